This design comes from an exercise in tuning for a short achievable clock period and few clock cycles on the open sky130 flow, not from production work.
RTL that was checked went through simulation tests only; none was proved equivalent to the original.
The runs stand in the order in which they began. Some may have run side by side, so a run need not build on the results above it, and the first need not be the original design.
Some runs may be left out. An edit can pass the tests and still lose a function that they never use.
No functional check of the RTL was part of runs 2 and 3.
Power is estimated from default activity; no workload was simulated.

File: config.mk
export PLATFORM = sky130hd
export DESIGN_NAME = rv32_core
export DESIGN_NICKNAME = rv32_core
export VERILOG_FILES = /design/flow/design.v
export SDC_FILE = /design/flow/constraint.sdc
export NUM_CORES = 4
export LEC_CHECK = 0
export CAP_MARGIN = 20
export CORE_MARGIN = 2
export CORE_UTILIZATION = 40
export PLACE_DENSITY = 0.6
export SLEW_MARGIN = 20
File: constraint.sdc
create_clock -name core_clock -period 8.0 [get_ports {clk}]
set_input_delay 1.6000 -clock core_clock [delete_from_list [all_inputs] [get_ports {clk}]]
set_output_delay 1.6000 -clock core_clock [all_outputs]
set_load 0.01 [all_outputs]
File: design.v
package rv32_pkg;
  typedef logic [31:0] u32;
  typedef enum logic [3:0] {
    ALU_ADD, ALU_SUB, ALU_AND, ALU_OR, ALU_XOR,
    ALU_SLT, ALU_SLTU, ALU_SLL, ALU_SRL, ALU_SRA
  } alu_op_e;
  typedef enum logic [2:0] {WB_NONE, WB_ALU, WB_MEM, WB_PC4, WB_IMM} wb_sel_e;
  typedef struct packed {
    logic valid;
    u32 pc;
    u32 instr;
    logic [4:0] rs1, rs2, rd;
    u32 rs1_val, rs2_val;
    u32 imm;
    logic regwrite;
    wb_sel_e wb_sel;
    logic memread;
    logic memwrite;
    logic [1:0] mem_size;  
    logic mem_sign;  
    logic is_branch;
    logic is_jal;
    logic is_jalr;
    logic [2:0] br_funct3;
    alu_op_e alu_op;
    logic alu_src_imm;  
  } idex_t;
  typedef struct packed {
    logic valid;
    u32 pc;
    u32 pc4;
    u32 alu_y;
    u32 rs2_fwd;  
    logic [4:0] rd;
    logic regwrite;
    wb_sel_e wb_sel;
    logic memread;
    logic memwrite;
    logic [1:0] mem_size;
    logic mem_sign;
    logic took_branch;
    u32 br_target;
  } exmem_t;
  typedef struct packed {
    logic valid;
    u32 pc4;
    u32 alu_y;
    u32 mem_rdata;
    logic [4:0] rd;
    logic regwrite;
    wb_sel_e wb_sel;
  } memwb_t;
endpackage
module rv32_alu (
  input rv32_pkg::alu_op_e op,
  input logic [31:0] a,
  input logic [31:0] b,
  output logic [31:0] y
);
  logic signed [31:0] as, bs;
  always_comb begin
    as = $signed(a);
    bs = $signed(b);
    y = 32'd0;
    unique case (op)
      rv32_pkg::ALU_ADD : y = a + b;
      rv32_pkg::ALU_SUB : y = a - b;
      rv32_pkg::ALU_AND : y = a & b;
      rv32_pkg::ALU_OR  : y = a | b;
      rv32_pkg::ALU_XOR : y = a ^ b;
      rv32_pkg::ALU_SLT : y = (as < bs) ? 32'd1 : 32'd0;
      rv32_pkg::ALU_SLTU: y = (a  < b ) ? 32'd1 : 32'd0;
      rv32_pkg::ALU_SLL : y = a << b[4:0];
      rv32_pkg::ALU_SRL : y = a >> b[4:0];
      rv32_pkg::ALU_SRA : y = as >>> b[4:0];
      default : y = 32'd0;
    endcase
  end
endmodule
module rv32_branch_unit (
  input logic is_branch,
  input logic [2:0] br_funct3,
  input logic is_jal,
  input logic is_jalr,
  input logic [31:0] pc,
  input logic [31:0] rs1,
  input logic [31:0] rs2,
  input logic [31:0] imm,
  output logic took,
  output logic [31:0] target
);
  logic signed [31:0] rs1s, rs2s;
  always_comb begin
    rs1s = $signed(rs1);
    rs2s = $signed(rs2);
    took = 1'b0;
    target = pc + 32'd4;
    if (is_jal) begin
      took = 1'b1;
      target = pc + imm;
    end else if (is_jalr) begin
      took = 1'b1;
      target = (rs1 + imm) & 32'hFFFF_FFFE;  
    end else if (is_branch) begin
      unique case (br_funct3)
        3'b000: took = (rs1 == rs2);  
        3'b001: took = (rs1 != rs2);  
        3'b100: took = (rs1s < rs2s);  
        3'b101: took = (rs1s >= rs2s);  
        3'b110: took = (rs1 < rs2);  
        3'b111: took = (rs1 >= rs2);  
        default: took = 1'b0;
      endcase
      target = pc + imm;
    end
  end
endmodule
module rv32_decode (
  input logic [31:0] instr,
  output logic regwrite,
  output rv32_pkg::wb_sel_e wb_sel,
  output logic memread,
  output logic memwrite,
  output logic [1:0] mem_size,  
  output logic mem_sign,  
  output rv32_pkg::alu_op_e alu_op,
  output logic alu_src_imm,
  output logic is_branch,
  output logic [2:0] br_funct3,
  output logic is_jal,
  output logic is_jalr,
  output logic [31:0] imm
);
  logic [6:0] opcode;
  logic [2:0] funct3;
  logic [6:0] funct7;
  function automatic logic [31:0] imm_i(input logic [31:0] i);
    imm_i = {{20{i[31]}}, i[31:20]};
  endfunction
  function automatic logic [31:0] imm_s(input logic [31:0] i);
    imm_s = {{20{i[31]}}, i[31:25], i[11:7]};
  endfunction
  function automatic logic [31:0] imm_b(input logic [31:0] i);
    imm_b = {{19{i[31]}}, i[31], i[7], i[30:25], i[11:8], 1'b0};
  endfunction
  function automatic logic [31:0] imm_u(input logic [31:0] i);
    imm_u = {i[31:12], 12'b0};
  endfunction
  function automatic logic [31:0] imm_j(input logic [31:0] i);
    imm_j = {{11{i[31]}}, i[31], i[19:12], i[20], i[30:21], 1'b0};
  endfunction
  always_comb begin
    opcode = instr[6:0];
    funct3 = instr[14:12];
    funct7 = instr[31:25];
    regwrite = 1'b0;
    wb_sel = rv32_pkg::WB_NONE;
    memread = 1'b0;
    memwrite = 1'b0;
    mem_size = 2'd2;  
    mem_sign = 1'b1;
    alu_op = rv32_pkg::ALU_ADD;
    alu_src_imm = 1'b0;
    is_branch = 1'b0;
    br_funct3 = funct3;
    is_jal = 1'b0;
    is_jalr = 1'b0;
    imm = 32'd0;
    unique case (opcode)
      7'b0110111: begin
        regwrite = 1'b1;
        wb_sel = rv32_pkg::WB_ALU;  
        alu_op = rv32_pkg::ALU_ADD;
        alu_src_imm = 1'b1;
        imm = imm_u(instr);
      end
      7'b0010111: begin
        regwrite = 1'b1;
        wb_sel = rv32_pkg::WB_ALU;  
        alu_op = rv32_pkg::ALU_ADD;
        alu_src_imm = 1'b1;
        imm = imm_u(instr);
      end
      7'b1101111: begin
        regwrite = 1'b1;
        wb_sel = rv32_pkg::WB_PC4;
        is_jal = 1'b1;
        imm = imm_j(instr);
      end
      7'b1100111: begin
        regwrite = 1'b1;
        wb_sel = rv32_pkg::WB_PC4;
        is_jalr = 1'b1;
        alu_op = rv32_pkg::ALU_ADD;
        alu_src_imm = 1'b1;
        imm = imm_i(instr);
      end
      7'b1100011: begin
        is_branch = 1'b1;
        br_funct3 = funct3;
        imm = imm_b(instr);
      end
      7'b0000011: begin
        regwrite = 1'b1;
        wb_sel = rv32_pkg::WB_MEM;
        memread = 1'b1;
        alu_op = rv32_pkg::ALU_ADD;
        alu_src_imm = 1'b1;
        imm = imm_i(instr);
        unique case (funct3)
          3'b000: begin mem_size = 2'd0; mem_sign = 1'b1; end  
          3'b001: begin mem_size = 2'd1; mem_sign = 1'b1; end  
          3'b010: begin mem_size = 2'd2; mem_sign = 1'b1; end  
          3'b100: begin mem_size = 2'd0; mem_sign = 1'b0; end  
          3'b101: begin mem_size = 2'd1; mem_sign = 1'b0; end  
          default: begin
            regwrite = 1'b0; memread = 1'b0; wb_sel = rv32_pkg::WB_NONE;
          end
        endcase
      end
      7'b0100011: begin
        memwrite = 1'b1;
        alu_op = rv32_pkg::ALU_ADD;
        alu_src_imm = 1'b1;
        imm = imm_s(instr);
        unique case (funct3)
          3'b000: mem_size = 2'd0;  
          3'b001: mem_size = 2'd1;  
          3'b010: mem_size = 2'd2;  
          default: begin
            memwrite = 1'b0;
          end
        endcase
      end
      7'b0010011: begin
        regwrite = 1'b1;
        wb_sel = rv32_pkg::WB_ALU;
        alu_src_imm = 1'b1;
        imm = imm_i(instr);
        unique case (funct3)
          3'b000: alu_op = rv32_pkg::ALU_ADD;  
          3'b010: alu_op = rv32_pkg::ALU_SLT;  
          3'b011: alu_op = rv32_pkg::ALU_SLTU;  
          3'b100: alu_op = rv32_pkg::ALU_XOR;  
          3'b110: alu_op = rv32_pkg::ALU_OR;  
          3'b111: alu_op = rv32_pkg::ALU_AND;  
          3'b001: alu_op = rv32_pkg::ALU_SLL;  
          3'b101: begin
            alu_op = (instr[30] == 1'b1) ? rv32_pkg::ALU_SRA : rv32_pkg::ALU_SRL;
          end
          default: begin
            regwrite = 1'b0; wb_sel = rv32_pkg::WB_NONE;
          end
        endcase
      end
      7'b0110011: begin
        regwrite = 1'b1;
        wb_sel = rv32_pkg::WB_ALU;
        alu_src_imm = 1'b0;
        unique case (funct3)
          3'b000: alu_op = (funct7 == 7'b0100000) ? rv32_pkg::ALU_SUB : rv32_pkg::ALU_ADD;
          3'b001: alu_op = rv32_pkg::ALU_SLL;
          3'b010: alu_op = rv32_pkg::ALU_SLT;
          3'b011: alu_op = rv32_pkg::ALU_SLTU;
          3'b100: alu_op = rv32_pkg::ALU_XOR;
          3'b101: alu_op = (funct7 == 7'b0100000) ? rv32_pkg::ALU_SRA : rv32_pkg::ALU_SRL;
          3'b110: alu_op = rv32_pkg::ALU_OR;
          3'b111: alu_op = rv32_pkg::ALU_AND;
          default: begin
            regwrite = 1'b0; wb_sel = rv32_pkg::WB_NONE;
          end
        endcase
      end
      default: begin
      end
    endcase
  end
endmodule
module rv32_forward (
  input logic [4:0] idex_rs1,
  input logic [4:0] idex_rs2,
  input logic exmem_regwrite,
  input logic [4:0] exmem_rd,
  input logic memwb_regwrite,
  input logic [4:0] memwb_rd,
  output logic [1:0] fwd_a_sel,
  output logic [1:0] fwd_b_sel
);
  always_comb begin
    fwd_a_sel = 2'b00;
    fwd_b_sel = 2'b00;
    if (exmem_regwrite && (exmem_rd != 5'd0) && (exmem_rd == idex_rs1)) fwd_a_sel = 2'b01;
    else if (memwb_regwrite && (memwb_rd != 5'd0) && (memwb_rd == idex_rs1)) fwd_a_sel = 2'b10;
    if (exmem_regwrite && (exmem_rd != 5'd0) && (exmem_rd == idex_rs2)) fwd_b_sel = 2'b01;
    else if (memwb_regwrite && (memwb_rd != 5'd0) && (memwb_rd == idex_rs2)) fwd_b_sel = 2'b10;
  end
endmodule
module rv32_hazard (
  input logic ifid_valid,
  input logic idex_valid,
  input logic idex_memread,
  input logic [4:0] ifid_rs1,
  input logic [4:0] ifid_rs2,
  input logic [4:0] idex_rd,
  output logic stall_if,
  output logic stall_id
);
  logic hazard;
  always_comb begin
    hazard = 1'b0;
    if (ifid_valid && idex_valid && idex_memread && (idex_rd != 5'd0)) begin
      if ((idex_rd == ifid_rs1) || (idex_rd == ifid_rs2)) hazard = 1'b1;
    end
    stall_if = hazard;
    stall_id = hazard;
  end
endmodule
module rv32_memmap (
  input logic [31:0] addr,
  output logic is_mmio,
  output logic mmio_we,
  output logic [31:0] mmio_addr
);
  always_comb begin
    is_mmio = 1'b0;
    mmio_we = 1'b0;
    mmio_addr = addr;
    if (addr[31:28] == 4'hF) begin
      is_mmio = 1'b1;
      mmio_we = 1'b0;
    end
  end
endmodule
module rv32_regfile (
  input logic clk,
  input logic rst_n,
  input logic [4:0] raddr1,
  input logic [4:0] raddr2,
  output logic [31:0] rdata1,
  output logic [31:0] rdata2,
  input logic we,
  input logic [4:0] waddr,
  input logic [31:0] wdata
);
  logic [31:0] regs [31:0];
  always_ff @(posedge clk) begin
    if (!rst_n) begin
    end else begin
      if (we && (waddr != 5'd0)) regs[waddr] <= wdata;
      regs[5'd0] <= 32'd0;
    end
  end
  always_comb begin
    rdata1 = (raddr1 == 5'd0) ? 32'd0 : regs[raddr1];
    rdata2 = (raddr2 == 5'd0) ? 32'd0 : regs[raddr2];
  end
endmodule
module rv32_core (
  input logic clk,
  input logic rst_n,
  output logic [31:0] imem_addr,
  input logic [31:0] imem_rdata,
  output logic dmem_valid,
  output logic dmem_we,
  output logic [31:0] dmem_addr,
  output logic [31:0] dmem_wdata,
  output logic [3:0] dmem_wstrb,
  input logic dmem_ready,
  input logic [31:0] dmem_rdata,
  output logic mmio_we,
  output logic [31:0] mmio_addr,
  output logic [31:0] mmio_wdata,
  input logic [31:0] mmio_rdata
);
  logic [31:0] pc_q, pc_d;
  logic [31:0] if_pc4;
  logic [31:0] if_instr;
  logic ifid_valid_q, ifid_valid_d;
  logic [31:0] ifid_pc_q, ifid_pc_d;
  logic [31:0] ifid_instr_q, ifid_instr_d;
  rv32_pkg::idex_t idex_q;
  rv32_pkg::idex_t idex_d;
  rv32_pkg::exmem_t exmem_q;
  rv32_pkg::exmem_t exmem_d;
  rv32_pkg::memwb_t memwb_q;
  rv32_pkg::memwb_t memwb_d;
  logic [4:0] rs1, rs2, rd;
  logic [31:0] rs1_val, rs2_val;
  logic dec_regwrite, dec_memread, dec_memwrite;
  logic [1:0] dec_mem_size;
  logic dec_mem_sign;
  rv32_pkg::wb_sel_e dec_wb_sel;
  rv32_pkg::alu_op_e dec_alu_op;
  logic dec_alu_src_imm;
  logic dec_is_branch, dec_is_jal, dec_is_jalr;
  logic [2:0] dec_br_funct3;
  logic [31:0] dec_imm;
  logic stall_if, stall_id;
  logic flush_ifid, flush_idex;
  logic [1:0] fwd_a_sel, fwd_b_sel;  
  logic [31:0] ex_op_a, ex_op_b, ex_op_b_raw;
  logic [31:0] alu_y;
  logic took_branch;
  logic [31:0] br_target;
  logic [31:0] pc_next_seq;
  logic [31:0] wb_data;
  assign imem_addr = pc_q;
  assign if_instr = imem_rdata;
  assign if_pc4 = pc_q + 32'd4;
  assign pc_next_seq = if_pc4;
  assign rs1 = ifid_instr_q[19:15];
  assign rs2 = ifid_instr_q[24:20];
  assign rd = ifid_instr_q[11:7];
  logic [31:0] rf_rdata1, rf_rdata2;
  rv32_regfile u_rf (
    .clk(clk), .rst_n(rst_n),
    .raddr1(rs1), .raddr2(rs2),
    .rdata1(rf_rdata1), .rdata2(rf_rdata2),
    .we(memwb_q.regwrite && memwb_q.valid && !stall_mem),
    .waddr(memwb_q.rd),
    .wdata(wb_data)
  );
  assign rs1_val = (memwb_q.regwrite && memwb_q.valid && (memwb_q.rd != 5'd0) && (memwb_q.rd == rs1)) ? wb_data : rf_rdata1;
  assign rs2_val = (memwb_q.regwrite && memwb_q.valid && (memwb_q.rd != 5'd0) && (memwb_q.rd == rs2)) ? wb_data : rf_rdata2;
  rv32_decode u_dec (
    .instr(ifid_instr_q),
    .regwrite(dec_regwrite),
    .wb_sel(dec_wb_sel),
    .memread(dec_memread),
    .memwrite(dec_memwrite),
    .mem_size(dec_mem_size),
    .mem_sign(dec_mem_sign),
    .alu_op(dec_alu_op),
    .alu_src_imm(dec_alu_src_imm),
    .is_branch(dec_is_branch),
    .br_funct3(dec_br_funct3),
    .is_jal(dec_is_jal),
    .is_jalr(dec_is_jalr),
    .imm(dec_imm)
  );
  rv32_hazard u_haz (
    .ifid_valid(ifid_valid_q),
    .idex_valid(idex_q.valid),
    .idex_memread(idex_q.memread),
    .ifid_rs1(rs1),
    .ifid_rs2(rs2),
    .idex_rd(idex_q.rd),
    .stall_if(stall_if),
    .stall_id(stall_id)
  );
  rv32_forward u_fwd (
    .idex_rs1(idex_q.rs1),
    .idex_rs2(idex_q.rs2),
    .exmem_regwrite(exmem_q.regwrite && exmem_q.valid),
    .exmem_rd(exmem_q.rd),
    .memwb_regwrite(memwb_q.regwrite && memwb_q.valid),
    .memwb_rd(memwb_q.rd),
    .fwd_a_sel(fwd_a_sel),
    .fwd_b_sel(fwd_b_sel)
  );
  always_comb begin
    flush_ifid = took_branch;
    flush_idex = took_branch;
  end
  always_comb begin
    idex_d = '0;
    idex_d.valid = ifid_valid_q && !flush_idex && !stall_id;
    idex_d.pc = ifid_pc_q;
    idex_d.instr = ifid_instr_q;
    idex_d.rs1 = rs1;
    idex_d.rs2 = rs2;
    idex_d.rd = rd;
    idex_d.rs1_val = rs1_val;
    idex_d.rs2_val = rs2_val;
    idex_d.imm = dec_imm;
    idex_d.regwrite = dec_regwrite;
    idex_d.wb_sel = dec_wb_sel;
    idex_d.memread = dec_memread;
    idex_d.memwrite = dec_memwrite;
    idex_d.mem_size = dec_mem_size;
    idex_d.mem_sign = dec_mem_sign;
    idex_d.is_branch = dec_is_branch;
    idex_d.br_funct3 = dec_br_funct3;
    idex_d.is_jal = dec_is_jal;
    idex_d.is_jalr = dec_is_jalr;
    idex_d.alu_op = dec_alu_op;
    idex_d.alu_src_imm = dec_alu_src_imm;
    if (stall_id) begin
      idex_d = '0;
    end
  end
  logic [6:0] ex_opcode;
  assign ex_opcode = idex_q.instr[6:0];
  always_comb begin
    ex_op_a = idex_q.rs1_val;
    ex_op_b_raw = idex_q.rs2_val;
    case (fwd_a_sel)
      2'b01: ex_op_a = exmem_q.alu_y;
      2'b10: ex_op_a = wb_data;
      default:   ;
    endcase
    case (fwd_b_sel)
      2'b01: ex_op_b_raw = exmem_q.alu_y;
      2'b10: ex_op_b_raw = wb_data;
      default:   ;
    endcase
    if (ex_opcode == 7'b0110111) begin
      ex_op_a = 32'd0;
    end else if (ex_opcode == 7'b0010111) begin
      ex_op_a = idex_q.pc;
    end
  end
  assign ex_op_b = (idex_q.alu_src_imm) ? idex_q.imm : ex_op_b_raw;
  rv32_alu u_alu (
    .op(idex_q.alu_op),
    .a(ex_op_a),
    .b(ex_op_b),
    .y(alu_y)
  );
  rv32_branch_unit u_bru (
    .is_branch(idex_q.is_branch && idex_q.valid),
    .br_funct3(idex_q.br_funct3),
    .is_jal(idex_q.is_jal && idex_q.valid),
    .is_jalr(idex_q.is_jalr && idex_q.valid),
    .pc(idex_q.pc),
    .rs1(ex_op_a),
    .rs2(ex_op_b_raw),
    .imm(idex_q.imm),
    .took(took_branch),
    .target(br_target)
  );
  always_comb begin
    pc_d = pc_q;
    if (!stall_if) begin
      pc_d = took_branch ? br_target : pc_next_seq;
    end
  end
  always_comb begin
    exmem_d = '0;
    exmem_d.valid = idex_q.valid;
    exmem_d.pc4 = idex_q.pc + 32'd4;
    exmem_d.alu_y = alu_y;
    exmem_d.rs2_fwd = ex_op_b_raw;
    exmem_d.rd = idex_q.rd;
    exmem_d.regwrite = idex_q.regwrite;
    exmem_d.wb_sel = idex_q.wb_sel;
    exmem_d.memread = idex_q.memread;
    exmem_d.memwrite = idex_q.memwrite;
    exmem_d.mem_size = idex_q.mem_size;
    exmem_d.mem_sign = idex_q.mem_sign;
    exmem_d.took_branch = took_branch;
    exmem_d.br_target = br_target;
  end
  logic mem_is_mmio, mem_mmio_we_unused;
  logic mem_rd, mem_wr;
  logic stall_mem;
  logic [3:0] mem_strb;
  logic [31:0] mem_wdata, mem_raw, mem_shifted, mem_load;
  rv32_memmap u_mm (
    .addr(exmem_q.alu_y),
    .is_mmio(mem_is_mmio),
    .mmio_we(mem_mmio_we_unused),
    .mmio_addr(mmio_addr)
  );
  assign mem_rd = exmem_q.valid && exmem_q.memread;
  assign mem_wr = exmem_q.valid && exmem_q.memwrite;
  always_comb begin
    unique case (exmem_q.mem_size)
      2'd0: begin
        mem_wdata = {4{exmem_q.rs2_fwd[7:0]}};
        mem_strb = 4'b0001 << exmem_q.alu_y[1:0];
      end
      2'd1: begin
        mem_wdata = {2{exmem_q.rs2_fwd[15:0]}};
        mem_strb = exmem_q.alu_y[1] ? 4'b1100 : 4'b0011;
      end
      default: begin
        mem_wdata = exmem_q.rs2_fwd;
        mem_strb = 4'b1111;
      end
    endcase
  end
  assign dmem_valid = (mem_rd || mem_wr) && !mem_is_mmio;
  assign dmem_we = mem_wr && !mem_is_mmio;
  assign dmem_addr = exmem_q.alu_y;
  assign dmem_wdata = mem_wdata;
  assign dmem_wstrb = mem_strb;
  assign mmio_we = mem_wr && mem_is_mmio;
  assign mmio_wdata = mem_wdata;
  assign stall_mem = dmem_valid && !dmem_ready;
  always_comb begin
    mem_raw = mem_is_mmio ? mmio_rdata : dmem_rdata;
    mem_shifted = mem_raw >> {exmem_q.alu_y[1:0], 3'b000};
    unique case (exmem_q.mem_size)
      2'd0: mem_load = {{24{exmem_q.mem_sign & mem_shifted[7]}}, mem_shifted[7:0]};
      2'd1: mem_load = {{16{exmem_q.mem_sign & mem_shifted[15]}}, mem_shifted[15:0]};
      default: mem_load = mem_shifted;
    endcase
  end
  always_comb begin
    memwb_d = '0;
    memwb_d.valid = exmem_q.valid;
    memwb_d.pc4 = exmem_q.pc4;
    memwb_d.alu_y = exmem_q.alu_y;
    memwb_d.mem_rdata = mem_load;
    memwb_d.rd = exmem_q.rd;
    memwb_d.regwrite = exmem_q.regwrite;
    memwb_d.wb_sel = exmem_q.wb_sel;
  end
  always_comb begin
    wb_data = 32'd0;
    unique case (memwb_q.wb_sel)
      rv32_pkg::WB_ALU: wb_data = memwb_q.alu_y;
      rv32_pkg::WB_MEM: wb_data = memwb_q.mem_rdata;
      rv32_pkg::WB_PC4: wb_data = memwb_q.pc4;
      rv32_pkg::WB_IMM: wb_data = memwb_q.alu_y;
      default: wb_data = 32'd0;
    endcase
  end
  always_ff @(posedge clk) begin
    if (!rst_n) begin
      pc_q <= 32'd0;
      ifid_valid_q <= 1'b0;
      ifid_pc_q <= 32'd0;
      ifid_instr_q <= 32'd0;
      idex_q <= '0;
      exmem_q <= '0;
      memwb_q <= '0;
    end else if (!stall_mem) begin
      pc_q <= pc_d;
      if (!stall_if) begin
        ifid_valid_q <= 1'b1;
        ifid_pc_q <= pc_q;
        ifid_instr_q <= if_instr;
      end
      if (flush_ifid) begin
        ifid_valid_q <= 1'b0;
      end
      idex_q <= idex_d;
      exmem_q <= exmem_d;
      memwb_q <= memwb_d;
    end
  end
endmodule
File: run.sh
#!/bin/bash
# synth_recipe.tcl (not shown) runs the flow's synth.tcl, then flattens the netlist and writes it again
# the make line also repeats each setting of config.mk as NAME=value (left out here)
make -C /OpenROAD-flow-scripts/flow DESIGN_CONFIG=/design/flow/config.mk WORK_HOME=/design/flow/orfs CLKGATE_MAP_FILE= SYNTH_SCRIPT=/design/flow/synth_recipe.tcl finish
==> results.sh, run 1 <==
export IMPL_status="finished clean"
export IMPL_grt_max_degree=169
export IMPL_clkPwrFrac=0.412
export IMPL_multi_input_area_um2=40300
export IMPL_fin_hold_ws_ns=0.447
export IMPL_clkSinkCount=1516
export IMPL_synth_ff_type="edfxtp_1"
export IMPL_regArea_um2=40300
export IMPL_end_kind="flop"
export IMPL_clkTransAtPathRegs_ns=0.06
export IMPL_yosys_warnings=8
export IMPL_place_port_buffers=265
export IMPL_final_cell_area_um2=95000
export IMPL_final_hold_violation_count=0
export IMPL_synthArstFlopShare=0
export IMPL_hold_depth=2
export IMPL_min_from="memwb_q[41]"
export IMPL_crit_chain="xnor2_1 > and2_1 > nand3_2 > buf_4 > nor2_1 > a21oi_1 > o21ai_0 > inv_1 > ha_1 > nand4_1 > nor4_1 > nand3_1 > xnor2_1 > a21oi_1 > or4_1 > or2_2 > a21oi_1 > nor2_1 > a22oi_1 > a41oi_1"
export IMPL_p_total_w=0.0189
export IMPL_r2r_start="memwb_q[5]"
export IMPL_cp_top_family="simple AND/OR/NAND/NOR gates"
export IMPL_die_h_um=462
export IMPL_fmax_mhz=135
export IMPL_drt_wirelength_per_cell_um=33.7
export IMPL_path_common_cell="a21oi_1"
export IMPL_cts_setup_buffers=0
export IMPL_grt_total_usage=0.311
export IMPL_swShare=0.278
export IMPL_antenna_found_initial=12
export IMPL_cts_buffers=165
export IMPL_powerDensity_nw_per_um2=199
export IMPL_ant_nets=0
export IMPL_yosysTopAreaCell="edfxtp_1"
export IMPL_syn_to_final_growth_pct=13.3
export IMPL_synth_fp_nets=7317
export IMPL_reg2reg_depth=20
export IMPL_cts_tree="yes"
export IMPL_cts_root_buf="clkbuf_16"
export IMPL_netlist_area_leader_share=0.355
export IMPL_final_period_utilization=0.926
export IMPL_setup_worst_path_class="flop to flop"
export IMPL_clock_latency_ns=0.85
export IMPL_maxCapViolCount=0
export IMPL_grt_pass1_vias=62750
export IMPL_syn_area_um2=83900
export IMPL_die_x_um=462
export IMPL_rows=168
export IMPL_crit_buf_inv=2
export IMPL_hold_buffers=0
export IMPL_grt_pass1_wl_um=475000
export IMPL_cpPeakStageDelay_ns=0.88
export IMPL_die_area_um2=213000
export IMPL_placed_area_um2=89500
export IMPL_rsz0062_at_grt="false"
export IMPL_hpwl_um=235000
export IMPL_postSynthCellCount=7022
export IMPL_fin_worst_skew_ns=0.0772
export IMPL_synth_seq_cells=1516
export IMPL_ys_types=108
export IMPL_worstSetupStartpoint="memwb_q[5]"
export IMPL_max_slew_margin=0.223
export IMPL_worst_pin_slew_ns=1.16
export IMPL_synth_edf_count=992
export IMPL_ir_drop_mv=0.231
export IMPL_intPower_w=0.0137
export IMPL_slew_viol_final=0
export IMPL_cp_data_required_time_ns=8.72
export IMPL_routed_wl_um=336000
export IMPL_tns_ns=0
export IMPL_final_nets=7350
export IMPL_hp_class="flop to flop"
export IMPL_cts_repair_resized=0
export IMPL_start_kind="flop"
export IMPL_syn_avg_cell_area_um2=11.9
export IMPL_combPwrFrac=0.129
export IMPL_grt_ovfl_total=0
export IMPL_setup_violations=0
export IMPL_drc=0
export IMPL_cp_max_fo=18
export IMPL_io_pins=266
export IMPL_cp_data_arrival_time_ns=8.12
export IMPL_period_minus_slack_ns=7.40
export IMPL_yosysSeqAreaShare=0.480
export IMPL_core_um2=209000
export IMPL_p_seq_frac=0.459
export IMPL_p_sw_w=0.00525
export IMPL_cp_slowest_cell="nor2_1"
export IMPL_first_pass_iters=6
export IMPL_fillers=18904
export IMPL_cp_depth=20
export IMPL_initial_core_util=0.401
export IMPL_drive_gt1_frac=0.193
export IMPL_first_iter_violations=8398
export IMPL_max_clock_path_buffers=3
export IMPL_place_congestion=1.02
export IMPL_synth_area_leaders="edfxtp_1 (36%), mux4_2 (17%), dfxtp_1 (13%)"
export IMPL_cts_max_level=4
export IMPL_via_per_inst=6.47
export IMPL_num_vias=64719
export IMPL_p_leak_nw=34.4
## worst reg2reg max path: stages, from the launching register on
cell and delay, ns:
dfxtp_1 0.78, xnor2_1 0.21, and2_1 0.42, nand3_2 0.54, buf_4 0.38, nor2_1 0.10
a21oi_1 0.10, o21ai_0 0.72, inv_1 0.24, ha_1 0.39, nand4_1 0.13, nor4_1 0.57
nand3_1 0.38, xnor2_1 0.23, a21oi_1 0.24, or4_1 0.25, or2_2 0.16, a21oi_1 0.10
nor2_1 0.88, a22oi_1 0.23, a41oi_1 0.27
## cell usage after synthesis, types with 28 or more instances
cell type  count
mux2i_1      150
o21a_1        28
and2_1        30
edfxtp_1     992
buf_4        111
a21oi_1      493
a22oi_1      201
dfxtp_1      524
nand2_1      644
a21o_1        69
buf_1         83
clkbuf_1     403
buf_2         39
ha_1         192
nor4_1        49
inv_1        184
mux4_2       643
nor2b_1       55
a211oi_1     117
nand3_1       89
o211ai_1      30
o22ai_1      105
nor2_1       549
xnor2_1       91
a31oi_1       83
o21ai_0      241
nor3_1       115
nand4_1       57
mux2_2        93
xor2_1        61
## path summary, 6_finish.rpt
path / endpoint / slack, ns
max: pc_q[29] / 0.60
min: memwb_q[41] / 0.45
max reg2reg: pc_q[29] / 0.60
min reg2reg: memwb_q[41] / 0.45
## power by group through the flow
stage	combinational, W	sequential, W	clock [W]
finish	0.00243	0.00869	0.00780
global route	0.00256	0.00868	0.00819
CTS	0.00238	0.00867	0.00789
detailed placement	0.00237	0.00884	0
global placement	0.00238	0.00884	0
floorplan	0.00155	0.00861	0
## stage by stage
stage,utilization,cells,setup slack [ns]
3_3_place_gp,0.428,9693,0.862
3_5_place_dp,0.429,9693,0.889
5_1_grt,0.455,9998,0.322
2_1_floorplan,-,7022,1.90
4_1_cts,0.455,9998,0.829
6_report,0.455,9999,0.596
## per-layer routing
| layer | wire (µm) | global-route usage |
|---|---|---|
| met1 | 129000 | 0.399 |
| met2 | 156000 | 0.494 |
| met3 | 26800 | 0.0475 |
| met4 | 24400 | 0.193 |
| met5 | 46 | 0 |
## sequential cells by signal (all words and copies together), names as in the netlist, named ones only
signal        flops
ifid_pc_q        32
ifid_valid_q      1
memwb_q         105
exmem_q         110
idex_q          170
ifid_instr_q     32
pc_q             32
u_rf.regs      1024
## cells in the final DEF, fill, tap and decap left out, types with 25 or more instances in the layout
cell | netlist | final
o211ai_1 | 30 | 30
nand3_1 | 89 | 88
a211oi_1 | 117 | 116
buf_4 | 111 | 234
a221oi_1 | 27 | 27
clkdlybuf4s50_1 | 0 | 264
inv_1 | 184 | 183
clkbuf_1 | 403 | 36
ha_1 | 192 | 192
nor3_1 | 115 | 110
dfxtp_1 | 524 | 512
a22oi_1 | 201 | 201
clkbuf_16 | 0 | 165
mux2i_1 | 150 | 150
xor2_1 | 61 | 61
mux2_2 | 93 | 93
o21ai_0 | 241 | 240
xnor2_1 | 91 | 91
clkinv_1 | 2 | 25
a21o_1 | 69 | 69
and2_1 | 30 | 30
nor2_1 | 549 | 521
nand4_1 | 57 | 57
mux4_2 | 643 | 643
nor2b_1 | 55 | 55
o22ai_1 | 105 | 105
nand2b_1 | 27 | 27
o21a_1 | 28 | 27
a31oi_1 | 83 | 83
a21oi_1 | 493 | 493
edfxtp_1 | 992 | 992
nor4_1 | 49 | 49
nand2_1 | 644 | 644
nor2_4 | 1 | 29
o221ai_1 | 25 | 25
## cell type report
cell class                 instances  area share
multi-input combinational       4669       0.425
sequential                      1516       0.424
timing repair buffer             510      0.0488
clock buffer                     216      0.0471
tap                             2805      0.0369
clock inverter                    89      0.0106
inverter                         193     0.00770
antenna                            1   0.0000263
## cells by family (layout without fill, tap and decap cells)
kind of cell,count (synthesis),count (layout),share of synthesized area
xor+xnor,152,152,0.0159
flops,1516,1516,0.480
simple gates,1736,1736,0.0924
buf+inv,837,1008,0.0436
mux,890,890,0.204
compound gates,1695,1695,0.134
other cells,0,1,0
fa+ha+maj,196,196,0.0296
Testbench counts, summed over its fixed seeds: cycles 197,697.
==> inputs of run 2 (changes only) <==
==> design.v (replaced) <==
package rv32_pkg;
  localparam logic [6:0] OP_LUI    = 7'b0110111;
  localparam logic [6:0] OP_AUIPC  = 7'b0010111;
  localparam logic [6:0] OP_JAL    = 7'b1101111;
  localparam logic [6:0] OP_JALR   = 7'b1100111;
  localparam logic [6:0] OP_BRANCH = 7'b1100011;
  localparam logic [6:0] OP_LOAD   = 7'b0000011;
  localparam logic [6:0] OP_STORE  = 7'b0100011;
  localparam logic [6:0] OP_IMM    = 7'b0010011;
  localparam logic [6:0] OP_REG    = 7'b0110011;
endpackage
module rv32_alu (
  input logic [31:0] a,
  input logic [31:0] b,
  input logic [31:0] link,
  input logic sub,
  input logic arith,
  input logic [8:0] sel,
  output logic [31:0] y,
  output logic [31:0] sum,
  output logic eq,
  output logic lt,
  output logic ltu
);
  logic [33:0] s34;
  logic [31:0] bx;
  logic [31:0] sll_y, sr_y;
  logic [32:0] sr_in;
  assign bx = b ^ {32{sub}};
  assign s34 = {1'b0, a, 1'b1} + {1'b0, bx, sub};
  assign sum = s34[32:1];
  assign ltu = ~s34[33];
  assign lt = (a[31] ^ b[31]) ? a[31] : s34[32];
  assign eq = (a == b);
  assign sll_y = a << b[4:0];
  assign sr_in = {arith & a[31], a};
  assign sr_y = 32'($signed(sr_in) >>> b[4:0]);
  assign y = ({32{sel[0]}} & sum)
           | ({32{sel[1]}} & (a & b))
           | ({32{sel[2]}} & (a | b))
           | ({32{sel[3]}} & (a ^ b))
           | {31'd0, (sel[4] & lt) | (sel[5] & ltu)}
           | ({32{sel[6]}} & sll_y)
           | ({32{sel[7]}} & sr_y)
           | ({32{sel[8]}} & link);
endmodule
module rv32_regfile (
  input logic clk,
  input logic [4:0] raddr1,
  input logic [4:0] raddr2,
  output logic [31:0] rdata1,
  output logic [31:0] rdata2,
  input logic we,
  input logic [4:0] waddr,
  input logic [31:0] wdata
);
  logic [31:0] regs [1:31];
  always_ff @(posedge clk) begin
    if (we && (waddr != 5'd0)) regs[waddr] <= wdata;
  end
  always_comb begin
    rdata1 = (raddr1 == 5'd0) ? 32'd0 : regs[raddr1];
    rdata2 = (raddr2 == 5'd0) ? 32'd0 : regs[raddr2];
  end
endmodule
module rv32_core (
  input logic clk,
  input logic rst_n,
  output logic [31:0] imem_addr,
  input logic [31:0] imem_rdata,
  output logic dmem_valid,
  output logic dmem_we,
  output logic [31:0] dmem_addr,
  output logic [31:0] dmem_wdata,
  output logic [3:0] dmem_wstrb,
  input logic dmem_ready,
  input logic [31:0] dmem_rdata,
  output logic mmio_we,
  output logic [31:0] mmio_addr,
  output logic [31:0] mmio_wdata,
  input logic [31:0] mmio_rdata
);
  localparam int BHT_N = 64;
  logic stall_mem;    
  logic stall_id;     
  logic redirect;     
  logic [31:0] redirect_pc;
  logic [31:0] pc_q, pc_d, if_pc4;
  logic [31:0] fi;
  logic f_is_jal, f_is_br, f_pred, f_bpred;
  logic [31:0] f_imm, f_target;
  logic [1:0] bht [0:BHT_N-1];
  logic [1:0] f_ctr;
  assign imem_addr = pc_q;
  assign fi = imem_rdata;
  assign if_pc4 = pc_q + 32'd4;
  assign f_is_jal = (fi[6:0] == rv32_pkg::OP_JAL);
  assign f_is_br = (fi[6:0] == rv32_pkg::OP_BRANCH);
  assign f_ctr = bht[pc_q[7:2]];
  assign f_bpred = (f_ctr == 2'b11) | ((f_ctr != 2'b00) & fi[31]);
  assign f_pred = f_is_jal | (f_is_br & f_bpred);
  assign f_imm = fi[3] ? {{12{fi[31]}}, fi[19:12], fi[20], fi[30:21], 1'b0}
                       : {{20{fi[31]}}, fi[7], fi[30:25], fi[11:8], 1'b0};
  assign f_target = pc_q + f_imm;
  always_comb begin
    if (redirect) pc_d = redirect_pc;
    else if (stall_id) pc_d = pc_q;
    else if (f_pred) pc_d = f_target;
    else pc_d = if_pc4;
  end
  logic ifid_valid;
  logic [31:0] ifid_pc, ifid_pc4, ifid_instr;
  logic ifid_pred;
  logic [31:0] di;
  logic [6:0] d_op;
  logic [2:0] d_f3;
  logic [4:0] d_rs1, d_rs2, d_rd;
  logic d_lui, d_auipc, d_jal, d_jalr, d_br, d_ld, d_st, d_opi, d_opr;
  logic d_use1, d_use2, d_regw, d_srcimm, d_sub, d_arith;
  logic [8:0] d_sel;
  logic [31:0] d_imm_i, d_imm_s, d_imm_b, d_imm_u, d_imm;
  logic [31:0] d_pcimm, d_alt;
  logic [31:0] rf_r1, rf_r2, d_v1, d_v2;
  assign di = ifid_instr;
  assign d_op = di[6:0];
  assign d_f3 = di[14:12];
  assign d_rs1 = di[19:15];
  assign d_rs2 = di[24:20];
  assign d_rd = di[11:7];
  assign d_lui = (d_op == rv32_pkg::OP_LUI);
  assign d_auipc = (d_op == rv32_pkg::OP_AUIPC);
  assign d_jal = (d_op == rv32_pkg::OP_JAL);
  assign d_jalr = (d_op == rv32_pkg::OP_JALR);
  assign d_br = (d_op == rv32_pkg::OP_BRANCH);
  assign d_ld = (d_op == rv32_pkg::OP_LOAD);
  assign d_st = (d_op == rv32_pkg::OP_STORE);
  assign d_opi = (d_op == rv32_pkg::OP_IMM);
  assign d_opr = (d_op == rv32_pkg::OP_REG);
  assign d_use1 = d_jalr | d_br | d_ld | d_st | d_opi | d_opr;
  assign d_use2 = d_br | d_st | d_opr;
  assign d_regw = (d_lui | d_auipc | d_jal | d_jalr | d_ld | d_opi | d_opr) && (d_rd != 5'd0);
  assign d_srcimm = !(d_opr | d_br);
  assign d_sub = (d_opr & (d_f3 == 3'b000) & di[30]) | ((d_opr | d_opi) & (d_f3[2:1] == 2'b01)) | d_br;
  assign d_arith = di[30];
  always_comb begin
    d_sel = 9'd0;
    if (d_opr | d_opi) begin
      unique case (d_f3)
        3'b000: d_sel[0] = 1'b1;
        3'b001: d_sel[6] = 1'b1;
        3'b010: d_sel[4] = 1'b1;
        3'b011: d_sel[5] = 1'b1;
        3'b100: d_sel[3] = 1'b1;
        3'b101: d_sel[7] = 1'b1;
        3'b110: d_sel[2] = 1'b1;
        default: d_sel[1] = 1'b1;
      endcase
    end else if (d_jal | d_jalr) begin
      d_sel[8] = 1'b1;
    end else begin
      d_sel[0] = 1'b1;    
    end
  end
  assign d_imm_i = {{20{di[31]}}, di[31:20]};
  assign d_imm_s = {{20{di[31]}}, di[31:25], di[11:7]};
  assign d_imm_b = {{20{di[31]}}, di[7], di[30:25], di[11:8], 1'b0};
  assign d_imm_u = {di[31:12], 12'd0};
  assign d_pcimm = ifid_pc + (d_auipc ? d_imm_u : d_imm_b);
  assign d_alt = ifid_pred ? ifid_pc4 : d_pcimm;
  always_comb begin
    if (d_st) d_imm = d_imm_s;
    else if (d_lui) d_imm = d_imm_u;
    else if (d_auipc) d_imm = d_pcimm;
    else d_imm = d_imm_i;
  end
  logic exmem_wr, exmem_ld, exmem_st, exmem_sign;
  logic [1:0] exmem_size;
  logic [4:0] exmem_rd;
  logic [31:0] exmem_res, exmem_sdata;
  logic memwb_wr;
  logic [4:0] memwb_rd;
  logic [31:0] memwb_res;
  rv32_regfile u_rf (
    .clk(clk),
    .raddr1(d_rs1), .raddr2(d_rs2),
    .rdata1(rf_r1), .rdata2(rf_r2),
    .we(memwb_wr), .waddr(memwb_rd), .wdata(memwb_res)
  );
  assign d_v1 = !d_use1 ? 32'd0 : (memwb_wr && memwb_rd == d_rs1) ? memwb_res : rf_r1;
  assign d_v2 = (memwb_wr && memwb_rd == d_rs2) ? memwb_res : rf_r2;
  logic idex_valid, idex_wr, idex_ld, idex_st, idex_br, idex_jalr;
  logic idex_pred, idex_sub, idex_arith, idex_srcimm, idex_sign;
  logic [1:0] idex_size;
  logic [2:0] idex_f3;
  logic [8:0] idex_sel;
  logic [4:0] idex_rd;
  logic [5:0] idex_bidx;
  logic [31:0] idex_v1, idex_v2, idex_imm, idex_link, idex_alt;
  logic idex_fa_m, idex_fa_w, idex_fb_m, idex_fb_w;
  assign stall_id = ifid_valid && idex_ld && idex_wr &&
                    ((d_use1 && idex_rd == d_rs1) || (d_use2 && idex_rd == d_rs2));
  logic d_go;
  assign d_go = ifid_valid && !redirect && !stall_id;
  logic d_fa_m, d_fa_w, d_fb_m, d_fb_w;
  assign d_fa_m = d_use1 && idex_wr && idex_rd == d_rs1;
  assign d_fa_w = d_use1 && !d_fa_m && exmem_wr && exmem_rd == d_rs1;
  assign d_fb_m = idex_wr && idex_rd == d_rs2;
  assign d_fb_w = !d_fb_m && exmem_wr && exmem_rd == d_rs2;
  logic [31:0] ex_a, ex_rs2, ex_b, ex_y, ex_sum, ex_sdata;
  logic ex_eq, ex_lt, ex_ltu, ex_cond, ex_taken;
  assign ex_a = ({32{idex_fa_m}} & exmem_res)
              | ({32{idex_fa_w}} & memwb_res)
              | ({32{!idex_fa_m && !idex_fa_w}} & idex_v1);
  assign ex_rs2 = ({32{idex_fb_m}} & exmem_res)
                | ({32{idex_fb_w}} & memwb_res)
                | ({32{!idex_fb_m && !idex_fb_w}} & idex_v2);
  assign ex_b = idex_srcimm ? idex_imm : ex_rs2;
  rv32_alu u_alu (
    .a(ex_a), .b(ex_b), .link(idex_link),
    .sub(idex_sub), .arith(idex_arith), .sel(idex_sel),
    .y(ex_y), .sum(ex_sum), .eq(ex_eq), .lt(ex_lt), .ltu(ex_ltu)
  );
  assign ex_cond = idex_f3[2] ? (idex_f3[1] ? ex_ltu : ex_lt) : ex_eq;
  assign ex_taken = ex_cond ^ idex_f3[0];
  assign redirect = idex_valid && (idex_jalr || (idex_br && (ex_taken != idex_pred)));
  assign redirect_pc = idex_jalr ? {ex_sum[31:1], 1'b0} : idex_alt;
  always_comb begin
    unique case (idex_size)
      2'd0: ex_sdata = {4{ex_rs2[7:0]}};
      2'd1: ex_sdata = {2{ex_rs2[15:0]}};
      default: ex_sdata = ex_rs2;
    endcase
  end
  logic mem_mmio;
  logic [31:0] mem_raw, mem_sh, mem_load, mem_res;
  assign mem_mmio = (exmem_res[31:28] == 4'hF);
  assign dmem_valid = (exmem_ld || exmem_st) && !mem_mmio;
  assign dmem_we = exmem_st && !mem_mmio;
  assign dmem_addr = exmem_res;
  assign dmem_wdata = exmem_sdata;
  always_comb begin
    unique case (exmem_size)
      2'd0: dmem_wstrb = 4'b0001 << exmem_res[1:0];
      2'd1: dmem_wstrb = exmem_res[1] ? 4'b1100 : 4'b0011;
      default: dmem_wstrb = 4'b1111;
    endcase
  end
  assign mmio_we = exmem_st && mem_mmio;
  assign mmio_addr = exmem_res;
  assign mmio_wdata = exmem_sdata;
  assign stall_mem = dmem_valid && !dmem_ready;
  always_comb begin
    mem_raw = mem_mmio ? mmio_rdata : dmem_rdata;
    mem_sh = mem_raw >> {exmem_res[1:0], 3'b000};
    unique case (exmem_size)
      2'd0: mem_load = {{24{exmem_sign & mem_sh[7]}}, mem_sh[7:0]};
      2'd1: mem_load = {{16{exmem_sign & mem_sh[15]}}, mem_sh[15:0]};
      default: mem_load = mem_sh;
    endcase
    mem_res = exmem_ld ? mem_load : exmem_res;
  end
  always_ff @(posedge clk) begin
    if (!rst_n) begin
      pc_q <= 32'd0;
      ifid_valid <= 1'b0;
      idex_valid <= 1'b0;
      idex_wr <= 1'b0;
      idex_ld <= 1'b0;
      idex_st <= 1'b0;
      idex_br <= 1'b0;
      idex_jalr <= 1'b0;
      exmem_wr <= 1'b0;
      exmem_ld <= 1'b0;
      exmem_st <= 1'b0;
      memwb_wr <= 1'b0;
    end else if (!stall_mem) begin
      pc_q <= pc_d;
      if (redirect) ifid_valid <= 1'b0;
      else if (!stall_id) ifid_valid <= 1'b1;
      idex_valid <= d_go;
      idex_wr <= d_go && d_regw;
      idex_ld <= d_go && d_ld;
      idex_st <= d_go && d_st;
      idex_br <= d_go && d_br;
      idex_jalr <= d_go && d_jalr;
      exmem_wr <= idex_wr;
      exmem_ld <= idex_ld;
      exmem_st <= idex_st;
      memwb_wr <= exmem_wr;
    end
  end
  always_ff @(posedge clk) begin
    if (!stall_mem) begin
      if (!stall_id) begin
        ifid_pc <= pc_q;
        ifid_pc4 <= if_pc4;
        ifid_instr <= fi;
        ifid_pred <= f_pred;
      end
      idex_pred <= ifid_pred;
      idex_sub <= d_sub;
      idex_arith <= d_arith;
      idex_srcimm <= d_srcimm;
      idex_sign <= !d_f3[2];
      idex_size <= d_f3[1:0];
      idex_f3 <= d_f3;
      idex_sel <= d_sel;
      idex_rd <= d_rd;
      idex_bidx <= ifid_pc[7:2];
      idex_v1 <= d_v1;
      idex_v2 <= d_v2;
      idex_imm <= d_imm;
      idex_link <= ifid_pc4;
      idex_alt <= d_alt;
      idex_fa_m <= d_fa_m;
      idex_fa_w <= d_fa_w;
      idex_fb_m <= d_fb_m;
      idex_fb_w <= d_fb_w;
      exmem_rd <= idex_rd;
      exmem_res <= ex_y;
      exmem_sdata <= ex_sdata;
      exmem_size <= idex_size;
      exmem_sign <= idex_sign;
      memwb_rd <= exmem_rd;
      memwb_res <= mem_res;
    end
  end
  always_ff @(posedge clk) begin
    if (!rst_n) begin
      for (int i = 0; i < BHT_N; i++) bht[i] <= 2'b01;
    end else if (!stall_mem && idex_valid && idex_br) begin
      if (ex_taken && bht[idex_bidx] != 2'b11) bht[idex_bidx] <= bht[idex_bidx] + 2'd1;
      if (!ex_taken && bht[idex_bidx] != 2'b00) bht[idex_bidx] <= bht[idex_bidx] - 2'd1;
    end
  end
endmodule
--- a/config.mk
+++ b/config.mk
@@ -7,2 +7,3 @@
 export LEC_CHECK = 0
+export ABC_CLOCK_PERIOD_IN_PS = 4500
 export CAP_MARGIN = 20
@@ -11,2 +12,4 @@
 export PLACE_DENSITY = 0.6
+export SETUP_SLACK_MARGIN = 3.5
 export SLEW_MARGIN = 20
+export TNS_END_PERCENT = 100
==> run 2 against run 1 <==
Critical endpoint is now bht[54][0]; clock skew rose by 0.0093 ns; still clean on timing, DRC and antenna; clock power rose by 5.4%; critical path type unchanged; largest power group unchanged; core utilization rose by 2.9 points.
==> results.sh, run 2 <==
export IMPL_status="finished clean"
export IMPL_synthTopCellsByCount="edfxtp_1 (1,516), mux4_2 (641), nand2_1 (576)"
export IMPL_hpwl_um=203000
export IMPL_die_x_um=463
export IMPL_synth_most_common_cell="edfxtp_1"
export IMPL_ir_drop_mv=0.222
export IMPL_synth_xor_area_frac=0.0177
export IMPL_place_port_buffers=265
export IMPL_drt_wirelength_per_cell_um=33.7
export IMPL_final_nets=6711
export IMPL_syn_area_um2=84200
export IMPL_first_pass_iters=7
export IMPL_largest_register="u_rf.regs"
export IMPL_synth_fp_nets=6374
export IMPL_ys_types=83
export IMPL_cp_data_required_time_ns=8.51
export IMPL_synth_seq_cells=1581
export IMPL_grt_ovfl_total=0
export IMPL_yosysSeqAreaShare=0.556
export IMPL_p_sw_w=0.00564
export IMPL_synth_edf_count=1516
export IMPL_crit_buf_inv=4
export IMPL_cp_top_family="compound AO/OA/AOI/OAI gates"
export IMPL_rows=168
export IMPL_netlist_area_leader_share=0.541
export IMPL_synth_compound_area_share=0.0930
export IMPL_fin_worst_skew_ns=0.0864
export IMPL_io_pins=266
export IMPL_synth_simple_area_share=0.0722
export IMPL_initial_core_util=0.402
export IMPL_cts_buffers=173
export IMPL_grt_pass1_wl_um=443000
export IMPL_first_iter_violations=8926
export IMPL_cp_slowest_cell="edfxtp_1"
export IMPL_start_kind="flop"
export IMPL_die_area_um2=214000
export IMPL_core_um2=209000
export IMPL_fmax_mhz=192
export IMPL_drc=0
export IMPL_setup_ws_ns=2.80
export IMPL_powerDensity_nw_per_um2=207
export IMPL_post_place_ws_ns=1.31
export IMPL_p_seq_frac=0.465
export IMPL_routed_wl_um=318000
export IMPL_setup_worst_path_class="flop to flop"
export IMPL_antenna_found_initial=37
export IMPL_synth_top_family_by_area="multiplexers"
export IMPL_die_h_um=463
export IMPL_combPwrFrac=0.142
export IMPL_synth_ff_type="edfxtp_1"
export IMPL_num_vias=60065
export IMPL_drive_gt1_frac=0.276
export IMPL_cpPeakStageDelay_ns=0.41
export IMPL_crit_chain="buf_6 > buf_6 > buf_16 > a22oi_2 > nand2_2 > mux2i_4 > xnor2_2 > ha_1 > buf_6 > a21oi_4 > nor2_2 > a311oi_2 > nor3b_4 > a21oi_4 > mux2i_4 > a2111oi_4 > or3_4 > mux2i_4 > and3_4 > nand3_4 > o21ai_4"
export IMPL_synthArstFlopShare=0
export IMPL_end_kind="flop"
export IMPL_syn_to_final_growth_pct=20.3
export IMPL_swShare=0.269
export IMPL_clkPwrFrac=0.393
export IMPL_final_cell_mix="edfxtp_1 (1,516), mux4_2 (641), nand2_1 (511)"
export IMPL_max_slew_margin=0.0809
export IMPL_period_minus_slack_ns=5.20
export IMPL_grt_pass1_vias=58186
export IMPL_postSynthCellCount=6115
export IMPL_grt_total_usage=0.289
export IMPL_clkSinkCount=1581
export IMPL_worst_pin_slew_ns=1.38
export IMPL_clock_latency_ns=0.86
export IMPL_via_per_inst=6.38
export IMPL_intPower_w=0.0153
export IMPL_synth_area_leaders="edfxtp_1 (54%), mux4_2 (17%), mux2i_1 (2.8%)"
export IMPL_cp_data_arrival_time_ns=5.72
export IMPL_place_congestion=1.01
export IMPL_yosys_warnings=2
export IMPL_max_clock_path_buffers=3
export IMPL_hp_class="flop to flop"
export IMPL_synthMuxAreaShare=0.206
export IMPL_cp_max_fo=8
export IMPL_reg_top3="u_rf.regs (992), bht (128)"
export IMPL_grt_max_degree=157
export IMPL_p_leak_nw=34.7
export IMPL_clkTransAtPathRegs_ns=0.06
export IMPL_final_hold_violation_count=0
export IMPL_rsz0062_at_grt="true"
export IMPL_cts_root_buf="clkbuf_16"
export IMPL_cts_tree="yes"
export IMPL_final_period_utilization=0.651
export IMPL_tns_ns=0
export IMPL_largest_reg_flops=992
export IMPL_synthAdderAreaFrac=0.0241
export IMPL_ant_nets=0
export IMPL_maxCapViolCount=0
export IMPL_syn_avg_cell_area_um2=13.8
export IMPL_slew_viol_final=0
export IMPL_yosysTopAreaCell="edfxtp_1"
export IMPL_setup_violations=0
export IMPL_final_common_cell="edfxtp_1"
export IMPL_cts_max_level=4
## run 2: kinds of logic (layout without fill, tap and decap cells)
family	count (synthesis)	after routing
xor gates and xnor gates	170	170
muxes	922	924
other	0	15
buffers and inverters	630	1103
AOI/OAI and AO/OA	1229	1230
adders and majority gates	161	161
and+or+nand+nor	1422	1428
DFF	1581	1581
## run 2: repair_timing
action | 4_1_cts | 5_1_grt
pin swaps | 92 | 84
hold buffers | 0 | 0
gates cloned | 23 | 2
buffers inserted | 180 | 41
endpoints found under the setup margin | 408 | 345
gates resized for setup | 409 | 208
## run 2: path summary, 6_finish.rpt
path,to,startpoint,slack [ns],cells past startpoint
worst min register to register,exmem_sign,idex_sign,0.42,0
worst min-delay path,exmem_sign,idex_sign,0.42,0
worst max register to register,bht[54][0],idex_fb_m,2.80,21
worst max-delay path,bht[54][0],idex_fb_m,2.80,21
## run 2: stage by stage
stage	instances	instance area (µm²)	hold slack, ns	total power, W	utilization
after CTS	9356	99900	0.422	0.0209	0.477
after detailed placement	8833	90200	0.407	0.0125	0.431
after global placement	8833	90200	0.405	0.0125	0.431
final	9417	101000	0.420	0.0209	0.484
after floorplan	6115	84800	0.400	0.0113	-
after global routing	9410	101000	0.437	0.0214	0.484
## run 2: per-layer routing
metal	part of all wire	vias up	track usage
met3	0.11	685	0.0662
met1	0.40	30923	0.403
met5	0.00077	-	0
met4	0.053	40	0.130
met2	0.44	3744	0.432
li1	-	24673	-
## run 2: power groups by stage
stage | Clock [W] | Sequential, W | Combinational (W)
3_3_place_gp | 0 | 0.00998 | 0.00249
3_5_place_dp | 0 | 0.00999 | 0.00250
6_report | 0.00822 | 0.00973 | 0.00297
2_1_floorplan | 0 | 0.00983 | 0.00143
5_1_grt | 0.00863 | 0.00973 | 0.00308
4_1_cts | 0.00832 | 0.00972 | 0.00286
## run 2: area by class of cell
class	count	area [µm²]
clock inverters	101	1160
flip-flops and latches	1581	46900
diodes	15	37.5
repair buffers	668	6710
multi-input cells	3913	37900
clock buffers	219	4680
well taps	2805	3510
fillers	17954	108000
inverters	115	452
==> inputs of run 3 (changes only) <==
--- a/design.v
+++ b/design.v
@@ -15,21 +15,15 @@
   input logic [31:0] link,
-  input logic sub,
   input logic arith,
-  input logic [8:0] sel,
-  output logic [31:0] y,
-  output logic [31:0] sum,
-  output logic eq,
-  output logic lt,
-  output logic ltu
+  input logic [9:0] sel,
+  output logic [31:0] y
 );
-  logic [33:0] s34;
-  logic [31:0] bx;
+  logic [31:0] sum, diff;
+  logic lt, ltu;
   logic [31:0] sll_y, sr_y;
   logic [32:0] sr_in;
-  assign bx = b ^ {32{sub}};
-  assign s34 = {1'b0, a, 1'b1} + {1'b0, bx, sub};
-  assign sum = s34[32:1];
-  assign ltu = ~s34[33];
-  assign lt = (a[31] ^ b[31]) ? a[31] : s34[32];
-  assign eq = (a == b);
+  logic co_s, co_d;
+  rv32_add u_sum (.a(a), .b(b), .ci(1'b0), .y(sum), .co(co_s));
+  rv32_add u_diff (.a(a), .b(~b), .ci(1'b1), .y(diff), .co(co_d));
+  rv32_ltu u_ltu (.a(a), .b(b), .ltu(ltu));
+  assign lt = ltu ^ a[31] ^ b[31];
   assign sll_y = a << b[4:0];
@@ -38,2 +32,3 @@
   assign y = ({32{sel[0]}} & sum)
+           | ({32{sel[9]}} & diff)
            | ({32{sel[1]}} & (a & b))
@@ -46,2 +41,72 @@
 endmodule
+module rv32_branch_unit (
+  input logic [5:0] csel,
+  input logic [31:0] a,
+  input logic [31:0] b,
+  output logic hit
+);
+  logic eq, lt, ltu;
+  assign eq = (a == b);
+  rv32_ltu u_ltu (.a(a), .b(b), .ltu(ltu));
+  assign lt = ltu ^ a[31] ^ b[31];
+  assign hit = (csel[0] & eq) | (csel[1] & !eq) | (csel[2] & lt) | (csel[3] & !lt)
+             | (csel[4] & ltu) | (csel[5] & !ltu);
+endmodule
+module rv32_add #(parameter int W = 32) (
+  input logic [W-1:0] a,
+  input logic [W-1:0] b,
+  input logic ci,
+  output logic [W-1:0] y,
+  output logic co
+);
+  localparam int L = $clog2(W);
+  logic [W-1:0] g [0:L];
+  logic [W-1:0] p [0:L];
+  logic [W-1:0] x;
+  always_comb begin
+    x = a ^ b;
+    g[0] = a & b;
+    p[0] = x;
+    g[0][0] = (a[0] & b[0]) | (x[0] & ci);
+    for (int k = 0; k < L; k++) begin
+      for (int i = 0; i < W; i++) begin
+        if (i >= (1 << k)) begin
+          g[k+1][i] = g[k][i] | (p[k][i] & g[k][i - (1 << k)]);
+          p[k+1][i] = p[k][i] & p[k][i - (1 << k)];
+        end else begin
+          g[k+1][i] = g[k][i];
+          p[k+1][i] = p[k][i];
+        end
+      end
+    end
+    y[0] = x[0] ^ ci;
+    for (int i = 1; i < W; i++) y[i] = x[i] ^ g[L][i-1];
+    co = g[L][W-1];
+  end
+endmodule
+module rv32_ltu #(parameter int W = 32) (
+  input logic [W-1:0] a,
+  input logic [W-1:0] b,
+  output logic ltu
+);
+  localparam int L = $clog2(W);
+  logic [W-1:0] g [0:L];
+  logic [W-1:0] p [0:L];
+  always_comb begin
+    g[0] = a & ~b;
+    p[0] = a | ~b;
+    for (int k = 0; k < L; k++) begin
+      for (int i = 0; i < W; i++) begin
+        if (i >= (1 << k)) begin
+          g[k+1][i] = g[k][i] | (p[k][i] & g[k][i - (1 << k)]);
+          p[k+1][i] = p[k][i] & p[k][i - (1 << k)];
+        end else begin
+          g[k+1][i] = g[k][i];
+          p[k+1][i] = p[k][i];
+        end
+      end
+    end
+    ltu = !(g[L][W-1] | p[L][W-1]);
+  end
+endmodule
 module rv32_regfile (
@@ -87,8 +152,10 @@
   logic [31:0] redirect_pc;
-  logic [31:0] pc_q, pc_d, if_pc4;
+  logic [31:0] pc_q, pc_a, pc_b, pc_b_d, if_pc4;
+  logic pc_sel;
   logic [31:0] fi;
   logic f_is_jal, f_is_br, f_pred, f_bpred;
-  logic [31:0] f_imm, f_target;
+  logic [31:0] f_target;
   logic [1:0] bht [0:BHT_N-1];
   logic [1:0] f_ctr;
+  assign pc_q = pc_sel ? pc_a : pc_b;
   assign imem_addr = pc_q;
@@ -101,10 +168,10 @@
   assign f_pred = f_is_jal | (f_is_br & f_bpred);
-  assign f_imm = fi[3] ? {{12{fi[31]}}, fi[19:12], fi[20], fi[30:21], 1'b0}
-                       : {{20{fi[31]}}, fi[7], fi[30:25], fi[11:8], 1'b0};
-  assign f_target = pc_q + f_imm;
+  logic [31:0] f_tj, f_tb;
+  assign f_tj = pc_q + {{12{fi[31]}}, fi[19:12], fi[20], fi[30:21], 1'b0};
+  assign f_tb = pc_q + {{20{fi[31]}}, fi[7], fi[30:25], fi[11:8], 1'b0};
+  assign f_target = ({32{fi[3]}} & f_tj) | ({32{!fi[3]}} & f_tb);
   always_comb begin
-    if (redirect) pc_d = redirect_pc;
-    else if (stall_id) pc_d = pc_q;
-    else if (f_pred) pc_d = f_target;
-    else pc_d = if_pc4;
+    if (stall_id) pc_b_d = pc_q;
+    else if (f_pred) pc_b_d = f_target;
+    else pc_b_d = if_pc4;
   end
@@ -118,4 +185,4 @@
   logic d_lui, d_auipc, d_jal, d_jalr, d_br, d_ld, d_st, d_opi, d_opr;
-  logic d_use1, d_use2, d_regw, d_srcimm, d_sub, d_arith;
-  logic [8:0] d_sel;
+  logic d_use1, d_use2, d_regw, d_srcimm, d_arith;
+  logic [9:0] d_sel;
   logic [31:0] d_imm_i, d_imm_s, d_imm_b, d_imm_u, d_imm;
@@ -142,9 +209,8 @@
   assign d_srcimm = !(d_opr | d_br);
-  assign d_sub = (d_opr & (d_f3 == 3'b000) & di[30]) | ((d_opr | d_opi) & (d_f3[2:1] == 2'b01)) | d_br;
   assign d_arith = di[30];
   always_comb begin
-    d_sel = 9'd0;
+    d_sel = 10'd0;
     if (d_opr | d_opi) begin
       unique case (d_f3)
-        3'b000: d_sel[0] = 1'b1;
+        3'b000: if (d_opr & di[30]) d_sel[9] = 1'b1; else d_sel[0] = 1'b1;
         3'b001: d_sel[6] = 1'b1;
@@ -167,3 +233,5 @@
   assign d_imm_u = {di[31:12], 12'd0};
-  assign d_pcimm = ifid_pc + (d_auipc ? d_imm_u : d_imm_b);
+  logic [31:0] d_pcu;
+  assign d_pcimm = ifid_pc + d_imm_b;
+  assign d_pcu = ifid_pc + d_imm_u;
   assign d_alt = ifid_pred ? ifid_pc4 : d_pcimm;
@@ -172,3 +240,3 @@
     else if (d_lui) d_imm = d_imm_u;
-    else if (d_auipc) d_imm = d_pcimm;
+    else if (d_auipc) d_imm = d_pcu;
     else d_imm = d_imm_i;
@@ -191,6 +259,5 @@
   logic idex_valid, idex_wr, idex_ld, idex_st, idex_br, idex_jalr;
-  logic idex_pred, idex_sub, idex_arith, idex_srcimm, idex_sign;
+  logic idex_pred, idex_arith, idex_sign;
   logic [1:0] idex_size;
-  logic [2:0] idex_f3;
-  logic [8:0] idex_sel;
+  logic [9:0] idex_sel;
   logic [4:0] idex_rd;
@@ -199,2 +266,8 @@
   logic idex_fa_m, idex_fa_w, idex_fb_m, idex_fb_w;
+  logic [2:0] idex_sa;
+  logic [8:0] idex_pair;
+  logic [5:0] idex_csel;    
+  logic [8:0] idex_pbr;    
+  logic idex_sbv, idex_sbm, idex_sbw;
+  logic [31:0] idex_bv;
   assign stall_id = ifid_valid && idex_ld && idex_wr &&
@@ -208,7 +281,18 @@
   assign d_fb_w = !d_fb_m && exmem_wr && exmem_rd == d_rs2;
-  logic [31:0] ex_a, ex_rs2, ex_b, ex_y, ex_sum, ex_sdata;
-  logic ex_eq, ex_lt, ex_ltu, ex_cond, ex_taken;
-  assign ex_a = ({32{idex_fa_m}} & exmem_res)
-              | ({32{idex_fa_w}} & memwb_res)
-              | ({32{!idex_fa_m && !idex_fa_w}} & idex_v1);
+  logic [2:0] d_sa, d_sb;    
+  assign d_sa = {d_fa_w, d_fa_m, !d_fa_m && !d_fa_w};
+  assign d_sb = {d_fb_w, d_fb_m, !d_fb_m && !d_fb_w};
+  logic [31:0] ex_a, ex_rs2, ex_b, ex_y, ex_sdata;
+  logic ex_cond, ex_taken;
+  logic [31:0] src [0:2];
+  assign src[0] = idex_v1;
+  assign src[1] = exmem_res;
+  assign src[2] = memwb_res;
+  logic [31:0] srcb [0:2];
+  assign srcb[0] = idex_v2;
+  assign srcb[1] = exmem_res;
+  assign srcb[2] = memwb_res;
+  assign ex_a = ({32{idex_sa[0]}} & idex_v1)
+              | ({32{idex_sa[1]}} & exmem_res)
+              | ({32{idex_sa[2]}} & memwb_res);
   assign ex_rs2 = ({32{idex_fb_m}} & exmem_res)
@@ -216,12 +300,25 @@
                 | ({32{!idex_fb_m && !idex_fb_w}} & idex_v2);
-  assign ex_b = idex_srcimm ? idex_imm : ex_rs2;
+  assign ex_b = ({32{idex_sbv}} & idex_bv)
+              | ({32{idex_sbm}} & exmem_res)
+              | ({32{idex_sbw}} & memwb_res);
   rv32_alu u_alu (
     .a(ex_a), .b(ex_b), .link(idex_link),
-    .sub(idex_sub), .arith(idex_arith), .sel(idex_sel),
-    .y(ex_y), .sum(ex_sum), .eq(ex_eq), .lt(ex_lt), .ltu(ex_ltu)
+    .arith(idex_arith), .sel(idex_sel), .y(ex_y)
   );
-  assign ex_cond = idex_f3[2] ? (idex_f3[1] ? ex_ltu : ex_lt) : ex_eq;
-  assign ex_taken = ex_cond ^ idex_f3[0];
-  assign redirect = idex_valid && (idex_jalr || (idex_br && (ex_taken != idex_pred)));
-  assign redirect_pc = idex_jalr ? {ex_sum[31:1], 1'b0} : idex_alt;
+  logic [8:0] ex_pcond;
+  logic [31:0] ex_jt [0:2];
+  logic [31:0] ex_jtarget;
+  for (genvar i = 0; i < 3; i++) begin : g_a
+    for (genvar j = 0; j < 3; j++) begin : g_b
+      rv32_branch_unit u_bru (.csel(idex_csel), .a(src[i]), .b(srcb[j]), .hit(ex_pcond[3*i+j]));
+    end
+    assign ex_jt[i] = src[i] + idex_imm;
+  end
+  assign ex_cond = |(ex_pcond & idex_pair);
+  assign ex_taken = ex_cond ^ idex_pred;
+  assign ex_jtarget = ({32{idex_sa[0]}} & ex_jt[0])
+                    | ({32{idex_sa[1]}} & ex_jt[1])
+                    | ({32{idex_sa[2]}} & ex_jt[2]);
+  assign redirect = idex_jalr || |(ex_pcond & idex_pbr);
+  assign redirect_pc = idex_jalr ? {ex_jtarget[31:1], 1'b0} : idex_alt;
   always_comb begin
@@ -263,3 +360,4 @@
     if (!rst_n) begin
-      pc_q <= 32'd0;
+      pc_b <= 32'd0;
+      pc_sel <= 1'b0;
       ifid_valid <= 1'b0;
@@ -276,3 +374,4 @@
     end else if (!stall_mem) begin
-      pc_q <= pc_d;
+      pc_b <= pc_b_d;
+      pc_sel <= redirect;
       if (redirect) ifid_valid <= 1'b0;
@@ -299,9 +398,7 @@
       end
+      pc_a <= redirect_pc;
       idex_pred <= ifid_pred;
-      idex_sub <= d_sub;
       idex_arith <= d_arith;
-      idex_srcimm <= d_srcimm;
       idex_sign <= !d_f3[2];
       idex_size <= d_f3[1:0];
-      idex_f3 <= d_f3;
       idex_sel <= d_sel;
@@ -311,3 +408,3 @@
       idex_v2 <= d_v2;
-      idex_imm <= d_imm;
+      idex_imm <= d_imm_i;
       idex_link <= ifid_pc4;
@@ -318,2 +415,23 @@
       idex_fb_w <= d_fb_w;
+      idex_sa <= d_sa;
+      for (int i = 0; i < 3; i++)
+        for (int j = 0; j < 3; j++)
+          idex_pair[3*i+j] <= d_sa[i] & d_sb[j];
+      for (int i = 0; i < 3; i++)
+        for (int j = 0; j < 3; j++)
+          idex_pbr[3*i+j] <= d_go && d_br && d_sa[i] && d_sb[j];
+      idex_csel <= '0;
+      unique case ({d_f3[2:1], d_f3[0] ^ ifid_pred})
+        3'b000: idex_csel[0] <= 1'b1;
+        3'b001: idex_csel[1] <= 1'b1;
+        3'b100: idex_csel[2] <= 1'b1;
+        3'b101: idex_csel[3] <= 1'b1;
+        3'b110: idex_csel[4] <= 1'b1;
+        3'b111: idex_csel[5] <= 1'b1;
+        default: ;
+      endcase
+      idex_bv <= d_srcimm ? d_imm : d_v2;
+      idex_sbv <= d_srcimm || d_sb[0];
+      idex_sbm <= !d_srcimm && d_sb[1];
+      idex_sbw <= !d_srcimm && d_sb[2];
       exmem_rd <= idex_rd;
@@ -327,2 +445,10 @@
   end
+  logic bu_en, bu_taken;
+  logic [5:0] bu_idx;
+  always_ff @(posedge clk) begin
+    if (!rst_n) bu_en <= 1'b0;
+    else bu_en <= !stall_mem && idex_valid && idex_br;
+    bu_taken <= ex_taken;
+    bu_idx <= idex_bidx;
+  end
   always_ff @(posedge clk) begin
@@ -330,5 +456,5 @@
       for (int i = 0; i < BHT_N; i++) bht[i] <= 2'b01;
-    end else if (!stall_mem && idex_valid && idex_br) begin
-      if (ex_taken && bht[idex_bidx] != 2'b11) bht[idex_bidx] <= bht[idex_bidx] + 2'd1;
-      if (!ex_taken && bht[idex_bidx] != 2'b00) bht[idex_bidx] <= bht[idex_bidx] - 2'd1;
+    end else if (bu_en) begin
+      if (bu_taken && bht[bu_idx] != 2'b11) bht[bu_idx] <= bht[bu_idx] + 2'd1;
+      if (!bu_taken && bht[bu_idx] != 2'b00) bht[bu_idx] <= bht[bu_idx] - 2'd1;
     end
--- a/config.mk
+++ b/config.mk
@@ -7,3 +7,3 @@
 export LEC_CHECK = 0
-export ABC_CLOCK_PERIOD_IN_PS = 4500
+export ABC_CLOCK_PERIOD_IN_PS = 4000
 export CAP_MARGIN = 20
@@ -12,3 +12,3 @@
 export PLACE_DENSITY = 0.6
-export SETUP_SLACK_MARGIN = 3.5
+export SETUP_SLACK_MARGIN = 4.0
 export SLEW_MARGIN = 20
==> run 3 against run 2 <==
Critical path depth is 2 lower; cell count is 36% higher; non-clock buffer count is 384 higher; final area is 24% higher; combinational power is 74% higher; wire length is 43% higher; synthesized area is 22% higher; sequential cell count is 66 higher; setup slack better by 0.86 ns; first-iteration DRC count is 38% higher; largest power group unchanged.
==> results.sh, run 3 <==
export IMPL_fin_worst_skew_ns=0.0895
export IMPL_intPower_w=0.0167
export IMPL_drc=0
export IMPL_largest_register="u_rf.regs"
export IMPL_routed_wl_um=455000
export IMPL_final_hold_violation_count=0
export IMPL_maxCapViolCount=0
export IMPL_r2r_start="idex_sa[2]"
export IMPL_place_port_buffers=265
export IMPL_multi_input_area_um2=53400
export IMPL_netlist_area_leader_share=0.462
export IMPL_io_pins=266
export IMPL_synth_ff_type="edfxtp_1"
export IMPL_drt_wirelength_per_cell_um=35.4
export IMPL_grt_total_usage=0.334
export IMPL_synth_most_common_cell="edfxtp_1"
export IMPL_max_slew_margin=0.181
export IMPL_ir_drop_mv=0.237
export IMPL_synth_area_leaders="edfxtp_1 (46%), mux4_2 (12%), ha_1 (8.5%)"
export IMPL_regArea_um2=48900
export IMPL_synthTopCellsByCount="edfxtp_1 (1,585), nor2_1 (710), ha_1 (696)"
export IMPL_cts_max_level=4
export IMPL_ys_types=95
export IMPL_setup_ws_ns=3.66
export IMPL_first_pass_iters=13
export IMPL_hp_class="flop to flop"
export IMPL_post_place_ws_ns=2.43
export IMPL_syn_avg_cell_area_um2=11.9
export IMPL_ant_nets=0
export IMPL_grt_ovfl_total=0
export IMPL_yosysTopAreaCell="edfxtp_1"
export IMPL_first_iter_violations=12276
export IMPL_final_cell_mix="edfxtp_1 (1,585), nor2_1 (662), nand2_1 (661)"
export IMPL_period_minus_slack_ns=4.34
export IMPL_rows=186
export IMPL_grt_max_degree=128
export IMPL_reg_top3="u_rf.regs (992), bht (128)"
export IMPL_r2r_setup_slack_ns=3.66
export IMPL_cp_max_fo=7
export IMPL_clkSinkCount=1647
export IMPL_worst_pin_slew_ns=1.22
export IMPL_fin_hold_ws_ns=0.336
export IMPL_p_seq_frac=0.422
export IMPL_rsz0062_at_grt="true"
export IMPL_core_um2=256000
export IMPL_reg2reg_depth=19
export IMPL_hpwl_um=298000
export IMPL_yosysSeqAreaShare=0.474
export IMPL_clock_latency_ns=0.91
export IMPL_end_kind="flop"
export IMPL_largest_reg_flops=992
export IMPL_clkPwrFrac=0.363
export IMPL_clkTransAtPathRegs_ns=0.06
export IMPL_num_vias=83866
export IMPL_start_kind="flop"
export IMPL_place_congestion=1.03
export IMPL_r2r_end="exmem_res[28]"
export IMPL_cts_root_buf="clkbuf_16"
export IMPL_final_cell_area_um2=125000
export IMPL_postSynthCellCount=8623
export IMPL_fmax_mhz=230
export IMPL_max_clock_path_buffers=3
export IMPL_via_per_inst=6.53
export IMPL_drive_gt1_frac=0.241
export IMPL_cts_tree="yes"
export IMPL_hold_buffers=0
export IMPL_die_area_um2=262000
export IMPL_synth_edf_count=1585
export IMPL_synthArstFlopShare=0
export IMPL_worstSetupStartpoint="idex_sa[2]"
export IMPL_synth_seq_cells=1647
export IMPL_cts_buffers=182
export IMPL_initial_core_util=0.402
export IMPL_p_sw_w=0.00728
export IMPL_placed_area_um2=110000
export IMPL_cp_data_arrival_time_ns=4.93
export IMPL_grt_pass1_vias=80612
export IMPL_yosys_warnings=14
export IMPL_syn_to_final_growth_pct=21.6
export IMPL_status="finished clean"
export IMPL_powerDensity_nw_per_um2=192
export IMPL_die_x_um=511
export IMPL_cp_data_required_time_ns=8.58
export IMPL_final_nets=10097
export IMPL_synth_fp_nets=9427
export IMPL_p_leak_nw=46.7
export IMPL_endpoint="exmem_res[28]"
export IMPL_combPwrFrac=0.215
export IMPL_setup_violations=0
export IMPL_slew_viol_final=0
export IMPL_syn_area_um2=103000
export IMPL_tns_ns=0
export IMPL_antenna_found_initial=35
export IMPL_final_common_cell="edfxtp_1"
export IMPL_setup_worst_path_class="flop to flop"
export IMPL_die_h_um=511
export IMPL_grt_pass1_wl_um=622000
export IMPL_final_period_utilization=0.543
export IMPL_fillers=22489
export IMPL_swShare=0.303
## run 3: layer usage
metal | track usage | share of wire | vias up
met3 | 0.0847 | 0.11 | 1204
met1 | 0.445 | 0.39 | 42351
met4 | 0.185 | 0.069 | 34
met5 | 0 | 0.00058 | -
li1 | - | - | 34656
met2 | 0.497 | 0.43 | 5621
## run 3: kinds of logic after synthesis
logic type,synth area share
muxes,0.159
adders and majority gates,0.0863
DFF,0.474
and+or+nand+nor,0.0905
xor gates and xnor gates,0.0190
AOI/OAI and AO/OA,0.132
buffers and inverters,0.0397
## run 3: worst min-delay path by stage
stage,startpoint,to,slack [ns],depth (start not counted)
CTS,idex_bidx[1],bu_idx[1],0.34,0
finish,idex_bidx[1],bu_idx[1],0.34,0
global placement,idex_bidx[2],bu_idx[2],0.34,0
floorplan,idex_bidx[0],bu_idx[0],0.32,0
detailed placement,idex_bidx[2],bu_idx[2],0.33,0
global route,idex_bidx[2],bu_idx[2],0.35,0
## run 3: repair_timing
action                     CTS  global route
setup buffers              360           125
setup endpoints to repair  835           393
resized for setup          639           347
pin swaps                  129           167
cloned                      32            14
## run 3: power groups by stage
stage	logic (W)	clock network [W]	registers (W)
floorplan	0.00236	0	0.0102
global placement	0.00407	0	0.0104
detailed placement	0.00408	0	0.0104
CTS	0.00478	0.00880	0.0101
global route	0.00535	0.00912	0.0101
finish	0.00517	0.00871	0.0101
## run 3: layout make-up
class / instances / area share
clock inverter: 119 / 0.0115
clock buffer: 218 / 0.0378
multi-input combinational: 5993 / 0.427
inverter: 410 / 0.0142
tap: 3384 / 0.0338
timing repair inverter: 7 / 0.000530
antenna: 12 / 0.000240
timing repair buffer: 1052 / 0.0851
sequential: 1647 / 0.390
## run 3: metrics by stage
step                      utilization  std cells  power (W)
after floorplan                     -       8623     0.0126
after CTS                       0.478      12691     0.0237
final                           0.488      12842     0.0240
after global routing            0.488      12835     0.0246
after detailed placement        0.430      11962     0.0145
after global placement          0.430      11960     0.0144
## run 3: worst max-delay path, cell delays in order (launching register included)
cell and delay (ns):
edfxtp_1 0.52, buf_6 0.20, a222oi_1 0.33, buf_4 0.22
inv_4 0.06, ha_4 0.16, fa_2 0.36, nor2b_4 0.15
o21a_1 0.21, o21bai_2 0.16, a21oi_2 0.10, o21a_2 0.26
o211ai_1 0.19, buf_4 0.18, buf_6 0.12, a2111oi_4 0.08
o41ai_2 0.28, inv_1 0.10, a221oi_2 0.27, o221ai_1 0.13
==> inputs of run 4 (changes only) <==
--- a/design.v
+++ b/design.v
@@ -12,30 +12,29 @@
 module rv32_alu (
-  input logic [31:0] a,
-  input logic [31:0] b,
-  input logic [31:0] link,
-  input logic arith,
-  input logic [9:0] sel,
-  output logic [31:0] y
+  input logic [31:0] sum_a, sum_b,      
+  input logic [31:0] dif_a, dif_b,      
+  input logic [31:0] oth_a, oth_b,      
+  input logic [2:0] lg_sel,             
+  input logic [1:0] cmp_sel,            
+  input logic [1:0] sh_sel,             
+  input logic sr_arith,
+  input logic [4:0] shamt,
+  output logic [31:0] y,
+  output logic [31:0] sum_y
 );
-  logic [31:0] sum, diff;
-  logic lt, ltu;
-  logic [31:0] sll_y, sr_y;
+  logic [31:0] sum, diff, lg, sll_y, sr_y;
+  logic lt, ltu, co_s, co_d;
   logic [32:0] sr_in;
-  logic co_s, co_d;
-  rv32_add u_sum (.a(a), .b(b), .ci(1'b0), .y(sum), .co(co_s));
-  rv32_add u_diff (.a(a), .b(~b), .ci(1'b1), .y(diff), .co(co_d));
-  rv32_ltu u_ltu (.a(a), .b(b), .ltu(ltu));
-  assign lt = ltu ^ a[31] ^ b[31];
-  assign sll_y = a << b[4:0];
-  assign sr_in = {arith & a[31], a};
-  assign sr_y = 32'($signed(sr_in) >>> b[4:0]);
-  assign y = ({32{sel[0]}} & sum)
-           | ({32{sel[9]}} & diff)
-           | ({32{sel[1]}} & (a & b))
-           | ({32{sel[2]}} & (a | b))
-           | ({32{sel[3]}} & (a ^ b))
-           | {31'd0, (sel[4] & lt) | (sel[5] & ltu)}
-           | ({32{sel[6]}} & sll_y)
-           | ({32{sel[7]}} & sr_y)
-           | ({32{sel[8]}} & link);
+  rv32_add u_sum (.a(sum_a), .b(sum_b), .ci(1'b0), .y(sum), .co(co_s));
+  rv32_add u_diff (.a(dif_a), .b(~dif_b), .ci(1'b1), .y(diff), .co(co_d));
+  rv32_ltu u_ltu (.a(oth_a), .b(oth_b), .ltu(ltu));
+  assign lt = ltu ^ oth_a[31] ^ oth_b[31];
+  assign lg = ({32{lg_sel[0]}} & (oth_a & oth_b))
+            | ({32{lg_sel[1]}} & (oth_a | oth_b))
+            | ({32{lg_sel[2]}} & (oth_a ^ oth_b));
+  assign sll_y = oth_a << shamt;
+  assign sr_in = {sr_arith & oth_a[31], oth_a};
+  assign sr_y = 32'($signed(sr_in) >>> shamt);
+  assign sum_y = sum;
+  assign y = sum | diff | lg | ({32{sh_sel[0]}} & sll_y) | ({32{sh_sel[1]}} & sr_y)
+           | {31'd0, (cmp_sel[0] & lt) | (cmp_sel[1] & ltu)};
 endmodule
@@ -61,3 +60,3 @@
 );
-  localparam int L = $clog2(W);
+  localparam int L = 5;    
   logic [W-1:0] g [0:L];
@@ -91,3 +90,3 @@
 );
-  localparam int L = $clog2(W);
+  localparam int L = 5;    
   logic [W-1:0] g [0:L];
@@ -113,4 +112,4 @@
   input logic clk,
-  input logic [4:0] raddr1,
-  input logic [4:0] raddr2,
+  input logic [31:1] rsel1,
+  input logic [31:1] rsel2,
   output logic [31:0] rdata1,
@@ -126,4 +125,8 @@
   always_comb begin
-    rdata1 = (raddr1 == 5'd0) ? 32'd0 : regs[raddr1];
-    rdata2 = (raddr2 == 5'd0) ? 32'd0 : regs[raddr2];
+    rdata1 = 32'd0;
+    rdata2 = 32'd0;
+    for (int i = 1; i < 32; i++) begin
+      rdata1 = rdata1 | ({32{rsel1[i]}} & regs[i]);
+      rdata2 = rdata2 | ({32{rsel2[i]}} & regs[i]);
+    end
   end
@@ -156,23 +159,38 @@
   logic f_is_jal, f_is_br, f_pred, f_bpred;
-  logic [31:0] f_target;
   logic [1:0] bht [0:BHT_N-1];
   logic [1:0] f_ctr;
-  assign pc_q = pc_sel ? pc_a : pc_b;
+  assign pc_q = ({32{pc_sel}} & pc_a) | ({32{!pc_sel}} & pc_b);
   assign imem_addr = pc_q;
   assign fi = imem_rdata;
-  assign if_pc4 = pc_q + 32'd4;
+  logic [31:0] imm_fj, imm_fb;
+  logic [31:0] pa4, pb4, pa_tj, pb_tj, pa_tb, pb_tb;
+  logic [1:0] ctr_a, ctr_b;
+  assign imm_fj = {{12{fi[31]}}, fi[19:12], fi[20], fi[30:21], 1'b0};
+  assign imm_fb = {{20{fi[31]}}, fi[7], fi[30:25], fi[11:8], 1'b0};
+  assign pa4 = pc_a + 32'd4;
+  assign pb4 = pc_b + 32'd4;
+  assign pa_tj = pc_a + imm_fj;
+  assign pb_tj = pc_b + imm_fj;
+  assign pa_tb = pc_a + imm_fb;
+  assign pb_tb = pc_b + imm_fb;
+  assign ctr_a = bht[pc_a[7:2]];
+  assign ctr_b = bht[pc_b[7:2]];
+  assign if_pc4 = ({32{pc_sel}} & pa4) | ({32{!pc_sel}} & pb4);
+  assign f_ctr = ({2{pc_sel}} & ctr_a) | ({2{!pc_sel}} & ctr_b);
   assign f_is_jal = (fi[6:0] == rv32_pkg::OP_JAL);
   assign f_is_br = (fi[6:0] == rv32_pkg::OP_BRANCH);
-  assign f_ctr = bht[pc_q[7:2]];
   assign f_bpred = (f_ctr == 2'b11) | ((f_ctr != 2'b00) & fi[31]);
   assign f_pred = f_is_jal | (f_is_br & f_bpred);
-  logic [31:0] f_tj, f_tb;
-  assign f_tj = pc_q + {{12{fi[31]}}, fi[19:12], fi[20], fi[30:21], 1'b0};
-  assign f_tb = pc_q + {{20{fi[31]}}, fi[7], fi[30:25], fi[11:8], 1'b0};
-  assign f_target = ({32{fi[3]}} & f_tj) | ({32{!fi[3]}} & f_tb);
-  always_comb begin
-    if (stall_id) pc_b_d = pc_q;
-    else if (f_pred) pc_b_d = f_target;
-    else pc_b_d = if_pc4;
-  end
+  logic s_hold, s_aj, s_bj, s_ab, s_bb, s_a4, s_b4;
+  assign s_hold = stall_id;
+  assign s_aj = !stall_id && f_pred && pc_sel && fi[3];
+  assign s_bj = !stall_id && f_pred && !pc_sel && fi[3];
+  assign s_ab = !stall_id && f_pred && pc_sel && !fi[3];
+  assign s_bb = !stall_id && f_pred && !pc_sel && !fi[3];
+  assign s_a4 = !stall_id && !f_pred && pc_sel;
+  assign s_b4 = !stall_id && !f_pred && !pc_sel;
+  assign pc_b_d = ({32{s_hold && pc_sel}} & pc_a) | ({32{s_hold && !pc_sel}} & pc_b)
+                | ({32{s_aj}} & pa_tj) | ({32{s_bj}} & pb_tj)
+                | ({32{s_ab}} & pa_tb) | ({32{s_bb}} & pb_tb)
+                | ({32{s_a4}} & pa4) | ({32{s_b4}} & pb4);
   logic ifid_valid;
@@ -180,2 +198,3 @@
   logic ifid_pred;
+  logic [31:1] ifid_rs1oh, ifid_rs2oh;    
   logic [31:0] di;
@@ -186,3 +205,2 @@
   logic d_use1, d_use2, d_regw, d_srcimm, d_arith;
-  logic [9:0] d_sel;
   logic [31:0] d_imm_i, d_imm_s, d_imm_b, d_imm_u, d_imm;
@@ -210,21 +228,14 @@
   assign d_arith = di[30];
-  always_comb begin
-    d_sel = 10'd0;
-    if (d_opr | d_opi) begin
-      unique case (d_f3)
-        3'b000: if (d_opr & di[30]) d_sel[9] = 1'b1; else d_sel[0] = 1'b1;
-        3'b001: d_sel[6] = 1'b1;
-        3'b010: d_sel[4] = 1'b1;
-        3'b011: d_sel[5] = 1'b1;
-        3'b100: d_sel[3] = 1'b1;
-        3'b101: d_sel[7] = 1'b1;
-        3'b110: d_sel[2] = 1'b1;
-        default: d_sel[1] = 1'b1;
-      endcase
-    end else if (d_jal | d_jalr) begin
-      d_sel[8] = 1'b1;
-    end else begin
-      d_sel[0] = 1'b1;    
-    end
-  end
+  logic d_alu, u_add, u_sub, u_lg, u_cmp, u_sll, u_sr;
+  logic [2:0] d_lgsel;
+  logic [1:0] d_cmpsel;
+  assign d_alu = d_opr | d_opi;
+  assign u_sub = d_opr & (d_f3 == 3'b000) & di[30];
+  assign u_add = (d_alu & (d_f3 == 3'b000) & !u_sub) | d_lui | d_auipc | d_ld | d_st | d_jal | d_jalr;
+  assign u_lg = d_alu & (d_f3[2:1] == 2'b11 || d_f3 == 3'b100);
+  assign u_cmp = d_alu & (d_f3[2:1] == 2'b01);
+  assign u_sll = d_alu & (d_f3 == 3'b001);
+  assign u_sr = d_alu & (d_f3 == 3'b101);
+  assign d_lgsel = {d_f3 == 3'b100, d_f3 == 3'b110, d_f3 == 3'b111};
+  assign d_cmpsel = {d_f3[0], !d_f3[0]};
   assign d_imm_i = {{20{di[31]}}, di[31:20]};
@@ -233,5 +244,3 @@
   assign d_imm_u = {di[31:12], 12'd0};
-  logic [31:0] d_pcu;
   assign d_pcimm = ifid_pc + d_imm_b;
-  assign d_pcu = ifid_pc + d_imm_u;
   assign d_alt = ifid_pred ? ifid_pc4 : d_pcimm;
@@ -239,4 +248,3 @@
     if (d_st) d_imm = d_imm_s;
-    else if (d_lui) d_imm = d_imm_u;
-    else if (d_auipc) d_imm = d_pcu;
+    else if (d_lui || d_auipc) d_imm = d_imm_u;
     else d_imm = d_imm_i;
@@ -250,23 +258,26 @@
   logic [31:0] memwb_res;
+  logic [31:0] memwb_rfd;    
+  logic [31:0] exmem_addr;   
   rv32_regfile u_rf (
     .clk(clk),
-    .raddr1(d_rs1), .raddr2(d_rs2),
+    .rsel1(ifid_rs1oh), .rsel2(ifid_rs2oh),
     .rdata1(rf_r1), .rdata2(rf_r2),
-    .we(memwb_wr), .waddr(memwb_rd), .wdata(memwb_res)
+    .we(memwb_wr), .waddr(memwb_rd), .wdata(memwb_rfd)
   );
-  assign d_v1 = !d_use1 ? 32'd0 : (memwb_wr && memwb_rd == d_rs1) ? memwb_res : rf_r1;
-  assign d_v2 = (memwb_wr && memwb_rd == d_rs2) ? memwb_res : rf_r2;
-  logic idex_valid, idex_wr, idex_ld, idex_st, idex_br, idex_jalr;
+  assign d_v1 = d_auipc ? ifid_pc : !d_use1 ? 32'd0 : (memwb_wr && memwb_rd == d_rs1) ? memwb_rfd : rf_r1;
+  assign d_v2 = (memwb_wr && memwb_rd == d_rs2) ? memwb_rfd : rf_r2;
+  logic idex_kill;    
+  logic idex_wr, idex_ld, idex_st, idex_br, idex_jalr;
   logic idex_pred, idex_arith, idex_sign;
   logic [1:0] idex_size;
-  logic [9:0] idex_sel;
   logic [4:0] idex_rd;
   logic [5:0] idex_bidx;
-  logic [31:0] idex_v1, idex_v2, idex_imm, idex_link, idex_alt;
-  logic idex_fa_m, idex_fa_w, idex_fb_m, idex_fb_w;
-  logic [2:0] idex_sa;
-  logic [8:0] idex_pair;
+  logic [31:0] idex_v1, idex_v2, idex_imm, idex_alt;
+  logic [2:0] idex_sa_sum, idex_sb_sum, idex_sa_dif, idex_sb_dif, idex_sa_oth, idex_sb_oth;
+  logic [2:0] idex_ss;
+  logic [1:0] idex_shsel;
+  logic [2:0] idex_lgsel;
+  logic [1:0] idex_cmpsel;
+  logic [2:0] idex_sa_br, idex_sb_br;
   logic [5:0] idex_csel;    
-  logic [8:0] idex_pbr;    
-  logic idex_sbv, idex_sbm, idex_sbw;
   logic [31:0] idex_bv;
@@ -275,3 +286,3 @@
   logic d_go;
-  assign d_go = ifid_valid && !redirect && !stall_id;
+  assign d_go = ifid_valid && !stall_id;
   logic d_fa_m, d_fa_w, d_fb_m, d_fb_w;
@@ -284,40 +295,36 @@
   assign d_sb = {d_fb_w, d_fb_m, !d_fb_m && !d_fb_w};
-  logic [31:0] ex_a, ex_rs2, ex_b, ex_y, ex_sdata;
-  logic ex_cond, ex_taken;
-  logic [31:0] src [0:2];
-  assign src[0] = idex_v1;
-  assign src[1] = exmem_res;
-  assign src[2] = memwb_res;
-  logic [31:0] srcb [0:2];
-  assign srcb[0] = idex_v2;
-  assign srcb[1] = exmem_res;
-  assign srcb[2] = memwb_res;
-  assign ex_a = ({32{idex_sa[0]}} & idex_v1)
-              | ({32{idex_sa[1]}} & exmem_res)
-              | ({32{idex_sa[2]}} & memwb_res);
-  assign ex_rs2 = ({32{idex_fb_m}} & exmem_res)
-                | ({32{idex_fb_w}} & memwb_res)
-                | ({32{!idex_fb_m && !idex_fb_w}} & idex_v2);
-  assign ex_b = ({32{idex_sbv}} & idex_bv)
-              | ({32{idex_sbm}} & exmem_res)
-              | ({32{idex_sbw}} & memwb_res);
+  logic [2:0] d_sbi;         
+  assign d_sbi = {!d_srcimm && d_fb_w, !d_srcimm && d_fb_m, d_srcimm || d_sb[0]};
+  logic [31:0] ex_rs2, ex_y, ex_sum, ex_sdata;
+  logic ex_taken;
+  function automatic logic [31:0] pick(input logic [2:0] sel, input logic [31:0] v,
+                                       input logic [31:0] m, input logic [31:0] w);
+    pick = ({32{sel[0]}} & v) | ({32{sel[1]}} & m) | ({32{sel[2]}} & w);
+  endfunction
+  logic [4:0] ex_shamt;
+  assign ex_shamt = ({5{idex_ss[0]}} & idex_bv[4:0])
+                  | ({5{idex_ss[1]}} & exmem_res[4:0])
+                  | ({5{idex_ss[2]}} & memwb_res[4:0]);
+  logic [31:0] ex_sum_a, ex_sum_b;
+  assign ex_sum_a = pick(idex_sa_sum, idex_v1, exmem_res, memwb_res);
+  assign ex_sum_b = pick(idex_sb_sum, idex_bv, exmem_res, memwb_res);
   rv32_alu u_alu (
-    .a(ex_a), .b(ex_b), .link(idex_link),
-    .arith(idex_arith), .sel(idex_sel), .y(ex_y)
+    .sum_a(ex_sum_a), .sum_b(ex_sum_b),
+    .dif_a(pick(idex_sa_dif, idex_v1, exmem_res, memwb_res)),
+    .dif_b(pick(idex_sb_dif, idex_bv, exmem_res, memwb_res)),
+    .oth_a(pick(idex_sa_oth, idex_v1, exmem_res, memwb_res)),
+    .oth_b(pick(idex_sb_oth, idex_bv, exmem_res, memwb_res)),
+    .lg_sel(idex_lgsel),
+    .cmp_sel(idex_cmpsel),
+    .sh_sel(idex_shsel),
+    .sr_arith(idex_arith), .shamt(ex_shamt), .y(ex_y), .sum_y(ex_sum)
   );
-  logic [8:0] ex_pcond;
-  logic [31:0] ex_jt [0:2];
-  logic [31:0] ex_jtarget;
-  for (genvar i = 0; i < 3; i++) begin : g_a
-    for (genvar j = 0; j < 3; j++) begin : g_b
-      rv32_branch_unit u_bru (.csel(idex_csel), .a(src[i]), .b(srcb[j]), .hit(ex_pcond[3*i+j]));
-    end
-    assign ex_jt[i] = src[i] + idex_imm;
-  end
-  assign ex_cond = |(ex_pcond & idex_pair);
-  assign ex_taken = ex_cond ^ idex_pred;
-  assign ex_jtarget = ({32{idex_sa[0]}} & ex_jt[0])
-                    | ({32{idex_sa[1]}} & ex_jt[1])
-                    | ({32{idex_sa[2]}} & ex_jt[2]);
-  assign redirect = idex_jalr || |(ex_pcond & idex_pbr);
+  logic [31:0] ex_ra, ex_jtarget;
+  logic ex_hit;
+  assign ex_ra = pick(idex_sa_br, idex_v1, exmem_res, memwb_res);
+  assign ex_rs2 = pick(idex_sb_br, idex_v2, exmem_res, memwb_res);
+  rv32_branch_unit u_bru (.csel(idex_csel), .a(ex_ra), .b(ex_rs2), .hit(ex_hit));
+  assign ex_jtarget = ex_ra + idex_imm;
+  assign ex_taken = ex_hit ^ idex_pred;
+  assign redirect = !idex_kill && (idex_jalr || (idex_br && ex_hit));
   assign redirect_pc = idex_jalr ? {ex_jtarget[31:1], 1'b0} : idex_alt;
@@ -332,6 +339,6 @@
   logic [31:0] mem_raw, mem_sh, mem_load, mem_res;
-  assign mem_mmio = (exmem_res[31:28] == 4'hF);
+  assign mem_mmio = (exmem_addr[31:28] == 4'hF);
   assign dmem_valid = (exmem_ld || exmem_st) && !mem_mmio;
   assign dmem_we = exmem_st && !mem_mmio;
-  assign dmem_addr = exmem_res;
+  assign dmem_addr = exmem_addr;
   assign dmem_wdata = exmem_sdata;
@@ -339,4 +346,4 @@
     unique case (exmem_size)
-      2'd0: dmem_wstrb = 4'b0001 << exmem_res[1:0];
-      2'd1: dmem_wstrb = exmem_res[1] ? 4'b1100 : 4'b0011;
+      2'd0: dmem_wstrb = 4'b0001 << exmem_addr[1:0];
+      2'd1: dmem_wstrb = exmem_addr[1] ? 4'b1100 : 4'b0011;
       default: dmem_wstrb = 4'b1111;
@@ -345,3 +352,3 @@
   assign mmio_we = exmem_st && mem_mmio;
-  assign mmio_addr = exmem_res;
+  assign mmio_addr = exmem_addr;
   assign mmio_wdata = exmem_sdata;
@@ -350,3 +357,3 @@
     mem_raw = mem_mmio ? mmio_rdata : dmem_rdata;
-    mem_sh = mem_raw >> {exmem_res[1:0], 3'b000};
+    mem_sh = mem_raw >> {exmem_addr[1:0], 3'b000};
     unique case (exmem_size)
@@ -363,3 +370,3 @@
       ifid_valid <= 1'b0;
-      idex_valid <= 1'b0;
+      idex_kill <= 1'b0;
       idex_wr <= 1'b0;
@@ -378,3 +385,3 @@
       else if (!stall_id) ifid_valid <= 1'b1;
-      idex_valid <= d_go;
+      idex_kill <= redirect;
       idex_wr <= d_go && d_regw;
@@ -384,5 +391,5 @@
       idex_jalr <= d_go && d_jalr;
-      exmem_wr <= idex_wr;
-      exmem_ld <= idex_ld;
-      exmem_st <= idex_st;
+      exmem_wr <= idex_wr && !idex_kill;
+      exmem_ld <= idex_ld && !idex_kill;
+      exmem_st <= idex_st && !idex_kill;
       memwb_wr <= exmem_wr;
@@ -396,2 +403,6 @@
         ifid_instr <= fi;
+        for (int i = 1; i < 32; i++) begin
+          ifid_rs1oh[i] <= (fi[19:15] == 5'(i));
+          ifid_rs2oh[i] <= (fi[24:20] == 5'(i));
+        end
         ifid_pred <= f_pred;
@@ -403,3 +414,2 @@
       idex_size <= d_f3[1:0];
-      idex_sel <= d_sel;
       idex_rd <= d_rd;
@@ -409,15 +419,5 @@
       idex_imm <= d_imm_i;
-      idex_link <= ifid_pc4;
       idex_alt <= d_alt;
-      idex_fa_m <= d_fa_m;
-      idex_fa_w <= d_fa_w;
-      idex_fb_m <= d_fb_m;
-      idex_fb_w <= d_fb_w;
-      idex_sa <= d_sa;
-      for (int i = 0; i < 3; i++)
-        for (int j = 0; j < 3; j++)
-          idex_pair[3*i+j] <= d_sa[i] & d_sb[j];
-      for (int i = 0; i < 3; i++)
-        for (int j = 0; j < 3; j++)
-          idex_pbr[3*i+j] <= d_go && d_br && d_sa[i] && d_sb[j];
+      idex_sa_br <= d_sa & {3{d_br || d_jalr}};
+      idex_sb_br <= d_sb & {3{d_br || d_st}};
       idex_csel <= '0;
@@ -432,8 +432,15 @@
       endcase
-      idex_bv <= d_srcimm ? d_imm : d_v2;
-      idex_sbv <= d_srcimm || d_sb[0];
-      idex_sbm <= !d_srcimm && d_sb[1];
-      idex_sbw <= !d_srcimm && d_sb[2];
+      idex_bv <= (d_jal || d_jalr) ? ifid_pc4 : d_srcimm ? d_imm : d_v2;
+      idex_sa_sum <= d_sa & {3{u_add && !d_jalr}};
+      idex_sb_sum <= d_sbi & {3{u_add}};
+      idex_sa_dif <= d_sa & {3{u_sub}};
+      idex_sb_dif <= d_sbi & {3{u_sub}};
+      idex_sa_oth <= d_sa & {3{u_lg || u_cmp || u_sll || u_sr}};
+      idex_sb_oth <= d_sbi & {3{u_lg || u_cmp}};
+      idex_shsel <= {u_sr, u_sll};
+      idex_ss <= d_sbi & {3{u_sll || u_sr}};
+      idex_lgsel <= d_lgsel & {3{u_lg}};
+      idex_cmpsel <= d_cmpsel & {2{u_cmp}};
       exmem_rd <= idex_rd;
-      exmem_res <= ex_y;
+      exmem_addr <= ex_sum;
       exmem_sdata <= ex_sdata;
@@ -443,18 +450,23 @@
       memwb_res <= mem_res;
+      memwb_rfd <= exmem_wr ? mem_res : 32'd0;
     end
   end
-  logic bu_en, bu_taken;
-  logic [5:0] bu_idx;
+  always_ff @(posedge clk) exmem_res <= ex_y;
+  logic [BHT_N-1:0] bu_we;
+  logic [1:0] bu_inc, bu_dec, ex_ctr;
+  logic bu_taken;
+  assign ex_ctr = bht[idex_bidx];
   always_ff @(posedge clk) begin
-    if (!rst_n) bu_en <= 1'b0;
-    else bu_en <= !stall_mem && idex_valid && idex_br;
+    for (int i = 0; i < BHT_N; i++) begin
+      if (!rst_n) bu_we[i] <= 1'b0;
+      else bu_we[i] <= !stall_mem && idex_br && !idex_kill && (idex_bidx == 6'(i));
+    end
     bu_taken <= ex_taken;
-    bu_idx <= idex_bidx;
+    bu_inc <= (ex_ctr == 2'b11) ? 2'b11 : ex_ctr + 2'd1;
+    bu_dec <= (ex_ctr == 2'b00) ? 2'b00 : ex_ctr - 2'd1;
   end
   always_ff @(posedge clk) begin
-    if (!rst_n) begin
-      for (int i = 0; i < BHT_N; i++) bht[i] <= 2'b01;
-    end else if (bu_en) begin
-      if (bu_taken && bht[bu_idx] != 2'b11) bht[bu_idx] <= bht[bu_idx] + 2'd1;
-      if (!bu_taken && bht[bu_idx] != 2'b00) bht[bu_idx] <= bht[bu_idx] - 2'd1;
+    for (int i = 0; i < BHT_N; i++) begin
+      if (!rst_n) bht[i] <= 2'b01;
+      else if (bu_we[i]) bht[i] <= bu_taken ? bu_inc : bu_dec;
     end
==> run 4 against run 3 <==
Still clean; first-iteration DRC count up 74%; maximum frequency down 1.3%; clock skew down 0.0098 ns; sequential power about the same; clock-buffer cell count up 31; synthesized area down 3.7%; non-clock buffer count down 110; synthesized cell count up 7.6%; global-route usage up 5.4 points; combinational power down 47%; core utilization down 1.0 points; largest cell class is now sequential cells.
==> results.sh, run 4 <==
export IMPL_status="finished clean"
export IMPL_place_inst=12438
export IMPL_die_h_um=502
export IMPL_hpwl_um=329000
export IMPL_via_per_inst=7.14
export IMPL_grt_pass1_vias=85766
export IMPL_max_slew_margin=0.105
export IMPL_final_cell_area_um2=118000
export IMPL_drc=0
export IMPL_setup_ws_ns=3.60
export IMPL_drive_gt1_frac=0.146
export IMPL_place_port_buffers=265
export IMPL_final_nets=10182
export IMPL_syn_area_um2=99200
export IMPL_synth_seq_cells=1789
export IMPL_cp_data_required_time_ns=8.64
export IMPL_grt_ovfl_total=0
export IMPL_cts_max_level=4
export IMPL_p_leak_nw=44.7
export IMPL_clkSinkCount=1789
export IMPL_setup_violations=0
export IMPL_final_hold_violation_count=0
export IMPL_regArea_um2=51000
export IMPL_hp_class="flop to flop"
export IMPL_num_vias=93943
export IMPL_postSynthCellCount=9282
export IMPL_initial_core_util=0.403
export IMPL_cts_tree="yes"
export IMPL_maxCapViolCount=0
export IMPL_synthTopCellsByCount="edfxtp_1 (1,517), nand2_1 (760), nor2_1 (642)"
export IMPL_swShare=0.271
export IMPL_cpPeakStageDelay_ns=0.92
export IMPL_synth_edf_count=1517
export IMPL_clock_latency_ns=0.91
export IMPL_cp_max_fo=17
export IMPL_ys_types=100
export IMPL_path_common_cell="buf_4"
export IMPL_synth_area_leaders="edfxtp_1 (46%), dfxtp_1 (5.5%), ha_1 (5.2%)"
export IMPL_ant_nets=0
export IMPL_post_route_util=0.478
export IMPL_synthArstFlopShare=0
export IMPL_fmax_mhz=227
export IMPL_slew_viol_final=0
export IMPL_tns_ns=0
export IMPL_die_area_um2=252000
export IMPL_max_clock_path_buffers=3
export IMPL_synth_most_common_cell="edfxtp_1"
export IMPL_drt_wirelength_per_cell_um=38.9
export IMPL_start_kind="flop"
export IMPL_fillers=22346
export IMPL_clkTransAtPathRegs_ns=0.06
export IMPL_stdcell_count=13162
export IMPL_cts_buffers=190
export IMPL_first_pass_iters=23
export IMPL_p_sw_w=0.00609
export IMPL_post_place_ws_ns=2.31
export IMPL_first_iter_violations=21321
export IMPL_worst_pin_slew_ns=1.33
export IMPL_place_congestion=1.06
export IMPL_reg_top3="u_rf.regs (992), bht (128), bu_we (64)"
export IMPL_grt_max_degree=177
export IMPL_crit_buf_inv=2
export IMPL_cp_top_family="compound AO/OA/AOI/OAI gates"
export IMPL_final_period_utilization=0.550
export IMPL_rows=182
export IMPL_synth_fp_nets=9799
export IMPL_crit_chain="buf_4 > buf_4 > a221oi_1 > nand4_1 > nor3_1 > a21oi_1 > mux2i_1 > o21ai_0"
export IMPL_grt_total_usage=0.388
export IMPL_syn_avg_cell_area_um2=10.7
export IMPL_core_um2=246000
export IMPL_intPower_w=0.0164
export IMPL_grt_pass1_wl_um=687000
export IMPL_multi_input_area_um2=45800
export IMPL_p_seq_frac=0.464
export IMPL_syn_to_final_growth_pct=18.7
export IMPL_final_common_cell="edfxtp_1"
export IMPL_netlist_area_leader_share=0.459
export IMPL_die_x_um=502
export IMPL_yosys_warnings=9
export IMPL_powerDensity_nw_per_um2=191
export IMPL_cts_root_buf="clkbuf_16"
export IMPL_yosysSeqAreaShare=0.514
export IMPL_placed_area_um2=106000
export IMPL_setup_worst_path_class="flop to flop"
export IMPL_synth_ff_type="edfxtp_1"
export IMPL_end_kind="flop"
export IMPL_largest_register="u_rf.regs"
export IMPL_rsz0062_at_grt="true"
export IMPL_cp_slowest_cell="nor3_1"
export IMPL_ir_drop_mv=0.212
export IMPL_routed_wl_um=512000
export IMPL_combPwrFrac=0.121
export IMPL_clkPwrFrac=0.414
export IMPL_antenna_found_initial=22
export IMPL_yosysTopAreaCell="edfxtp_1"
export IMPL_period_minus_slack_ns=4.40
export IMPL_io_pins=266
export IMPL_hold_buffers=0
export IMPL_cp_data_arrival_time_ns=5.03
export IMPL_largest_reg_flops=992
export IMPL_fin_worst_skew_ns=0.0796
export IMPL_final_cell_mix="edfxtp_1 (1,517), nand2_1 (752), nor2_1 (605)"
==> run 4: path summary, 6_finish.rpt <==
kind	from	endpoint	slack, ns	cells past startpoint
setup / recovery	ifid_rs2oh[30]	idex_bv[31]	3.60	8
hold / removal	idex_sign	exmem_sign	0.45	0
setup reg to reg	ifid_rs2oh[30]	idex_bv[31]	3.60	8
hold reg to reg	idex_sign	exmem_sign	0.45	0
==> run 4: power by group through the flow <==
| stage | registers, W | logic [W] | clock network [W] |
|---|---|---|---|
| 2_1_floorplan | 0.0105 | 0.00141 | 0 |
| 3_3_place_gp | 0.0106 | 0.00227 | 0 |
| 3_5_place_dp | 0.0106 | 0.00227 | 0 |
| 4_1_cts | 0.0104 | 0.00245 | 0.00929 |
| 5_1_grt | 0.0104 | 0.00280 | 0.00964 |
| 6_report | 0.0104 | 0.00273 | 0.00931 |
==> run 4: kinds of logic after synthesis <==
| group | count (synthesis) | share of synthesized area |
|---|---|---|
| AO/OA/AOI/OAI | 3045 | 0.227 |
| XOR/XNOR | 280 | 0.0247 |
| adder cells (fa/ha/maj) | 418 | 0.0533 |
| buffers and inverters | 1125 | 0.0466 |
| flip-flops | 1789 | 0.514 |
| multiplexers | 156 | 0.0169 |
| AND/OR/NAND/NOR | 2469 | 0.117 |
==> run 4: cell type report <==
class                   count  share of cell area
repair buffers            942              0.0742
repair inverters            1           0.0000638
diodes                     24            0.000510
clock buffers             249              0.0439
multi-input cells        6369               0.389
well taps                3312              0.0352
flip-flops and latches   1789               0.433
inverters                 372              0.0122
clock inverters           104              0.0111
==> run 4: through the flow <==
step | hold WS [ns] | total power [W]
global route | 0.466 | 0.0229
detailed placement | 0.418 | 0.0129
floorplan | 0.400 | 0.0119
global placement | 0.417 | 0.0129
CTS | 0.453 | 0.0222
finish | 0.445 | 0.0225
==> run 4: what timing repair did <==
item | CTS | global route
setup buffers | 196 | 117
endpoints found under the setup margin | 371 | 281
resized for setup | 341 | 277
cloned | 10 | 9
pin swaps | 120 | 186
==> run 4: metal layers <==
| metal | vias up | GRT usage | share of wire |
|---|---|---|---|
| li1 | 37089 | - | - |
| met1 | 45197 | 0.491 | 0.35 |
| met2 | 9171 | 0.535 | 0.39 |
| met3 | 2458 | 0.152 | 0.16 |
| met4 | 28 | 0.279 | 0.094 |
| met5 | - | 0.0135 | 0.00098 |
Testbench counts for the RTL of run 4, summed over its fixed seeds: cycles 174,594.
==> inputs of run 5 (changes only) <==
--- a/design.v
+++ b/design.v
@@ -155,2 +155,4 @@
   logic [31:0] redirect_pc;
+  logic id_flip;      
+  logic [31:0] id_target;
   logic [31:0] pc_q, pc_a, pc_b, pc_b_d, if_pc4;
@@ -181,3 +183,3 @@
   assign f_is_br = (fi[6:0] == rv32_pkg::OP_BRANCH);
-  assign f_bpred = (f_ctr == 2'b11) | ((f_ctr != 2'b00) & fi[31]);
+  assign f_bpred = fi[31];
   assign f_pred = f_is_jal | (f_is_br & f_bpred);
@@ -185,9 +187,12 @@
   assign s_hold = stall_id;
-  assign s_aj = !stall_id && f_pred && pc_sel && fi[3];
-  assign s_bj = !stall_id && f_pred && !pc_sel && fi[3];
-  assign s_ab = !stall_id && f_pred && pc_sel && !fi[3];
-  assign s_bb = !stall_id && f_pred && !pc_sel && !fi[3];
-  assign s_a4 = !stall_id && !f_pred && pc_sel;
-  assign s_b4 = !stall_id && !f_pred && !pc_sel;
+  logic s_go;
+  assign s_go = !stall_id && !id_flip;
+  assign s_aj = s_go && f_pred && pc_sel && fi[3];
+  assign s_bj = s_go && f_pred && !pc_sel && fi[3];
+  assign s_ab = s_go && f_pred && pc_sel && !fi[3];
+  assign s_bb = s_go && f_pred && !pc_sel && !fi[3];
+  assign s_a4 = s_go && !f_pred && pc_sel;
+  assign s_b4 = s_go && !f_pred && !pc_sel;
   assign pc_b_d = ({32{s_hold && pc_sel}} & pc_a) | ({32{s_hold && !pc_sel}} & pc_b)
+                | ({32{id_flip}} & id_target)
                 | ({32{s_aj}} & pa_tj) | ({32{s_bj}} & pb_tj)
@@ -198,2 +203,3 @@
   logic ifid_pred;
+  logic [1:0] ifid_ctr;      
   logic [31:1] ifid_rs1oh, ifid_rs2oh;    
@@ -245,3 +251,7 @@
   assign d_pcimm = ifid_pc + d_imm_b;
-  assign d_alt = ifid_pred ? ifid_pc4 : d_pcimm;
+  logic d_pred;
+  assign d_pred = !d_br ? ifid_pred : (ifid_ctr == 2'b11) ? 1'b1 : (ifid_ctr == 2'b00) ? 1'b0 : ifid_pred;
+  assign id_flip = ifid_valid && d_br && (d_pred != ifid_pred) && !stall_id;
+  assign id_target = d_pred ? d_pcimm : ifid_pc4;
+  assign d_alt = d_pred ? ifid_pc4 : d_pcimm;
   always_comb begin
@@ -255,2 +265,3 @@
   logic [31:0] exmem_res, exmem_sdata;
+  logic [31:0] exmem_fwd;
   logic memwb_wr;
@@ -305,4 +316,4 @@
   assign ex_shamt = ({5{idex_ss[0]}} & idex_bv[4:0])
-                  | ({5{idex_ss[1]}} & exmem_res[4:0])
-                  | ({5{idex_ss[2]}} & memwb_res[4:0]);
+                  | ({5{idex_ss[1]}} & exmem_fwd[4:0])
+                  | ({5{idex_ss[2]}} & memwb_rfd[4:0]);
   logic [31:0] ex_sum_a, ex_sum_b;
@@ -314,4 +325,4 @@
     .dif_b(pick(idex_sb_dif, idex_bv, exmem_res, memwb_res)),
-    .oth_a(pick(idex_sa_oth, idex_v1, exmem_res, memwb_res)),
-    .oth_b(pick(idex_sb_oth, idex_bv, exmem_res, memwb_res)),
+    .oth_a(pick(idex_sa_oth, idex_v1, exmem_fwd, memwb_rfd)),
+    .oth_b(pick(idex_sb_oth, idex_bv, exmem_fwd, memwb_rfd)),
     .lg_sel(idex_lgsel),
@@ -323,4 +334,4 @@
   logic ex_hit;
-  assign ex_ra = pick(idex_sa_br, idex_v1, exmem_res, memwb_res);
-  assign ex_rs2 = pick(idex_sb_br, idex_v2, exmem_res, memwb_res);
+  assign ex_ra = pick(idex_sa_br, idex_v1, exmem_fwd, memwb_rfd);
+  assign ex_rs2 = pick(idex_sb_br, idex_v2, exmem_fwd, memwb_rfd);
   rv32_branch_unit u_bru (.csel(idex_csel), .a(ex_ra), .b(ex_rs2), .hit(ex_hit));
@@ -363,3 +374,3 @@
     endcase
-    mem_res = exmem_ld ? mem_load : exmem_res;
+    mem_res = exmem_ld ? mem_load : exmem_fwd;
   end
@@ -383,3 +394,3 @@
       pc_sel <= redirect;
-      if (redirect) ifid_valid <= 1'b0;
+      if (redirect || id_flip) ifid_valid <= 1'b0;
       else if (!stall_id) ifid_valid <= 1'b1;
@@ -408,5 +419,6 @@
         ifid_pred <= f_pred;
+        ifid_ctr <= f_ctr;
       end
       pc_a <= redirect_pc;
-      idex_pred <= ifid_pred;
+      idex_pred <= d_pred;
       idex_arith <= d_arith;
@@ -423,3 +435,3 @@
       idex_csel <= '0;
-      unique case ({d_f3[2:1], d_f3[0] ^ ifid_pred})
+      unique case ({d_f3[2:1], d_f3[0] ^ d_pred})
         3'b000: idex_csel[0] <= 1'b1;
@@ -453,3 +465,6 @@
   end
-  always_ff @(posedge clk) exmem_res <= ex_y;
+  always_ff @(posedge clk) begin
+    exmem_res <= ex_y;
+    exmem_fwd <= (idex_wr && !idex_kill) ? ex_y : 32'd0;
+  end
   logic [BHT_N-1:0] bu_we;
--- a/config.mk
+++ b/config.mk
@@ -7,7 +7,6 @@
 export LEC_CHECK = 0
-export ABC_CLOCK_PERIOD_IN_PS = 4000
 export CAP_MARGIN = 20
 export CORE_MARGIN = 2
-export CORE_UTILIZATION = 40
-export PLACE_DENSITY = 0.6
+export CORE_UTILIZATION = 35
+export PLACE_DENSITY = 0.5
 export SETUP_SLACK_MARGIN = 4.0
==> run 5 against run 4 <==
Maximum frequency grew 4.5%; global-route usage down 4.3 points; cell count increased by 2.1%; critical path type unchanged; critical path depth up 7; synthesized cell count is 1.7% lower; setup slack better by 0.19 ns; synthesized area is 0.26% higher; critical endpoint is now pc_a[30]; sequential power barely moved; clock-buffer cell count is 8 higher; power rose by 3.2%; clock skew increased by 0.025 ns; first-iteration DRC count decreased by 10%.
==> results.sh, run 5 <==
export IMPL_grt_pass1_vias=84876
export IMPL_final_nets=10024
export IMPL_synth_area_leaders="edfxtp_1 (46%), dfxtp_1 (6.1%), ha_1 (5.2%)"
export IMPL_cts_tree="yes"
export IMPL_syn_avg_cell_area_um2=10.9
export IMPL_cts_root_buf="clkbuf_16"
export IMPL_fmax_mhz=238
export IMPL_reg_top3="u_rf.regs (992), bht (128), bu_we (64)"
export IMPL_via_per_inst=6.87
export IMPL_cp_max_fo=3
export IMPL_cp_data_required_time_ns=8.63
export IMPL_synth_most_common_cell="edfxtp_1"
export IMPL_final_hold_violation_count=0
export IMPL_drc=0
export IMPL_setup_worst_path_class="flop to flop"
export IMPL_reg2reg_depth=15
export IMPL_clkSinkCount=1823
export IMPL_largest_reg_flops=992
export IMPL_end_kind="flop"
export IMPL_synth_edf_count=1519
export IMPL_synth_ff_type="edfxtp_1"
export IMPL_syn_area_um2=99500
export IMPL_cp_data_arrival_time_ns=4.84
export IMPL_synthArstFlopShare=0
export IMPL_tns_ns=0
export IMPL_cts_max_level=4
export IMPL_powerDensity_nw_per_um2=196
export IMPL_netlist_area_leader_share=0.459
export IMPL_place_port_buffers=265
export IMPL_synth_seq_cells=1823
export IMPL_drive_gt1_frac=0.138
export IMPL_grt_total_usage=0.345
export IMPL_die_area_um2=288000
export IMPL_maxCapViolCount=0
export IMPL_r2r_end="pc_a[30]"
export IMPL_cts_buffers=210
export IMPL_post_route_util=0.418
export IMPL_synthTopCellsByCount="edfxtp_1 (1,519), nor2_1 (711), nand2_1 (599)"
export IMPL_io_pins=266
export IMPL_num_vias=92380
export IMPL_synth_fp_nets=9642
export IMPL_ys_types=97
export IMPL_place_congestion=0.999
export IMPL_grt_pass1_wl_um=699000
export IMPL_r2r_start="idex_v1[0]"
export IMPL_period_minus_slack_ns=4.21
export IMPL_postSynthCellCount=9125
export IMPL_die_h_um=537
export IMPL_max_slew_margin=0.151
export IMPL_max_clock_path_buffers=4
export IMPL_slew_viol_final=0
export IMPL_first_pass_iters=13
export IMPL_core_um2=283000
export IMPL_ant_nets=0
export IMPL_r2r_setup_slack_ns=3.79
export IMPL_setup_violations=0
export IMPL_whs_endpoint="exmem_sign"
export IMPL_first_iter_violations=19147
export IMPL_hpwl_um=334000
export IMPL_hold_buffers=0
export IMPL_rows=195
export IMPL_grt_max_degree=170
export IMPL_worst_pin_slew_ns=1.26
export IMPL_clock_latency_ns=0.94
export IMPL_initial_core_util=0.352
export IMPL_largest_register="u_rf.regs"
export IMPL_yosysTopAreaCell="edfxtp_1"
export IMPL_yosysSeqAreaShare=0.520
export IMPL_p_leak_nw=44.1
export IMPL_hold_depth=0
export IMPL_min_from="idex_sign"
export IMPL_status="finished clean"
export IMPL_start_kind="flop"
export IMPL_fillers=26794
export IMPL_final_cell_mix="edfxtp_1 (1,519), nor2_1 (671), nand2_1 (596)"
export IMPL_ir_drop_mv=0.188
export IMPL_die_x_um=537
export IMPL_final_period_utilization=0.526
export IMPL_fin_worst_skew_ns=0.104
export IMPL_rsz0062_at_grt="true"
export IMPL_hp_class="flop to flop"
export IMPL_antenna_found_initial=30
export IMPL_drt_wirelength_per_cell_um=38.8
export IMPL_syn_to_final_growth_pct=18.8
export IMPL_yosys_warnings=9
export IMPL_clkTransAtPathRegs_ns=0.06
export IMPL_routed_wl_um=522000
export IMPL_final_common_cell="edfxtp_1"
export IMPL_grt_ovfl_total=0
[run 5: cell count changes in the layout (fill, tap and decap cells not counted), moves of 43 or more]
cell,previous run,this run
nand2_1,752,596
mux2i_1,81,169
nor2_1,605,671
mux2_2,57,100
o211a_1,66,2
buf_4,564,510
a211oi_1,20,124
[run 5: stage by stage]
stage                     hold WS, ns  std cells  area, µm²  total power [W]  worst slack, ns
after global placement          0.420      12821     107000           0.0130             2.06
after floorplan                 0.400       9125      99700           0.0119             3.10
final                           0.433      13438     118000           0.0232             3.79
after detailed placement        0.406      12823     107000           0.0130             2.04
after CTS                       0.441      13345     117000           0.0231             3.90
after global routing            0.466      13425     118000           0.0237             3.79
[run 5: kinds of logic after synthesis]
kind of cell,share of synthesized area
AND/OR/NAND/NOR,0.105
AO/OA/AOI/OAI,0.227
buffers and inverters,0.0414
multiplexers,0.0301
adder cells (fa/ha/maj),0.0532
flip-flops,0.520
XOR/XNOR,0.0236
[run 5: what timing repair did]
action | CTS | global route
gates cloned | 18 | 3
setup endpoints to repair | 168 | 97
pin swaps | 88 | 94
setup buffers | 118 | 75
gates resized for setup | 253 | 178
[run 5: cell type report]
type | count | area, µm² | share of cell area
antenna | 14 | 35.0 | 0.000296
sequential | 1823 | 51700 | 0.438
timing repair buffer | 845 | 7850 | 0.0665
clock inverter | 129 | 1470 | 0.0124
clock buffer | 257 | 5640 | 0.0478
inverter | 338 | 1280 | 0.0109
multi-input combinational | 6289 | 45500 | 0.385
tap | 3743 | 4680 | 0.0396
[run 5: worst max-delay path by stage]
stage                              start       endpoint  slack, ns  cells after the start
final                         idex_v1[0]       pc_a[30]       3.79                     15
after global routing      idex_sb_dif[1]  exmem_fwd[26]       3.79                     16
after CTS                 idex_sb_sum[1]  exmem_fwd[26]       3.90                     17
after detailed placement   imem_rdata[2]       pc_b[26]       2.04                     12
after global placement     imem_rdata[2]       pc_b[27]       2.06                     12
after floorplan               dmem_ready     ifid_valid       3.10                      6
[run 5: per-layer routing]
metal | GRT usage | part of all wire | vias up
li1 | - | - | 36899
met1 | 0.474 | 0.39 | 45732
met5 | 0.00132 | 0.00030 | -
met4 | 0.175 | 0.064 | 20
met2 | 0.494 | 0.41 | 8056
met3 | 0.0986 | 0.14 | 1673
[run 5: where the power goes]
group	switching [W]	internal, W
clock	0.00423	0.00595
sequential	0.000230	0.0103
combinational	0.00167	0.000779
[run 5: worst max-delay path: stages (launching register included)]
cell and delay, ns:
edfxtp_1 0.49, buf_4 0.22, a222oi_1 0.55, buf_4 0.28, nor2b_4 0.05, fa_2 0.36, a21o_1 0.19, a21oi_2 0.15
o21ai_2 0.08, a41o_1 0.23, o221a_4 0.30, o21a_1 0.21, nand3b_1 0.17, a31oi_1 0.20, xnor2_1 0.12, mux2_4 0.28
Testbench counts for the RTL of run 5, summed over its fixed seeds: cycles 178,277.
==> inputs of run 6 (changes only) <==
--- a/design.v
+++ b/design.v
@@ -185,6 +185,5 @@
   assign f_pred = f_is_jal | (f_is_br & f_bpred);
-  logic s_hold, s_aj, s_bj, s_ab, s_bb, s_a4, s_b4;
-  assign s_hold = stall_id;
+  logic s_aj, s_bj, s_ab, s_bb, s_a4, s_b4;
   logic s_go;
-  assign s_go = !stall_id && !id_flip;
+  assign s_go = !id_flip;
   assign s_aj = s_go && f_pred && pc_sel && fi[3];
@@ -195,4 +194,3 @@
   assign s_b4 = s_go && !f_pred && !pc_sel;
-  assign pc_b_d = ({32{s_hold && pc_sel}} & pc_a) | ({32{s_hold && !pc_sel}} & pc_b)
-                | ({32{id_flip}} & id_target)
+  assign pc_b_d = ({32{id_flip}} & id_target)
                 | ({32{s_aj}} & pa_tj) | ({32{s_bj}} & pb_tj)
@@ -392,7 +390,9 @@
     end else if (!stall_mem) begin
-      pc_b <= pc_b_d;
-      pc_sel <= redirect;
+      if (!stall_id) begin
+        pc_b <= pc_b_d;
+        pc_sel <= redirect;
+      end
       if (redirect || id_flip) ifid_valid <= 1'b0;
       else if (!stall_id) ifid_valid <= 1'b1;
-      idex_kill <= redirect;
+      idex_kill <= redirect && ifid_valid;
       idex_wr <= d_go && d_regw;
@@ -421,3 +421,3 @@
       end
-      pc_a <= redirect_pc;
+      if (!stall_id) pc_a <= redirect_pc;
       idex_pred <= d_pred;
==> run 6 against run 5 <==
Via count fell by 1.3%; setup slack improved by 0.080 ns; sequential power barely moved; final area fell by 0.56%; wire length rose by 0.17%; register-to-register slack improved by 0.08 ns; cell count fell by 0.25%; still clean on timing, DRC and antenna; synthesized cell count barely moved; non-clock buffer count fell by 40; power fell by 0.74%.
==> results.sh, run 6 <==
export IMPL_ys_types=101
export IMPL_regArea_um2=51700
export IMPL_synth_ff_type="edfxtp_1"
export IMPL_drc=0
export IMPL_grt_ovfl_total=0
export IMPL_r2r_start="idex_sb_dif[1]"
export IMPL_synth_edf_count=1519
export IMPL_fillers=26686
export IMPL_die_area_um2=288000
export IMPL_grt_pass1_wl_um=702000
export IMPL_slew_viol_final=0
export IMPL_grt_max_degree=163
export IMPL_clkSinkCount=1824
export IMPL_cts_tree="yes"
export IMPL_grt_total_usage=0.348
export IMPL_core_um2=282000
export IMPL_status="finished clean"
export IMPL_yosys_warnings=9
export IMPL_final_hold_violation_count=0
export IMPL_cts_buffers=206
export IMPL_clkTransAtPathRegs_ns=0.06
export IMPL_synth_area_leaders="edfxtp_1 (46%), dfxtp_1 (6.1%), ha_1 (5.2%)"
export IMPL_multi_input_area_um2=45300
export IMPL_first_pass_iters=17
export IMPL_final_period_utilization=0.516
export IMPL_largest_register="u_rf.regs"
export IMPL_place_inst=12821
export IMPL_final_cell_mix="edfxtp_1 (1,519), nor2_1 (675), nand2_1 (605)"
export IMPL_synthArstFlopShare=0
export IMPL_setup_worst_path_class="flop to flop"
export IMPL_hp_class="flop to flop"
export IMPL_placed_area_um2=107000
export IMPL_final_cell_area_um2=118000
export IMPL_syn_to_final_growth_pct=18.2
export IMPL_die_x_um=537
export IMPL_tns_ns=0
export IMPL_reg2reg_depth=12
export IMPL_max_slew_margin=0.0616
export IMPL_fmax_mhz=242
export IMPL_synthTopCellsByCount="edfxtp_1 (1,519), nor2_1 (720), nand2_1 (609)"
export IMPL_ant_nets=0
export IMPL_r2r_setup_slack_ns=3.87
export IMPL_clock_latency_ns=0.92
export IMPL_place_congestion=0.992
export IMPL_postSynthCellCount=9127
export IMPL_initial_core_util=0.352
export IMPL_max_clock_path_buffers=4
export IMPL_synth_fp_nets=9644
export IMPL_cts_max_level=4
export IMPL_synth_seq_cells=1824
export IMPL_routed_wl_um=522000
export IMPL_die_h_um=537
export IMPL_powerDensity_nw_per_um2=196
export IMPL_largest_reg_flops=992
export IMPL_io_pins=266
export IMPL_cp_max_fo=32
export IMPL_rsz0062_at_grt="true"
export IMPL_reg_top3="u_rf.regs (992), bht (128), bu_we (64)"
export IMPL_setup_violations=0
export IMPL_drt_wirelength_per_cell_um=39.0
export IMPL_final_common_cell="edfxtp_1"
export IMPL_netlist_area_leader_share=0.459
export IMPL_via_per_inst=6.80
export IMPL_end_kind="flop"
export IMPL_synth_most_common_cell="edfxtp_1"
export IMPL_hold_depth=0
export IMPL_p_leak_nw=44.0
export IMPL_cp_data_required_time_ns=8.82
export IMPL_start_kind="flop"
export IMPL_syn_area_um2=99400
export IMPL_maxCapViolCount=0
export IMPL_place_port_buffers=265
export IMPL_final_nets=9997
export IMPL_drive_gt1_frac=0.133
export IMPL_whs_endpoint="exmem_sign"
export IMPL_stdcell_count=13404
export IMPL_min_from="idex_sign"
export IMPL_syn_avg_cell_area_um2=10.9
export IMPL_rows=195
export IMPL_grt_pass1_vias=84772
export IMPL_hpwl_um=337000
export IMPL_cp_data_arrival_time_ns=4.94
export IMPL_antenna_found_initial=24
export IMPL_num_vias=91142
export IMPL_yosysTopAreaCell="edfxtp_1"
export IMPL_worst_pin_slew_ns=1.41
export IMPL_ir_drop_mv=0.206
export IMPL_period_minus_slack_ns=4.13
export IMPL_first_iter_violations=18684
export IMPL_r2r_end="exmem_fwd[31]"
export IMPL_hold_buffers=0
export IMPL_yosysSeqAreaShare=0.520
export IMPL_cts_root_buf="clkbuf_16"
export IMPL_fin_worst_skew_ns=0.0973
==> run 6: logic make-up after synthesis <==
group | count (synthesis) | synth area share
mux | 243 | 0.0256
xor+xnor | 263 | 0.0232
flops | 1824 | 0.520
compound gates | 3061 | 0.228
buf+inv | 1002 | 0.0413
fa+ha+maj | 418 | 0.0532
simple gates | 2316 | 0.109
==> run 6: worst max-delay path by stage <==
stage / endpoint / depth (start not counted) / slack [ns] / start
global placement: pc_b[22] / 11 / 2.44 / imem_rdata[20]
floorplan: pc_b[21] / 8 / 0.14 / dmem_ready
finish: exmem_fwd[31] / 12 / 3.87 / idex_sb_dif[1]
global route: pc_a[31] / 16 / 3.76 / idex_sa_br[1]
detailed placement: pc_b[27] / 13 / 2.36 / imem_rdata[21]
CTS: exmem_fwd[31] / 15 / 3.88 / idex_sa_sum[0]
==> run 6: per-stage QoR <==
stage / setup WS (ns) / util / power, W / hold WS (ns)
3_3_place_gp: 2.44 / 0.379 / 0.0129 / 0.407
5_1_grt: 3.76 / 0.416 / 0.0235 / 0.429
2_1_floorplan: 0.138 / - / 0.0118 / 0.400
4_1_cts: 3.88 / 0.411 / 0.0229 / 0.421
3_5_place_dp: 2.36 / 0.379 / 0.0129 / 0.406
6_report: 3.87 / 0.416 / 0.0230 / 0.420
==> run 6: critical path: stages, from the launching register on <==
cell and delay (ns):
edfxtp_1 0.35, buf_4 0.28, a222oi_1 0.66, ha_4 0.32
a2111o_1 0.43, o211a_1 0.28, o2111ai_2 0.25, a31o_4 0.24
nor3_4 0.05, o31ai_4 0.32, mux2i_1 0.13, or4b_4 0.56
and2_1 0.15
==> run 6: report_power, final <==
part           leakage (nW)  internal [W]  switching (W)  total, W
Sequential             17.8        0.0103       0.000216    0.0106
Clock                  3.41       0.00584        0.00422    0.0101
Combinational          22.8      0.000770        0.00164   0.00241
==> run 6: final cells by class <==
cell class,count,share of cell area
timing repair inverter,1,0.0000426
clock buffer,249,0.0467
clock inverter,127,0.0130
antenna,13,0.000277
sequential,1824,0.440
multi-input combinational,6301,0.386
timing repair buffer,805,0.0627
inverter,341,0.0112
tap,3743,0.0399
==> run 6: timing repair <==
| item | CTS | global route |
|---|---|---|
| gates resized for setup | 216 | 223 |
| setup buffers | 108 | 72 |
| pin swaps | 76 | 117 |
| hold endpoints to repair | 0 | 0 |
| gates cloned | 10 | 2 |
| setup endpoints to repair | 194 | 110 |
==> run 6: metal layers <==
metal	up-vias	global-route usage	routed length, µm
met3	1578	0.105	71600
li1	36826	-	-
met4	28	0.174	32400
met1	45211	0.472	204000
met5	-	0	302
met2	7499	0.499	215000
Testbench counts for the RTL of run 6, summed over its fixed seeds: cycles 178,277.
==> inputs of run 7 (changes only) <==
--- a/design.v
+++ b/design.v
@@ -155,4 +155,2 @@
   logic [31:0] redirect_pc;
-  logic id_flip;      
-  logic [31:0] id_target;
   logic [31:0] pc_q, pc_a, pc_b, pc_b_d, if_pc4;
@@ -183,14 +181,13 @@
   assign f_is_br = (fi[6:0] == rv32_pkg::OP_BRANCH);
-  assign f_bpred = fi[31];
+  assign f_bpred = (f_ctr == 2'b11) | ((f_ctr != 2'b00) & fi[31]);
   assign f_pred = f_is_jal | (f_is_br & f_bpred);
-  logic s_aj, s_bj, s_ab, s_bb, s_a4, s_b4;
-  logic s_go;
-  assign s_go = !id_flip;
-  assign s_aj = s_go && f_pred && pc_sel && fi[3];
-  assign s_bj = s_go && f_pred && !pc_sel && fi[3];
-  assign s_ab = s_go && f_pred && pc_sel && !fi[3];
-  assign s_bb = s_go && f_pred && !pc_sel && !fi[3];
-  assign s_a4 = s_go && !f_pred && pc_sel;
-  assign s_b4 = s_go && !f_pred && !pc_sel;
-  assign pc_b_d = ({32{id_flip}} & id_target)
+  logic s_hold, s_aj, s_bj, s_ab, s_bb, s_a4, s_b4;
+  assign s_hold = stall_id;
+  assign s_aj = !stall_id && f_pred && pc_sel && fi[3];
+  assign s_bj = !stall_id && f_pred && !pc_sel && fi[3];
+  assign s_ab = !stall_id && f_pred && pc_sel && !fi[3];
+  assign s_bb = !stall_id && f_pred && !pc_sel && !fi[3];
+  assign s_a4 = !stall_id && !f_pred && pc_sel;
+  assign s_b4 = !stall_id && !f_pred && !pc_sel;
+  assign pc_b_d = ({32{s_hold && pc_sel}} & pc_a) | ({32{s_hold && !pc_sel}} & pc_b)
                 | ({32{s_aj}} & pa_tj) | ({32{s_bj}} & pb_tj)
@@ -201,3 +198,2 @@
   logic ifid_pred;
-  logic [1:0] ifid_ctr;      
   logic [31:1] ifid_rs1oh, ifid_rs2oh;    
@@ -249,7 +245,3 @@
   assign d_pcimm = ifid_pc + d_imm_b;
-  logic d_pred;
-  assign d_pred = !d_br ? ifid_pred : (ifid_ctr == 2'b11) ? 1'b1 : (ifid_ctr == 2'b00) ? 1'b0 : ifid_pred;
-  assign id_flip = ifid_valid && d_br && (d_pred != ifid_pred) && !stall_id;
-  assign id_target = d_pred ? d_pcimm : ifid_pc4;
-  assign d_alt = d_pred ? ifid_pc4 : d_pcimm;
+  assign d_alt = ifid_pred ? ifid_pc4 : d_pcimm;
   always_comb begin
@@ -390,9 +382,7 @@
     end else if (!stall_mem) begin
-      if (!stall_id) begin
-        pc_b <= pc_b_d;
-        pc_sel <= redirect;
-      end
-      if (redirect || id_flip) ifid_valid <= 1'b0;
+      pc_b <= pc_b_d;
+      pc_sel <= redirect;
+      if (redirect) ifid_valid <= 1'b0;
       else if (!stall_id) ifid_valid <= 1'b1;
-      idex_kill <= redirect && ifid_valid;
+      idex_kill <= redirect;
       idex_wr <= d_go && d_regw;
@@ -419,6 +409,5 @@
         ifid_pred <= f_pred;
-        ifid_ctr <= f_ctr;
       end
-      if (!stall_id) pc_a <= redirect_pc;
-      idex_pred <= d_pred;
+      pc_a <= redirect_pc;
+      idex_pred <= ifid_pred;
       idex_arith <= d_arith;
@@ -435,3 +424,3 @@
       idex_csel <= '0;
-      unique case ({d_f3[2:1], d_f3[0] ^ d_pred})
+      unique case ({d_f3[2:1], d_f3[0] ^ ifid_pred})
         3'b000: idex_csel[0] <= 1'b1;
==> run 7 against run 6 <==
Final area rose by 2.1%; maximum frequency decreased by 1.6%; global-route usage grew 0.92 points; worst hold slack worse by 0.00066 ns; first-iteration DRC count up 0.19%; critical endpoint is now idex_bv[24].
==> results.sh, run 7 <==
export IMPL_cp_max_fo=20
export IMPL_cts_buffers=211
export IMPL_min_from="bu_we[7]"
export IMPL_cp_slowest_cell="nor3_2"
export IMPL_place_congestion=1.01
export IMPL_syn_avg_cell_area_um2=10.8
export IMPL_synth_seq_cells=1821
export IMPL_grt_max_degree=163
export IMPL_r2r_setup_slack_ns=3.81
export IMPL_netlist_area_leader_share=0.457
export IMPL_setup_worst_path_class="flop to flop"
export IMPL_postSynthCellCount=9209
export IMPL_cts_tree="yes"
export IMPL_multi_input_area_um2=46500
export IMPL_cts_root_buf="clkbuf_16"
export IMPL_swShare=0.283
export IMPL_max_slew_margin=0.0934
export IMPL_yosys_warnings=9
export IMPL_yosysTopAreaCell="edfxtp_1"
export IMPL_ys_types=113
export IMPL_hpwl_um=344000
export IMPL_synth_area_leaders="edfxtp_1 (46%), dfxtp_1 (6.1%), ha_1 (5.1%)"
export IMPL_cp_data_required_time_ns=8.56
export IMPL_drive_gt1_frac=0.153
export IMPL_synth_most_common_cell="edfxtp_1"
export IMPL_end_kind="flop"
export IMPL_combPwrFrac=0.156
export IMPL_final_nets=10192
export IMPL_rsz0062_at_grt="true"
export IMPL_p_leak_nw=44.6
export IMPL_first_pass_iters=14
export IMPL_intPower_w=0.0177
export IMPL_period_minus_slack_ns=4.19
export IMPL_max_clock_path_buffers=4
export IMPL_grt_pass1_wl_um=718000
export IMPL_synth_edf_count=1517
export IMPL_final_common_cell="edfxtp_1"
export IMPL_rows=195
export IMPL_grt_pass1_vias=85588
export IMPL_p_sw_w=0.00699
export IMPL_final_hold_violation_count=0
export IMPL_synth_fp_nets=9726
export IMPL_grt_total_usage=0.357
export IMPL_synth_ff_type="edfxtp_1"
export IMPL_cp_top_family="compound AO/OA/AOI/OAI gates"
export IMPL_io_pins=266
export IMPL_die_x_um=538
export IMPL_worst_pin_slew_ns=1.35
export IMPL_die_h_um=538
export IMPL_final_cell_mix="edfxtp_1 (1,517), nor2_1 (671), nand2_1 (658)"
export IMPL_tns_ns=0
export IMPL_hold_depth=1
export IMPL_first_iter_violations=18719
export IMPL_cpPeakStageDelay_ns=1.10
export IMPL_status="finished clean"
export IMPL_p_seq_frac=0.435
export IMPL_clkSinkCount=1821
export IMPL_largest_reg_flops=992
export IMPL_fin_worst_skew_ns=0.106
export IMPL_regArea_um2=51700
export IMPL_syn_area_um2=99700
export IMPL_core_um2=283000
export IMPL_reg2reg_depth=9
export IMPL_post_place_ws_ns=2.37
export IMPL_cp_data_arrival_time_ns=4.76
export IMPL_worstSetupStartpoint="ifid_rs2oh[12]"
export IMPL_ant_nets=0
export IMPL_ir_drop_mv=0.175
export IMPL_yosysSeqAreaShare=0.518
export IMPL_fillers=26545
export IMPL_whs_endpoint="bht[7][1]"
export IMPL_setup_ws_ns=3.81
export IMPL_reg_top3="u_rf.regs (992), bht (128), bu_we (64)"
export IMPL_clkPwrFrac=0.409
export IMPL_antenna_found_initial=38
export IMPL_largest_register="u_rf.regs"
export IMPL_hp_class="flop to flop"
export IMPL_r2r_start="ifid_rs2oh[12]"
export IMPL_routed_wl_um=541000
export IMPL_synthTopCellsByCount="edfxtp_1 (1,517), nor2_1 (705), nand2_1 (666)"
export IMPL_grt_ovfl_total=0
export IMPL_start_kind="flop"
export IMPL_fmax_mhz=238
export IMPL_maxCapViolCount=0
export IMPL_drt_wirelength_per_cell_um=39.8
export IMPL_drc=0
export IMPL_hold_buffers=0
export IMPL_via_per_inst=6.83
export IMPL_setup_violations=0
export IMPL_final_period_utilization=0.524
export IMPL_synthArstFlopShare=0
export IMPL_num_vias=92918
export IMPL_initial_core_util=0.353
export IMPL_powerDensity_nw_per_um2=206
export IMPL_crit_buf_inv=2
export IMPL_slew_viol_final=0
export IMPL_syn_to_final_growth_pct=20.3
export IMPL_clock_latency_ns=0.93
export IMPL_cts_max_level=4
export IMPL_clkTransAtPathRegs_ns=0.06
export IMPL_place_port_buffers=265
export IMPL_r2r_end="idex_bv[24]"
export IMPL_crit_chain="buf_4 > buf_4 > a22o_1 > a221oi_1 > nand4_1 > nor3_2 > a21oi_1 > a21oi_1 > o21ai_0"
export IMPL_die_area_um2=289000
==> run 7: routing by layer <==
| layer | global-route usage | part of all wire | vias up |
|---|---|---|---|
| li1 | - | - | 37175 |
| met1 | 0.470 | 0.38 | 45977 |
| met2 | 0.512 | 0.41 | 7877 |
| met3 | 0.115 | 0.14 | 1861 |
| met4 | 0.206 | 0.075 | 28 |
| met5 | 0.00724 | 0.00085 | - |
==> run 7: area by class of cell <==
cell class              instances  area share
well taps                    3743      0.0390
inverters                     336      0.0108
diodes                         22    0.000459
clock inverters               116      0.0119
flip-flops and latches       1821       0.431
repair inverters                1   0.0000417
repair buffers                928      0.0735
clock buffers                 257      0.0462
multi-input cells            6376       0.387
==> run 7: kinds of logic after synthesis <==
family | share of synthesized area
and+or+nand+nor | 0.121
buffers and inverters | 0.0439
AOI/OAI and AO/OA | 0.221
DFF | 0.518
muxes | 0.0182
adders and majority gates | 0.0532
xor gates and xnor gates | 0.0251
==> run 7: worst max path at each step <==
stage | end | cells past startpoint
5_1_grt | pc_a[28] | 17
2_1_floorplan | ifid_instr[0] | 4
3_3_place_gp | pc_b[31] | 14
4_1_cts | pc_a[28] | 17
6_report | idex_bv[24] | 9
3_5_place_dp | pc_b[31] | 15
==> run 7: power by group through the flow <==
stage	logic, W	clock network (W)	registers, W
4_1_cts	0.00346	0.0101	0.0108
6_report	0.00387	0.0101	0.0108
3_3_place_gp	0.00324	0	0.0110
2_1_floorplan	0.00211	0	0.0107
3_5_place_dp	0.00322	0	0.0110
5_1_grt	0.00402	0.0105	0.0108
==> run 7: timing repair <==
item                                    CTS  global route
resized for setup                       356           335
endpoints found under the setup margin  381           134
cloned                                   18             7
pin swaps                               157           150
endpoints found under the hold margin     0             0
buffers inserted                        201            93
==> run 7: through the flow <==
stage | cells | hold slack [ns] | util | instance area (µm²) | total power, W
2_1_floorplan | 9209 | 0.400 | - | 100000 | 0.0129
3_3_place_gp | 12878 | 0.419 | 0.379 | 107000 | 0.0142
3_5_place_dp | 12884 | 0.422 | 0.379 | 107000 | 0.0142
4_1_cts | 13476 | 0.420 | 0.415 | 117000 | 0.0244
5_1_grt | 13581 | 0.438 | 0.424 | 120000 | 0.0253
6_report | 13600 | 0.420 | 0.424 | 120000 | 0.0247
Testbench counts for the RTL of run 7, summed over its fixed seeds: cycles 174,594.
==> inputs of run 8 (changes only) <==
--- a/design.v
+++ b/design.v
@@ -155,2 +155,4 @@
   logic [31:0] redirect_pc;
+  logic id_flip;      
+  logic [31:0] id_target;
   logic [31:0] pc_q, pc_a, pc_b, pc_b_d, if_pc4;
@@ -181,13 +183,14 @@
   assign f_is_br = (fi[6:0] == rv32_pkg::OP_BRANCH);
-  assign f_bpred = (f_ctr == 2'b11) | ((f_ctr != 2'b00) & fi[31]);
+  assign f_bpred = fi[31];
   assign f_pred = f_is_jal | (f_is_br & f_bpred);
-  logic s_hold, s_aj, s_bj, s_ab, s_bb, s_a4, s_b4;
-  assign s_hold = stall_id;
-  assign s_aj = !stall_id && f_pred && pc_sel && fi[3];
-  assign s_bj = !stall_id && f_pred && !pc_sel && fi[3];
-  assign s_ab = !stall_id && f_pred && pc_sel && !fi[3];
-  assign s_bb = !stall_id && f_pred && !pc_sel && !fi[3];
-  assign s_a4 = !stall_id && !f_pred && pc_sel;
-  assign s_b4 = !stall_id && !f_pred && !pc_sel;
-  assign pc_b_d = ({32{s_hold && pc_sel}} & pc_a) | ({32{s_hold && !pc_sel}} & pc_b)
+  logic s_aj, s_bj, s_ab, s_bb, s_a4, s_b4;
+  logic s_go;
+  assign s_go = !id_flip;
+  assign s_aj = s_go && f_pred && pc_sel && fi[3];
+  assign s_bj = s_go && f_pred && !pc_sel && fi[3];
+  assign s_ab = s_go && f_pred && pc_sel && !fi[3];
+  assign s_bb = s_go && f_pred && !pc_sel && !fi[3];
+  assign s_a4 = s_go && !f_pred && pc_sel;
+  assign s_b4 = s_go && !f_pred && !pc_sel;
+  assign pc_b_d = ({32{id_flip}} & id_target)
                 | ({32{s_aj}} & pa_tj) | ({32{s_bj}} & pb_tj)
@@ -198,2 +201,3 @@
   logic ifid_pred;
+  logic [1:0] ifid_ctr;      
   logic [31:1] ifid_rs1oh, ifid_rs2oh;    
@@ -245,3 +249,7 @@
   assign d_pcimm = ifid_pc + d_imm_b;
-  assign d_alt = ifid_pred ? ifid_pc4 : d_pcimm;
+  logic d_pred;
+  assign d_pred = !d_br ? ifid_pred : (ifid_ctr == 2'b11) ? 1'b1 : (ifid_ctr == 2'b00) ? 1'b0 : ifid_pred;
+  assign id_flip = ifid_valid && d_br && (d_pred != ifid_pred) && !stall_id;
+  assign id_target = d_pred ? d_pcimm : ifid_pc4;
+  assign d_alt = d_pred ? ifid_pc4 : d_pcimm;
   always_comb begin
@@ -275,2 +283,3 @@
   logic [5:0] idex_bidx;
+  logic [1:0] idex_ctr;
   logic [31:0] idex_v1, idex_v2, idex_imm, idex_alt;
@@ -382,7 +391,9 @@
     end else if (!stall_mem) begin
-      pc_b <= pc_b_d;
-      pc_sel <= redirect;
-      if (redirect) ifid_valid <= 1'b0;
+      if (!stall_id) begin
+        pc_b <= pc_b_d;
+        pc_sel <= redirect;
+      end
+      if (redirect || id_flip) ifid_valid <= 1'b0;
       else if (!stall_id) ifid_valid <= 1'b1;
-      idex_kill <= redirect;
+      idex_kill <= redirect && ifid_valid;
       idex_wr <= d_go && d_regw;
@@ -409,5 +420,6 @@
         ifid_pred <= f_pred;
+        ifid_ctr <= f_ctr;
       end
-      pc_a <= redirect_pc;
-      idex_pred <= ifid_pred;
+      if (!stall_id) pc_a <= redirect_pc;
+      idex_pred <= d_pred;
       idex_arith <= d_arith;
@@ -417,2 +429,3 @@
       idex_bidx <= ifid_pc[7:2];
+      idex_ctr <= ifid_ctr;
       idex_v1 <= d_v1;
@@ -424,3 +437,3 @@
       idex_csel <= '0;
-      unique case ({d_f3[2:1], d_f3[0] ^ ifid_pred})
+      unique case ({d_f3[2:1], d_f3[0] ^ d_pred})
         3'b000: idex_csel[0] <= 1'b1;
@@ -461,3 +474,3 @@
   logic bu_taken;
-  assign ex_ctr = bht[idex_bidx];
+  assign ex_ctr = idex_ctr;    
   always_ff @(posedge clk) begin
==> run 8 against run 7 <==
Combinational power is 42% lower; highest routed layer unchanged; wire length shrank 7.4%; still clean on timing, DRC and antenna; clock power about the same; first-iteration DRC count down 4.4%; final area decreased by 2.2%; clock-buffer cell count down 9; cell count shrank 2.6%.
==> results.sh, run 8 <==
export IMPL_fillers=26275
export IMPL_die_x_um=535
export IMPL_synth_fp_nets=9495
export IMPL_hold_buffers=0
export IMPL_synthArstFlopShare=0
export IMPL_yosysTopAreaCell="edfxtp_1"
export IMPL_clock_latency_ns=0.93
export IMPL_clkSinkCount=1826
export IMPL_first_iter_violations=17891
export IMPL_hpwl_um=320000
export IMPL_io_pins=266
export IMPL_die_area_um2=286000
export IMPL_postSynthCellCount=8978
export IMPL_cts_max_level=4
export IMPL_synthTopCellsByCount="edfxtp_1 (1,521), nand2_1 (700), nor2_1 (600)"
export IMPL_grt_max_degree=142
export IMPL_yosys_warnings=9
export IMPL_final_hold_violation_count=0
export IMPL_end_kind="flop"
export IMPL_p_total_w=0.0231
export IMPL_clkTransAtPathRegs_ns=0.06
export IMPL_setup_ws_ns=3.74
export IMPL_first_pass_iters=15
export IMPL_start_kind="flop"
export IMPL_ys_types=89
export IMPL_max_clock_path_buffers=4
export IMPL_routed_wl_um=501000
export IMPL_drc=0
export IMPL_period_minus_slack_ns=4.26
export IMPL_syn_area_um2=98600
export IMPL_p_leak_nw=44.6
export IMPL_netlist_area_leader_share=0.463
export IMPL_synthMuxAreaShare=0.0264
export IMPL_grt_pass1_vias=82070
export IMPL_fmax_mhz=235
export IMPL_status="finished clean"
export IMPL_post_place_ws_ns=2.38
export IMPL_synth_top_family_by_area="compound AO/OA/AOI/OAI gates"
export IMPL_setup_violations=0
export IMPL_grt_total_usage=0.333
export IMPL_synth_edf_count=1521
export IMPL_via_per_inst=6.73
export IMPL_grt_pass1_wl_um=671000
export IMPL_ant_nets=0
export IMPL_final_common_cell="edfxtp_1"
export IMPL_regArea_um2=51800
export IMPL_cts_buffers=208
export IMPL_maxCapViolCount=0
export IMPL_synthAdderAreaFrac=0.0536
export IMPL_synth_xor_area_frac=0.0242
export IMPL_powerDensity_nw_per_um2=197
export IMPL_largest_reg_flops=992
export IMPL_synth_seq_cells=1826
export IMPL_place_port_buffers=265
export IMPL_initial_core_util=0.352
export IMPL_drive_gt1_frac=0.135
export IMPL_synth_ff_type="edfxtp_1"
export IMPL_cts_tree="yes"
export IMPL_multi_input_area_um2=44700
export IMPL_r2r_setup_slack_ns=3.74
export IMPL_slew_viol_final=0
export IMPL_synth_simple_area_share=0.107
export IMPL_worst_pin_slew_ns=1.24
export IMPL_hp_class="flop to flop"
export IMPL_synth_compound_area_share=0.223
export IMPL_final_period_utilization=0.532
export IMPL_max_slew_margin=0.171
export IMPL_rsz0062_at_grt="true"
export IMPL_synth_most_common_cell="edfxtp_1"
export IMPL_antenna_found_initial=15
export IMPL_tns_ns=0
export IMPL_cp_data_required_time_ns=8.58
export IMPL_largest_register="u_rf.regs"
export IMPL_syn_to_final_growth_pct=18.9
export IMPL_yosysSeqAreaShare=0.525
export IMPL_synth_area_leaders="edfxtp_1 (46%), dfxtp_1 (6.2%), ha_1 (5.2%)"
export IMPL_reg_top3="u_rf.regs (992), bht (128), bu_we (64)"
export IMPL_cp_data_arrival_time_ns=4.83
export IMPL_final_nets=9864
export IMPL_grt_ovfl_total=0
export IMPL_ir_drop_mv=0.196
export IMPL_num_vias=89164
export IMPL_cts_root_buf="clkbuf_16"
export IMPL_drt_wirelength_per_cell_um=37.8
export IMPL_fin_worst_skew_ns=0.0696
export IMPL_place_congestion=0.975
export IMPL_post_route_util=0.419
export IMPL_setup_worst_path_class="flop to flop"
export IMPL_core_um2=280000
export IMPL_rows=194
export IMPL_cp_max_fo=24
export IMPL_syn_avg_cell_area_um2=11.0
export IMPL_die_h_um=535
export IMPL_final_cell_mix="edfxtp_1 (1,521), nand2_1 (692), nor2_1 (566)"
## run 8: power by group
group	total, W	internal [W]	switching, W	leakage [nW]
Combinational	0.00224	0.000723	0.00151	23.4
Clock	0.0102	0.00602	0.00422	3.45
Sequential	0.0106	0.0104	0.000236	17.8
## run 8: metrics by stage
stage,instances,instance area (µm²),hold slack [ns]
floorplan,8978,98900,0.400
global placement,12633,106000,0.430
detailed placement,12636,106000,0.410
CTS,13152,116000,0.424
global route,13236,117000,0.443
finish,13246,117000,0.424
## run 8: final timing paths
path / startpoint / end / cells after the start
min: idex_sign / exmem_sign / 0
min reg2reg: idex_sign / exmem_sign / 0
max: ifid_rs2oh[31] / idex_bv[26] / 8
max reg2reg: ifid_rs2oh[31] / idex_bv[26] / 8
## run 8: critical path, stage by stage, from the launching register on
cell and delay (ns):
edfxtp_1 0.79, buf_4 0.55, a22o_1 0.30, a221oi_1 0.22
nand3_1 0.15, nor3_1 0.50, a21oi_1 0.32, a221oi_1 0.80
nor2_1 0.28
## run 8: cell families (layout without fill, tap and decap cells)
| logic type | after synthesis | count (layout) |
|---|---|---|
| other | 0 | 11 |
| flip-flops | 1826 | 1826 |
| AO/OA/AOI/OAI | 2945 | 2945 |
| adder cells (fa/ha/maj) | 418 | 418 |
| multiplexers | 247 | 247 |
| XOR/XNOR | 272 | 272 |
| AND/OR/NAND/NOR | 2253 | 2254 |
| buffers and inverters | 1017 | 1549 |
## run 8: layer usage
layer	global-route usage	up-vias	share of wire
met5	0.00550	-	0.00060
met2	0.480	7484	0.41
met1	0.454	44113	0.39
met3	0.0940	1460	0.14
li1	-	36093	-
met4	0.166	14	0.061
## run 8: cell type report
cell class,count,share of cell area
antenna,11,0.000235
multi-input combinational,6136,0.381
timing repair buffer,817,0.0654
tap,3724,0.0397
clock buffer,248,0.0467
inverter,358,0.0116
clock inverter,126,0.0141
sequential,1826,0.441
## run 8: what timing repair did
action	in CTS	in global routing
hold endpoints to repair	0	0
pin swaps	91	97
gates cloned	10	7
endpoints found under the setup margin	290	209
resized for setup	249	186
setup buffers	132	76
Testbench counts for the RTL of run 8, summed over its fixed seeds: cycles 178,277.
==> inputs of run 9 (changes only) <==
--- a/design.v
+++ b/design.v
@@ -150,3 +150,3 @@
 );
-  localparam int BHT_N = 64;
+  localparam int BHT_N = 16;
   logic stall_mem;    
@@ -155,4 +155,2 @@
   logic [31:0] redirect_pc;
-  logic id_flip;      
-  logic [31:0] id_target;
   logic [31:0] pc_q, pc_a, pc_b, pc_b_d, if_pc4;
@@ -177,4 +175,4 @@
   assign pb_tb = pc_b + imm_fb;
-  assign ctr_a = bht[pc_a[7:2]];
-  assign ctr_b = bht[pc_b[7:2]];
+  assign ctr_a = bht[pc_a[5:2]];
+  assign ctr_b = bht[pc_b[5:2]];
   assign if_pc4 = ({32{pc_sel}} & pa4) | ({32{!pc_sel}} & pb4);
@@ -183,14 +181,13 @@
   assign f_is_br = (fi[6:0] == rv32_pkg::OP_BRANCH);
-  assign f_bpred = fi[31];
+  assign f_bpred = (f_ctr == 2'b11) | ((f_ctr != 2'b00) & fi[31]);
   assign f_pred = f_is_jal | (f_is_br & f_bpred);
-  logic s_aj, s_bj, s_ab, s_bb, s_a4, s_b4;
-  logic s_go;
-  assign s_go = !id_flip;
-  assign s_aj = s_go && f_pred && pc_sel && fi[3];
-  assign s_bj = s_go && f_pred && !pc_sel && fi[3];
-  assign s_ab = s_go && f_pred && pc_sel && !fi[3];
-  assign s_bb = s_go && f_pred && !pc_sel && !fi[3];
-  assign s_a4 = s_go && !f_pred && pc_sel;
-  assign s_b4 = s_go && !f_pred && !pc_sel;
-  assign pc_b_d = ({32{id_flip}} & id_target)
+  logic s_hold, s_aj, s_bj, s_ab, s_bb, s_a4, s_b4;
+  assign s_hold = stall_id;
+  assign s_aj = !stall_id && f_pred && pc_sel && fi[3];
+  assign s_bj = !stall_id && f_pred && !pc_sel && fi[3];
+  assign s_ab = !stall_id && f_pred && pc_sel && !fi[3];
+  assign s_bb = !stall_id && f_pred && !pc_sel && !fi[3];
+  assign s_a4 = !stall_id && !f_pred && pc_sel;
+  assign s_b4 = !stall_id && !f_pred && !pc_sel;
+  assign pc_b_d = ({32{s_hold && pc_sel}} & pc_a) | ({32{s_hold && !pc_sel}} & pc_b)
                 | ({32{s_aj}} & pa_tj) | ({32{s_bj}} & pb_tj)
@@ -201,3 +198,2 @@
   logic ifid_pred;
-  logic [1:0] ifid_ctr;      
   logic [31:1] ifid_rs1oh, ifid_rs2oh;    
@@ -249,7 +245,3 @@
   assign d_pcimm = ifid_pc + d_imm_b;
-  logic d_pred;
-  assign d_pred = !d_br ? ifid_pred : (ifid_ctr == 2'b11) ? 1'b1 : (ifid_ctr == 2'b00) ? 1'b0 : ifid_pred;
-  assign id_flip = ifid_valid && d_br && (d_pred != ifid_pred) && !stall_id;
-  assign id_target = d_pred ? d_pcimm : ifid_pc4;
-  assign d_alt = d_pred ? ifid_pc4 : d_pcimm;
+  assign d_alt = ifid_pred ? ifid_pc4 : d_pcimm;
   always_comb begin
@@ -282,4 +274,3 @@
   logic [4:0] idex_rd;
-  logic [5:0] idex_bidx;
-  logic [1:0] idex_ctr;
+  logic [3:0] idex_bidx;
   logic [31:0] idex_v1, idex_v2, idex_imm, idex_alt;
@@ -391,9 +382,7 @@
     end else if (!stall_mem) begin
-      if (!stall_id) begin
-        pc_b <= pc_b_d;
-        pc_sel <= redirect;
-      end
-      if (redirect || id_flip) ifid_valid <= 1'b0;
+      pc_b <= pc_b_d;
+      pc_sel <= redirect;
+      if (redirect) ifid_valid <= 1'b0;
       else if (!stall_id) ifid_valid <= 1'b1;
-      idex_kill <= redirect && ifid_valid;
+      idex_kill <= redirect;
       idex_wr <= d_go && d_regw;
@@ -420,6 +409,5 @@
         ifid_pred <= f_pred;
-        ifid_ctr <= f_ctr;
       end
-      if (!stall_id) pc_a <= redirect_pc;
-      idex_pred <= d_pred;
+      pc_a <= redirect_pc;
+      idex_pred <= ifid_pred;
       idex_arith <= d_arith;
@@ -428,4 +416,3 @@
       idex_rd <= d_rd;
-      idex_bidx <= ifid_pc[7:2];
-      idex_ctr <= ifid_ctr;
+      idex_bidx <= ifid_pc[5:2];
       idex_v1 <= d_v1;
@@ -437,3 +424,3 @@
       idex_csel <= '0;
-      unique case ({d_f3[2:1], d_f3[0] ^ d_pred})
+      unique case ({d_f3[2:1], d_f3[0] ^ ifid_pred})
         3'b000: idex_csel[0] <= 1'b1;
@@ -474,3 +461,3 @@
   logic bu_taken;
-  assign ex_ctr = idex_ctr;    
+  assign ex_ctr = bht[idex_bidx];
   always_ff @(posedge clk) begin
@@ -478,3 +465,3 @@
       if (!rst_n) bu_we[i] <= 1'b0;
-      else bu_we[i] <= !stall_mem && idex_br && !idex_kill && (idex_bidx == 6'(i));
+      else bu_we[i] <= !stall_mem && idex_br && !idex_kill && (idex_bidx == 4'(i));
     end
==> run 9 against run 8 <==
Still clean; worst hold slack gained 0.0081 ns; core utilization is essentially flat; via count shrank 7.7%; sequential cell count shrank 151; clock skew grew 0.011 ns; sequential share of layout area grew 0.24 points; largest cell class unchanged; largest power group unchanged; highest routed layer unchanged.
==> results.sh, run 9 <==
export IMPL_status="finished clean"
export IMPL_place_inst=11637
export IMPL_maxCapViolCount=0
export IMPL_largest_reg_flops=992
export IMPL_regArea_um2=48700
export IMPL_cts_tree="yes"
export IMPL_postSynthCellCount=8136
export IMPL_r2r_start="memwb_rfd[4]"
export IMPL_clkTransAtPathRegs_ns=0.06
export IMPL_synth_fp_nets=8653
export IMPL_setup_violations=0
export IMPL_hold_buffers=0
export IMPL_first_pass_iters=14
export IMPL_setup_worst_path_class="flop to flop"
export IMPL_syn_to_final_growth_pct=19.4
export IMPL_whs_endpoint="exmem_sign"
export IMPL_max_slew_margin=0.177
export IMPL_grt_ovfl_total=0
export IMPL_via_per_inst=6.73
export IMPL_synthTopCellsByCount="edfxtp_1 (1,515), nand2_1 (518), nor2_1 (497)"
export IMPL_multi_input_area_um2=41200
export IMPL_max_clock_path_buffers=3
export IMPL_tns_ns=0
export IMPL_core_um2=262000
export IMPL_cp_max_fo=5
export IMPL_syn_avg_cell_area_um2=11.3
export IMPL_cp_data_arrival_time_ns=4.82
export IMPL_cts_root_buf="clkbuf_16"
export IMPL_yosysSeqAreaShare=0.530
export IMPL_ant_nets=0
export IMPL_drive_gt1_frac=0.142
export IMPL_final_period_utilization=0.529
export IMPL_fillers=24619
export IMPL_min_from="idex_sign"
export IMPL_stdcell_count=12229
export IMPL_rows=188
export IMPL_synth_ff_type="edfxtp_1"
export IMPL_slew_viol_final=0
export IMPL_first_iter_violations=17802
export IMPL_clkSinkCount=1675
export IMPL_synth_compound_area_share=0.220
export IMPL_final_common_cell="edfxtp_1"
export IMPL_clock_latency_ns=0.90
export IMPL_p_total_w=0.0215
export IMPL_initial_core_util=0.351
export IMPL_final_hold_violation_count=0
export IMPL_powerDensity_nw_per_um2=196
export IMPL_fmax_mhz=236
export IMPL_synthMuxAreaShare=0.0275
export IMPL_start_kind="flop"
export IMPL_grt_pass1_vias=76140
export IMPL_io_pins=266
export IMPL_routed_wl_um=467000
export IMPL_final_cell_mix="edfxtp_1 (1,515), nand2_1 (512), nor2_1 (467)"
export IMPL_synth_simple_area_share=0.0992
export IMPL_die_area_um2=267000
export IMPL_end_kind="flop"
export IMPL_synth_most_common_cell="edfxtp_1"
export IMPL_netlist_area_leader_share=0.495
export IMPL_place_port_buffers=265
export IMPL_yosys_warnings=9
export IMPL_cts_max_level=4
export IMPL_yosysTopAreaCell="edfxtp_1"
export IMPL_drt_wirelength_per_cell_um=38.2
export IMPL_antenna_found_initial=27
export IMPL_largest_register="u_rf.regs"
export IMPL_final_nets=9057
export IMPL_syn_area_um2=91900
export IMPL_synth_xor_area_frac=0.0251
export IMPL_rsz0062_at_grt="true"
export IMPL_worst_pin_slew_ns=1.22
export IMPL_grt_pass1_wl_um=625000
export IMPL_num_vias=82342
export IMPL_synthAdderAreaFrac=0.0576
export IMPL_ys_types=95
export IMPL_fin_worst_skew_ns=0.0810
export IMPL_r2r_setup_slack_ns=3.77
export IMPL_synth_top_family_by_area="compound AO/OA/AOI/OAI gates"
export IMPL_hold_depth=0
export IMPL_ir_drop_mv=0.243
export IMPL_grt_total_usage=0.336
export IMPL_place_congestion=0.980
export IMPL_reg2reg_depth=16
export IMPL_synth_edf_count=1515
export IMPL_hpwl_um=299000
export IMPL_period_minus_slack_ns=4.23
export IMPL_cp_data_required_time_ns=8.59
export IMPL_die_h_um=516
export IMPL_drc=0
export IMPL_synth_area_leaders="edfxtp_1 (49%), ha_1 (5.6%), a222oi_1 (3.5%)"
export IMPL_synth_seq_cells=1675
export IMPL_hp_class="flop to flop"
export IMPL_synthArstFlopShare=0
export IMPL_r2r_end="pc_a[31]"
export IMPL_grt_max_degree=154
export IMPL_p_leak_nw=41.9
export IMPL_cts_buffers=189
export IMPL_die_x_um=516
==> run 9: metrics by stage <==
step                setup slack, ns  cell area (µm²)  hold slack, ns   util
floorplan                      3.24            92200           0.400      -
global placement               2.47            99300           0.414  0.379
detailed placement             2.50            99300           0.410  0.379
CTS                            3.80           108000           0.425  0.413
global route                   3.72           110000           0.441  0.419
finish                         3.77           110000           0.432  0.419
==> run 9: how the worst max path moves through the flow <==
| stage | depth (start not counted) | start | end | slack, ns |
|---|---|---|---|---|
| 6_report | 16 | memwb_rfd[4] | pc_a[31] | 3.77 |
| 5_1_grt | 16 | idex_sa_br[1] | pc_a[31] | 3.72 |
| 4_1_cts | 14 | idex_sa_br[0] | pc_a[27] | 3.80 |
| 3_5_place_dp | 12 | imem_rdata[22] | pc_b[28] | 2.50 |
| 3_3_place_gp | 11 | imem_rdata[20] | pc_b[30] | 2.47 |
| 2_1_floorplan | 6 | dmem_ready | idex_ld | 3.24 |
==> run 9: power by group <==
group / leakage [nW] / total, W / internal, W / switching (W)
logic: 22.2 / 0.00226 / 0.000807 / 0.00146
registers: 16.6 / 0.00991 / 0.00964 / 0.000277
clock network: 3.17 / 0.00933 / 0.00538 / 0.00395
total: 41.9 / 0.0215 / 0.0158 / 0.00569
==> run 9: repair_timing <==
action / CTS / global route
setup buffers: 132 / 73
pin swaps: 81 / 102
gates cloned: 12 / 6
setup endpoints to repair: 221 / 195
gates resized for setup: 237 / 218
==> run 9: final cells by class <==
cell class	count	share of cell area
flip-flops and latches	1675	0.444
multi-input cells	5532	0.376
repair buffers	799	0.0680
clock buffers	216	0.0447
well taps	3515	0.0401
clock inverters	138	0.0156
inverters	343	0.0118
diodes	11	0.000251
==> run 9: kinds of logic (layout without fill, tap and decap cells) <==
group	after synthesis	in the layout
flops	1675	1675
compound gates	2705	2705
other cells	0	11
fa+ha+maj	418	418
xor+xnor	263	263
buf+inv	930	1496
mux	243	243
simple gates	1902	1903
==> run 9: routing by layer <==
metal | vias to the layer above | share of wire | global-route usage
met3 | 1500 | 0.14 | 0.0992
li1 | 33201 | - | -
met2 | 6986 | 0.41 | 0.479
met4 | 32 | 0.066 | 0.176
met1 | 40623 | 0.39 | 0.456
met5 | - | 0.00063 | 0.00126
==> run 9: worst max-delay path, cell delays in order (launching register included) <==
cell	delay (ns)
edfxtp_1	0.49
buf_12	0.18
a222oi_1	0.31
buf_4	0.20
inv_4	0.04
ha_4	0.27
a2111oi_4	0.38
o21ai_2	0.14
a21oi_2	0.23
o31a_1	0.28
nor2_4	0.06
o41ai_4	0.36
o21ai_2	0.15
a21o_1	0.25
buf_6	0.13
nor4b_4	0.12
o32a_1	0.35
Testbench counts for the RTL of run 9, summed over its fixed seeds: cycles 174,832.
==> inputs of run 10 (changes only) <==
--- a/config.mk
+++ b/config.mk
@@ -9,4 +9,4 @@
 export CORE_MARGIN = 2
-export CORE_UTILIZATION = 35
-export PLACE_DENSITY = 0.5
+export CORE_UTILIZATION = 30
+export PLACE_DENSITY = 0.45
 export SETUP_SLACK_MARGIN = 4.0
==> run 10 against run 9 <==
Cell count increased by 5.0%; clock skew increased by 0.0016 ns; largest cell class unchanged; via count decreased by 0.49%; global-route usage decreased by 3.5 points; still clean on timing, DRC and antenna; sequential power about the same; non-clock buffer count increased by 16; sequential cell count unchanged; critical path type unchanged; critical endpoint is now idex_bv[22]; setup slack improved by 0.050 ns; core utilization decreased by 5.8 points; critical path depth decreased by 8.
==> results.sh, run 10 <==
export IMPL_status="finished clean"
export IMPL_die_h_um=558
export IMPL_die_x_um=558
export IMPL_cts_root_buf="clkbuf_16"
export IMPL_via_per_inst=6.38
export IMPL_synthArstFlopShare=0
export IMPL_post_place_ws_ns=2.40
export IMPL_max_slew_margin=0.163
export IMPL_syn_avg_cell_area_um2=11.3
export IMPL_num_vias=81940
export IMPL_final_cell_area_um2=110000
export IMPL_synth_ff_type="edfxtp_1"
export IMPL_hpwl_um=312000
export IMPL_final_nets=9079
export IMPL_ys_types=95
export IMPL_fin_hold_ws_ns=0.460
export IMPL_final_cell_mix="edfxtp_1 (1,515), nand2_1 (512), buf_4 (484)"
export IMPL_yosysSeqAreaShare=0.530
export IMPL_slew_viol_final=0
export IMPL_p_seq_frac=0.465
export IMPL_syn_to_final_growth_pct=19.9
export IMPL_clkSinkCount=1675
export IMPL_grt_ovfl_total=0
export IMPL_cts_max_level=4
export IMPL_initial_core_util=0.301
export IMPL_clock_latency_ns=0.95
export IMPL_cts_tree="yes"
export IMPL_synth_edf_count=1515
export IMPL_clkTransAtPathRegs_ns=0.06
export IMPL_ant_nets=0
export IMPL_largest_register="u_rf.regs"
export IMPL_cts_buffers=196
export IMPL_antenna_found_initial=23
export IMPL_synth_most_common_cell="edfxtp_1"
export IMPL_synth_area_leaders="edfxtp_1 (49%), ha_1 (5.6%), a222oi_1 (3.5%)"
export IMPL_end_kind="flop"
export IMPL_powerDensity_nw_per_um2=193
export IMPL_grt_max_degree=124
export IMPL_hold_buffers=0
export IMPL_clkPwrFrac=0.427
export IMPL_drc=0
export IMPL_io_pins=266
export IMPL_setup_ws_ns=3.82
export IMPL_first_pass_iters=14
export IMPL_start_kind="flop"
export IMPL_drt_wirelength_per_cell_um=37.9
export IMPL_rows=203
export IMPL_grt_total_usage=0.300
export IMPL_max_clock_path_buffers=4
export IMPL_core_um2=305000
export IMPL_die_area_um2=311000
export IMPL_synth_seq_cells=1675
export IMPL_yosysTopAreaCell="edfxtp_1"
export IMPL_hp_class="flop to flop"
export IMPL_intPower_w=0.0156
export IMPL_largest_reg_flops=992
export IMPL_syn_area_um2=91900
export IMPL_place_congestion=0.946
export IMPL_maxCapViolCount=0
export IMPL_routed_wl_um=486000
export IMPL_synth_fp_nets=8653
export IMPL_final_period_utilization=0.522
export IMPL_final_common_cell="edfxtp_1"
export IMPL_grt_pass1_vias=76736
export IMPL_fillers=29959
export IMPL_setup_violations=0
export IMPL_swShare=0.269
export IMPL_p_sw_w=0.00573
export IMPL_p_leak_nw=41.7
export IMPL_synthTopCellsByCount="edfxtp_1 (1,515), nand2_1 (518), nor2_1 (497)"
export IMPL_p_total_w=0.0213
export IMPL_rsz0062_at_grt="true"
export IMPL_postSynthCellCount=8136
export IMPL_netlist_area_leader_share=0.495
export IMPL_combPwrFrac=0.107
export IMPL_cp_data_required_time_ns=8.57
export IMPL_yosys_warnings=9
export IMPL_setup_worst_path_class="flop to flop"
export IMPL_placed_area_um2=100000
export IMPL_final_hold_violation_count=0
export IMPL_drive_gt1_frac=0.143
export IMPL_place_port_buffers=265
export IMPL_worst_pin_slew_ns=1.25
export IMPL_ir_drop_mv=0.172
export IMPL_fmax_mhz=239
export IMPL_first_iter_violations=15540
export IMPL_grt_pass1_wl_um=649000
export IMPL_fin_worst_skew_ns=0.0826
export IMPL_period_minus_slack_ns=4.18
export IMPL_cp_data_arrival_time_ns=4.75
export IMPL_tns_ns=0
export IMPL_cp_max_fo=19
run 10: changes by cell type in the layout (fill, tap and decap cells not counted), sizes merged, moves of 3 or more:
cell           before  now
clkbuf            227  248
dlygate4sd2        21   40
buf               523  540
bufinv             29   16
dlymetal6s2s       23   11
clkinv             84   92
clkinvlp           18   11
clkdlybuf4s50     210  204
inv               350  346
diode              11   14
run 10: worst paths after layout:
| check | startpoint | endpoint | slack, ns | depth (start not counted) |
|---|---|---|---|---|
| hold reg to reg | idex_sign | exmem_sign | 0.46 | 0 |
| setup reg to reg | ifid_rs2oh[2] | idex_bv[22] | 3.82 | 8 |
| setup / recovery | ifid_rs2oh[2] | idex_bv[22] | 3.82 | 8 |
| hold / removal | idex_sign | exmem_sign | 0.46 | 0 |
run 10: cells by family after synthesis:
logic type / Yosys count / synth area share
adders and majority gates: 418 / 0.0576
AOI/OAI and AO/OA: 2705 / 0.220
and+or+nand+nor: 1902 / 0.0992
buffers and inverters: 930 / 0.0413
muxes: 243 / 0.0275
xor gates and xnor gates: 263 / 0.0251
DFF: 1675 / 0.530
run 10: final cells by class:
class	instances	area, µm²	share of cell area
diodes	14	35.0	0.000318
clock buffers	239	5190	0.0471
clock inverters	122	1160	0.0105
inverters	343	1300	0.0118
multi-input cells	5531	41300	0.374
flip-flops and latches	1675	48700	0.442
well taps	4100	5130	0.0465
repair buffers	815	7460	0.0677
run 10: per-layer routing:
layer / part of all wire / vias up / global-route usage
met2: 0.42 / 6314 / 0.443
met3: 0.12 / 1285 / 0.0764
met4: 0.059 / 10 / 0.143
li1: - / 33267 / -
met1: 0.40 / 41064 / 0.408
met5: 0.00024 / - / 0.000463
run 10: stage by stage:
step                       util  std cells
after floorplan               -       8136
after global placement    0.328      12228
after detailed placement  0.328      12231
after CTS                 0.357      12754
after global routing      0.361      12826
final                     0.361      12839
run 10: power groups by stage:
stage	clock network (W)	registers (W)	logic, W
floorplan	0	0.00993	0.00123
global placement	0	0.0101	0.00213
detailed placement	0	0.0101	0.00212
CTS	0.00920	0.00991	0.00219
global route	0.00952	0.00993	0.00238
finish	0.00911	0.00992	0.00229
run 10: worst max-delay path, stage by stage (launching register included):
cell and delay [ns]:
edfxtp_1 0.77, buf_4 0.63, a22o_1 0.25, a221oi_1 0.05, nand4_1 0.18, nor3_2 0.10
a21oi_1 0.65, o221ai_1 0.46, o21ai_0 0.70
run 10: what timing repair did:
item / in CTS / in global routing
setup buffers: 151 / 67
cloned: 11 / 2
gates resized for setup: 267 / 185
pin swaps: 73 / 75
endpoints found under the setup margin: 280 / 166

[static timing again, ports no longer ideal]
In the flow no input, the clock included, has a driving cell. The finished layouts below were timed again as built, in two steps.
Step 1: set_driving_cell puts a clkbuf_16 on clk and a buf_2 on each other input, an assumption about the parent block.
Step 2 moves the port delays by t, midway between the first and last clock arrival at a register: inputs arrive t later, outputs are due t later. That takes back most of the time a late clock gives input paths.
a / b / c = ideal ports / drivers / drivers and shift; a / b = the first two.
run | t, ns | setup slack, ns | slew at the worst register clock pin (ns)
run 1 | 0.907 | 0.596 / 0.596 / 0.596 | 0.07 / 0.07
run 2 | 0.904 | 2.796 / 2.796 / 2.281 | 0.07 / 0.07
run 3 | 0.955 | 3.659 / 3.659 / 3.075 | 0.07 / 0.07
run 4 | 0.983 | 3.604 / 3.604 / 3.024 | 0.07 / 0.07
run 5 | 0.988 | 3.794 / 3.794 / 3.126 | 0.07 / 0.07
run 6 | 0.987 | 3.874 / 3.874 / 3.121 | 0.08 / 0.08
run 7 | 0.978 | 3.806 / 3.806 / 3.150 | 0.07 / 0.07
run 8 | 0.999 | 3.744 / 3.744 / 3.147 | 0.07 / 0.07
run 9 | 0.957 | 3.771 / 3.771 / 3.198 | 0.08 / 0.08
run 10 | 1.012 | 3.821 / 3.821 / 3.152 | 0.07 / 0.07
After both steps every run listed still meets setup and hold. The setup slack of run 6, which loses most, moves by 0.000 ns with the drivers and by -0.753 ns with both steps.
